Background: an optimization exercise with open tools, aiming at small area, a short achievable clock period and few clock cycles per item. Do not read the settings as production practice. RTL that was checked went through simulation tests only; none was proved equivalent to the original. Order is by start time. A run may have started before the one above it ended, and the first run may already hold edits. The series may have gaps, and a smaller design here may also do less where the tests do not look. No functional check of the RTL was part of run 2. Power figures rest on the tool's default switching activity, not on a simulated workload.

`design/flow/config.mk`:
```
export PLATFORM = sky130hd
export DESIGN_NAME = booth_multiplier
export DESIGN_NICKNAME = booth_multiplier
export VERILOG_FILES = /design/flow/design.v
export SDC_FILE = /design/flow/constraint.sdc
export NUM_CORES = 4
export LEC_CHECK = 0
export CAP_MARGIN = 20
export CORE_MARGIN = 2
export CORE_UTILIZATION = 40
export SLEW_MARGIN = 20
```
`design/flow/constraint.sdc`:
```
create_clock -name core_clock -period 4.5 [get_ports {clk}]
set_input_delay 0.9000 -clock core_clock [delete_from_list [all_inputs] [get_ports {clk}]]
set_output_delay 0.9000 -clock core_clock [all_outputs]
set_load 0.01 [all_outputs]
```
`design/flow/design.v`:
```
module booth_multiplier #(
    parameter N = 32
) (
    input clk,
    input start,
    input signed [N-1:0] multiplicand,
    input signed [N-1:0] multiplier,
    output reg signed [2*N-1:0] product,
    output reg done
);
    always @(posedge clk) begin
        if (start) begin
            product <= multiplicand * multiplier;
            done <= 1'b1;
        end
    end
endmodule
```
`design/flow/run.sh`:
```
#!/bin/bash
# synth_recipe.tcl (not shown) runs the flow's synth.tcl, then flattens the netlist and writes it again
# the make line also repeats each setting of config.mk as NAME=value (left out here)
make -C /OpenROAD-flow-scripts/flow DESIGN_CONFIG=/design/flow/config.mk WORK_HOME=/design/flow/orfs CLKGATE_MAP_FILE= SYNTH_SCRIPT=/design/flow/synth_recipe.tcl finish
```
==> impl_metrics.ini, run 1 <==
[run_status]
status = failed layout checks
so_faults = negative setup slack

[synthesis]
synth_cell_types = 65
synthArstFlopShare = 0
syn-num-nets = 5218
synth_cells = 3886
synth.yosys.seq_area_share = 0.0507
ys_seq_elements = 64
synth_area_leader_cell = fa_1
synthDominantCellAreaShare = 0.572
synth_ff_type = edfxtp_1
synth_most_common_cell = fa_1
syn-cell-area_mm2 = 0.0379
ys.warnings.count = 1
synth-edff-count = 64
syn_avg_cell_area_um2 = 9.75
synthTopCellsByArea = fa_1 (57%), inv_1 (9.4%), and2_1 (8.5%)
yosys-top-cells-count = fa_1 (1,082), inv_1 (952), and2_1 (516)

[finish]
drive_gt1_frac = 0.293
largest_reg_flops = 64
reg_top3 = product (64)
area_delta_synth_final_pct = 36.8
utilization = 0.554
layout.nets = 5897
regMostFlops = product
final_area_mm2 = 0.0518

[floorplan]
rows = 112
io_pins = 131
die_area_mm2 = 0.0972
chipHeight_um = 312
die_w_um = 312
fp.coreArea_mm2 = 0.0936
start_util = 0.405

[worst_setup_path]
path_class = input pin to flop
arrival_ns = 7.93
critPathLaunchType = input pin
crit_slowest_cell = fa_2
critPathMaxStageDelay_ns = 0.64
cp-startpoint = multiplicand[31]
crit_fanout = 6
cp-end-kind = flop
cp.required_ns = 4.59
cpMostUsedCell = fa_1

[run]
drv_cap = 0

[clock_network]
path_clk_slew_ns = 0.06
cts_htree_levels = 3
cts_made_buffers = 9
cts_tree = built
clockRootBuffer = clkbuf_16
clock-sinks = 64
cts_buffer_depth = 2
holdBufCountCts = 0

[detailed_routing]
first_pass_iters = 5
wl_per_cell_um = 21.7
drt_iter0_drc = 1778
vias = 29400
drc_errors = 0
antenna_left = 0
post_drt_via_cell_ratio = 5.05
routed_wl_mm = 127

[grt]
grt_max_degree = 65
grt_pass1_vias = 33800
antenna_found_initial = 7
grt_usage = 0.270
grt_overflow = 0
grt_first_pass_wirelength_mm = 197

[min_path]
min_from = multiplier[0]
whs_endpoint = product[0]
whs_path_depth = 3
worstHoldPathType = input pin to flop

[timing]
tightestPinTransition_ns = 0.920
slew_headroom = 0.387
setup_ws_ns = -3.34
hold_violations = 0
slew_violations = 0
fin_crit_ns = 7.84
setup_viol = 58
rsz0062_at_grt = true
min_period_over_period = 1.74
clock.fmax_mhz = 128

[place]
place_hpwl_mm = 90.5
place.gp.congestion = 0.871
placed_cell_area_mm2 = 0.0454
io_buffers = 129
-- area by class of cell --
cell class	count	area, um^2
clock buffers	10	229
flip-flops and latches	64	1920
multi-input cells	2669	34200
repair buffers	869	10300
well taps	1254	1570
fillers	8057	41800
inverters	952	3580
clock inverters	6	60.1
diodes	1	2.50
-- routing by layer --
layer  share of wire  up-vias  track usage  routed length, um
met2            0.51     1062        0.475              64700
li1                -    12500            -                  -
met1            0.35    15500        0.308              44700
met5        0.000055        -            0                  7
met4           0.065        2        0.144               8250
met3           0.070      357       0.0536               8860
-- through the flow --
step	setup TNS, ns	cells	hold WS (ns)	setup WS, ns
5_1_grt	-159.30	5825	1.16	-3.52
4_1_cts	-151.49	5803	1.13	-3.29
3_5_place_dp	-195.00	5539	1.69	-4.29
3_3_place_gp	-193.80	5539	1.70	-4.21
2_1_floorplan	-128.66	3886	1.01	-3.52
6_report	-149.93	5825	1.15	-3.34
-- logic make-up after synthesis --
logic type / synth area share
compound gates: 0.0340
fa+ha+maj: 0.632
buf+inv: 0.114
simple gates: 0.151
flops: 0.0507
xor+xnor: 0.0173
other cells: 0.0000990
-- critical path, delay by kind of cell --
kind / cells / cell delay, ns
simple gates: 4 / 0.76
xor+xnor: 1 / 0.10
compound gates: 4 / 0.64
fa+ha+maj: 9 / 4.52
buf+inv: 10 / 1.00
-- how the worst max path moves through the flow --
stage	endpoint	cells past startpoint
after floorplan	product[62]	25
after global placement	product[58]	24
after detailed placement	product[62]	24
after CTS	product[62]	24
after global routing	product[62]	28
final	product[62]	28
-- layout by cell type, fill, tap and decap left out, drive strengths merged, types with 4 or more instances in the layout --
cell | synthesis | final
nand2 | 511 | 511
and2 | 516 | 516
o31ai | 7 | 7
a31oi | 13 | 13
a21o | 25 | 25
or3 | 5 | 5
nand2b | 9 | 9
o21bai | 15 | 15
nor2 | 42 | 42
nand3 | 15 | 15
clkinvlp | 0 | 4
clkdlybuf4s50 | 0 | 64
clkbuf | 195 | 13
nand4 | 7 | 7
a21oi | 68 | 68
buf | 6 | 759
edfxtp | 64 | 64
bufbuf | 0 | 37
o21ai | 31 | 31
nor3 | 7 | 7
o21a | 4 | 4
inv | 952 | 950
xnor2 | 53 | 53
and3 | 9 | 9
ha | 184 | 184
and4 | 4 | 4
fa | 1082 | 1082
xor2 | 22 | 22
a211oi | 8 | 8
-- timing repair --
item                       in CTS  in global routing
setup endpoints to repair      59                 58
cloned                         67                  2
setup buffers                 190                 52
pin swaps                     340                181
resized for setup             831                193
Testbench counts, summed over its fixed seeds: cycles 2,400, items 2,400.
Power of run 1 is not shown: default switching activity piles up to over one toggle a cycle in this logic, so the estimate is an artifact.
## Run 2: large edit since run 1, in outline
design/flow/design.v: 17 -> 1665 lines; modules unchanged: 0
  booth_multiplier: edited, 17 -> 1665 lines, shown in part
==> module booth_multiplier, changes in run 2, first 25 of 1662 lines <==
@@ -7,8 +7,1655 @@
     input signed [N-1:0] multiplier,
-    output reg signed [2*N-1:0] product,
+    output signed [2*N-1:0] product,
     output reg done
 );
+    wire one1 = multiplier[0] ^ 1'b0;
+    wire two2 = (multiplier[1] ^ multiplier[0]) & ~(multiplier[0] ^ 1'b0);
+    wire pp3 = ((one1 & multiplicand[0])) ^ multiplier[1];
+    wire pp4 = ((one1 & multiplicand[1]) | (two2 & multiplicand[0])) ^ multiplier[1];
+    wire pp5 = ((one1 & multiplicand[2]) | (two2 & multiplicand[1])) ^ multiplier[1];
+    wire pp6 = ((one1 & multiplicand[3]) | (two2 & multiplicand[2])) ^ multiplier[1];
+    wire pp7 = ((one1 & multiplicand[4]) | (two2 & multiplicand[3])) ^ multiplier[1];
+    wire pp8 = ((one1 & multiplicand[5]) | (two2 & multiplicand[4])) ^ multiplier[1];
+    wire pp9 = ((one1 & multiplicand[6]) | (two2 & multiplicand[5])) ^ multiplier[1];
+    wire pp10 = ((one1 & multiplicand[7]) | (two2 & multiplicand[6])) ^ multiplier[1];
+    wire pp11 = ((one1 & multiplicand[8]) | (two2 & multiplicand[7])) ^ multiplier[1];
+    wire pp12 = ((one1 & multiplicand[9]) | (two2 & multiplicand[8])) ^ multiplier[1];
+    wire pp13 = ((one1 & multiplicand[10]) | (two2 & multiplicand[9])) ^ multiplier[1];
+    wire pp14 = ((one1 & multiplicand[11]) | (two2 & multiplicand[10])) ^ multiplier[1];
+    wire pp15 = ((one1 & multiplicand[12]) | (two2 & multiplicand[11])) ^ multiplier[1];
+    wire pp16 = ((one1 & multiplicand[13]) | (two2 & multiplicand[12])) ^ multiplier[1];
+    wire pp17 = ((one1 & multiplicand[14]) | (two2 & multiplicand[13])) ^ multiplier[1];
+    wire pp18 = ((one1 & multiplicand[15]) | (two2 & multiplicand[14])) ^ multiplier[1];
+    wire pp19 = ((one1 & multiplicand[16]) | (two2 & multiplicand[15])) ^ multiplier[1];
==> run 2 against run 1 <==
  * The layout still fails its checks (negative setup slack)
  * Count of clock-buffer cells in the layout up 8
  * Global-route usage rose by 9.0 points
  * Sequential share of layout area increased by 3.6 points
  * Hold slack got worse by 0.23 ns
  * Die area is 5.0% lower
  * Routed wire length increased by 37%
  * Cell count increased by 15%
  * Critical path depth down 8
  * Via count is 43% higher
  * Area after synthesis decreased by 5.1%
  * Largest cell class unchanged
==> impl_metrics.ini, run 2 <==
[run_status]
status = failed layout checks
so_faults = negative setup slack

[synthesis]
synthDominantCellAreaShare = 0.233
synth_compound_area_frac = 0.314
synthTopCellsByArea = fa_1 (23%), edfxtp_1 (10%), a21oi_1 (7.4%)
synthAdderAreaFrac = 0.308
syn-num-nets = 5506
synthArstFlopShare = 0
synth_top_family_by_area = compound AO/OA/AOI/OAI gates
synth_cell_types = 68
synth_most_common_cell = nand2_1
ys_seq_elements = 125
synth_ff_type = edfxtp_1
synth.area.mux_share = 0.000869
synth-simple-area-share = 0.132
synth.yosys.seq_area_share = 0.104
ys.warnings.count = 1
synth_cells = 4899
synth-edff-count = 125
syn_avg_cell_area_um2 = 7.34
syn-cell-area_mm2 = 0.0360
yosys-top-cells-count = nand2_1 (575), a21oi_1 (530), clkbuf_1 (526)
synth_area_leader_cell = fa_1
synth_xor_area_frac = 0.0297

[clock_network]
cts_tree = built
path_clk_slew_ns = 0.06
clockRootBuffer = clkbuf_16
holdBufCountCts = 0
cts_made_buffers = 17
cts_htree_levels = 4
cts_buffer_depth = 2
clock-sinks = 125

[detailed_routing]
first_pass_iters = 9
vias = 42100
post_drt_via_cell_ratio = 6.26
drt_iter0_drc = 5885
drc_errors = 0
wl_per_cell_um = 25.8
antenna_left = 0
routed_wl_mm = 173

[finish]
layout_commonest_cell = buf_4
largest_reg_flops = 63
area_delta_synth_final_pct = 42.4
fillCellCount = 7924
drive_gt1_frac = 0.373
reg_top3 = acc_s (63), acc_c (62)
regMostFlops = acc_s
layout.nets = 6154
final_cell_mix = buf_4 (885), nand2_1 (549), a21oi_1 (453)

[worst_setup_path]
path_class = input pin to flop
cp-end-kind = flop
crit_fanout = 6
critPathBufInv = 9
critPathLaunchType = input pin
cp.required_ns = 4.66
cpMostUsedCell = fa_2
crit_cells = 20
crit_slowest_cell = fa_2
arrival_ns = 4.99
cp_top_family = adder cells
critPathMaxStageDelay_ns = 0.55
crit_chain = buf_12 -> buf_12 -> buf_8 -> nor2_4 -> buf_12 -> buf_16 -> a21oi_2 -> nor2_1 -> a221oi_2 -> fa_2 -> fa_2 -> inv_2 -> fa_2 -> fa_2 -> inv_2 -> fa_1 -> inv_2 -> fa_2 -> inv_2 -> fa_1

[timing]
tightestPinTransition_ns = 0.704
setup_ws_ns = -0.324
fin_crit_ns = 4.82
slew_violations = 0
setup_viol = 43
hold-worst-slack_ns = 0.924
min_period_over_period = 1.07
hold_violations = 0
clock.fmax_mhz = 207
slew_headroom = 0.531
rsz0062_at_grt = true

[power]
power_uw = 34100
p_sw_frac = 0.501
p_int_uw = 17000
peakVddDrop_mv = 0.635
leakage_uw = 0.0208
power_switching_uw = 17100
comb_power_share = 0.863
pwr_density_cell_mw_per_mm2 = 665
clkPwrFrac = 0.040
p_seq_frac = 0.097

[floorplan]
fp.coreArea_mm2 = 0.0888
chipHeight_um = 304
io_pins = 131
die_w_um = 304
start_util = 0.405
die_area_mm2 = 0.0924
rows = 109

[grt]
grt_first_pass_wirelength_mm = 254
antenna_found_initial = 3
grt_pass1_vias = 39100
grt_usage = 0.360
grt_overflow = 0
grt_max_degree = 71

[place]
place.gp.congestion = 0.995
io_buffers = 129
place_hpwl_mm = 134

[min_path]
worstHoldPathType = input pin to flop
whs_path_depth = 1

[run]
drv_cap = 0
[run 2: cell count changes after synthesis, sizes merged, moves of 64 or more]
cell,before,now
o22ai,0,170
a211oi,8,126
nand2,511,575
a221oi,1,142
nor2,42,379
o21ai,31,378
fa,1082,419
inv,952,417
buf,6,109
clkbuf,195,526
a22oi,0,255
maj3,0,117
a21oi,68,530
and2,516,31
[run 2: timing repair]
item	in CTS	in global routing
buffers inserted	117	66
endpoints found under the setup margin	109	101
gates cloned	17	2
gates resized for setup	811	396
pin swaps	271	236
[run 2: routing by layer]
| metal | vias up | share of wire | track usage |
|---|---|---|---|
| met5 | - | 0.00020 | 0 |
| met4 | 4 | 0.046 | 0.128 |
| met3 | 475 | 0.13 | 0.0866 |
| met2 | 2828 | 0.42 | 0.535 |
| met1 | 20400 | 0.41 | 0.506 |
| li1 | 18400 | - | - |
[run 2: power groups by stage]
stage	clock network, uW	logic, uW	registers [uW]
final	1360	29400	3300
after global routing	1410	31800	3360
after CTS	1380	27700	3280
after detailed placement	0	25300	3270
after global placement	0	25100	3270
after floorplan	0	13600	3190
[run 2: path summary, 6_finish.rpt]
| check | start | to | slack [ns] |
|---|---|---|---|
| setup / recovery | multiplier[11] | acc_c[32] | -0.32 |
| hold / removal | start | acc_c[14] | 0.92 |
[run 2: cell type report]
class                           instances  area (um^2)  share of cell area
Antenna cell                            1         2.50           0.0000488
Clock buffer                           18          429             0.00838
Clock inverter                         12          146             0.00286
Inverter                              425         1660              0.0324
Multi-Input combinational cell       3717        31700               0.618
Sequential cell                       125         3750              0.0733
Tap cell                             1165         1460              0.0285
Timing Repair Buffer                 1261        12100               0.236
[run 2: logic make-up after synthesis]
family                     after synthesis
other                                    1
adders and majority gates              658
AOI/OAI and AO/OA                     1784
xor gates and xnor gates               122
and+or+nand+nor                       1146
DFF                                    125
muxes                                    3
buffers and inverters                 1060
[run 2: per-stage QoR]
step	util	area (um^2)	worst slack [ns]	std cells	TNS [ns]
after CTS	0.557	49500	-0.293	6668	-5.72
after detailed placement	0.508	45100	-1.53	6518	-93.14
after global placement	0.508	45100	-1.50	6518	-90.80
after floorplan	-	37400	-0.438	4899	-10.43
final	0.577	51200	-0.324	6724	-6.72
after global routing	0.577	51200	-0.382	6723	-10.22
--- run 3: outline of the changes from run 2 ---
design/flow/design.v: 1665 -> 2308 lines; modules unchanged: 0
  booth_multiplier: edited, 1665 -> 2308 lines, shown in part
==> module booth_multiplier as of run 3, first 33 of 2308 lines <==
module booth_multiplier #(
    parameter N = 32
) (
    input clk,
    input start,
    input signed [N-1:0] multiplicand,
    input signed [N-1:0] multiplier,
    output signed [2*N-1:0] product,
    output reg done
);
    wire one1 = multiplier[0] ^ 1'b0;
    wire two2 = (multiplier[1] ^ multiplier[0]) & ~(multiplier[0] ^ 1'b0);
    wire sel3 = (one1 & multiplicand[0]);
    wire sel4 = (one1 & multiplicand[1]) | (two2 & multiplicand[0]);
    wire sel5 = (one1 & multiplicand[2]) | (two2 & multiplicand[1]);
    wire sel6 = (one1 & multiplicand[3]) | (two2 & multiplicand[2]);
    wire sel7 = (one1 & multiplicand[4]) | (two2 & multiplicand[3]);
    wire sel8 = (one1 & multiplicand[5]) | (two2 & multiplicand[4]);
    wire sel9 = (one1 & multiplicand[6]) | (two2 & multiplicand[5]);
    wire sel10 = (one1 & multiplicand[7]) | (two2 & multiplicand[6]);
    wire sel11 = (one1 & multiplicand[8]) | (two2 & multiplicand[7]);
    wire sel12 = (one1 & multiplicand[9]) | (two2 & multiplicand[8]);
    wire sel13 = (one1 & multiplicand[10]) | (two2 & multiplicand[9]);
    wire sel14 = (one1 & multiplicand[11]) | (two2 & multiplicand[10]);
    wire sel15 = (one1 & multiplicand[12]) | (two2 & multiplicand[11]);
    wire sel16 = (one1 & multiplicand[13]) | (two2 & multiplicand[12]);
    wire sel17 = (one1 & multiplicand[14]) | (two2 & multiplicand[13]);
    wire sel18 = (one1 & multiplicand[15]) | (two2 & multiplicand[14]);
    wire sel19 = (one1 & multiplicand[16]) | (two2 & multiplicand[15]);
    wire sel20 = (one1 & multiplicand[17]) | (two2 & multiplicand[16]);
    wire sel21 = (one1 & multiplicand[18]) | (two2 & multiplicand[17]);
    wire sel22 = (one1 & multiplicand[19]) | (two2 & multiplicand[18]);
    wire sel23 = (one1 & multiplicand[20]) | (two2 & multiplicand[19]);
--- a/design/flow/config.mk
+++ b/design/flow/config.mk
@@ -9,3 +9,3 @@
 export CORE_MARGIN = 2
-export CORE_UTILIZATION = 40
+export CORE_UTILIZATION = 60
 export SLEW_MARGIN = 20
==> run 3 against run 2 <==
  * Still fails the layout checks on negative setup slack
  * Count of clock-buffer cells in the layout down 1
  * Non-clock buffer count decreased by 108
  * Area after synthesis is 4.3% higher
  * Setup slack better by 0.14 ns
  * Sequential cell count unchanged
  * Via count increased by 3.2%
  * Global-route usage grew 11 points
  * Combinational power fell by 1%
  * Largest power group unchanged
  * Hold slack better by 0.096 ns
  * Maximum frequency rose by 3.0%
==> impl_metrics.ini, run 3 <==
[run_status]
status = failed layout checks
so_faults = negative setup slack

[floorplan]
rows = 91
start_util = 0.607
chipHeight_um = 254
io_pins = 131
die_w_um = 254
fp.coreArea_mm2 = 0.0618
die_area_mm2 = 0.0646

[clock_network]
holdBufCountCts = 0
cts_tree = built
path_clk_slew_ns = 0.06
clockRootBuffer = clkbuf_16
clock-sinks = 125
cts_buffer_depth = 2
cts_htree_levels = 4
cts_made_buffers = 17

[timing]
slew_violations = 0
hold_violations = 0
finalSetupTns_ns = -0.497
fin_crit_ns = 4.68
hold-worst-slack_ns = 1.02
rsz0062_at_grt = true
setup_ws_ns = -0.184
slew_headroom = 0.399
tightestPinTransition_ns = 0.892
min_period_over_period = 1.04
clock.fmax_mhz = 213
setup_viol = 5

[synthesis]
syn_avg_cell_area_um2 = 7.13
synth_most_common_cell = nand2_1
synth.yosys.seq_area_share = 0.100
ys_seq_elements = 125
synthTopCellsByArea = fa_1 (17%), edfxtp_1 (10%), nand2_1 (7.1%)
syn-cell-area_mm2 = 0.0375
synthDominantCellAreaShare = 0.168
synthArstFlopShare = 0
synth_area_leader_cell = fa_1
synth-edff-count = 125
yosys-top-cells-count = nand2_1 (708), a21oi_1 (520), clkbuf_1 (516)
synth_ff_type = edfxtp_1
synth_cells = 5264
synth_cell_types = 73
ys.warnings.count = 1
syn-num-nets = 5762

[finish]
fillCellCount = 4709
reg_top3 = acc_s (63), acc_c (62)
layout_commonest_cell = buf_4
final_area_mm2 = 0.0476
drive_gt1_frac = 0.238
layout.nets = 6284
largest_reg_flops = 63
final_cell_mix = buf_4 (933), nand2_1 (704), a21oi_1 (509)
area_delta_synth_final_pct = 26.7
regMostFlops = acc_s

[worst_setup_path]
critPathBufInv = 3
crit_chain = ha_4 -> o211ai_1 -> o211ai_1 -> a211oi_2 -> buf_4 -> nor4_4 -> o211ai_1 -> buf_4 -> a21oi_2 -> a41oi_2 -> o31ai_4 -> xnor2_1 -> buf_2
crit_cells = 13
critPathMaxStageDelay_ns = 0.44
path_class = flop to output port
cp_top_family = compound AO/OA/AOI/OAI gates
cp.required_ns = 3.60
cpMostUsedCell = o211ai_1
cp-end-kind = output port
critPathLaunchType = flop
arrival_ns = 3.78
crit_fanout = 3
crit_slowest_cell = edfxtp_1

[power]
pwr_density_cell_mw_per_mm2 = 707
leakage_uw = 0.0198
peakVddDrop_mv = 0.682
power_uw = 33600

[detailed_routing]
drc_errors = 0
first_pass_iters = 9
routed_wl_mm = 155
vias = 43500
antenna_left = 0
post_drt_via_cell_ratio = 6.55
drt_iter0_drc = 6821
wl_per_cell_um = 23.3

[min_path]
min_from = multiplier[1]
whs_path_depth = 2
worstHoldPathType = input pin to flop
whs_endpoint = acc_c[2]

[grt]
grt_first_pass_wirelength_mm = 230
grt_max_degree = 126
antenna_found_initial = 2
grt_pass1_vias = 38800
grt_overflow = 0
grt_usage = 0.466

[place]
place.gp.congestion = 1.09
place_hpwl_mm = 122
pre_cts_ws_ns = -0.978
placed_cell_area_mm2 = 0.0459
io_buffers = 129

[run]
drv_cap = 0
-- run 3: logic make-up after synthesis --
kind of cell	synth area share
other	0.0000999
and+or+nand+nor	0.152
xor gates and xnor gates	0.0698
DFF	0.100
muxes	0.00670
AOI/OAI and AO/OA	0.307
buffers and inverters	0.0979
adders and majority gates	0.267
-- run 3: report_power, final --
group / switching, uW / internal, uW / total [uW]
logic: 15200 / 13800 / 29000
clock network: 591 / 880 / 1470
registers: 289 / 2890 / 3180
total: 16000 / 17600 / 33600
-- run 3: worst max path at each step --
| stage | start | to | slack, ns |
|---|---|---|---|
| after floorplan | multiplier[28] | acc_s[30] | -0.06 |
| after global placement | multiplier[20] | acc_s[37] | -0.87 |
| after detailed placement | multiplier[20] | acc_s[37] | -0.98 |
| after CTS | acc_s[3] | product[60] | -0.04 |
| after global routing | acc_c[4] | product[60] | -0.27 |
| final | acc_c[4] | product[62] | -0.18 |
-- run 3: through the flow --
| stage | instances | util |
|---|---|---|
| 2_1_floorplan | 5264 | - |
| 3_3_place_gp | 6584 | 0.743 |
| 3_5_place_dp | 6584 | 0.743 |
| 4_1_cts | 6628 | 0.761 |
| 5_1_grt | 6636 | 0.769 |
| 6_report | 6637 | 0.769 |
-- run 3: final cells by class --
type	instances	area, um^2	share of cell area
Clock inverter	15	186	0.00392
Antenna cell	1	2.50	0.0000526
Inverter	326	1220	0.0257
Timing Repair Buffer	1153	9760	0.205
Multi-Input combinational cell	4163	31100	0.655
Tap cell	837	1050	0.0220
Clock buffer	17	425	0.00895
Sequential cell	125	3750	0.0789
-- run 3: timing repair --
| action | in CTS | in global routing |
|---|---|---|
| endpoints found under the hold margin | 0 | 0 |
| pin swaps | 51 | 58 |
| setup buffers | 12 | 9 |
| setup endpoints to repair | 96 | 90 |
| gates cloned | 2 | 1 |
| gates resized for setup | 167 | 184 |
-- run 3: layer usage --
layer	vias to the layer above	routed length [um]	track usage
li1	19500	-	-
met1	20400	60100	0.638
met2	3110	63100	0.670
met3	474	25200	0.181
met4	6	6430	0.152
met5	-	83	0.00463
Testbench counts for the RTL of run 3, summed over its fixed seeds: cycles 2,400, items 2,400.
==> inputs of run 4 (changes only) <==
==> design/flow/flow/run.sh (new file) <==
#!/bin/bash
# Standard layout, except that the delay cells (clkdlybuf*, dlygate*, dlymetal*)
# may not be used after synthesis: the port buffers and repairs then use
# ordinary buffers.  Synthesis is the standard one.
set -e
cp standard.sh standard_sh.txt
bash standard.sh synth > run_synth.log 2>&1
cat >> config.mk <<'CFG'
export DONT_USE_CELLS += sky130_fd_sc_hd__clkdlybuf4s15_1 sky130_fd_sc_hd__clkdlybuf4s15_2 sky130_fd_sc_hd__clkdlybuf4s18_1 sky130_fd_sc_hd__clkdlybuf4s18_2 sky130_fd_sc_hd__clkdlybuf4s25_1 sky130_fd_sc_hd__clkdlybuf4s25_2 sky130_fd_sc_hd__clkdlybuf4s50_1 sky130_fd_sc_hd__clkdlybuf4s50_2 sky130_fd_sc_hd__dlygate4sd1_1 sky130_fd_sc_hd__dlygate4sd2_1 sky130_fd_sc_hd__dlygate4sd3_1 sky130_fd_sc_hd__dlymetal6s2s_1 sky130_fd_sc_hd__dlymetal6s4s_1 sky130_fd_sc_hd__dlymetal6s6s_1
CFG
bash standard.sh finish > run_finish.log 2>&1
==> design/flow/standard.sh (new file) <==
#!/bin/bash
# synth_recipe.tcl (not shown) runs the flow's synth.tcl, then flattens the netlist and writes it again
# the make line also repeats each setting of config.mk as NAME=value (left out here)
make -C /OpenROAD-flow-scripts/flow DESIGN_CONFIG=/design/flow/config.mk WORK_HOME=/design/flow/orfs CLKGATE_MAP_FILE= SYNTH_SCRIPT=/design/flow/synth_recipe.tcl "${@:-finish}"
--- a/design/flow/config.mk
+++ b/design/flow/config.mk
@@ -11 +11,2 @@
 export SLEW_MARGIN = 20
+export DONT_USE_CELLS += sky130_fd_sc_hd__clkdlybuf4s15_1 sky130_fd_sc_hd__clkdlybuf4s15_2 sky130_fd_sc_hd__clkdlybuf4s18_1 sky130_fd_sc_hd__clkdlybuf4s18_2 sky130_fd_sc_hd__clkdlybuf4s25_1 sky130_fd_sc_hd__clkdlybuf4s25_2 sky130_fd_sc_hd__clkdlybuf4s50_1 sky130_fd_sc_hd__clkdlybuf4s50_2 sky130_fd_sc_hd__dlygate4sd1_1 sky130_fd_sc_hd__dlygate4sd2_1 sky130_fd_sc_hd__dlygate4sd3_1 sky130_fd_sc_hd__dlymetal6s2s_1 sky130_fd_sc_hd__dlymetal6s4s_1 sky130_fd_sc_hd__dlymetal6s6s_1
removed: design/flow/run.sh
==> run 4 against run 3 <==
  * The layout still fails its checks (negative setup slack)
  * Critical path depth is 1 higher
  * Total power fell by 6.8%
  * Cell count increased by 4.2%
  * Global-route usage increased by 0.059 points
  * First-iteration DRC count rose by 6.1%
  * Combinational power shrank 8.3%
  * Sequential power increased by 2%
  * Clock power about the same
  * Routed wire length grew 0.45%
==> impl_metrics.ini, run 4 <==
[timing]
setup_ws_ns = -0.0844
tightestPinTransition_ns = 0.925
slew_headroom = 0.383
min_period_over_period = 1.02
rsz0062_at_grt = true
hold_violations = 0
fin_crit_ns = 4.58
clock.fmax_mhz = 218
setup_viol = 6
finalSetupTns_ns = -0.210
slew_violations = 0

[grt]
grt_max_degree = 70
grt_pass1_vias = 39100
grt_usage = 0.466
antenna_found_initial = 6
grt_overflow = 0
grt_first_pass_wirelength_mm = 230

[power]
peakVddDrop_mv = 0.542
leakage_uw = 0.0187
pwr_density_cell_mw_per_mm2 = 680

[finish]
utilization = 0.745
drive_gt1_frac = 0.191
fin_cells = 6915
layout.nets = 6558
area_delta_synth_final_pct = 22.8
largest_reg_flops = 63
fillCellCount = 4965
regMostFlops = acc_s
final_cell_mix = nand2_1 (707), buf_1 (514), a21oi_1 (511)
reg_top3 = acc_s (63), acc_c (62)
layout_commonest_cell = nand2_1

[floorplan]
rows = 91
chipHeight_um = 254
start_util = 0.607
die_w_um = 254
die_area_mm2 = 0.0646
io_pins = 131
fp.coreArea_mm2 = 0.0618

[detailed_routing]
first_pass_iters = 9
drt_iter0_drc = 7235
antenna_left = 0
routed_wl_mm = 156
drc_errors = 0
wl_per_cell_um = 22.5
post_drt_via_cell_ratio = 6.41
vias = 44300

[place]
pre_cts_ws_ns = -0.619
dp.cells = 6840
place.gp.congestion = 1.06
place_hpwl_mm = 124
io_buffers = 129

[worst_setup_path]
cp-end-kind = output port
critPathLaunchType = flop
crit_fanout = 3
cp.required_ns = 3.60
path_class = flop to output port
arrival_ns = 3.68

[clock_network]
cts_htree_levels = 4
clock-sinks = 125
path_clk_slew_ns = 0.06
holdBufCountCts = 0
cts_tree = built
cts_buffer_depth = 2
cts_made_buffers = 17
clockRootBuffer = clkbuf_16

[synthesis]
yosys-top-cells-count = nand2_1 (708), a21oi_1 (520), clkbuf_1 (516)
synthDominantCellAreaShare = 0.168
synthAdderAreaFrac = 0.267
syn-cell-area_mm2 = 0.0375
synth_top_family_by_area = compound AO/OA/AOI/OAI gates
syn-num-nets = 5762
ys_seq_elements = 125
synth.area.mux_share = 0.00670
syn_avg_cell_area_um2 = 7.13
synth_compound_area_frac = 0.307
synth_area_leader_cell = fa_1
synth_cells = 5264
synth_ff_type = edfxtp_1
synth-edff-count = 125
synth_most_common_cell = nand2_1
synthTopCellsByArea = fa_1 (17%), edfxtp_1 (10%), nand2_1 (7.1%)
synthArstFlopShare = 0
synth.yosys.seq_area_share = 0.100
synth_xor_area_frac = 0.0698
synth-simple-area-share = 0.152
synth_cell_types = 73
ys.warnings.count = 1

[run]
drv_cap = 0

[run_status]
status = failed layout checks
so_faults = negative setup slack

[min_path]
worstHoldPathType = input pin to flop
## run 4: cell counts after synthesis
Identical to the previous run, type by type.
## run 4: timing repair
item	CTS	global route
pin swaps	22	43
setup endpoints to repair	46	81
resized for setup	45	199
buffers inserted	30	17
## run 4: worst max-delay path, cell delays in order, from the launching register on
cell and delay (ns):
edfxtp_1 0.42, ha_4 0.27, buf_6 0.12, a31oi_4 0.21, buf_6 0.14, a221oi_4 0.07
o41ai_4 0.39, o211ai_2 0.18, a21oi_4 0.30, o41ai_4 0.10, a21o_2 0.24, a2111o_1 0.42
o311ai_1 0.10, buf_2 0.17, buf_6 0.10
## run 4: report_power, final
group | switching [uW] | internal (uW)
Combinational | 14900 | 11800
Clock | 668 | 780
Sequential | 362 | 2890
## run 4: metrics by stage
| step | area [um^2] | hold slack [ns] | power, uW |
|---|---|---|---|
| after floorplan | 38500 | 0.999 | 19500 |
| after global placement | 44600 | 1.45 | 26700 |
| after detailed placement | 44600 | 1.48 | 27600 |
| after CTS | 45400 | 1.18 | 29600 |
| after global routing | 46100 | 1.23 | 33300 |
| final | 46100 | 1.22 | 31300 |
## run 4: layer usage
metal,up-vias,part of all wire,track usage
li1,20100,-,-
met1,20800,0.39,0.631
met2,2987,0.41,0.670
met3,461,0.16,0.185
met4,8,0.042,0.169
met5,-,0.00040,0
## run 4: final timing paths
kind                          start     endpoint  depth (start not counted)
worst min-delay path  multiplier[1]     acc_s[0]                          2
worst max-delay path       acc_c[2]  product[53]                         14
## run 4: logic make-up (layout without fill, tap and decap cells)
group / count (synthesis) / after routing
multiplexers: 25 / 25
XOR/XNOR: 296 / 296
buffers and inverters: 976 / 1785
AND/OR/NAND/NOR: 1362 / 1362
AO/OA/AOI/OAI: 1821 / 1821
other: 1 / 6
adder cells (fa/ha/maj): 658 / 658
flip-flops: 125 / 125
## run 4: final cells by class
class / instances / area, um^2 / area share
Tap cell: 837 / 1050 / 0.0227
Multi-Input combinational cell: 4163 / 31000 / 0.673
Sequential cell: 125 / 3750 / 0.0815
Clock inverter: 15 / 153 / 0.00331
Inverter: 326 / 1230 / 0.0266
Antenna cell: 5 / 12.5 / 0.000272
Timing Repair Buffer: 1427 / 8450 / 0.183
Clock buffer: 17 / 425 / 0.00923
==> inputs of run 5 (changes only) <==
--- a/design/flow/config.mk
+++ b/design/flow/config.mk
@@ -7,5 +7,6 @@
 export LEC_CHECK = 0
+export ABC_AREA = 1
 export CAP_MARGIN = 20
 export CORE_MARGIN = 2
-export CORE_UTILIZATION = 60
+export CORE_UTILIZATION = 50
 export SLEW_MARGIN = 20
==> run 5 against run 4 <==
  * The run now finishes clean
  * Cell count shrank 22%
  * Sequential share of layout area grew 2.3 points
  * Synthesized cell count shrank 23%
  * Area after synthesis shrank 19%
  * Sequential cell count is the same
  * Highest routed layer unchanged
==> impl_metrics.ini, run 5 <==
[grt]
grt_overflow = 0
antenna_found_initial = 2
grt_usage = 0.364
grt_pass1_vias = 28400
grt_first_pass_wirelength_mm = 172
grt_max_degree = 70

[worst_setup_path]
crit_chain = clkbuf_2 -> buf_8 -> nor2_4 -> buf_1 -> inv_1 -> nand2_4 -> buf_6 -> o22ai_1 -> xor2_1 -> fa_1 -> fa_2 -> fa_1 -> inv_1 -> ha_2 -> xnor2_1 -> inv_1 -> or2_4 -> nand2_4 -> xor2_2 -> xor2_1
critPathMaxStageDelay_ns = 0.55
cp_top_family = adder cells
critPathLaunchType = input pin
path_class = input pin to flop
critPathBufInv = 7
cp.required_ns = 4.69
cp-end-kind = flop
crit_fanout = 9
cpMostUsedCell = inv_1
crit_slowest_cell = fa_1
arrival_ns = 4.60

[place]
place_hpwl_mm = 95.2
place.gp.congestion = 1.01
io_buffers = 129
pre_cts_ws_ns = -0.488

[clock_network]
holdBufCountCts = 0
cts_tree = built
clock-sinks = 125
clockRootBuffer = clkbuf_16
cts_htree_levels = 4
cts_buffer_depth = 2
cts_made_buffers = 17
path_clk_slew_ns = 0.06

[finish]
layout_commonest_cell = nand2_1
regMostFlops = acc_s
drive_gt1_frac = 0.144
reg_top3 = acc_s (63), acc_c (62)
area_delta_synth_final_pct = 18.5
diodes = 0
utilization = 0.599
layout.nets = 5109
final_cell_mix = nand2_1 (769), inv_1 (644), xor2_1 (619)
largest_reg_flops = 63

[synthesis]
synth-edff-count = 125
syn-num-nets = 4528
synthTopCellsByArea = fa_1 (21%), xor2_1 (18%), edfxtp_1 (12%)
synth_ff_type = edfxtp_1
syn_avg_cell_area_um2 = 7.55
ys.warnings.count = 1
synthDominantCellAreaShare = 0.207
syn-cell-area_mm2 = 0.0304
ys_seq_elements = 125
synth_cells = 4030
synth_area_leader_cell = fa_1
yosys-top-cells-count = nand2_1 (780), inv_1 (648), xor2_1 (626)
synth_most_common_cell = nand2_1
synth.yosys.seq_area_share = 0.123
synth_cell_types = 44
synthArstFlopShare = 0

[timing]
rsz0062_at_grt = true
clock.fmax_mhz = 227
min_period_over_period = 0.981
tightestPinTransition_ns = 0.979
slew_headroom = 0.348
setup_ws_ns = 0.0874
hold_violations = 0
setup_viol = 0
fin_crit_ns = 4.41
slew_violations = 0

[floorplan]
die_area_mm2 = 0.0629
rows = 90
chipHeight_um = 251
io_pins = 131
start_util = 0.505
die_w_um = 251
fp.coreArea_mm2 = 0.0602

[detailed_routing]
post_drt_via_cell_ratio = 5.49
drt_iter0_drc = 3222
drc_errors = 0
wl_per_cell_um = 21.0
routed_wl_mm = 114
vias = 29700
antenna_left = 0
first_pass_iters = 6

[run_status]
status = no timing/DRC/antenna violations

[min_path]
worstHoldPathType = input pin to flop

[run]
drv_cap = 0
==> run 5: changes by cell type after synthesis, moves of 262 or more <==
cell / before / now
a21oi_1: 520 / 86
o22ai_1: 216 / 478
inv_1: 322 / 648
clkbuf_1: 516 / 85
o21ai_0: 411 / 46
xor2_1: 74 / 626
==> run 5: final cells by class <==
cell class                      instances  area (um^2)
Clock inverter                         15          150
Sequential cell                       125         3750
Timing Repair Buffer                  818         4870
Multi-Input combinational cell       2981        23400
Inverter                              668         2530
Tap cell                              782          978
Fill cell                            5707        24200
Clock buffer                           17          425
==> run 5: routing by layer <==
layer | track usage | vias to the layer above | wire, um | part of all wire
met2 | 0.526 | 1608 | 46400 | 0.41
met5 | 0 | - | 13 | 0.00011
met3 | 0.0926 | 215 | 13400 | 0.12
met4 | 0.128 | 2 | 4300 | 0.038
li1 | - | 14000 | - | -
met1 | 0.523 | 13800 | 49600 | 0.44
==> run 5: through the flow <==
stage	cell area [um^2]	cells	hold WS, ns	TNS, ns
2_1_floorplan	30700	4030	0.999	-0.0115
3_3_place_gp	35200	5369	1.49	-19.47
3_5_place_dp	35200	5369	1.49	-21.96
4_1_cts	35800	5403	1.02	0
5_1_grt	36100	5406	1.04	-0.161
6_report	36100	5406	1.04	0
==> run 5: logic make-up after synthesis <==
| logic type | Yosys count | synth area share |
|---|---|---|
| buf+inv | 924 | 0.123 |
| fa+ha+maj | 459 | 0.264 |
| flops | 125 | 0.123 |
| xor+xnor | 708 | 0.204 |
| simple gates | 1157 | 0.154 |
| other cells | 1 | 0.000123 |
| mux | 2 | 0.000740 |
| compound gates | 654 | 0.131 |
==> run 5: worst paths after layout <==
kind,endpoint,depth (start not counted),slack (ns),from
worst max-delay path,acc_s[30],20,0.09,multiplier[15]
worst min-delay path,acc_c[0],4,1.04,multiplicand[0]
==> run 5: timing repair <==
| action | CTS | global route |
|---|---|---|
| endpoints found under the hold margin | 0 | 0 |
| pin swaps | 2 | 26 |
| setup endpoints to repair | 2 | 50 |
| setup buffers | 2 | 3 |
| resized for setup | 1 | 73 |
Power of run 5 is not shown: the default activity estimate is doubtful for this run.
==> run 6: too many edits to list; what changed since run 5 <==
design/flow/design.v: 2308 -> 2136 lines; modules unchanged: 0
  booth_multiplier: edited, 2308 -> 2136 lines, shown in part
==> module booth_multiplier as of run 6, first 33 of 2136 lines <==
module booth_multiplier #(
    parameter N = 32
) (
    input clk,
    input start,
    input signed [N-1:0] multiplicand,
    input signed [N-1:0] multiplier,
    output signed [2*N-1:0] product,
    output reg done
);
    wire one1 = multiplier[0] ^ 1'b0;
    wire two2 = (multiplier[1] ^ multiplier[0]) & ~(multiplier[0] ^ 1'b0);
    wire sel3 = (one1 & multiplicand[0]);
    wire sel4 = (one1 & multiplicand[1]) | (two2 & multiplicand[0]);
    wire sel5 = (one1 & multiplicand[2]) | (two2 & multiplicand[1]);
    wire sel6 = (one1 & multiplicand[3]) | (two2 & multiplicand[2]);
    wire sel7 = (one1 & multiplicand[4]) | (two2 & multiplicand[3]);
    wire sel8 = (one1 & multiplicand[5]) | (two2 & multiplicand[4]);
    wire sel9 = (one1 & multiplicand[6]) | (two2 & multiplicand[5]);
    wire sel10 = (one1 & multiplicand[7]) | (two2 & multiplicand[6]);
    wire sel11 = (one1 & multiplicand[8]) | (two2 & multiplicand[7]);
    wire sel12 = (one1 & multiplicand[9]) | (two2 & multiplicand[8]);
    wire sel13 = (one1 & multiplicand[10]) | (two2 & multiplicand[9]);
    wire sel14 = (one1 & multiplicand[11]) | (two2 & multiplicand[10]);
    wire sel15 = (one1 & multiplicand[12]) | (two2 & multiplicand[11]);
    wire sel16 = (one1 & multiplicand[13]) | (two2 & multiplicand[12]);
    wire sel17 = (one1 & multiplicand[14]) | (two2 & multiplicand[13]);
    wire sel18 = (one1 & multiplicand[15]) | (two2 & multiplicand[14]);
    wire sel19 = (one1 & multiplicand[16]) | (two2 & multiplicand[15]);
    wire sel20 = (one1 & multiplicand[17]) | (two2 & multiplicand[16]);
    wire sel21 = (one1 & multiplicand[18]) | (two2 & multiplicand[17]);
    wire sel22 = (one1 & multiplicand[19]) | (two2 & multiplicand[18]);
    wire sel23 = (one1 & multiplicand[20]) | (two2 & multiplicand[19]);
removed: design/flow/flow/run.sh
removed: design/flow/standard.sh
==> design/flow/run.sh (new file) <==
#!/bin/bash
# synth_recipe.tcl (not shown) runs the flow's synth.tcl, then flattens the netlist and writes it again
# the make line also repeats each setting of config.mk as NAME=value (left out here)
make -C /OpenROAD-flow-scripts/flow DESIGN_CONFIG=/design/flow/config.mk WORK_HOME=/design/flow/orfs CLKGATE_MAP_FILE= SYNTH_SCRIPT=/design/flow/synth_recipe.tcl finish
==> design/flow/config.mk (replaced) <==
export PLATFORM = sky130hd
export DESIGN_NAME = booth_multiplier
export DESIGN_NICKNAME = booth_multiplier
export VERILOG_FILES = /design/flow/design.v
export SDC_FILE = /design/flow/constraint.sdc
export NUM_CORES = 4
export LEC_CHECK = 0
export ABC_AREA = 1
export CAP_MARGIN = 20
export CORE_MARGIN = 2
export CORE_UTILIZATION = 50
export SETUP_SLACK_MARGIN = 0.4
export SLEW_MARGIN = 20
==> run 6 against run 5 <==
  * Critical path depth decreased by 7
  * Maximum frequency up 2.7%
  * Synthesized cell count down 7.7%
  * Core utilization rose by 8.0 points
  * Routed wire length grew 15%
  * Hold slack worse by 0.28 ns
  * Area after synthesis is 2.9% higher
  * Count of clock-buffer cells in the layout rose by 1
  * Global-route usage rose by 3.4 points
  * Cell count shrank 7.0%
  * Via count down 1.1%
  * First-iteration DRC count grew 0.12%
==> impl_metrics.ini, run 6 <==
[run_status]
status = no timing/DRC/antenna violations

[timing]
tightestPinTransition_ns = 0.601
min_period_over_period = 0.955
hold_violations = 0
fin_crit_ns = 4.30
finalSetupTns_ns = 0
slew_headroom = 0.598
rsz0062_at_grt = true
clock.fmax_mhz = 233
slew_violations = 0
setup_viol = 0

[synthesis]
synth_cells = 3719
synth_most_common_cell = inv_1
synthTopCellsByArea = fa_1 (27%), edfxtp_1 (17%), xor2_1 (15%)
ys.warnings.count = 1
yosys-top-cells-count = inv_1 (708), nand2_1 (635), xor2_1 (537)
syn-cell-area_mm2 = 0.0313
synth-edff-count = 181
ys_seq_elements = 181
synth_cell_types = 42
synthDominantCellAreaShare = 0.270
synth_area_leader_cell = fa_1
synthArstFlopShare = 0
synth.yosys.seq_area_share = 0.174
synth_ff_type = edfxtp_1
syn_avg_cell_area_um2 = 8.42
syn-num-nets = 4321

[worst_setup_path]
cp-end-kind = output port
crit_fanout = 4
crit_chain = fa_2 -> ha_4 -> nand2_1 -> nor2_2 -> nand2_2 -> nor2_1 -> nand2_1 -> nand3_4 -> nand2_2 -> nand3_1 -> nand2_1 -> nand2_1 -> clkdlybuf4s50_1
critPathLaunchType = flop
path_class = flop to output port
critPathMaxStageDelay_ns = 0.57
crit_slowest_cell = fa_2
cp.required_ns = 3.60
cpMostUsedCell = nand2_1
arrival_ns = 3.40

[floorplan]
die_area_mm2 = 0.0647
fp.coreArea_mm2 = 0.0618
chipHeight_um = 254
start_util = 0.507
die_w_um = 254
rows = 91
io_pins = 131

[finish]
diodes = 0
drive_gt1_frac = 0.331
layout.nets = 4780
layout_commonest_cell = inv_1
regMostFlops = acc_s
area_delta_synth_final_pct = 34.0
largest_reg_flops = 62
utilization = 0.679
final_cell_mix = inv_1 (623), nand2_1 (515), xor2_1 (469)
reg_top3 = acc_s (62), acc_c (61), acc_t (58)

[clock_network]
cts_made_buffers = 17
cts_buffer_depth = 2
clock-sinks = 181
path_clk_slew_ns = 0.07
cts_tree = built
cts_htree_levels = 4
clockRootBuffer = clkbuf_16

[grt]
grt_pass1_vias = 29400
grt_max_degree = 68
antenna_found_initial = 3
grt_overflow = 0
grt_usage = 0.398
grt_first_pass_wirelength_mm = 186

[detailed_routing]
post_drt_via_cell_ratio = 5.84
vias = 29300
wl_per_cell_um = 26.1
first_pass_iters = 7
antenna_left = 0
routed_wl_mm = 131
drt_iter0_drc = 3226
drc_errors = 0

[place]
io_buffers = 129
place_hpwl_mm = 101
place.gp.congestion = 1.03

[run]
drv_cap = 0

[min_path]
worstHoldPathType = input pin to flop
## run 6: cell count changes after synthesis, sizes merged, moves of 15 or more
| cell | before | now |
|---|---|---|
| a21oi | 87 | 59 |
| edfxtp | 125 | 181 |
| fa | 314 | 423 |
| nand2 | 803 | 647 |
| nand3 | 113 | 66 |
| or2 | 18 | 3 |
| o21ai | 58 | 23 |
| maj3 | 27 | 0 |
| xnor2 | 82 | 1 |
| xor2 | 626 | 538 |
| inv | 668 | 726 |
| nor2 | 190 | 136 |
## run 6: path summary, 6_finish.rpt
kind	startpoint	end	slack, ns	cells after the start
max	acc_t[17]	product[54]	0.20	13
min	multiplier[3]	acc_s[2]	0.76	1
## run 6: cell families after synthesis
| kind of cell | count (synthesis) | synth area share |
|---|---|---|
| AND/OR/NAND/NOR | 887 | 0.115 |
| flip-flops | 181 | 0.174 |
| XOR/XNOR | 539 | 0.151 |
| buffers and inverters | 980 | 0.126 |
| AO/OA/AOI/OAI | 595 | 0.118 |
| other | 1 | 0.000120 |
| adder cells (fa/ha/maj) | 536 | 0.316 |
## run 6: final cells by class
cell class / instances / area, um^2
fillers: 4908 / 19900
multi-input cells: 2558 / 25700
clock inverters: 14 / 140
flip-flops and latches: 181 / 5440
inverters: 727 / 2790
repair buffers: 693 / 6470
well taps: 837 / 1050
clock buffers: 18 / 429
## run 6: critical path, delay by kind of cell, from the launching register on
| family | cells | cell delay (ns) |
|---|---|---|
| simple gates | 10 | 1.05 |
| fa+ha+maj | 2 | 0.92 |
| buf+inv | 1 | 0.52 |
| flops | 1 | 0.41 |
## run 6: timing repair
item	4_1_cts	5_1_grt
cloned	6	6
resized for setup	654	463
buffers inserted	59	74
hold buffers	0	0
setup endpoints to repair	144	89
pin swaps	152	208
## run 6: through the flow
stage	cell area (um^2)	worst slack, ns	std cells	hold slack, ns
after floorplan	32100	0.107	3719	0.999
after global placement	36400	-0.591	4851	1.29
after CTS	39800	0.149	4948	0.767
final	42000	0.203	5028	0.763
after global routing	42000	0.0550	5028	0.746
after detailed placement	36400	-0.656	4851	1.29
## run 6: routing by layer
layer | track usage | wire length, um | up-vias
met2 | 0.594 | 55900 | 1903
li1 | - | - | 12700
met5 | 0 | 13 | -
met4 | 0.161 | 7860 | 2
met1 | 0.539 | 51300 | 14300
met3 | 0.124 | 16200 | 431
Testbench counts for the RTL of run 6, summed over its fixed seeds: cycles 2,400, items 2,400.
Power of run 6 is not shown: the default activity estimate is doubtful for this run.
==> inputs of run 7 (changes only) <==
==> design/flow/flow/run.sh (new file) <==
#!/bin/bash
# Standard layout, except that the delay cells (clkdlybuf*, dlygate*, dlymetal*)
# may not be used after synthesis: the port buffers and repairs then use
# ordinary buffers.  Synthesis is the standard one.
set -e
cp standard.sh standard_sh.txt
bash standard.sh synth > run_synth.log 2>&1
cat >> config.mk <<'CFG'
export DONT_USE_CELLS += sky130_fd_sc_hd__clkdlybuf4s15_1 sky130_fd_sc_hd__clkdlybuf4s15_2 sky130_fd_sc_hd__clkdlybuf4s18_1 sky130_fd_sc_hd__clkdlybuf4s18_2 sky130_fd_sc_hd__clkdlybuf4s25_1 sky130_fd_sc_hd__clkdlybuf4s25_2 sky130_fd_sc_hd__clkdlybuf4s50_1 sky130_fd_sc_hd__clkdlybuf4s50_2 sky130_fd_sc_hd__dlygate4sd1_1 sky130_fd_sc_hd__dlygate4sd2_1 sky130_fd_sc_hd__dlygate4sd3_1 sky130_fd_sc_hd__dlymetal6s2s_1 sky130_fd_sc_hd__dlymetal6s4s_1 sky130_fd_sc_hd__dlymetal6s6s_1
CFG
bash standard.sh finish > run_finish.log 2>&1
==> design/flow/standard.sh (new file) <==
#!/bin/bash
# synth_recipe.tcl (not shown) runs the flow's synth.tcl, then flattens the netlist and writes it again
# the make line also repeats each setting of config.mk as NAME=value (left out here)
make -C /OpenROAD-flow-scripts/flow DESIGN_CONFIG=/design/flow/config.mk WORK_HOME=/design/flow/orfs CLKGATE_MAP_FILE= SYNTH_SCRIPT=/design/flow/synth_recipe.tcl "${@:-finish}"
--- a/design/flow/config.mk
+++ b/design/flow/config.mk
@@ -13 +13,2 @@
 export SLEW_MARGIN = 20
+export DONT_USE_CELLS += sky130_fd_sc_hd__clkdlybuf4s15_1 sky130_fd_sc_hd__clkdlybuf4s15_2 sky130_fd_sc_hd__clkdlybuf4s18_1 sky130_fd_sc_hd__clkdlybuf4s18_2 sky130_fd_sc_hd__clkdlybuf4s25_1 sky130_fd_sc_hd__clkdlybuf4s25_2 sky130_fd_sc_hd__clkdlybuf4s50_1 sky130_fd_sc_hd__clkdlybuf4s50_2 sky130_fd_sc_hd__dlygate4sd1_1 sky130_fd_sc_hd__dlygate4sd2_1 sky130_fd_sc_hd__dlygate4sd3_1 sky130_fd_sc_hd__dlymetal6s2s_1 sky130_fd_sc_hd__dlymetal6s4s_1 sky130_fd_sc_hd__dlymetal6s6s_1
removed: design/flow/run.sh
==> run 7 against run 6 <==
  * Critical path depth increased by 2
  * First-iteration DRC count fell by 4.6%
  * Core utilization shrank 8.1 points
  * Count of clock-buffer cells in the layout fell by 1
  * Maximum frequency is 2.7% higher
  * Setup slack better by 0.11 ns
  * Via count down 5.1%
  * Hold slack improved by 0.10 ns
  * Highest routed layer unchanged
==> impl_metrics.ini, run 7 <==
[worst_setup_path]
path_class = input pin to flop
cp-end-kind = flop
crit_fanout = 5
arrival_ns = 4.38
cp.required_ns = 4.70
critPathLaunchType = input pin

[synthesis]
ys_seq_elements = 181
synth_cell_types = 42
synthDominantCellAreaShare = 0.270
synthArstFlopShare = 0
synth_ff_type = edfxtp_1
synth_most_common_cell = inv_1
synth.yosys.seq_area_share = 0.174
ys.warnings.count = 1
synthTopCellsByArea = fa_1 (27%), edfxtp_1 (17%), xor2_1 (15%)
syn-cell-area_mm2 = 0.0313
syn_avg_cell_area_um2 = 8.42
synth_area_leader_cell = fa_1
yosys-top-cells-count = inv_1 (708), nand2_1 (635), xor2_1 (537)
synth_cells = 3719
syn-num-nets = 4321
synth-edff-count = 181

[place]
place_hpwl_mm = 94.7
placed_cell_area_mm2 = 0.0346
dp.cells = 4819
place.gp.congestion = 0.996
io_buffers = 129

[grt]
grt_overflow = 0
gr-max-usage-layer = met2
antenna_found_initial = 4
grt_pass1_vias = 26900
grt_first_pass_wirelength_mm = 171
grt_usage = 0.361
grt_util_met2 = 0.538
grt_max_degree = 103
use_met3 = 0.102
grtUsageMet1 = 0.504

[finish]
fin_cells = 4890
largest_reg_flops = 62
layout.nets = 4639
layout_commonest_cell = inv_1
drive_gt1_frac = 0.187
area_delta_synth_final_pct = 18.0
multi_input_area_mm2 = 0.0236
final_cell_mix = inv_1 (686), nand2_1 (586), xor2_1 (515)
final_area_mm2 = 0.0370
reg_top3 = acc_s (62), acc_c (61), acc_t (58)
fillCellCount = 5625
utilization = 0.598
regMostFlops = acc_s
seqCellArea_mm2 = 0.00544

[detailed_routing]
drc_errors = 0
vias = 27800
wl_per_cell_um = 24.0
drt_iter0_drc = 3076
post_drt_via_cell_ratio = 5.69
routed_wl_mm = 117
antenna_left = 0
first_pass_iters = 6

[timing]
setup_viol = 0
min_period_over_period = 0.930
fin_crit_ns = 4.18
tightestPinTransition_ns = 0.795
hold-worst-slack_ns = 0.865
hold_violations = 0
slew_violations = 0
clock.fmax_mhz = 239
slew_headroom = 0.470
rsz0062_at_grt = true

[run_status]
status = no timing/DRC/antenna violations

[floorplan]
fp.coreArea_mm2 = 0.0618
chipHeight_um = 254
die_area_mm2 = 0.0647
rows = 91
start_util = 0.507
die_w_um = 254
io_pins = 131

[clock_network]
cts_buffer_depth = 2
cts_htree_levels = 4
cts_tree = built
path_clk_slew_ns = 0.10
clock-sinks = 181
clockRootBuffer = clkbuf_16
cts_made_buffers = 17

[run]
drv_cap = 0

[min_path]
whs_path_depth = 1
worstHoldPathType = input pin to flop
==> run 7: cell counts after synthesis <==
Identical to the previous run, type by type.
==> run 7: final timing paths <==
| path | from | endpoint | slack, ns |
|---|---|---|---|
| hold / removal | start | acc_t[44] | 0.87 |
| setup / recovery | multiplier[15] | acc_t[29] | 0.32 |
==> run 7: stage by stage <==
step / TNS [ns] / worst slack (ns)
2_1_floorplan: 0 / 0.107
3_3_place_gp: -4.27 / -0.245
3_5_place_dp: -4.63 / -0.287
4_1_cts: 0 / 0.370
5_1_grt: 0 / 0.303
6_report: 0 / 0.316
==> run 7: critical path, cell delays in order <==
cell and delay [ns]:
buf_1 0.12, buf_8 0.16, nor2_4 0.06, inv_1 0.09
nand2_4 0.08, buf_6 0.13, o22ai_2 0.15, xor2_1 0.30
fa_2 0.54, fa_2 0.39, fa_2 0.36, fa_1 0.55
inv_1 0.05, ha_1 0.19, ha_1 0.29
==> run 7: layout make-up <==
type                       instances  area share
tap                              837      0.0283
inverter                         727      0.0744
multi-input combinational       2559       0.640
timing repair buffer             551      0.0944
antenna                            3    0.000203
clock inverter                    15     0.00444
clock buffer                      17      0.0115
sequential                       181       0.147
==> run 7: metal layers <==
layer,up-vias,wire length [um]
li1,12400,-
met1,13400,48000
met2,1663,49900
met3,296,14100
met4,4,5140
met5,-,44
==> run 7: logic make-up (layout without fill, tap and decap cells) <==
family,count (synthesis),after routing,synth area share
other,1,4,0.000120
buffers and inverters,980,1310,0.126
xor gates and xnor gates,539,539,0.151
AOI/OAI and AO/OA,595,595,0.118
adders and majority gates,536,536,0.316
and+or+nand+nor,887,888,0.115
DFF,181,181,0.174
==> run 7: what timing repair did <==
item / CTS / global route
gates cloned: 0 / 3
gates resized for setup: 49 / 359
setup endpoints to repair: 43 / 98
hold buffers: 0 / 0
pin swaps: 7 / 72
buffers inserted: 3 / 30
Power of run 7 is not shown: the default activity estimate is doubtful for this run.
--- run 8: outline of the changes from run 7 ---
design/flow/design.v: 2136 -> 2575 lines; modules unchanged: 0
  booth_multiplier: edited, 2136 -> 2575 lines, shown in part
==> module booth_multiplier as of run 8, first 33 of 2575 lines <==
module booth_multiplier #(
    parameter N = 32
) (
    input clk,
    input start,
    input signed [N-1:0] multiplicand,
    input signed [N-1:0] multiplier,
    output signed [2*N-1:0] product,
    output reg done
);
    wire one1 = multiplier[0] ^ 1'b0;
    wire two2 = (multiplier[1] ^ multiplier[0]) & ~(multiplier[0] ^ 1'b0);
    wire sel3 = (one1 & multiplicand[0]);
    wire sel4 = (one1 & multiplicand[1]) | (two2 & multiplicand[0]);
    wire sel5 = (one1 & multiplicand[2]) | (two2 & multiplicand[1]);
    wire sel6 = (one1 & multiplicand[3]) | (two2 & multiplicand[2]);
    wire sel7 = (one1 & multiplicand[4]) | (two2 & multiplicand[3]);
    wire sel8 = (one1 & multiplicand[5]) | (two2 & multiplicand[4]);
    wire sel9 = (one1 & multiplicand[6]) | (two2 & multiplicand[5]);
    wire sel10 = (one1 & multiplicand[7]) | (two2 & multiplicand[6]);
    wire sel11 = (one1 & multiplicand[8]) | (two2 & multiplicand[7]);
    wire sel12 = (one1 & multiplicand[9]) | (two2 & multiplicand[8]);
    wire sel13 = (one1 & multiplicand[10]) | (two2 & multiplicand[9]);
    wire sel14 = (one1 & multiplicand[11]) | (two2 & multiplicand[10]);
    wire sel15 = (one1 & multiplicand[12]) | (two2 & multiplicand[11]);
    wire sel16 = (one1 & multiplicand[13]) | (two2 & multiplicand[12]);
    wire sel17 = (one1 & multiplicand[14]) | (two2 & multiplicand[13]);
    wire sel18 = (one1 & multiplicand[15]) | (two2 & multiplicand[14]);
    wire sel19 = (one1 & multiplicand[16]) | (two2 & multiplicand[15]);
    wire sel20 = (one1 & multiplicand[17]) | (two2 & multiplicand[16]);
    wire sel21 = (one1 & multiplicand[18]) | (two2 & multiplicand[17]);
    wire sel22 = (one1 & multiplicand[19]) | (two2 & multiplicand[18]);
    wire sel23 = (one1 & multiplicand[20]) | (two2 & multiplicand[19]);
--- a/design/flow/config.mk
+++ b/design/flow/config.mk
@@ -10,4 +10,4 @@
 export CORE_MARGIN = 2
-export CORE_UTILIZATION = 50
-export SETUP_SLACK_MARGIN = 0.4
+export CORE_UTILIZATION = 60
+export SETUP_SLACK_MARGIN = 0.55
 export SLEW_MARGIN = 20
==> run 8 against run 7 <==
  * Setup slack gained 0.022 ns
  * Maximum frequency grew 0.53%
  * Synthesized cell count shrank 3.0%
  * Core utilization grew 18 points
  * Sequential share of layout area shrank 2.8 points
  * Sequential cell count shrank 26
  * Hold slack gained 0.20 ns
  * Cell count shrank 3.9%
  * Routed wire length grew 3.6%
  * Area after synthesis shrank 2.8%
==> impl_metrics.ini, run 8 <==
[finish]
regMostFlops = acc_s
multi_input_area_mm2 = 0.0262
layout.nets = 4645
seqCellArea_mm2 = 0.00465
final_cell_mix = nand2_1 (569), inv_1 (550), xor2_1 (454)
drive_gt1_frac = 0.306
area_delta_synth_final_pct = 28.3
layout_commonest_cell = nand2_1
diodes = 0
reg_top3 = acc_s (63), acc_c (62), acc_t (30)
fillCellCount = 3321
largest_reg_flops = 63

[detailed_routing]
vias = 29500
antenna_left = 0
routed_wl_mm = 121
wl_per_cell_um = 25.8
drt_iter0_drc = 4178
post_drt_via_cell_ratio = 6.28
first_pass_iters = 6
drc_errors = 0

[worst_setup_path]
cp-startpoint = multiplier[21]
critPathLaunchType = input pin
cp-end-kind = flop
crit_fanout = 5
arrival_ns = 4.37
cp.required_ns = 4.70
path_class = input pin to flop

[clock_network]
cts_htree_levels = 4
clockRootBuffer = clkbuf_16
cts_tree = built
path_clk_slew_ns = 0.07
cts_buffer_depth = 2
clock-sinks = 155
cts_made_buffers = 17

[timing]
min_period_over_period = 0.925
rsz0062_at_grt = true
slew_headroom = 0.522
tightestPinTransition_ns = 0.710
setup_viol = 0
clock.fmax_mhz = 240
slew_violations = 0
finalSetupTns_ns = 0
fin_crit_ns = 4.16
hold_violations = 0

[floorplan]
die_area_mm2 = 0.0526
io_pins = 131
start_util = 0.607
rows = 82
chipHeight_um = 229
fp.coreArea_mm2 = 0.0502
die_w_um = 229

[grt]
grt_pass1_vias = 28600
grt_usage = 0.437
antenna_found_initial = 5
grt_first_pass_wirelength_mm = 172
grt_overflow = 0
grt_max_degree = 70

[min_path]
worstHoldPathType = input pin to flop
whs_path_depth = 2
min_from = multiplier[1]

[synthesis]
synthDominantCellAreaShare = 0.276
synthTopCellsByArea = fa_1 (28%), xor2_1 (15%), edfxtp_1 (15%)
synth.yosys.seq_area_share = 0.153
yosys-top-cells-count = nand2_1 (651), inv_1 (586), xor2_1 (536)
ys.warnings.count = 1
synth_most_common_cell = nand2_1
synth_cell_types = 35
syn-num-nets = 4242
synth_cells = 3609
synth_ff_type = edfxtp_1
synth-edff-count = 155
syn-cell-area_mm2 = 0.0304
syn_avg_cell_area_um2 = 8.44
synthArstFlopShare = 0
synth_area_leader_cell = fa_1
ys_seq_elements = 155

[place]
io_buffers = 129
place_hpwl_mm = 89.9
place.gp.congestion = 1.05

[run]
drv_cap = 0

[run_status]
status = no timing/DRC/antenna violations
-- run 8: cell count changes in the layout (fill, tap and decap cells not counted), moves of 24 or more --
cell,delta
inv_1,-136
fa_1,-134
fa_2,+131
o22ai_1,-101
o22ai_2,+75
xor2_1,-61
xor2_2,+59
edfxtp_1,-26
o22ai_4,+26
nor2_4,+25
ha_1,+24
-- run 8: per-stage QoR --
stage	setup slack, ns	instances	util	cell area (um^2)	hold slack, ns
finish	0.338	4697	0.779	39100	1.06
detailed placement	-0.301	4569	0.676	33900	1.46
floorplan	0.192	3609	-	31400	0.999
global route	0.234	4697	0.779	39100	1.05
global placement	-0.256	4569	0.676	33900	1.47
CTS	0.478	4625	0.712	35700	1.01
-- run 8: logic make-up after synthesis --
kind of cell    after synthesis  share of synthesized area
fa+ha+maj                   567                      0.337
other cells                   1                   0.000123
flops                       155                      0.153
buf+inv                     852                      0.113
xor+xnor                    539                      0.155
compound gates              583                      0.120
simple gates                912                      0.123
-- run 8: layout make-up --
class | count | area share
Tap cell | 672 | 0.0215
Timing Repair Buffer | 631 | 0.113
Clock buffer | 17 | 0.0109
Inverter | 604 | 0.0588
Multi-Input combinational cell | 2603 | 0.671
Sequential cell | 155 | 0.119
Clock inverter | 15 | 0.00483
-- run 8: per-layer routing --
layer / track usage / vias up / wire length, um
li1: - / 12300 / -
met1: 0.568 / 14100 / 43400
met2: 0.657 / 2431 / 51700
met3: 0.151 / 658 / 17900
met4: 0.203 / 4 / 8370
met5: 0 / - / 27
-- run 8: critical path, stage by stage --
cell     delay, ns
buf_1         0.09
buf_6         0.17
inv_2         0.08
nand2_2       0.09
o21ai_4       0.06
buf_6         0.13
buf_1         0.11
o22ai_2       0.14
xor2_1        0.22
fa_1          0.49
fa_2          0.45
fa_1          0.53
fa_1          0.41
inv_1         0.09
fa_2          0.42
-- run 8: path summary, 6_finish.rpt --
kind	end
max	acc_t[30]
min	acc_s[0]
-- run 8: what timing repair did --
item	4_1_cts	5_1_grt
resized for setup	251	703
hold buffers	0	0
gates cloned	1	5
setup endpoints to repair	117	136
pin swaps	77	203
buffers inserted	23	67
Testbench counts for the RTL of run 8, summed over its fixed seeds: cycles 2,400, items 2,400.
Power of run 8 is not shown: the default activity estimate is doubtful for this run.
==> inputs of run 9 (changes only) <==
--- a/design/flow/config.mk
+++ b/design/flow/config.mk
@@ -11,3 +11,3 @@
 export CORE_UTILIZATION = 60
-export SETUP_SLACK_MARGIN = 0.55
+export SETUP_SLACK_MARGIN = 0.4
 export SLEW_MARGIN = 20
==> run 9 against run 8 <==
  * Still clean
  * Cell area shrank 6.4%
  * Setup slack worse by 0.022 ns
  * Synthesized cell count did not move
  * Hold slack got worse by 0.016 ns
  * Sequential share of layout area increased by 0.82 points
  * Highest routed layer is now met4
==> impl_metrics.ini, run 9 <==
[run_status]
status = no timing/DRC/antenna violations

[detailed_routing]
vias = 29000
met2WireLength_mm = 51.2
dr.max_layer_used = met4
first_pass_iters = 8
drt-met1-wl_mm = 43.1
routed_wl_mm = 118
wl_per_cell_um = 25.2
post_drt_via_cell_ratio = 6.19
drt_iter0_drc = 3761
antenna_left = 0
drc_errors = 0
met3_length_mm = 15.9

[synthesis]
synthTopCellsByArea = fa_1 (28%), xor2_1 (15%), edfxtp_1 (15%)
synth_cell_types = 35
syn_avg_cell_area_um2 = 8.44
yosys-top-cells-count = nand2_1 (651), inv_1 (586), xor2_1 (536)
synth-edff-count = 155
synthDominantCellAreaShare = 0.276
synth_ff_type = edfxtp_1
synth_most_common_cell = nand2_1
ys_seq_elements = 155
synth_cells = 3609
synth_area_leader_cell = fa_1
ys.warnings.count = 1
syn-cell-area_mm2 = 0.0304
synthArstFlopShare = 0
syn-num-nets = 4242
synth.yosys.seq_area_share = 0.153

[min_path]
worstHoldPathType = input pin to flop

[floorplan]
rows = 82
die_area_mm2 = 0.0526
fp.coreArea_mm2 = 0.0502
die_w_um = 229
io_pins = 131
start_util = 0.607
chipHeight_um = 229

[finish]
regMostFlops = acc_s
layout.nets = 4625
utilization = 0.729
drive_gt1_frac = 0.211
largest_reg_flops = 63
reg_top3 = acc_s (63), acc_c (62), acc_t (30)
final_cell_mix = nand2_1 (611), inv_1 (575), xor2_1 (508)
layout_commonest_cell = nand2_1
area_delta_synth_final_pct = 20.1

[worst_setup_path]
critPathMaxStageDelay_ns = 0.46
path_class = input pin to flop
cpMostUsedCell = fa_1
crit_fanout = 9
cp.required_ns = 4.69
arrival_ns = 4.37
crit_chain = clkbuf_2 -> buf_1 -> nand2_2 -> nand2_2 -> o21ai_4 -> buf_4 -> buf_6 -> o22ai_1 -> xor2_1 -> fa_2 -> fa_1 -> fa_2 -> fa_1 -> inv_1 -> fa_1
cp-end-kind = flop
cp_top_family = adder cells
critPathBufInv = 5
critPathLaunchType = input pin
crit_slowest_cell = fa_1

[timing]
tightestPinTransition_ns = 0.927
rsz0062_at_grt = true
hold_violations = 0
slew_headroom = 0.382
fin_crit_ns = 4.18
min_period_over_period = 0.930
hold-worst-slack_ns = 1.05
clock.fmax_mhz = 239
setup_viol = 0
slew_violations = 0

[grt]
grt_usage = 0.434
grt_first_pass_wirelength_mm = 171
grt_max_degree = 53
antenna_found_initial = 0
grt_overflow = 0
grt_pass1_vias = 28600

[place]
place.gp.congestion = 1.07
place_hpwl_mm = 90.5
io_buffers = 129

[clock_network]
path_clk_slew_ns = 0.07
cts_buffer_depth = 2
cts_htree_levels = 4
clockRootBuffer = clkbuf_16
cts_tree = built
cts_made_buffers = 17
clock-sinks = 155

[run]
drv_cap = 0
[run 9: cell counts after synthesis]
No cell type changed its count.
[run 9: kinds of logic after synthesis]
| group | Yosys count | share of synthesized area |
|---|---|---|
| and+or+nand+nor | 912 | 0.123 |
| buffers and inverters | 852 | 0.113 |
| AOI/OAI and AO/OA | 583 | 0.120 |
| DFF | 155 | 0.153 |
| other | 1 | 0.000123 |
| adders and majority gates | 567 | 0.337 |
| xor gates and xnor gates | 539 | 0.155 |
[run 9: path summary, 6_finish.rpt]
check	from	endpoint	slack (ns)	cells after the start
worst min-delay path	multiplier[0]	acc_c[0]	1.05	4
worst max-delay path	multiplier[15]	acc_t[30]	0.32	15
[run 9: cell type report]
type / instances / area (um^2)
clock buffer: 17 / 425
tap: 672 / 841
antenna: 1 / 2.50
fill: 3768 / 13600
sequential: 155 / 4650
clock inverter: 15 / 175
inverter: 604 / 2280
multi-input combinational: 2602 / 24200
timing repair buffer: 612 / 4000
[run 9: stage by stage]
stage	worst slack [ns]	setup TNS (ns)	instance area, um^2	instances
floorplan	0.189	0	31000	3609
global placement	-0.180	-3.77	33700	4593
detailed placement	-0.278	-6.85	33700	4593
CTS	0.313	0	34600	4632
global route	0.264	0	36600	4677
finish	0.316	0	36600	4678
[run 9: worst min-delay path, stage by stage]
cell	delay, ns
clkbuf_2	0.11
buf_1	0.12
nand2_1	0.09
xor2_1	0.10
[run 9: what timing repair did]
item | 4_1_cts | 5_1_grt
hold buffers | 0 | 0
buffers inserted | 7 | 40
cloned | 0 | 5
endpoints found under the setup margin | 57 | 103
resized for setup | 65 | 400
pin swaps | 16 | 105
[run 9: per-layer routing]
layer  GRT usage  vias to the layer above
met5           0                        -
met4       0.202                        0
met3       0.134                      590
met2       0.667                     2162
met1       0.562                    13900
li1            -                    12300
Power of run 9 is not shown: the default activity estimate is doubtful for this run.
==> inputs of run 10 (changes only) <==
--- a/design/flow/design.v
+++ b/design/flow/design.v
@@ -2573,3 +2573,603 @@
     end
-    assign product = {1'b1, acc_s[62], acc_s[61], acc_s[60], acc_s[59], acc_s[58], acc_s[57], acc_s[56], acc_s[55], acc_s[54], acc_s[53], acc_s[52], acc_s[51], acc_s[50], acc_s[49], acc_s[48], acc_s[47], acc_s[46], acc_s[45], acc_s[44], acc_s[43], acc_s[42], acc_s[41], acc_s[40], acc_s[39], acc_s[38], acc_s[37], acc_s[36], acc_s[35], acc_s[34], acc_s[33], acc_s[32], acc_s[31], acc_s[30], acc_s[29], acc_s[28], acc_s[27], acc_s[26], acc_s[25], acc_s[24], acc_s[23], acc_s[22], acc_s[21], acc_s[20], acc_s[19], acc_s[18], acc_s[17], acc_s[16], acc_s[15], acc_s[14], acc_s[13], acc_s[12], acc_s[11], acc_s[10], acc_s[9], acc_s[8], acc_s[7], acc_s[6], acc_s[5], acc_s[4], acc_s[3], acc_s[2], acc_s[1], acc_s[0]} + {1'b0, acc_c[62], acc_c[61], acc_c[60], acc_c[59], acc_c[58], acc_c[57], acc_c[56], acc_c[55], acc_c[54], acc_c[53], acc_c[52], acc_c[51], acc_c[50], acc_c[49], acc_c[48], acc_c[47], acc_c[46], acc_c[45], acc_c[44], acc_c[43], acc_c[42], acc_c[41], acc_c[40], acc_c[39], acc_c[38], acc_c[37], acc_c[36], acc_c[35], acc_c[34], acc_c[33], acc_c[32], acc_c[31], acc_c[30], acc_c[29], acc_c[28], acc_c[27], acc_c[26], acc_c[25], acc_c[24], acc_c[23], acc_c[22], acc_c[21], acc_c[20], acc_c[19], acc_c[18], acc_c[17], acc_c[16], acc_c[15], acc_c[14], acc_c[13], acc_c[12], acc_c[11], acc_c[10], acc_c[9], acc_c[8], acc_c[7], acc_c[6], acc_c[5], acc_c[4], acc_c[3], acc_c[2], 1'b0, acc_c[0]} + {1'b0, 1'b0, 1'b0, 1'b0, 1'b0, 1'b0, 1'b0, 1'b0, 1'b0, 1'b0, 1'b0, 1'b0, 1'b0, 1'b0, 1'b0, 1'b0, acc_t[47], acc_t[46], acc_t[45], acc_t[44], acc_t[43], acc_t[42], acc_t[41], acc_t[40], acc_t[39], acc_t[38], acc_t[37], acc_t[36], acc_t[35], acc_t[34], acc_t[33], acc_t[32], acc_t[31], acc_t[30], acc_t[29], acc_t[28], acc_t[27], acc_t[26], acc_t[25], acc_t[24], acc_t[23], acc_t[22], acc_t[21], acc_t[20], acc_t[19], acc_t[18], 1'b0, 1'b0, 1'b0, 1'b0, 1'b0, 1'b0, 1'b0, 1'b0, 1'b0, 1'b0, 1'b0, 1'b0, 1'b0, 1'b0, 1'b0, 1'b0, 1'b0, 1'b0};
+    wire os2402 = acc_s[18] ^ acc_c[18];
+    wire oc2403 = acc_s[18] & acc_c[18];
+    wire os2404 = acc_s[19] ^ acc_c[19] ^ acc_t[19];
+    wire oc2405 = (acc_s[19] & acc_c[19]) | (acc_s[19] & acc_t[19]) | (acc_c[19] & acc_t[19]);
+    wire os2406 = acc_s[20] ^ acc_c[20] ^ acc_t[20];
+    wire oc2407 = (acc_s[20] & acc_c[20]) | (acc_s[20] & acc_t[20]) | (acc_c[20] & acc_t[20]);
+    wire os2408 = acc_s[21] ^ acc_c[21] ^ acc_t[21];
+    wire oc2409 = (acc_s[21] & acc_c[21]) | (acc_s[21] & acc_t[21]) | (acc_c[21] & acc_t[21]);
+    wire os2410 = acc_s[22] ^ acc_c[22] ^ acc_t[22];
+    wire oc2411 = (acc_s[22] & acc_c[22]) | (acc_s[22] & acc_t[22]) | (acc_c[22] & acc_t[22]);
+    wire os2412 = acc_s[23] ^ acc_c[23] ^ acc_t[23];
+    wire oc2413 = (acc_s[23] & acc_c[23]) | (acc_s[23] & acc_t[23]) | (acc_c[23] & acc_t[23]);
+    wire os2414 = acc_s[24] ^ acc_c[24] ^ acc_t[24];
+    wire oc2415 = (acc_s[24] & acc_c[24]) | (acc_s[24] & acc_t[24]) | (acc_c[24] & acc_t[24]);
+    wire os2416 = acc_s[25] ^ acc_c[25] ^ acc_t[25];
+    wire oc2417 = (acc_s[25] & acc_c[25]) | (acc_s[25] & acc_t[25]) | (acc_c[25] & acc_t[25]);
+    wire os2418 = acc_s[26] ^ acc_c[26] ^ acc_t[26];
+    wire oc2419 = (acc_s[26] & acc_c[26]) | (acc_s[26] & acc_t[26]) | (acc_c[26] & acc_t[26]);
+    wire os2420 = acc_s[27] ^ acc_c[27] ^ acc_t[27];
+    wire oc2421 = (acc_s[27] & acc_c[27]) | (acc_s[27] & acc_t[27]) | (acc_c[27] & acc_t[27]);
+    wire os2422 = acc_s[28] ^ acc_c[28] ^ acc_t[28];
+    wire oc2423 = (acc_s[28] & acc_c[28]) | (acc_s[28] & acc_t[28]) | (acc_c[28] & acc_t[28]);
+    wire os2424 = acc_s[29] ^ acc_c[29] ^ acc_t[29];
+    wire oc2425 = (acc_s[29] & acc_c[29]) | (acc_s[29] & acc_t[29]) | (acc_c[29] & acc_t[29]);
+    wire os2426 = acc_s[30] ^ acc_c[30] ^ acc_t[30];
+    wire oc2427 = (acc_s[30] & acc_c[30]) | (acc_s[30] & acc_t[30]) | (acc_c[30] & acc_t[30]);
+    wire os2428 = acc_s[31] ^ acc_c[31] ^ acc_t[31];
+    wire oc2429 = (acc_s[31] & acc_c[31]) | (acc_s[31] & acc_t[31]) | (acc_c[31] & acc_t[31]);
+    wire os2430 = acc_s[32] ^ acc_c[32] ^ acc_t[32];
+    wire oc2431 = (acc_s[32] & acc_c[32]) | (acc_s[32] & acc_t[32]) | (acc_c[32] & acc_t[32]);
+    wire os2432 = acc_s[33] ^ acc_c[33] ^ acc_t[33];
+    wire oc2433 = (acc_s[33] & acc_c[33]) | (acc_s[33] & acc_t[33]) | (acc_c[33] & acc_t[33]);
+    wire os2434 = acc_s[34] ^ acc_c[34] ^ acc_t[34];
+    wire oc2435 = (acc_s[34] & acc_c[34]) | (acc_s[34] & acc_t[34]) | (acc_c[34] & acc_t[34]);
+    wire os2436 = acc_s[35] ^ acc_c[35] ^ acc_t[35];
+    wire oc2437 = (acc_s[35] & acc_c[35]) | (acc_s[35] & acc_t[35]) | (acc_c[35] & acc_t[35]);
+    wire os2438 = acc_s[36] ^ acc_c[36] ^ acc_t[36];
+    wire oc2439 = (acc_s[36] & acc_c[36]) | (acc_s[36] & acc_t[36]) | (acc_c[36] & acc_t[36]);
+    wire os2440 = acc_s[37] ^ acc_c[37] ^ acc_t[37];
+    wire oc2441 = (acc_s[37] & acc_c[37]) | (acc_s[37] & acc_t[37]) | (acc_c[37] & acc_t[37]);
+    wire os2442 = acc_s[38] ^ acc_c[38] ^ acc_t[38];
+    wire oc2443 = (acc_s[38] & acc_c[38]) | (acc_s[38] & acc_t[38]) | (acc_c[38] & acc_t[38]);
+    wire os2444 = acc_s[39] ^ acc_c[39] ^ acc_t[39];
+    wire oc2445 = (acc_s[39] & acc_c[39]) | (acc_s[39] & acc_t[39]) | (acc_c[39] & acc_t[39]);
+    wire os2446 = acc_s[40] ^ acc_c[40] ^ acc_t[40];
+    wire oc2447 = (acc_s[40] & acc_c[40]) | (acc_s[40] & acc_t[40]) | (acc_c[40] & acc_t[40]);
+    wire os2448 = acc_s[41] ^ acc_c[41] ^ acc_t[41];
+    wire oc2449 = (acc_s[41] & acc_c[41]) | (acc_s[41] & acc_t[41]) | (acc_c[41] & acc_t[41]);
+    wire os2450 = acc_s[42] ^ acc_c[42] ^ acc_t[42];
+    wire oc2451 = (acc_s[42] & acc_c[42]) | (acc_s[42] & acc_t[42]) | (acc_c[42] & acc_t[42]);
+    wire os2452 = acc_s[43] ^ acc_c[43] ^ acc_t[43];
+    wire oc2453 = (acc_s[43] & acc_c[43]) | (acc_s[43] & acc_t[43]) | (acc_c[43] & acc_t[43]);
+    wire os2454 = acc_s[44] ^ acc_c[44] ^ acc_t[44];
+    wire oc2455 = (acc_s[44] & acc_c[44]) | (acc_s[44] & acc_t[44]) | (acc_c[44] & acc_t[44]);
+    wire os2456 = acc_s[45] ^ acc_c[45] ^ acc_t[45];
+    wire oc2457 = (acc_s[45] & acc_c[45]) | (acc_s[45] & acc_t[45]) | (acc_c[45] & acc_t[45]);
+    wire os2458 = acc_s[46] ^ acc_c[46] ^ acc_t[46];
+    wire oc2459 = (acc_s[46] & acc_c[46]) | (acc_s[46] & acc_t[46]) | (acc_c[46] & acc_t[46]);
+    wire os2460 = acc_s[47] ^ acc_c[47] ^ acc_t[47];
+    wire oc2461 = (acc_s[47] & acc_c[47]) | (acc_s[47] & acc_t[47]) | (acc_c[47] & acc_t[47]);
+    wire os2462 = acc_s[48] ^ acc_c[48];
+    wire oc2463 = acc_s[48] & acc_c[48];
+    wire os2464 = acc_s[49] ^ acc_c[49];
+    wire oc2465 = acc_s[49] & acc_c[49];
+    wire os2466 = acc_s[50] ^ acc_c[50];
+    wire oc2467 = acc_s[50] & acc_c[50];
+    wire os2468 = acc_s[51] ^ acc_c[51];
+    wire oc2469 = acc_s[51] & acc_c[51];
+    wire os2470 = acc_s[52] ^ acc_c[52];
+    wire oc2471 = acc_s[52] & acc_c[52];
+    wire os2472 = acc_s[53] ^ acc_c[53];
+    wire oc2473 = acc_s[53] & acc_c[53];
+    wire os2474 = acc_s[54] ^ acc_c[54];
+    wire oc2475 = acc_s[54] & acc_c[54];
+    wire os2476 = acc_s[55] ^ acc_c[55];
+    wire oc2477 = acc_s[55] & acc_c[55];
+    wire os2478 = acc_s[56] ^ acc_c[56];
+    wire oc2479 = acc_s[56] & acc_c[56];
+    wire os2480 = acc_s[57] ^ acc_c[57];
+    wire oc2481 = acc_s[57] & acc_c[57];
+    wire os2482 = acc_s[58] ^ acc_c[58];
+    wire oc2483 = acc_s[58] & acc_c[58];
+    wire os2484 = acc_s[59] ^ acc_c[59];
+    wire oc2485 = acc_s[59] & acc_c[59];
+    wire os2486 = acc_s[60] ^ acc_c[60];
+    wire oc2487 = acc_s[60] & acc_c[60];
+    wire os2488 = acc_s[61] ^ acc_c[61];
+    wire oc2489 = acc_s[61] & acc_c[61];
+    wire os2490 = acc_s[62] ^ acc_c[62];
+    wire oc2491 = acc_s[62] & acc_c[62];
+    wire op2492 = acc_s[0] ^ acc_c[0];
+    wire og2493 = acc_s[0] & acc_c[0];
+    wire op2494 = acc_s[2] ^ acc_c[2];
+    wire og2495 = acc_s[2] & acc_c[2];
+    wire op2496 = acc_s[3] ^ acc_c[3];
+    wire og2497 = acc_s[3] & acc_c[3];
+    wire op2498 = acc_s[4] ^ acc_c[4];
+    wire og2499 = acc_s[4] & acc_c[4];
+    wire op2500 = acc_s[5] ^ acc_c[5];
+    wire og2501 = acc_s[5] & acc_c[5];
+    wire op2502 = acc_s[6] ^ acc_c[6];
+    wire og2503 = acc_s[6] & acc_c[6];
+    wire op2504 = acc_s[7] ^ acc_c[7];
+    wire og2505 = acc_s[7] & acc_c[7];
+    wire op2506 = acc_s[8] ^ acc_c[8];
+    wire og2507 = acc_s[8] & acc_c[8];
+    wire op2508 = acc_s[9] ^ acc_c[9];
+    wire og2509 = acc_s[9] & acc_c[9];
+    wire op2510 = acc_s[10] ^ acc_c[10];
+    wire og2511 = acc_s[10] & acc_c[10];
+    wire op2512 = acc_s[11] ^ acc_c[11];
+    wire og2513 = acc_s[11] & acc_c[11];
+    wire op2514 = acc_s[12] ^ acc_c[12];
+    wire og2515 = acc_s[12] & acc_c[12];
+    wire op2516 = acc_s[13] ^ acc_c[13];
+    wire og2517 = acc_s[13] & acc_c[13];
+    wire op2518 = acc_s[14] ^ acc_c[14];
+    wire og2519 = acc_s[14] & acc_c[14];
+    wire op2520 = acc_s[15] ^ acc_c[15];
+    wire og2521 = acc_s[15] & acc_c[15];
+    wire op2522 = acc_s[16] ^ acc_c[16];
+    wire og2523 = acc_s[16] & acc_c[16];
+    wire op2524 = acc_s[17] ^ acc_c[17];
+    wire og2525 = acc_s[17] & acc_c[17];
+    wire op2526 = acc_t[18] ^ os2402;
+    wire og2527 = acc_t[18] & os2402;
+    wire op2528 = oc2403 ^ os2404;
+    wire og2529 = oc2403 & os2404;
+    wire op2530 = oc2405 ^ os2406;
+    wire og2531 = oc2405 & os2406;
+    wire op2532 = oc2407 ^ os2408;
+    wire og2533 = oc2407 & os2408;
+    wire op2534 = oc2409 ^ os2410;
+    wire og2535 = oc2409 & os2410;
+    wire op2536 = oc2411 ^ os2412;
+    wire og2537 = oc2411 & os2412;
+    wire op2538 = oc2413 ^ os2414;
+    wire og2539 = oc2413 & os2414;
+    wire op2540 = oc2415 ^ os2416;
+    wire og2541 = oc2415 & os2416;
+    wire op2542 = oc2417 ^ os2418;
+    wire og2543 = oc2417 & os2418;
+    wire op2544 = oc2419 ^ os2420;
+    wire og2545 = oc2419 & os2420;
+    wire op2546 = oc2421 ^ os2422;
+    wire og2547 = oc2421 & os2422;
+    wire op2548 = oc2423 ^ os2424;
+    wire og2549 = oc2423 & os2424;
+    wire op2550 = oc2425 ^ os2426;
+    wire og2551 = oc2425 & os2426;
+    wire op2552 = oc2427 ^ os2428;
+    wire og2553 = oc2427 & os2428;
+    wire op2554 = oc2429 ^ os2430;
+    wire og2555 = oc2429 & os2430;
+    wire op2556 = oc2431 ^ os2432;
+    wire og2557 = oc2431 & os2432;
+    wire op2558 = oc2433 ^ os2434;
+    wire og2559 = oc2433 & os2434;
+    wire op2560 = oc2435 ^ os2436;
+    wire og2561 = oc2435 & os2436;
+    wire op2562 = oc2437 ^ os2438;
+    wire og2563 = oc2437 & os2438;
+    wire op2564 = oc2439 ^ os2440;
+    wire og2565 = oc2439 & os2440;
+    wire op2566 = oc2441 ^ os2442;
+    wire og2567 = oc2441 & os2442;
+    wire op2568 = oc2443 ^ os2444;
+    wire og2569 = oc2443 & os2444;
+    wire op2570 = oc2445 ^ os2446;
+    wire og2571 = oc2445 & os2446;
+    wire op2572 = oc2447 ^ os2448;
+    wire og2573 = oc2447 & os2448;
+    wire op2574 = oc2449 ^ os2450;
+    wire og2575 = oc2449 & os2450;
+    wire op2576 = oc2451 ^ os2452;
+    wire og2577 = oc2451 & os2452;
+    wire op2578 = oc2453 ^ os2454;
+    wire og2579 = oc2453 & os2454;
+    wire op2580 = oc2455 ^ os2456;
+    wire og2581 = oc2455 & os2456;
+    wire op2582 = oc2457 ^ os2458;
+    wire og2583 = oc2457 & os2458;
+    wire op2584 = oc2459 ^ os2460;
+    wire og2585 = oc2459 & os2460;
+    wire op2586 = oc2461 ^ os2462;
+    wire og2587 = oc2461 & os2462;
+    wire op2588 = oc2463 ^ os2464;
+    wire og2589 = oc2463 & os2464;
+    wire op2590 = oc2465 ^ os2466;
+    wire og2591 = oc2465 & os2466;
+    wire op2592 = oc2467 ^ os2468;
+    wire og2593 = oc2467 & os2468;
+    wire op2594 = oc2469 ^ os2470;
+    wire og2595 = oc2469 & os2470;
+    wire op2596 = oc2471 ^ os2472;
+    wire og2597 = oc2471 & os2472;
+    wire op2598 = oc2473 ^ os2474;
+    wire og2599 = oc2473 & os2474;
+    wire op2600 = oc2475 ^ os2476;
+    wire og2601 = oc2475 & os2476;
+    wire op2602 = oc2477 ^ os2478;
+    wire og2603 = oc2477 & os2478;
+    wire op2604 = oc2479 ^ os2480;
+    wire og2605 = oc2479 & os2480;
+    wire op2606 = oc2481 ^ os2482;
+    wire og2607 = oc2481 & os2482;
+    wire op2608 = oc2483 ^ os2484;
+    wire og2609 = oc2483 & os2484;
+    wire op2610 = oc2485 ^ os2486;
+    wire og2611 = oc2485 & os2486;
+    wire op2612 = oc2487 ^ os2488;
+    wire og2613 = oc2487 & os2488;
+    wire op2614 = oc2489 ^ os2490;
+    wire og2615 = oc2489 & os2490;
+    wire op2616 = 1'b1 ^ oc2491;
+    wire og2617 = 1'b1 & oc2491;
+    wire pg2618 = 1'b0 | (acc_s[1] & og2493);
+    wire pp2619 = acc_s[1] & op2492;
+    wire pg2620 = og2497 | (op2496 & og2495);
+    wire pp2621 = op2496 & op2494;
+    wire pg2622 = og2501 | (op2500 & og2499);
+    wire pp2623 = op2500 & op2498;
+    wire pg2624 = og2505 | (op2504 & og2503);
+    wire pp2625 = op2504 & op2502;
+    wire pg2626 = og2509 | (op2508 & og2507);
+    wire pp2627 = op2508 & op2506;
+    wire pg2628 = og2513 | (op2512 & og2511);
+    wire pp2629 = op2512 & op2510;
+    wire pg2630 = og2517 | (op2516 & og2515);
+    wire pp2631 = op2516 & op2514;
+    wire pg2632 = og2521 | (op2520 & og2519);
+    wire pp2633 = op2520 & op2518;
+    wire pg2634 = og2525 | (op2524 & og2523);
+    wire pp2635 = op2524 & op2522;
+    wire pg2636 = og2529 | (op2528 & og2527);
+    wire pp2637 = op2528 & op2526;
+    wire pg2638 = og2533 | (op2532 & og2531);
+    wire pp2639 = op2532 & op2530;
+    wire pg2640 = og2537 | (op2536 & og2535);
+    wire pp2641 = op2536 & op2534;
+    wire pg2642 = og2541 | (op2540 & og2539);
+    wire pp2643 = op2540 & op2538;
+    wire pg2644 = og2545 | (op2544 & og2543);
+    wire pp2645 = op2544 & op2542;
+    wire pg2646 = og2549 | (op2548 & og2547);
+    wire pp2647 = op2548 & op2546;
+    wire pg2648 = og2553 | (op2552 & og2551);
+    wire pp2649 = op2552 & op2550;
+    wire pg2650 = og2557 | (op2556 & og2555);
+    wire pp2651 = op2556 & op2554;
+    wire pg2652 = og2561 | (op2560 & og2559);
+    wire pp2653 = op2560 & op2558;
+    wire pg2654 = og2565 | (op2564 & og2563);
+    wire pp2655 = op2564 & op2562;
+    wire pg2656 = og2569 | (op2568 & og2567);
+    wire pp2657 = op2568 & op2566;
+    wire pg2658 = og2573 | (op2572 & og2571);
+    wire pp2659 = op2572 & op2570;
+    wire pg2660 = og2577 | (op2576 & og2575);
+    wire pp2661 = op2576 & op2574;
+    wire pg2662 = og2581 | (op2580 & og2579);
+    wire pp2663 = op2580 & op2578;
+    wire pg2664 = og2585 | (op2584 & og2583);
+    wire pp2665 = op2584 & op2582;
+    wire pg2666 = og2589 | (op2588 & og2587);
+    wire pp2667 = op2588 & op2586;
+    wire pg2668 = og2593 | (op2592 & og2591);
+    wire pp2669 = op2592 & op2590;
+    wire pg2670 = og2597 | (op2596 & og2595);
+    wire pp2671 = op2596 & op2594;
+    wire pg2672 = og2601 | (op2600 & og2599);
+    wire pp2673 = op2600 & op2598;
+    wire pg2674 = og2605 | (op2604 & og2603);
+    wire pp2675 = op2604 & op2602;
+    wire pg2676 = og2609 | (op2608 & og2607);
+    wire pp2677 = op2608 & op2606;
+    wire pg2678 = og2613 | (op2612 & og2611);
+    wire pp2679 = op2612 & op2610;
+    wire pg2680 = og2617 | (op2616 & og2615);
+    wire pp2681 = op2616 & op2614;
+    wire pg2682 = og2495 | (op2494 & pg2618);
+    wire pp2683 = op2494 & pp2619;
+    wire pg2684 = pg2620 | (pp2621 & pg2618);
+    wire pp2685 = pp2621 & pp2619;
+    wire pg2686 = og2503 | (op2502 & pg2622);
+    wire pp2687 = op2502 & pp2623;
+    wire pg2688 = pg2624 | (pp2625 & pg2622);
+    wire pp2689 = pp2625 & pp2623;
+    wire pg2690 = og2511 | (op2510 & pg2626);
+    wire pp2691 = op2510 & pp2627;
+    wire pg2692 = pg2628 | (pp2629 & pg2626);
+    wire pp2693 = pp2629 & pp2627;
+    wire pg2694 = og2519 | (op2518 & pg2630);
+    wire pp2695 = op2518 & pp2631;
+    wire pg2696 = pg2632 | (pp2633 & pg2630);
+    wire pp2697 = pp2633 & pp2631;
+    wire pg2698 = og2527 | (op2526 & pg2634);
+    wire pp2699 = op2526 & pp2635;
+    wire pg2700 = pg2636 | (pp2637 & pg2634);
+    wire pp2701 = pp2637 & pp2635;
+    wire pg2702 = og2535 | (op2534 & pg2638);
+    wire pp2703 = op2534 & pp2639;
+    wire pg2704 = pg2640 | (pp2641 & pg2638);
+    wire pp2705 = pp2641 & pp2639;
+    wire pg2706 = og2543 | (op2542 & pg2642);
+    wire pp2707 = op2542 & pp2643;
+    wire pg2708 = pg2644 | (pp2645 & pg2642);
+    wire pp2709 = pp2645 & pp2643;
+    wire pg2710 = og2551 | (op2550 & pg2646);
+    wire pp2711 = op2550 & pp2647;
+    wire pg2712 = pg2648 | (pp2649 & pg2646);
+    wire pp2713 = pp2649 & pp2647;
+    wire pg2714 = og2559 | (op2558 & pg2650);
+    wire pp2715 = op2558 & pp2651;
+    wire pg2716 = pg2652 | (pp2653 & pg2650);
+    wire pp2717 = pp2653 & pp2651;
+    wire pg2718 = og2567 | (op2566 & pg2654);
+    wire pp2719 = op2566 & pp2655;
+    wire pg2720 = pg2656 | (pp2657 & pg2654);
+    wire pp2721 = pp2657 & pp2655;
+    wire pg2722 = og2575 | (op2574 & pg2658);
+    wire pp2723 = op2574 & pp2659;
+    wire pg2724 = pg2660 | (pp2661 & pg2658);
+    wire pp2725 = pp2661 & pp2659;
+    wire pg2726 = og2583 | (op2582 & pg2662);
+    wire pp2727 = op2582 & pp2663;
+    wire pg2728 = pg2664 | (pp2665 & pg2662);
+    wire pp2729 = pp2665 & pp2663;
+    wire pg2730 = og2591 | (op2590 & pg2666);
+    wire pp2731 = op2590 & pp2667;
+    wire pg2732 = pg2668 | (pp2669 & pg2666);
+    wire pp2733 = pp2669 & pp2667;
+    wire pg2734 = og2599 | (op2598 & pg2670);
+    wire pp2735 = op2598 & pp2671;
+    wire pg2736 = pg2672 | (pp2673 & pg2670);
+    wire pp2737 = pp2673 & pp2671;
+    wire pg2738 = og2607 | (op2606 & pg2674);
+    wire pp2739 = op2606 & pp2675;
+    wire pg2740 = pg2676 | (pp2677 & pg2674);
+    wire pp2741 = pp2677 & pp2675;
+    wire pg2742 = og2615 | (op2614 & pg2678);
+    wire pp2743 = op2614 & pp2679;
+    wire pg2744 = pg2680 | (pp2681 & pg2678);
+    wire pp2745 = pp2681 & pp2679;
+    wire pg2746 = og2499 | (op2498 & pg2684);
+    wire pp2747 = op2498 & pp2685;
+    wire pg2748 = pg2622 | (pp2623 & pg2684);
+    wire pp2749 = pp2623 & pp2685;
+    wire pg2750 = pg2686 | (pp2687 & pg2684);
+    wire pp2751 = pp2687 & pp2685;
+    wire pg2752 = pg2688 | (pp2689 & pg2684);
+    wire pp2753 = pp2689 & pp2685;
+    wire pg2754 = og2515 | (op2514 & pg2692);
+    wire pp2755 = op2514 & pp2693;
+    wire pg2756 = pg2630 | (pp2631 & pg2692);
+    wire pp2757 = pp2631 & pp2693;
+    wire pg2758 = pg2694 | (pp2695 & pg2692);
+    wire pp2759 = pp2695 & pp2693;
+    wire pg2760 = pg2696 | (pp2697 & pg2692);
+    wire pp2761 = pp2697 & pp2693;
+    wire pg2762 = og2531 | (op2530 & pg2700);
+    wire pp2763 = op2530 & pp2701;
+    wire pg2764 = pg2638 | (pp2639 & pg2700);
+    wire pp2765 = pp2639 & pp2701;
+    wire pg2766 = pg2702 | (pp2703 & pg2700);
+    wire pp2767 = pp2703 & pp2701;
+    wire pg2768 = pg2704 | (pp2705 & pg2700);
+    wire pp2769 = pp2705 & pp2701;
+    wire pg2770 = og2547 | (op2546 & pg2708);
+    wire pp2771 = op2546 & pp2709;
+    wire pg2772 = pg2646 | (pp2647 & pg2708);
+    wire pp2773 = pp2647 & pp2709;
+    wire pg2774 = pg2710 | (pp2711 & pg2708);
+    wire pp2775 = pp2711 & pp2709;
+    wire pg2776 = pg2712 | (pp2713 & pg2708);
+    wire pp2777 = pp2713 & pp2709;
+    wire pg2778 = og2563 | (op2562 & pg2716);
+    wire pp2779 = op2562 & pp2717;
+    wire pg2780 = pg2654 | (pp2655 & pg2716);
+    wire pp2781 = pp2655 & pp2717;
+    wire pg2782 = pg2718 | (pp2719 & pg2716);
+    wire pp2783 = pp2719 & pp2717;
+    wire pg2784 = pg2720 | (pp2721 & pg2716);
+    wire pp2785 = pp2721 & pp2717;
+    wire pg2786 = og2579 | (op2578 & pg2724);
+    wire pp2787 = op2578 & pp2725;
+    wire pg2788 = pg2662 | (pp2663 & pg2724);
+    wire pp2789 = pp2663 & pp2725;
+    wire pg2790 = pg2726 | (pp2727 & pg2724);
+    wire pp2791 = pp2727 & pp2725;
+    wire pg2792 = pg2728 | (pp2729 & pg2724);
+    wire pp2793 = pp2729 & pp2725;
+    wire pg2794 = og2595 | (op2594 & pg2732);
+    wire pp2795 = op2594 & pp2733;
+    wire pg2796 = pg2670 | (pp2671 & pg2732);
+    wire pp2797 = pp2671 & pp2733;
+    wire pg2798 = pg2734 | (pp2735 & pg2732);
+    wire pp2799 = pp2735 & pp2733;
+    wire pg2800 = pg2736 | (pp2737 & pg2732);
+    wire pp2801 = pp2737 & pp2733;
+    wire pg2802 = og2611 | (op2610 & pg2740);
+    wire pp2803 = op2610 & pp2741;
+    wire pg2804 = pg2678 | (pp2679 & pg2740);
+    wire pp2805 = pp2679 & pp2741;
+    wire pg2806 = pg2742 | (pp2743 & pg2740);
+    wire pp2807 = pp2743 & pp2741;
+    wire pg2808 = pg2744 | (pp2745 & pg2740);
+    wire pp2809 = pp2745 & pp2741;
+    wire pg2810 = og2507 | (op2506 & pg2752);
+    wire pp2811 = op2506 & pp2753;
+    wire pg2812 = pg2626 | (pp2627 & pg2752);
+    wire pp2813 = pp2627 & pp2753;
+    wire pg2814 = pg2690 | (pp2691 & pg2752);
+    wire pp2815 = pp2691 & pp2753;
+    wire pg2816 = pg2692 | (pp2693 & pg2752);
+    wire pp2817 = pp2693 & pp2753;
+    wire pg2818 = pg2754 | (pp2755 & pg2752);
+    wire pp2819 = pp2755 & pp2753;
+    wire pg2820 = pg2756 | (pp2757 & pg2752);
+    wire pp2821 = pp2757 & pp2753;
+    wire pg2822 = pg2758 | (pp2759 & pg2752);
+    wire pp2823 = pp2759 & pp2753;
+    wire pg2824 = pg2760 | (pp2761 & pg2752);
+    wire pp2825 = pp2761 & pp2753;
+    wire pg2826 = og2539 | (op2538 & pg2768);
+    wire pp2827 = op2538 & pp2769;
+    wire pg2828 = pg2642 | (pp2643 & pg2768);
+    wire pp2829 = pp2643 & pp2769;
+    wire pg2830 = pg2706 | (pp2707 & pg2768);
+    wire pp2831 = pp2707 & pp2769;
+    wire pg2832 = pg2708 | (pp2709 & pg2768);
+    wire pp2833 = pp2709 & pp2769;
+    wire pg2834 = pg2770 | (pp2771 & pg2768);
+    wire pp2835 = pp2771 & pp2769;
+    wire pg2836 = pg2772 | (pp2773 & pg2768);
+    wire pp2837 = pp2773 & pp2769;
+    wire pg2838 = pg2774 | (pp2775 & pg2768);
+    wire pp2839 = pp2775 & pp2769;
+    wire pg2840 = pg2776 | (pp2777 & pg2768);
+    wire pp2841 = pp2777 & pp2769;
+    wire pg2842 = og2571 | (op2570 & pg2784);
+    wire pp2843 = op2570 & pp2785;
+    wire pg2844 = pg2658 | (pp2659 & pg2784);
+    wire pp2845 = pp2659 & pp2785;
+    wire pg2846 = pg2722 | (pp2723 & pg2784);
+    wire pp2847 = pp2723 & pp2785;
+    wire pg2848 = pg2724 | (pp2725 & pg2784);
+    wire pp2849 = pp2725 & pp2785;
+    wire pg2850 = pg2786 | (pp2787 & pg2784);
+    wire pp2851 = pp2787 & pp2785;
+    wire pg2852 = pg2788 | (pp2789 & pg2784);
+    wire pp2853 = pp2789 & pp2785;
+    wire pg2854 = pg2790 | (pp2791 & pg2784);
+    wire pp2855 = pp2791 & pp2785;
+    wire pg2856 = pg2792 | (pp2793 & pg2784);
+    wire pp2857 = pp2793 & pp2785;
+    wire pg2858 = og2603 | (op2602 & pg2800);
+    wire pp2859 = op2602 & pp2801;
+    wire pg2860 = pg2674 | (pp2675 & pg2800);
+    wire pp2861 = pp2675 & pp2801;
+    wire pg2862 = pg2738 | (pp2739 & pg2800);
+    wire pp2863 = pp2739 & pp2801;
+    wire pg2864 = pg2740 | (pp2741 & pg2800);
+    wire pp2865 = pp2741 & pp2801;
+    wire pg2866 = pg2802 | (pp2803 & pg2800);
+    wire pp2867 = pp2803 & pp2801;
+    wire pg2868 = pg2804 | (pp2805 & pg2800);
+    wire pp2869 = pp2805 & pp2801;
+    wire pg2870 = pg2806 | (pp2807 & pg2800);
+    wire pp2871 = pp2807 & pp2801;
+    wire pg2872 = pg2808 | (pp2809 & pg2800);
+    wire pp2873 = pp2809 & pp2801;
+    wire pg2874 = og2523 | (op2522 & pg2824);
+    wire pp2875 = op2522 & pp2825;
+    wire pg2876 = pg2634 | (pp2635 & pg2824);
+    wire pp2877 = pp2635 & pp2825;
+    wire pg2878 = pg2698 | (pp2699 & pg2824);
+    wire pp2879 = pp2699 & pp2825;
+    wire pg2880 = pg2700 | (pp2701 & pg2824);
+    wire pp2881 = pp2701 & pp2825;
+    wire pg2882 = pg2762 | (pp2763 & pg2824);
+    wire pp2883 = pp2763 & pp2825;
+    wire pg2884 = pg2764 | (pp2765 & pg2824);
+    wire pp2885 = pp2765 & pp2825;
+    wire pg2886 = pg2766 | (pp2767 & pg2824);
+    wire pp2887 = pp2767 & pp2825;
+    wire pg2888 = pg2768 | (pp2769 & pg2824);
+    wire pp2889 = pp2769 & pp2825;
+    wire pg2890 = pg2826 | (pp2827 & pg2824);
+    wire pp2891 = pp2827 & pp2825;
+    wire pg2892 = pg2828 | (pp2829 & pg2824);
+    wire pp2893 = pp2829 & pp2825;
+    wire pg2894 = pg2830 | (pp2831 & pg2824);
+    wire pp2895 = pp2831 & pp2825;
+    wire pg2896 = pg2832 | (pp2833 & pg2824);
+    wire pp2897 = pp2833 & pp2825;
+    wire pg2898 = pg2834 | (pp2835 & pg2824);
+    wire pp2899 = pp2835 & pp2825;
+    wire pg2900 = pg2836 | (pp2837 & pg2824);
+    wire pp2901 = pp2837 & pp2825;
+    wire pg2902 = pg2838 | (pp2839 & pg2824);
+    wire pp2903 = pp2839 & pp2825;
+    wire pg2904 = pg2840 | (pp2841 & pg2824);
+    wire pp2905 = pp2841 & pp2825;
+    wire pg2906 = og2587 | (op2586 & pg2856);
+    wire pp2907 = op2586 & pp2857;
+    wire pg2908 = pg2666 | (pp2667 & pg2856);
+    wire pp2909 = pp2667 & pp2857;
+    wire pg2910 = pg2730 | (pp2731 & pg2856);
+    wire pp2911 = pp2731 & pp2857;
+    wire pg2912 = pg2732 | (pp2733 & pg2856);
+    wire pp2913 = pp2733 & pp2857;
+    wire pg2914 = pg2794 | (pp2795 & pg2856);
+    wire pp2915 = pp2795 & pp2857;
+    wire pg2916 = pg2796 | (pp2797 & pg2856);
+    wire pp2917 = pp2797 & pp2857;
+    wire pg2918 = pg2798 | (pp2799 & pg2856);
+    wire pp2919 = pp2799 & pp2857;
+    wire pg2920 = pg2800 | (pp2801 & pg2856);
+    wire pp2921 = pp2801 & pp2857;
+    wire pg2922 = pg2858 | (pp2859 & pg2856);
+    wire pp2923 = pp2859 & pp2857;
+    wire pg2924 = pg2860 | (pp2861 & pg2856);
+    wire pp2925 = pp2861 & pp2857;
+    wire pg2926 = pg2862 | (pp2863 & pg2856);
+    wire pp2927 = pp2863 & pp2857;
+    wire pg2928 = pg2864 | (pp2865 & pg2856);
+    wire pp2929 = pp2865 & pp2857;
+    wire pg2930 = pg2866 | (pp2867 & pg2856);
+    wire pp2931 = pp2867 & pp2857;
+    wire pg2932 = pg2868 | (pp2869 & pg2856);
+    wire pp2933 = pp2869 & pp2857;
+    wire pg2934 = pg2870 | (pp2871 & pg2856);
+    wire pp2935 = pp2871 & pp2857;
+    wire pg2936 = pg2872 | (pp2873 & pg2856);
+    wire pp2937 = pp2873 & pp2857;
+    wire pg2938 = og2555 | (op2554 & pg2904);
+    wire pp2939 = op2554 & pp2905;
+    wire pg2940 = pg2650 | (pp2651 & pg2904);
+    wire pp2941 = pp2651 & pp2905;
+    wire pg2942 = pg2714 | (pp2715 & pg2904);
+    wire pp2943 = pp2715 & pp2905;
+    wire pg2944 = pg2716 | (pp2717 & pg2904);
+    wire pp2945 = pp2717 & pp2905;
+    wire pg2946 = pg2778 | (pp2779 & pg2904);
+    wire pp2947 = pp2779 & pp2905;
+    wire pg2948 = pg2780 | (pp2781 & pg2904);
+    wire pp2949 = pp2781 & pp2905;
+    wire pg2950 = pg2782 | (pp2783 & pg2904);
+    wire pp2951 = pp2783 & pp2905;
+    wire pg2952 = pg2784 | (pp2785 & pg2904);
+    wire pp2953 = pp2785 & pp2905;
+    wire pg2954 = pg2842 | (pp2843 & pg2904);
+    wire pp2955 = pp2843 & pp2905;
+    wire pg2956 = pg2844 | (pp2845 & pg2904);
+    wire pp2957 = pp2845 & pp2905;
+    wire pg2958 = pg2846 | (pp2847 & pg2904);
+    wire pp2959 = pp2847 & pp2905;
+    wire pg2960 = pg2848 | (pp2849 & pg2904);
+    wire pp2961 = pp2849 & pp2905;
+    wire pg2962 = pg2850 | (pp2851 & pg2904);
+    wire pp2963 = pp2851 & pp2905;
+    wire pg2964 = pg2852 | (pp2853 & pg2904);
+    wire pp2965 = pp2853 & pp2905;
+    wire pg2966 = pg2854 | (pp2855 & pg2904);
+    wire pp2967 = pp2855 & pp2905;
+    wire pg2968 = pg2856 | (pp2857 & pg2904);
+    wire pp2969 = pp2857 & pp2905;
+    wire pg2970 = pg2906 | (pp2907 & pg2904);
+    wire pp2971 = pp2907 & pp2905;
+    wire pg2972 = pg2908 | (pp2909 & pg2904);
+    wire pp2973 = pp2909 & pp2905;
+    wire pg2974 = pg2910 | (pp2911 & pg2904);
+    wire pp2975 = pp2911 & pp2905;
+    wire pg2976 = pg2912 | (pp2913 & pg2904);
+    wire pp2977 = pp2913 & pp2905;
+    wire pg2978 = pg2914 | (pp2915 & pg2904);
+    wire pp2979 = pp2915 & pp2905;
+    wire pg2980 = pg2916 | (pp2917 & pg2904);
+    wire pp2981 = pp2917 & pp2905;
+    wire pg2982 = pg2918 | (pp2919 & pg2904);
+    wire pp2983 = pp2919 & pp2905;
+    wire pg2984 = pg2920 | (pp2921 & pg2904);
+    wire pp2985 = pp2921 & pp2905;
+    wire pg2986 = pg2922 | (pp2923 & pg2904);
+    wire pp2987 = pp2923 & pp2905;
+    wire pg2988 = pg2924 | (pp2925 & pg2904);
+    wire pp2989 = pp2925 & pp2905;
+    wire pg2990 = pg2926 | (pp2927 & pg2904);
+    wire pp2991 = pp2927 & pp2905;
+    wire pg2992 = pg2928 | (pp2929 & pg2904);
+    wire pp2993 = pp2929 & pp2905;
+    wire pg2994 = pg2930 | (pp2931 & pg2904);
+    wire pp2995 = pp2931 & pp2905;
+    wire pg2996 = pg2932 | (pp2933 & pg2904);
+    wire pp2997 = pp2933 & pp2905;
+    wire pg2998 = pg2934 | (pp2935 & pg2904);
+    wire pp2999 = pp2935 & pp2905;
+    wire pg3000 = pg2936 | (pp2937 & pg2904);
+    wire pp3001 = pp2937 & pp2905;
+    assign product = {op2616 ^ pg2998, op2614 ^ pg2996, op2612 ^ pg2994, op2610 ^ pg2992, op2608 ^ pg2990, op2606 ^ pg2988, op2604 ^ pg2986, op2602 ^ pg2984, op2600 ^ pg2982, op2598 ^ pg2980, op2596 ^ pg2978, op2594 ^ pg2976, op2592 ^ pg2974, op2590 ^ pg2972, op2588 ^ pg2970, op2586 ^ pg2968, op2584 ^ pg2966, op2582 ^ pg2964, op2580 ^ pg2962, op2578 ^ pg2960, op2576 ^ pg2958, op2574 ^ pg2956, op2572 ^ pg2954, op2570 ^ pg2952, op2568 ^ pg2950, op2566 ^ pg2948, op2564 ^ pg2946, op2562 ^ pg2944, op2560 ^ pg2942, op2558 ^ pg2940, op2556 ^ pg2938, op2554 ^ pg2904, op2552 ^ pg2902, op2550 ^ pg2900, op2548 ^ pg2898, op2546 ^ pg2896, op2544 ^ pg2894, op2542 ^ pg2892, op2540 ^ pg2890, op2538 ^ pg2888, op2536 ^ pg2886, op2534 ^ pg2884, op2532 ^ pg2882, op2530 ^ pg2880, op2528 ^ pg2878, op2526 ^ pg2876, op2524 ^ pg2874, op2522 ^ pg2824, op2520 ^ pg2822, op2518 ^ pg2820, op2516 ^ pg2818, op2514 ^ pg2816, op2512 ^ pg2814, op2510 ^ pg2812, op2508 ^ pg2810, op2506 ^ pg2752, op2504 ^ pg2750, op2502 ^ pg2748, op2500 ^ pg2746, op2498 ^ pg2684, op2496 ^ pg2682, op2494 ^ pg2618, acc_s[1] ^ og2493, op2492};
 endmodule
==> run 10 against run 9 <==
  * Still clean
  * Die area fell by 7.8%
  * Maximum frequency about the same
  * First-iteration DRC count shrank 23%
  * Count of clock-buffer cells in the layout grew 2
  * Hold slack got worse by 0.28 ns
  * Routed wire length is 14% lower
  * Critical endpoint is now acc_t[32]
  * Highest routed layer unchanged
==> impl_metrics.ini, run 10 <==
[finish]
area_delta_synth_final_pct = 21.3
largest_reg_flops = 63
utilization = 0.734
layout_commonest_cell = xor2_1
drive_gt1_frac = 0.230
diodes = 0
layout.nets = 3991
regMostFlops = acc_s
final_cell_mix = xor2_1 (497), o22ai_1 (440), inv_1 (380)
reg_top3 = acc_s (63), acc_c (62), acc_t (30)

[synthesis]
syn_avg_cell_area_um2 = 9.24
synth.yosys.seq_area_share = 0.166
synthArstFlopShare = 0
syn-num-nets = 3658
synth_xor_area_frac = 0.165
synth_compound_area_frac = 0.135
synth_most_common_cell = xor2_1
synthAdderAreaFrac = 0.362
synth-edff-count = 155
synth.area.mux_share = 0
synth_ff_type = edfxtp_1
syn-cell-area_mm2 = 0.0280
yosys-top-cells-count = xor2_1 (520), o22ai_1 (495), fa_1 (424)
synth_cell_types = 42
synth_cells = 3036
synthTopCellsByArea = fa_1 (30%), edfxtp_1 (17%), xor2_1 (16%)
synth-simple-area-share = 0.0783
ys_seq_elements = 155
ys.warnings.count = 1
synthDominantCellAreaShare = 0.303
synth_area_leader_cell = fa_1
synth_top_family_by_area = adder cells

[floorplan]
rows = 79
io_pins = 131
chipHeight_um = 220
die_area_mm2 = 0.0485
die_w_um = 220
start_util = 0.605
fp.coreArea_mm2 = 0.0464

[worst_setup_path]
arrival_ns = 4.41
crit_fanout = 9
crit_chain = buf_2 -> nor2_2 -> inv_1 -> nand2_4 -> buf_2 -> o22ai_2 -> xor2_1 -> fa_2 -> fa_2 -> fa_1 -> inv_1 -> fa_1 -> fa_1
critPathBufInv = 4
cp_top_family = adder cells
critPathLaunchType = input pin
crit_slowest_cell = fa_2
critPathMaxStageDelay_ns = 0.55
path_class = input pin to flop
cpMostUsedCell = fa_1
cp.required_ns = 4.73
cp-end-kind = flop

[detailed_routing]
first_pass_iters = 6
vias = 25200
wl_per_cell_um = 25.3
routed_wl_mm = 101
antenna_left = 0
drt_iter0_drc = 2896
post_drt_via_cell_ratio = 6.32
drc_errors = 0

[clock_network]
clockRootBuffer = clkbuf_16
cts_made_buffers = 17
holdBufCountCts = 0
cts_buffer_depth = 2
cts_htree_levels = 4
clock-sinks = 155
path_clk_slew_ns = 0.07
cts_tree = built

[timing]
setup_viol = 0
fin_crit_ns = 4.18
tightestPinTransition_ns = 0.815
rsz0062_at_grt = true
slew_violations = 0
slew_headroom = 0.457
hold_violations = 0
finalSetupTns_ns = 0
clock.fmax_mhz = 239
min_period_over_period = 0.929

[run_status]
status = no timing/DRC/antenna violations

[place]
place.gp.congestion = 0.961
place_hpwl_mm = 72.6
io_buffers = 129

[grt]
grt_pass1_vias = 25000
grt_first_pass_wirelength_mm = 145
antenna_found_initial = 1
grt_usage = 0.409
grt_overflow = 0
grt_max_degree = 54

[min_path]
worstHoldPathType = input pin to flop

[run]
drv_cap = 0
## run 10: metal layers
metal	vias up	global-route usage	part of all wire	wire [um]
met2	1833	0.618	0.44	44900
met5	-	0	0	0
li1	10700	-	-	-
met4	0	0.202	0.054	5500
met3	439	0.122	0.12	12500
met1	12300	0.538	0.38	38200
## run 10: stage by stage
stage | std cells | instance area, um^2 | hold WS [ns] | setup slack (ns)
2_1_floorplan | 3036 | 29000 | 0.999 | 0.256
3_3_place_gp | 3907 | 31600 | 1.33 | -0.174
3_5_place_dp | 3907 | 31600 | 1.30 | -0.244
4_1_cts | 3948 | 32500 | 0.775 | 0.388
5_1_grt | 3989 | 34000 | 0.753 | 0.275
6_report | 3989 | 34000 | 0.764 | 0.318
## run 10: cell families (layout without fill, tap and decap cells)
logic type / count (synthesis) / in the layout
flops: 155 / 155
other cells: 1 / 1
buf+inv: 663 / 1007
compound gates: 607 / 607
fa+ha+maj: 556 / 556
xor+xnor: 529 / 529
simple gates: 525 / 527
## run 10: path summary, 6_finish.rpt
path / from / endpoint / cells after the start
worst min-delay path: multiplier[1] / acc_s[0] / 2
worst max-delay path: multiplier[7] / acc_t[32] / 13
## run 10: layout make-up
cell class / count / area (um^2)
clock buffers: 19 / 433
fillers: 3299 / 12400
clock inverters: 13 / 143
inverters: 409 / 1570
multi-input cells: 2220 / 22500
repair buffers: 566 / 3990
flip-flops and latches: 155 / 4650
well taps: 607 / 759
## run 10: what timing repair did
item                       in CTS  in global routing
setup endpoints to repair      48                 85
pin swaps                      14                 93
resized for setup              52                305
buffers inserted                7                 35
cloned                          2                  6
Testbench counts for the RTL of run 10, summed over its fixed seeds: cycles 2,400, items 2,400.
Power of run 10 is not shown: the default activity estimate is doubtful for this run.
## Run 11: large edit since run 10, in outline
design/flow/design.v: 3175 -> 3183 lines; modules unchanged: 0
  booth_multiplier: edited, 3175 -> 3183 lines, shown in part
==> module booth_multiplier as of run 11, first 33 of 3183 lines <==
module booth_multiplier #(
    parameter N = 32
) (
    input clk,
    input start,
    input signed [N-1:0] multiplicand,
    input signed [N-1:0] multiplier,
    output signed [2*N-1:0] product,
    output reg done
);
    wire one1 = multiplier[0] ^ 1'b0;
    wire two2 = (multiplier[1] ^ multiplier[0]) & ~(multiplier[0] ^ 1'b0);
    wire sel3 = (one1 & multiplicand[0]);
    wire sel4 = (one1 & multiplicand[1]) | (two2 & multiplicand[0]);
    wire sel5 = (one1 & multiplicand[2]) | (two2 & multiplicand[1]);
    wire sel6 = (one1 & multiplicand[3]) | (two2 & multiplicand[2]);
    wire sel7 = (one1 & multiplicand[4]) | (two2 & multiplicand[3]);
    wire sel8 = (one1 & multiplicand[5]) | (two2 & multiplicand[4]);
    wire sel9 = (one1 & multiplicand[6]) | (two2 & multiplicand[5]);
    wire sel10 = (one1 & multiplicand[7]) | (two2 & multiplicand[6]);
    wire sel11 = (one1 & multiplicand[8]) | (two2 & multiplicand[7]);
    wire sel12 = (one1 & multiplicand[9]) | (two2 & multiplicand[8]);
    wire sel13 = (one1 & multiplicand[10]) | (two2 & multiplicand[9]);
    wire sel14 = (one1 & multiplicand[11]) | (two2 & multiplicand[10]);
    wire sel15 = (one1 & multiplicand[12]) | (two2 & multiplicand[11]);
    wire sel16 = (one1 & multiplicand[13]) | (two2 & multiplicand[12]);
    wire sel17 = (one1 & multiplicand[14]) | (two2 & multiplicand[13]);
    wire sel18 = (one1 & multiplicand[15]) | (two2 & multiplicand[14]);
    wire sel19 = (one1 & multiplicand[16]) | (two2 & multiplicand[15]);
    wire sel20 = (one1 & multiplicand[17]) | (two2 & multiplicand[16]);
    wire sel21 = (one1 & multiplicand[18]) | (two2 & multiplicand[17]);
    wire sel22 = (one1 & multiplicand[19]) | (two2 & multiplicand[18]);
    wire sel23 = (one1 & multiplicand[20]) | (two2 & multiplicand[19]);
--- a/design/flow/config.mk
+++ b/design/flow/config.mk
@@ -10,3 +10,3 @@
 export CORE_MARGIN = 2
-export CORE_UTILIZATION = 60
+export CORE_UTILIZATION = 55
 export SETUP_SLACK_MARGIN = 0.4
==> run 11 against run 10 <==
  * Highest routed layer unchanged
  * Routed wire length increased by 1.0%
  * Synthesized cell count is 0.72% lower
  * Critical path type unchanged
  * Via count decreased by 0.61%
  * Largest cell class unchanged
  * First-iteration DRC count decreased by 5.6%
  * Die area up 7.6%
  * Setup slack worse by 0.065 ns
==> impl_metrics.ini, run 11 <==
[run_status]
status = no timing/DRC/antenna violations

[run]
drv_cap = 0

[grt]
grt_usage = 0.384
grt_max_degree = 53
grt_first_pass_wirelength_mm = 150
antenna_found_initial = 0
grt_pass1_vias = 25300
grt_overflow = 0

[timing]
fin_crit_ns = 4.25
slew_headroom = 0.411
min_period_over_period = 0.944
finalSetupTns_ns = 0
setup_viol = 0
tightestPinTransition_ns = 0.884
hold_violations = 0
clock.fmax_mhz = 235
rsz0062_at_grt = true
slew_violations = 0

[finish]
regMostFlops = acc_s
layout_commonest_cell = xor2_1
final_cell_mix = xor2_1 (474), o22ai_1 (401), inv_1 (344)
diodes = 0
largest_reg_flops = 63
area_delta_synth_final_pct = 28.1
layout.nets = 4085
drive_gt1_frac = 0.297
reg_top3 = acc_s (63), acc_c (62), acc_t (20)

[synthesis]
ys_seq_elements = 145
syn_avg_cell_area_um2 = 9.19
ys.warnings.count = 1
synth_most_common_cell = xor2_1
synth_area_leader_cell = fa_1
syn-num-nets = 3640
synthArstFlopShare = 0
synth-edff-count = 145
synth_ff_type = edfxtp_1
synth_cell_types = 41
syn-cell-area_mm2 = 0.0277
yosys-top-cells-count = xor2_1 (520), o22ai_1 (495), fa_1 (424)
synthTopCellsByArea = fa_1 (31%), xor2_1 (16%), edfxtp_1 (16%)
synth_cells = 3014
synthDominantCellAreaShare = 0.306
synth.yosys.seq_area_share = 0.157

[detailed_routing]
wl_per_cell_um = 24.6
drc_errors = 0
drt_iter0_drc = 2734
antenna_left = 0
first_pass_iters = 7
post_drt_via_cell_ratio = 6.05
routed_wl_mm = 102
vias = 25100

[worst_setup_path]
critPathLaunchType = input pin
crit_fanout = 5
crit_chain = buf_4 -> nor2_4 -> o21ai_4 -> buf_6 -> buf_12 -> buf_6 -> o22ai_4 -> xor2_2 -> fa_2 -> fa_2 -> fa_1 -> fa_2 -> inv_1 -> fa_1
critPathMaxStageDelay_ns = 0.54
path_class = input pin to flop
cp-end-kind = flop
cpMostUsedCell = fa_2
crit_slowest_cell = fa_2
arrival_ns = 4.48
cp.required_ns = 4.73

[place]
io_buffers = 129
place_hpwl_mm = 77.0
place.gp.congestion = 0.982

[clock_network]
clockRootBuffer = clkbuf_16
clock-sinks = 145
holdBufCountCts = 0
cts_made_buffers = 17
cts_buffer_depth = 2
cts_htree_levels = 4
path_clk_slew_ns = 0.06
cts_tree = built

[floorplan]
die_w_um = 228
start_util = 0.554
chipHeight_um = 228
io_pins = 131
fp.coreArea_mm2 = 0.0500
die_area_mm2 = 0.0522
rows = 82

[min_path]
worstHoldPathType = input pin to flop
## run 11: layout make-up
cell class	count	area (um^2)
repair buffers	676	4830
flip-flops and latches	145	4350
well taps	672	841
multi-input cells	2231	23500
inverters	388	1490
clock buffers	20	437
clock inverters	12	83.8
fillers	3842	14500
## run 11: cell families after synthesis
logic type      Yosys count  share of synthesized area
xor+xnor                530                      0.168
other cells               1                   0.000135
simple gates            533                     0.0821
fa+ha+maj               560                      0.368
flops                   145                      0.157
buf+inv                 640                     0.0904
compound gates          605                      0.135
## run 11: per-stage QoR
stage,setup WS [ns],std cells,hold WS (ns),instance area (um^2),util
after CTS,0.311,4085,0.705,33300,0.667
final,0.253,4144,0.605,35500,0.710
after global routing,0.208,4144,0.592,35500,0.710
after global placement,-0.336,4032,1.22,32000,0.641
after floorplan,0.00844,3014,0.999,28900,-
after detailed placement,-0.368,4032,1.21,32000,0.641
## run 11: final timing paths
kind	startpoint	endpoint	slack [ns]	cells past startpoint
max	multiplier[3]	acc_t[30]	0.25	14
min	multiplier[1]	acc_s[0]	0.60	1
## run 11: timing repair
item                       in CTS  in global routing
setup endpoints to repair      84                 99
resized for setup             149                427
gates cloned                    2                  8
setup buffers                  19                 51
pin swaps                      48                125
## run 11: per-layer routing
layer	vias up	GRT usage	wire, um
met5	-	0	0
met4	0	0.136	3850
met3	246	0.0855	11100
met2	1497	0.581	45400
met1	12500	0.544	41700
li1	10800	-	-
## run 11: critical path: cells and delay by family
| family | cells | cell delay, ns |
|---|---|---|
| AOI/OAI and AO/OA | 2 | 0.23 |
| xor gates and xnor gates | 1 | 0.18 |
| adders and majority gates | 5 | 2.34 |
| buffers and inverters | 5 | 0.62 |
| and+or+nand+nor | 1 | 0.20 |
Testbench counts for the RTL of run 11, summed over its fixed seeds: cycles 2,400, items 2,400.
Power of run 11 is not shown: the default activity estimate is doubtful for this run.
==> inputs of run 12 (changes only) <==
==> design/flow/design.v: back to that of run 10 <==
--- a/design/flow/config.mk
+++ b/design/flow/config.mk
@@ -10,4 +10,4 @@
 export CORE_MARGIN = 2
-export CORE_UTILIZATION = 55
-export SETUP_SLACK_MARGIN = 0.4
+export CORE_UTILIZATION = 60
+export SETUP_SLACK_MARGIN = 0.3
 export SLEW_MARGIN = 20
==> run 12 against run 11 <==
  * Die area down 7.1%
  * Count of clock-buffer cells in the layout unchanged
  * Cell area down 7.1%
  * Setup slack better by 0.037 ns
  * First-iteration DRC count down 0.48%
  * Cell count down 3.9%
  * Via count down 0.87%
  * Hold slack better by 0.30 ns
  * Sequential share of layout area up 1.9 points
  * Routed wire length down 5.2%
  * Maximum frequency up 0.88%
  * Critical endpoint is now product[51]
  * Largest cell class unchanged
==> impl_metrics.ini, run 12 <==
[timing]
slew_headroom = 0.533
hold_violations = 0
setup_viol = 0
tightestPinTransition_ns = 0.700
setup_ws_ns = 0.290
finalSetupTns_ns = 0
min_period_over_period = 0.936
hold-worst-slack_ns = 0.903
fin_crit_ns = 4.21
slew_violations = 0
clock.fmax_mhz = 238
rsz0062_at_grt = true

[synthesis]
synth-edff-count = 155
yosys-top-cells-count = xor2_1 (520), o22ai_1 (495), fa_1 (424)
synth_area_leader_cell = fa_1
synthArstFlopShare = 0
synth_cells = 3036
synth_cell_types = 42
synthDominantCellAreaShare = 0.303
syn-num-nets = 3658
ys.warnings.count = 1
synthTopCellsByArea = fa_1 (30%), edfxtp_1 (17%), xor2_1 (16%)
ys_seq_elements = 155
synth_ff_type = edfxtp_1
syn_avg_cell_area_um2 = 9.24
synth.yosys.seq_area_share = 0.166
syn-cell-area_mm2 = 0.0280
synth_most_common_cell = xor2_1

[finish]
largest_reg_flops = 63
multi_input_area_mm2 = 0.0216
layout.nets = 3985
layout_commonest_cell = xor2_1
drive_gt1_frac = 0.180
fillCellCount = 3510
final_cell_mix = xor2_1 (517), o22ai_1 (477), inv_1 (386)
seqCellArea_mm2 = 0.00465
area_delta_synth_final_pct = 17.5
regMostFlops = acc_s
reg_top3 = acc_s (63), acc_c (62), acc_t (30)
final_area_mm2 = 0.0330

[detailed_routing]
drt_iter0_drc = 2721
drc_errors = 0
first_pass_iters = 9
post_drt_via_cell_ratio = 6.24
antenna_left = 0
routed_wl_mm = 96.8
vias = 24800
wl_per_cell_um = 24.3

[place]
placed_cell_area_mm2 = 0.0315
pre_cts_ws_ns = -0.301
place.gp.congestion = 0.967
io_buffers = 129
place_hpwl_mm = 71.8

[clock_network]
path_clk_slew_ns = 0.07
clockRootBuffer = clkbuf_16
cts_buffer_depth = 2
cts_tree = built
cts_htree_levels = 4
clock-sinks = 155
cts_made_buffers = 17

[run]
drv_cap = 0

[worst_setup_path]
cp-end-kind = output port
path_class = flop to output port
endpoint = product[51]
cp_top_family = adder cells
arrival_ns = 3.31
cp.required_ns = 3.60
crit_slowest_cell = fa_2
crit_chain = fa_2 -> ha_1 -> nand2_1 -> a21oi_1 -> nor2_4 -> nand2_4 -> nand2_8 -> nand2_8 -> buf_1 -> a21oi_4 -> nand2_1 -> nand2_1 -> nand2_1 -> clkbuf_2
crit_fanout = 8
cp-startpoint = acc_s[39]
critPathMaxStageDelay_ns = 0.57
critPathLaunchType = flop
crit_cells = 14
critPathBufInv = 2
cpMostUsedCell = nand2_1

[min_path]
worstHoldPathType = input pin to flop

[grt]
grt_first_pass_wirelength_mm = 142
grt_max_degree = 55
antenna_found_initial = 1
grt_pass1_vias = 24500
grt_usage = 0.397
grt_overflow = 0

[floorplan]
chipHeight_um = 220
die_area_mm2 = 0.0485
start_util = 0.605
rows = 79
die_w_um = 220
io_pins = 131
fp.coreArea_mm2 = 0.0464

[run_status]
status = no timing/DRC/antenna violations
## run 12: cell types whose count changed in the layout (fill, tap and decap cells not counted), sizes merged, moves of 2 or more
cell,previous run,this run
buf,646,514
bufinv,0,6
clkbuf,50,64
clkinvlp,4,1
edfxtp,145,155
ha,136,132
inv,391,408
nand2,363,359
nor2,91,89
nor3,10,12
## run 12: timing repair
action / 4_1_cts / 5_1_grt
setup buffers: 1 / 29
gates cloned: 0 / 6
gates resized for setup: 17 / 140
pin swaps: 1 / 28
hold buffers: 0 / 0
endpoints found under the setup margin: 39 / 79
## run 12: tightest hold or removal path, cell delays in order
cell and delay, ns:
buf_1 0.10, nand2_2 0.11, a21oi_1 0.07, a21oi_1 0.10
## run 12: area by class of cell
cell class,instances,share of cell area
flip-flops and latches,155,0.141
inverters,409,0.0475
well taps,607,0.0230
diodes,1,0.0000759
repair buffers,558,0.113
clock inverters,11,0.00661
clock buffers,20,0.0133
multi-input cells,2222,0.655
## run 12: stage by stage
step	utilization	std cells
after CTS	0.695	3947
final	0.711	3983
after detailed placement	0.679	3915
after global routing	0.711	3983
after floorplan	-	3036
after global placement	0.679	3915
## run 12: metal layers
metal	vias up	share of wire	wire length, um	track usage
li1	10700	-	-	-
met1	12100	0.39	37700	0.537
met2	1685	0.45	43200	0.610
met3	358	0.11	11000	0.0977
met4	0	0.051	4890	0.176
met5	-	0	0	0
## run 12: worst min-delay path by stage
stage	slack (ns)	startpoint	cells past startpoint	to
detailed placement	1.39	multiplier[30]	4	acc_s[62]
floorplan	1.0	multiplier[1]	0	acc_s[0]
CTS	0.86	multiplier[30]	4	acc_s[62]
global placement	1.40	multiplier[30]	4	acc_s[62]
finish	0.90	multiplier[30]	4	acc_s[62]
global route	0.94	multiplier[30]	4	acc_s[62]
## run 12: kinds of logic after synthesis
kind of cell / synth area share
other: 0.000134
buffers and inverters: 0.0934
flip-flops: 0.166
XOR/XNOR: 0.165
AND/OR/NAND/NOR: 0.0783
AO/OA/AOI/OAI: 0.135
adder cells (fa/ha/maj): 0.362
Testbench counts for the RTL of run 12, summed over its fixed seeds: cycles 2,400, items 2,400.
Power of run 12 is not shown: the default activity estimate is doubtful for this run.
==> inputs of run 13 (changes only) <==
--- a/design/flow/config.mk
+++ b/design/flow/config.mk
@@ -10,4 +10,4 @@
 export CORE_MARGIN = 2
-export CORE_UTILIZATION = 60
-export SETUP_SLACK_MARGIN = 0.3
+export CORE_UTILIZATION = 65
+export SETUP_SLACK_MARGIN = 0.4
 export SLEW_MARGIN = 20
==> run 13 against run 12 <==
  * Sequential cell count stayed put
  * Critical path type unchanged
  * Maximum frequency is 0.22% lower
  * Hold slack worse by 0.15 ns
  * Core utilization is 8.1 points higher
  * Routed wire length is 3.4% higher
  * Count of clock-buffer cells in the layout is 2 lower
  * Still clean on timing, DRC and antenna
  * Cell area is 2.8% higher
  * First-iteration DRC count is 14% higher
==> impl_metrics.ini, run 13 <==
[run_status]
status = no timing/DRC/antenna violations

[grt]
grt_overflow = 0
grt_pass1_vias = 25700
grt_first_pass_wirelength_mm = 146
grt_max_degree = 80
grt_usage = 0.440
antenna_found_initial = 2

[timing]
hold_violations = 0
slew_headroom = 0.480
tightestPinTransition_ns = 0.780
rsz0062_at_grt = true
finalSetupTns_ns = 0
setup_viol = 0
slew_violations = 0
clock.fmax_mhz = 237
hold-worst-slack_ns = 0.754
fin_crit_ns = 4.22
min_period_over_period = 0.938

[min_path]
worstHoldPathType = input pin to flop
whs_endpoint = acc_s[0]
whs_path_depth = 2
min_from = multiplier[1]

[synthesis]
yosys-top-cells-count = xor2_1 (520), o22ai_1 (495), fa_1 (424)
ys_seq_elements = 155
synth.yosys.seq_area_share = 0.166
synthTopCellsByArea = fa_1 (30%), edfxtp_1 (17%), xor2_1 (16%)
synthDominantCellAreaShare = 0.303
ys.warnings.count = 1
synth-edff-count = 155
syn-num-nets = 3658
synth_ff_type = edfxtp_1
synth_cell_types = 42
syn_avg_cell_area_um2 = 9.24
synth_area_leader_cell = fa_1
synth_cells = 3036
syn-cell-area_mm2 = 0.0280
synth_most_common_cell = xor2_1
synthArstFlopShare = 0

[floorplan]
io_pins = 131
die_w_um = 212
die_area_mm2 = 0.0448
fp.coreArea_mm2 = 0.0428
chipHeight_um = 212
rows = 76
start_util = 0.655

[worst_setup_path]
path_class = flop to output port
critPathLaunchType = flop
cp-end-kind = output port
critPathMaxStageDelay_ns = 0.55
crit_chain = fa_1 -> ha_4 -> nand2_1 -> nor2_2 -> nand2_2 -> nor2_1 -> nand2_1 -> nand2_4 -> buf_8 -> clkbuf_16 -> a21oi_2 -> nor2_1 -> buf_2
crit_fanout = 7
arrival_ns = 3.32
cp.required_ns = 3.60
crit_slowest_cell = fa_1

[detailed_routing]
drt_iter0_drc = 3093
first_pass_iters = 8
routed_wl_mm = 100
post_drt_via_cell_ratio = 6.47
vias = 25500
wl_per_cell_um = 25.3
antenna_left = 0
drc_errors = 0

[finish]
final_cell_mix = xor2_1 (505), o22ai_1 (445), inv_1 (379)
largest_reg_flops = 63
layout_commonest_cell = xor2_1
reg_top3 = acc_s (63), acc_c (62), acc_t (30)
layout.nets = 4010
drive_gt1_frac = 0.227
regMostFlops = acc_s
area_delta_synth_final_pct = 20.8

[place]
place.gp.congestion = 1.00
place_hpwl_mm = 72.7
io_buffers = 129

[clock_network]
cts_made_buffers = 17
cts_htree_levels = 4
clockRootBuffer = clkbuf_16
cts_buffer_depth = 2
path_clk_slew_ns = 0.07
cts_tree = built
clock-sinks = 155

[run]
drv_cap = 0
==> run 13: per-stage QoR <==
stage	utilization	instances	setup slack, ns	area, um^2
final	0.792	3948	0.280	33900
after global routing	0.792	3948	0.166	33900
after CTS	0.759	3900	0.381	32500
after detailed placement	0.737	3859	-0.229	31500
after global placement	0.737	3859	-0.155	31500
after floorplan	-	3036	0.256	29000
==> run 13: what timing repair did <==
action,CTS,global route
pin swaps,10,91
gates cloned,1,5
endpoints found under the setup margin,61,87
buffers inserted,8,42
resized for setup,55,281
hold buffers,0,0
==> run 13: how the worst max path moves through the flow <==
stage | from | endpoint | slack (ns) | cells past startpoint
floorplan | multiplier[5] | acc_t[30] | 0.26 | 12
detailed placement | multiplier[7] | acc_c[17] | -0.23 | 13
global placement | multiplier[17] | acc_t[35] | -0.16 | 14
finish | acc_t[29] | product[34] | 0.28 | 13
global route | acc_t[29] | product[60] | 0.17 | 15
CTS | acc_t[41] | product[63] | 0.38 | 14
==> run 13: kinds of logic after synthesis <==
family,share of synthesized area
buf+inv,0.0934
compound gates,0.135
fa+ha+maj,0.362
xor+xnor,0.165
simple gates,0.0783
flops,0.166
other cells,0.000134
==> run 13: per-layer routing <==
| metal | vias to the layer above | share of wire | track usage |
|---|---|---|---|
| met3 | 479 | 0.12 | 0.114 |
| li1 | 10700 | - | - |
| met4 | 2 | 0.066 | 0.249 |
| met1 | 12300 | 0.37 | 0.572 |
| met5 | - | 0.00013 | 0 |
| met2 | 1976 | 0.45 | 0.673 |
==> run 13: cell type report <==
type / count / area, um^2
Multi-Input combinational cell: 2219 / 22400
Tap cell: 546 / 683
Inverter: 409 / 1570
Clock inverter: 14 / 159
Fill cell: 2795 / 8920
Antenna cell: 1 / 2.50
Timing Repair Buffer: 586 / 3960
Clock buffer: 18 / 429
Sequential cell: 155 / 4650
==> run 13: worst max-delay path: cells and delay by family (launching register included) <==
kind / cells / cell delay, ns
AOI/OAI and AO/OA: 1 / 0.07
adders and majority gates: 2 / 0.87
buffers and inverters: 3 / 0.52
DFF: 1 / 0.40
and+or+nand+nor: 7 / 0.96
Power of run 13 is not shown: the default activity estimate is doubtful for this run.
==> inputs of run 14 (changes only) <==
--- a/design/flow/config.mk
+++ b/design/flow/config.mk
@@ -10,4 +10,4 @@
 export CORE_MARGIN = 2
-export CORE_UTILIZATION = 65
-export SETUP_SLACK_MARGIN = 0.4
+export CORE_UTILIZATION = 60
+export SETUP_SLACK_MARGIN = 0.2
 export SLEW_MARGIN = 20
==> run 14 against run 13 <==
  * Cell area down 5.1%
  * Routed wire length down 5.4%
  * First-iteration DRC count down 11%
  * Critical endpoint is now acc_c[15]
  * Still clean
  * Hold slack better by 0.20 ns
  * Non-clock buffer count down 58
  * Highest routed layer is now met4
  * Critical path type is now input pin to flop
  * Critical path depth up 2
  * Core utilization down 9.8 points
  * Global-route usage down 4.5 points
==> impl_metrics.ini, run 14 <==
[clock_network]
cts_made_buffers = 17
clock-sinks = 155
clockRootBuffer = clkbuf_16
path_clk_slew_ns = 0.07
cts_htree_levels = 4
cts_buffer_depth = 2
cts_tree = built

[timing]
min_period_over_period = 0.940
setup_viol = 0
hold_violations = 0
fin_crit_ns = 4.23
slew_headroom = 0.375
rsz0062_at_grt = true
clock.fmax_mhz = 236
slew_violations = 0
tightestPinTransition_ns = 0.938

[grt]
grt_overflow = 0
grt_usage = 0.394
grt_pass1_vias = 24700
grt_max_degree = 57
antenna_found_initial = 0
grt_first_pass_wirelength_mm = 141

[detailed_routing]
routed_wl_mm = 94.6
wl_per_cell_um = 23.9
met2WireLength_mm = 41.7
drc_errors = 0
dr.max_layer_used = met4
first_pass_iters = 6
vias = 24500
post_drt_via_cell_ratio = 6.21
drt_iter0_drc = 2762
met3_length_mm = 10.9
drt-met1-wl_mm = 37.1
antenna_left = 0

[synthesis]
synthDominantCellAreaShare = 0.303
synth.yosys.seq_area_share = 0.166
synth_cell_types = 42
synthArstFlopShare = 0
synthTopCellsByArea = fa_1 (30%), edfxtp_1 (17%), xor2_1 (16%)
synth_area_leader_cell = fa_1
ys.warnings.count = 1
synth-edff-count = 155
synth_cells = 3036
ys_seq_elements = 155
synth_most_common_cell = xor2_1
synth_ff_type = edfxtp_1
syn_avg_cell_area_um2 = 9.24
yosys-top-cells-count = xor2_1 (520), o22ai_1 (495), fa_1 (424)
syn-num-nets = 3658
syn-cell-area_mm2 = 0.0280

[floorplan]
io_pins = 131
die_area_mm2 = 0.0485
rows = 79
fp.coreArea_mm2 = 0.0464
start_util = 0.605
die_w_um = 220
chipHeight_um = 220

[min_path]
worstHoldPathType = input pin to flop

[place]
io_buffers = 129
place_hpwl_mm = 70.2
placed_cell_area_mm2 = 0.0311
dp.cells = 3902
place.gp.congestion = 0.951

[worst_setup_path]
arrival_ns = 4.50
critPathLaunchType = input pin
crit_fanout = 3
cp.required_ns = 4.76
cp-end-kind = flop
path_class = input pin to flop

[finish]
regMostFlops = acc_s
area_delta_synth_final_pct = 14.6
diodes = 0
drive_gt1_frac = 0.137
final_area_mm2 = 0.0321
layout.nets = 3954
fillCellCount = 3745
fin_cells = 3952
reg_top3 = acc_s (63), acc_c (62), acc_t (30)
final_cell_mix = xor2_1 (519), o22ai_1 (491), fa_1 (405)
layout_commonest_cell = xor2_1
largest_reg_flops = 63

[run]
drv_cap = 0

[run_status]
status = no timing/DRC/antenna violations
run 14: cell types whose count changed in the layout (fill, tap and decap cells not counted), moves of 20 or more:
cell      delta
clkbuf_2    -23
fa_1        +79
fa_2        -79
ha_1        +22
ha_4        -23
nand2_1     +42
nand2_2     -20
nand2_4     -22
o22ai_1     +46
o22ai_2     -43
run 14: metal layers:
metal / global-route usage / up-vias
met1: 0.529 / 12000
met4: 0.197 / 0
met3: 0.0950 / 328
li1: - / 10600
met5: 0 / -
met2: 0.601 / 1610
run 14: cells by family after synthesis:
kind of cell               after synthesis  share of synthesized area
buffers and inverters                  663                     0.0934
AOI/OAI and AO/OA                      607                      0.135
adders and majority gates              556                      0.362
xor gates and xnor gates               529                      0.165
and+or+nand+nor                        525                     0.0783
DFF                                    155                      0.166
other                                    1                   0.000134
run 14: final cells by class:
type | count | area (um^2) | area share
Sequential cell | 155 | 4650 | 0.145
Clock buffer | 20 | 437 | 0.0136
Tap cell | 607 | 759 | 0.0236
Clock inverter | 12 | 148 | 0.00459
Multi-Input combinational cell | 2221 | 21200 | 0.659
Timing Repair Buffer | 528 | 3430 | 0.107
Inverter | 409 | 1540 | 0.0480
run 14: critical path, cell delays in order:
cell and delay [ns]:
buf_1 0.23, nor2_4 0.05, buf_2 0.17, buf_6 0.14, o21ai_4 0.15, buf_2 0.18, buf_1 0.17, o22ai_1 0.10
xor2_1 0.17, fa_1 0.43, fa_1 0.42, fa_1 0.51, fa_1 0.54, inv_1 0.04, ha_1 0.28
run 14: repair_timing:
action | 4_1_cts | 5_1_grt
setup buffers | 0 | 15
endpoints found under the hold margin | 0 | 0
setup endpoints to repair | 31 | 64
hold buffers | 0 | 0
pin swaps | 2 | 11
cloned | 0 | 3
gates resized for setup | 14 | 58
run 14: final timing paths:
kind,cells after the start,endpoint,startpoint
max,15,acc_c[15],multiplier[4]
min,2,acc_s[0],multiplier[1]
run 14: stage by stage:
stage	hold WS [ns]	setup TNS, ns	util	setup slack, ns
finish	0.952	0	0.693	0.268
floorplan	0.999	0	-	0.185
global route	0.961	0	0.693	0.123
CTS	0.927	0	0.685	0.212
global placement	1.46	-7.19	0.672	-0.293
detailed placement	1.46	-10.23	0.672	-0.328
Power of run 14 is not shown: the default activity estimate is doubtful for this run.
==> inputs of run 15 (changes only) <==
--- a/design/flow/config.mk
+++ b/design/flow/config.mk
@@ -11,3 +11,3 @@
 export CORE_UTILIZATION = 60
-export SETUP_SLACK_MARGIN = 0.2
+export SETUP_SLACK_MARGIN = 0.1
 export SLEW_MARGIN = 20
==> run 15 against run 14 <==
  * Still clean
  * Die area stayed put
  * Routed wire length is 0.42% lower
  * Core utilization decreased by 0.46 points
  * Non-clock buffer count fell by 11
  * Hold slack gained 0.10 ns
  * Global-route usage grew 0.29 points
  * Cell count is 0.33% lower
  * Critical path depth fell by 2
  * Via count grew 0.66%
  * Highest routed layer unchanged
==> impl_metrics.ini, run 15 <==
[run_status]
status = no timing/DRC/antenna violations

[timing]
rsz0062_at_grt = false
hold-worst-slack_ns = 1.05
slew_headroom = 0.450
tightestPinTransition_ns = 0.825
clock.fmax_mhz = 234
setup_viol = 0
fin_crit_ns = 4.27
hold_violations = 0
min_period_over_period = 0.948
slew_violations = 0

[synthesis]
synthAdderAreaFrac = 0.362
synth_top_family_by_area = adder cells
synth_xor_area_frac = 0.165
synth_ff_type = edfxtp_1
synth_cell_types = 42
ys_seq_elements = 155
synth.area.mux_share = 0
synth_cells = 3036
synth_area_leader_cell = fa_1
yosys-top-cells-count = xor2_1 (520), o22ai_1 (495), fa_1 (424)
synthTopCellsByArea = fa_1 (30%), edfxtp_1 (17%), xor2_1 (16%)
syn-num-nets = 3658
ys.warnings.count = 1
synthDominantCellAreaShare = 0.303
syn_avg_cell_area_um2 = 9.24
synth_most_common_cell = xor2_1
syn-cell-area_mm2 = 0.0280
synthArstFlopShare = 0
synth-edff-count = 155
synth.yosys.seq_area_share = 0.166
synth_compound_area_frac = 0.135
synth-simple-area-share = 0.0783

[finish]
fillCellCount = 3753
final_cell_mix = xor2_1 (520), o22ai_1 (494), fa_1 (422)
seqCellArea_mm2 = 0.00465
layout.nets = 3941
drive_gt1_frac = 0.119
regMostFlops = acc_s
largest_reg_flops = 63
multi_input_area_mm2 = 0.0209
diodes = 0
reg_top3 = acc_s (63), acc_c (62), acc_t (30)
layout_commonest_cell = xor2_1
area_delta_synth_final_pct = 13.8

[floorplan]
die_area_mm2 = 0.0485
start_util = 0.605
io_pins = 131
rows = 79
die_w_um = 220
chipHeight_um = 220
fp.coreArea_mm2 = 0.0464

[worst_setup_path]
crit_fanout = 9
crit_chain = fa_1 -> ha_4 -> nand2_1 -> inv_1 -> nand2_1 -> nand2_1 -> nand2_1 -> nand2_4 -> a21oi_2 -> nand2_4 -> fa_1 -> xor2_1 -> clkbuf_2
critPathMaxStageDelay_ns = 0.62
cp-end-kind = output port
cp-startpoint = acc_t[19]
crit_slowest_cell = fa_1
arrival_ns = 3.37
critPathBufInv = 2
cpMostUsedCell = nand2_1
critPathLaunchType = flop
cp_top_family = adder cells
path_class = flop to output port
cp.required_ns = 3.60

[detailed_routing]
antenna_left = 0
first_pass_iters = 9
drc_errors = 0
vias = 24700
routed_wl_mm = 94.2
wl_per_cell_um = 23.9
drt_iter0_drc = 2884
post_drt_via_cell_ratio = 6.27

[place]
place.gp.congestion = 0.955
place_hpwl_mm = 70.3
io_buffers = 129

[clock_network]
clockRootBuffer = clkbuf_16
cts_buffer_depth = 2
clock-sinks = 155
cts_made_buffers = 17
cts_tree = built
cts_htree_levels = 4
path_clk_slew_ns = 0.06

[run]
drv_cap = 0

[grt]
antenna_found_initial = 0
grt_max_degree = 52
grt_overflow = 0
grt_first_pass_wirelength_mm = 142
grt_usage = 0.397
grt_pass1_vias = 24600

[min_path]
min_from = multiplier[0]
worstHoldPathType = input pin to flop
==> run 15: changes by cell type in the layout (fill, tap and decap cells not counted), moves of 4 or more <==
cell,change
buf_8,+6
nand2_1,+14
buf_1,+10
buf_4,+16
clkbuf_2,-11
buf_2,-30
fa_2,-17
nor2_1,+4
buf_12,-4
fa_1,+17
nand2_2,-13
==> run 15: what timing repair did <==
| item | CTS | global route |
|---|---|---|
| cloned | 0 | 1 |
| buffers inserted | 0 | 5 |
| setup endpoints to repair | 6 | 36 |
| gates resized for setup | 3 | 23 |
| hold buffers | 0 | 0 |
| pin swaps | 0 | 3 |
==> run 15: metrics by stage <==
stage / cells / setup WS (ns) / utilization / area [um^2] / setup TNS (ns)
floorplan: 3036 / 0.0546 / - / 28100 / 0
global placement: 3901 / -0.278 / 0.672 / 31200 / -5.47
finish: 3939 / 0.235 / 0.689 / 31900 / 0
global route: 3939 / 0.0920 / 0.689 / 31900 / 0
CTS: 3933 / 0.107 / 0.686 / 31800 / 0
detailed placement: 3901 / -0.335 / 0.672 / 31200 / -8.93
==> run 15: final timing paths <==
check  depth (start not counted)          end  slack (ns)
min                            4     acc_c[0]        1.05
max                           13  product[33]        0.23
==> run 15: cell type report <==
type                       instances  area share
sequential                       155       0.146
clock buffer                      18      0.0134
tap                              607      0.0238
timing repair buffer             517       0.107
inverter                         409      0.0482
clock inverter                    14     0.00604
multi-input combinational       2219       0.656
==> run 15: worst min-delay path, stage by stage <==
cell and delay [ns]:
buf_1 0.12, buf_1 0.14, nand2_1 0.13, xor2_1 0.09
==> run 15: cell families after synthesis <==
group / count (synthesis)
AO/OA/AOI/OAI: 607
AND/OR/NAND/NOR: 525
other: 1
adder cells (fa/ha/maj): 556
XOR/XNOR: 529
flip-flops: 155
buffers and inverters: 663
==> run 15: routing by layer <==
layer  GRT usage  vias up  share of wire
met5           0        -              0
met4       0.187        0          0.051
met1       0.542    12000           0.39
li1            -    10600              -
met2       0.589     1687           0.43
met3       0.111      416           0.12
Power of run 15 is not shown: the default activity estimate is doubtful for this run.
==> inputs of run 16 (changes only) <==
--- a/design/flow/config.mk
+++ b/design/flow/config.mk
@@ -10,4 +10,4 @@
 export CORE_MARGIN = 2
-export CORE_UTILIZATION = 60
-export SETUP_SLACK_MARGIN = 0.1
+export CORE_UTILIZATION = 65
+export SETUP_SLACK_MARGIN = 0.2
 export SLEW_MARGIN = 20
==> run 16 against run 15 <==
  * Maximum frequency down 0.36%
  * Non-clock buffer count decreased by 16
  * Cell count is 1.9% lower
  * Hold slack got worse by 0.32 ns
  * First-iteration DRC count down 3.7%
  * Critical endpoint is now acc_t[38]
  * Highest routed layer unchanged
==> impl_metrics.ini, run 16 <==
[synthesis]
synth.yosys.seq_area_share = 0.166
ys_seq_elements = 155
yosys-top-cells-count = xor2_1 (520), o22ai_1 (495), fa_1 (424)
synthTopCellsByArea = fa_1 (30%), edfxtp_1 (17%), xor2_1 (16%)
ys.warnings.count = 1
synthDominantCellAreaShare = 0.303
syn_avg_cell_area_um2 = 9.24
synth_cells = 3036
syn-cell-area_mm2 = 0.0280
synth_area_leader_cell = fa_1
syn-num-nets = 3658
synth_ff_type = edfxtp_1
synth_cell_types = 42
synthArstFlopShare = 0
synth-edff-count = 155
synth_most_common_cell = xor2_1

[finish]
layout.nets = 3925
regMostFlops = acc_s
reg_top3 = acc_s (63), acc_c (62), acc_t (30)
final_area_mm2 = 0.0318
area_delta_synth_final_pct = 13.5
layout_commonest_cell = xor2_1
drive_gt1_frac = 0.130
largest_reg_flops = 63
final_cell_mix = xor2_1 (518), o22ai_1 (491), fa_1 (403)
fillCellCount = 3205

[min_path]
worstHoldPathType = input pin to flop

[timing]
slew_headroom = 0.391
setup_viol = 0
tightestPinTransition_ns = 0.903
slew_violations = 0
hold_violations = 0
hold-worst-slack_ns = 0.732
fin_crit_ns = 4.28
rsz0062_at_grt = true
clock.fmax_mhz = 234
min_period_over_period = 0.951

[run_status]
status = no timing/DRC/antenna violations

[floorplan]
rows = 76
fp.coreArea_mm2 = 0.0428
start_util = 0.655
die_area_mm2 = 0.0448
die_w_um = 212
io_pins = 131
chipHeight_um = 212

[worst_setup_path]
path_class = input pin to flop
cp.required_ns = 4.76
crit_fanout = 6
critPathMaxStageDelay_ns = 0.53
arrival_ns = 4.54
crit_slowest_cell = fa_1
cp-end-kind = flop
crit_chain = buf_1 -> inv_1 -> o22ai_1 -> xor2_1 -> fa_1 -> fa_1 -> fa_1 -> fa_1 -> fa_1 -> inv_1
cpMostUsedCell = fa_1
critPathLaunchType = input pin

[run]
drv_cap = 0

[grt]
antenna_found_initial = 1
grt_max_degree = 74
grt_overflow = 0
grt_first_pass_wirelength_mm = 140
grt_usage = 0.421
grt_pass1_vias = 25200

[clock_network]
cts_buffer_depth = 2
clockRootBuffer = clkbuf_16
path_clk_slew_ns = 0.07
cts_htree_levels = 4
cts_made_buffers = 17
clock-sinks = 155
holdBufCountCts = 0
cts_tree = built

[place]
place.gp.congestion = 0.977
placed_cell_area_mm2 = 0.0308
place_hpwl_mm = 69.2
io_buffers = 129

[detailed_routing]
post_drt_via_cell_ratio = 6.39
drc_errors = 0
drt_iter0_drc = 2776
routed_wl_mm = 92.8
antenna_left = 0
vias = 24700
first_pass_iters = 6
wl_per_cell_um = 24.0
## run 16: metrics by stage
| step | utilization | std cells | setup WS [ns] | setup TNS [ns] |
|---|---|---|---|---|
| 2_1_floorplan | - | 3036 | 0.185 | 0 |
| 3_3_place_gp | 0.720 | 3821 | -0.289 | -6.81 |
| 3_5_place_dp | 0.720 | 3821 | -0.306 | -9.18 |
| 4_1_cts | 0.736 | 3854 | 0.167 | 0 |
| 5_1_grt | 0.744 | 3863 | 0.123 | 0 |
| 6_report | 0.744 | 3863 | 0.220 | 0 |
## run 16: layer usage
metal / vias up / part of all wire / track usage
li1: 10500 / - / -
met2: 1762 / 0.45 / 0.652
met4: 0 / 0.052 / 0.215
met5: - / 0 / 0
met3: 375 / 0.12 / 0.112
met1: 12000 / 0.37 / 0.548
## run 16: repair_timing
item	CTS	global route
setup endpoints to repair	31	52
resized for setup	8	47
buffers inserted	1	6
gates cloned	0	2
pin swaps	1	8
## run 16: area by class of cell
class	count	area, um^2	area share
inverter	409	1540	0.0485
timing repair buffer	501	3160	0.0993
multi-input combinational	2219	21200	0.665
clock buffer	18	429	0.0135
sequential	155	4650	0.146
tap	546	683	0.0215
antenna	1	2.50	0.0000787
clock inverter	14	194	0.00610
## run 16: critical path, delay by kind of cell
family                   cells  cell delay, ns
buffers and inverters        3            0.64
adder cells (fa/ha/maj)      5            2.41
AO/OA/AOI/OAI                1            0.28
XOR/XNOR                     1            0.30
## run 16: worst paths after layout
kind	from	to	cells after the start	slack, ns
worst max-delay path	multiplicand[31]	acc_t[38]	10	0.22
worst min-delay path	multiplier[1]	acc_s[0]	1	0.73
## run 16: kinds of logic (layout without fill, tap and decap cells)
logic type,count (synthesis),in the layout,synth area share
buffers and inverters,663,942,0.0934
AO/OA/AOI/OAI,607,607,0.135
XOR/XNOR,529,529,0.165
AND/OR/NAND/NOR,525,526,0.0783
other,1,2,0.000134
flip-flops,155,155,0.166
adder cells (fa/ha/maj),556,556,0.362
Power of run 16 is not shown: the default activity estimate is doubtful for this run.
==> inputs of run 17 (changes only) <==
--- a/design/flow/config.mk
+++ b/design/flow/config.mk
@@ -10,5 +10,6 @@
 export CORE_MARGIN = 2
-export CORE_UTILIZATION = 65
+export CORE_UTILIZATION = 60
 export SETUP_SLACK_MARGIN = 0.2
 export SLEW_MARGIN = 20
+export TNS_END_PERCENT = 20
 export DONT_USE_CELLS += sky130_fd_sc_hd__clkdlybuf4s15_1 sky130_fd_sc_hd__clkdlybuf4s15_2 sky130_fd_sc_hd__clkdlybuf4s18_1 sky130_fd_sc_hd__clkdlybuf4s18_2 sky130_fd_sc_hd__clkdlybuf4s25_1 sky130_fd_sc_hd__clkdlybuf4s25_2 sky130_fd_sc_hd__clkdlybuf4s50_1 sky130_fd_sc_hd__clkdlybuf4s50_2 sky130_fd_sc_hd__dlygate4sd1_1 sky130_fd_sc_hd__dlygate4sd2_1 sky130_fd_sc_hd__dlygate4sd3_1 sky130_fd_sc_hd__dlymetal6s2s_1 sky130_fd_sc_hd__dlymetal6s4s_1 sky130_fd_sc_hd__dlymetal6s6s_1
==> run 17 against run 16 <==
  * Critical path type is now flop to output port
  * Global-route usage decreased by 2.5 points
  * Via count decreased by 1.1%
  * Core utilization decreased by 5.9 points
  * Setup slack improved by 0.013 ns
  * Highest routed layer unchanged
  * Critical endpoint is now product[33]
  * Largest cell class unchanged
  * Maximum frequency increased by 0.29%
  * Critical path depth increased by 3
  * Sequential share of layout area about the same
==> impl_metrics.ini, run 17 <==
[min_path]
whs_path_depth = 2
worstHoldPathType = input pin to flop

[synthesis]
synth_xor_area_frac = 0.165
synth.yosys.seq_area_share = 0.166
synth_most_common_cell = xor2_1
synth_compound_area_frac = 0.135
synthDominantCellAreaShare = 0.303
synth_ff_type = edfxtp_1
synthAdderAreaFrac = 0.362
synthTopCellsByArea = fa_1 (30%), edfxtp_1 (17%), xor2_1 (16%)
synth_top_family_by_area = adder cells
ys_seq_elements = 155
yosys-top-cells-count = xor2_1 (520), o22ai_1 (495), fa_1 (424)
synth-edff-count = 155
synth-simple-area-share = 0.0783
synthArstFlopShare = 0
ys.warnings.count = 1
syn_avg_cell_area_um2 = 9.24
synth.area.mux_share = 0
synth_cells = 3036
synth_area_leader_cell = fa_1
syn-cell-area_mm2 = 0.0280
synth_cell_types = 42
syn-num-nets = 3658

[timing]
setup_viol = 0
slew_violations = 0
tightestPinTransition_ns = 0.857
hold_violations = 0
fin_crit_ns = 4.27
slew_headroom = 0.422
setup_ws_ns = 0.232
min_period_over_period = 0.948
rsz0062_at_grt = true
clock.fmax_mhz = 234

[detailed_routing]
post_drt_via_cell_ratio = 6.25
routed_wl_mm = 94.2
drt-met1-wl_mm = 36.0
first_pass_iters = 6
vias = 24400
wl_per_cell_um = 24.1
dr.max_layer_used = met4
drc_errors = 0
antenna_left = 0
met2WireLength_mm = 41.3
met3_length_mm = 11.5
drt_iter0_drc = 2747

[worst_setup_path]
cp.required_ns = 3.60
arrival_ns = 3.37
crit_fanout = 9
critPathLaunchType = flop
cp-end-kind = output port
path_class = flop to output port

[finish]
area_delta_synth_final_pct = 13.1
final_area_mm2 = 0.0317
fillCellCount = 3745
seqCellArea_mm2 = 0.00465
diodes = 0
final_cell_mix = xor2_1 (520), o22ai_1 (492), fa_1 (408)
multi_input_area_mm2 = 0.0210
drive_gt1_frac = 0.125
layout.nets = 3910
regMostFlops = acc_s
largest_reg_flops = 63
layout_commonest_cell = xor2_1
reg_top3 = acc_s (63), acc_c (62), acc_t (30)

[grt]
grt_pass1_vias = 24900
grt_overflow = 0
antenna_found_initial = 0
grt_usage = 0.396
grt_max_degree = 50
grt_first_pass_wirelength_mm = 142

[clock_network]
cts_tree = built
cts_buffer_depth = 2
holdBufCountCts = 0
cts_htree_levels = 4
path_clk_slew_ns = 0.06
clockRootBuffer = clkbuf_16
cts_made_buffers = 17
clock-sinks = 155

[run]
drv_cap = 0

[place]
io_buffers = 129
placed_cell_area_mm2 = 0.0308
pre_cts_ws_ns = -0.316
place_hpwl_mm = 69.2
place.gp.congestion = 0.944

[floorplan]
start_util = 0.605
chipHeight_um = 220
fp.coreArea_mm2 = 0.0464
rows = 79
die_w_um = 220
die_area_mm2 = 0.0485
io_pins = 131

[run_status]
status = no timing/DRC/antenna violations
[run 17: worst paths after layout]
check	from	slack (ns)	endpoint
worst min-delay path	multiplier[1]	0.95	acc_s[0]
worst max-delay path	acc_s[19]	0.23	product[33]
[run 17: stage by stage]
stage               TNS, ns   util  hold WS [ns]  std cells
floorplan                 0      -         0.999       3036
finish                    0  0.684         0.953       3906
global placement      -9.82  0.665          1.46       3860
detailed placement   -12.12  0.665          1.46       3860
global route              0  0.684         0.968       3906
CTS                       0  0.679         0.932       3890
[run 17: worst max-delay path, cell delays in order, from the launching register on]
cell      delay [ns]
edfxtp_1        0.40
fa_1            0.48
ha_1            0.33
nand2_1         0.12
inv_1           0.05
nand2_1         0.06
nand2_1         0.09
nand2_1         0.09
nand2_2         0.14
a21oi_4         0.20
nand2_4         0.13
fa_1            0.40
xor2_1          0.20
clkbuf_2        0.16
[run 17: logic make-up (layout without fill, tap and decap cells)]
family / after synthesis / in the layout
simple gates: 525 / 526
compound gates: 607 / 607
other cells: 1 / 1
fa+ha+maj: 556 / 556
flops: 155 / 155
xor+xnor: 529 / 529
buf+inv: 663 / 925
[run 17: layout make-up]
type                       count  share of cell area
clock buffer                  18              0.0135
clock inverter                12             0.00619
inverter                     409              0.0486
multi-input combinational   2219               0.663
sequential                   155               0.147
tap                          607              0.0239
timing repair buffer         486              0.0975
[run 17: repair_timing]
action                                  CTS  global route
endpoints found under the setup margin   18            77
setup buffers                             0            15
resized for setup                         5            42
pin swaps                                 0             5
gates cloned                              0             1
[run 17: layer usage]
| layer | GRT usage | vias up |
|---|---|---|
| met1 | 0.515 | 11800 |
| met5 | 0 | - |
| met3 | 0.116 | 412 |
| li1 | - | 10500 |
| met4 | 0.204 | 0 |
| met2 | 0.605 | 1658 |
Power of run 17 is not shown: the default activity estimate is doubtful for this run.
==> inputs of run 18 (changes only) <==
--- a/design/flow/config.mk
+++ b/design/flow/config.mk
@@ -11,3 +11,4 @@
 export CORE_UTILIZATION = 60
-export SETUP_SLACK_MARGIN = 0.2
+export GPL_TIMING_DRIVEN = 0
+export SETUP_SLACK_MARGIN = 0.3
 export SLEW_MARGIN = 20
==> run 18 against run 17 <==
  * Area after synthesis unchanged
  * Routed wire length increased by 44%
  * Maximum frequency decreased by 3.7%
  * Core utilization increased by 2.8 points
==> impl_metrics.ini, run 18 <==
[grt]
grt_max_degree = 38
grt_first_pass_wirelength_mm = 183
grt_overflow = 0
antenna_found_initial = 5
grt_pass1_vias = 27300
grt_usage = 0.546

[floorplan]
chipHeight_um = 220
die_w_um = 220
io_pins = 131
rows = 79
fp.coreArea_mm2 = 0.0464
start_util = 0.605
die_area_mm2 = 0.0485

[worst_setup_path]
cp-end-kind = output port
arrival_ns = 3.53
crit_fanout = 10
critPathLaunchType = flop
path_class = flop to output port
cp.required_ns = 3.60

[synthesis]
yosys-top-cells-count = xor2_1 (520), o22ai_1 (495), fa_1 (424)
synth_ff_type = edfxtp_1
synth_area_leader_cell = fa_1
synth_cell_types = 42
synth-edff-count = 155
synthTopCellsByArea = fa_1 (30%), edfxtp_1 (17%), xor2_1 (16%)
ys_seq_elements = 155
syn-num-nets = 3658
syn-cell-area_mm2 = 0.0280
ys.warnings.count = 1
synth.yosys.seq_area_share = 0.166
synthArstFlopShare = 0
synth_cells = 3036
syn_avg_cell_area_um2 = 9.24
synth_most_common_cell = xor2_1
synthDominantCellAreaShare = 0.303

[finish]
layout.nets = 3845
final_cell_mix = xor2_1 (494), o22ai_1 (460), inv_1 (376)
fin_cells = 3849
largest_reg_flops = 63
regMostFlops = acc_s
fillCellCount = 3275
multi_input_area_mm2 = 0.0222
layout_commonest_cell = xor2_1
drive_gt1_frac = 0.206
reg_top3 = acc_s (63), acc_c (62), acc_t (30)
seqCellArea_mm2 = 0.00465
area_delta_synth_final_pct = 17.7

[timing]
hold_violations = 0
setup_viol = 0
fin_crit_ns = 4.43
finalSetupTns_ns = 0
min_period_over_period = 0.984
clock.fmax_mhz = 226
slew_violations = 0
tightestPinTransition_ns = 0.963
rsz0062_at_grt = true
hold-worst-slack_ns = 0.624
slew_headroom = 0.351
setup_ws_ns = 0.0703

[clock_network]
clockRootBuffer = clkbuf_16
cts_buffer_depth = 2
cts_tree = built
path_clk_slew_ns = 0.07
holdBufCountCts = 0
cts_htree_levels = 4
cts_made_buffers = 17
clock-sinks = 155

[detailed_routing]
wl_per_cell_um = 35.3
first_pass_iters = 13
vias = 27900
post_drt_via_cell_ratio = 7.26
routed_wl_mm = 136
drt_iter0_drc = 4978
antenna_left = 0
drc_errors = 0

[place]
dp.cells = 3772
place.gp.congestion = 1.19
pre_cts_ws_ns = -1.18
io_buffers = 125
place_hpwl_mm = 99.3

[min_path]
whs_path_depth = 1
worstHoldPathType = input pin to flop

[run_status]
status = no timing/DRC/antenna violations

[run]
drv_cap = 0
[run 18: path summary, 6_finish.rpt]
kind | start | endpoint | slack (ns)
max | acc_s[25] | product[55] | 0.07
min | multiplier[1] | acc_s[0] | 0.62
[run 18: cell type report]
type / count / share of cell area
clock inverters: 15 / 0.00705
diodes: 6 / 0.000455
well taps: 607 / 0.0230
multi-input cells: 2218 / 0.673
plain buffers: 254 / 0.0672
clock buffers: 17 / 0.0129
repair buffers: 168 / 0.0266
inverters: 409 / 0.0483
flip-flops and latches: 155 / 0.141
[run 18: logic make-up (layout without fill, tap and decap cells)]
| kind of cell | count (synthesis) | after routing | synth area share |
|---|---|---|---|
| AOI/OAI and AO/OA | 607 | 607 | 0.135 |
| xor gates and xnor gates | 529 | 529 | 0.165 |
| adders and majority gates | 556 | 556 | 0.362 |
| buffers and inverters | 663 | 863 | 0.0934 |
| DFF | 155 | 155 | 0.166 |
| other | 1 | 7 | 0.000134 |
| and+or+nand+nor | 525 | 525 | 0.0783 |
[run 18: per-stage QoR]
step                      utilization  instance area, um^2
after detailed placement        0.648                30000
after floorplan                     -                28700
final                           0.712                33000
after global routing            0.712                33000
after CTS                       0.687                31900
after global placement          0.646                29900
[run 18: repair_timing]
| item | in CTS | in global routing |
|---|---|---|
| setup buffers | 15 | 23 |
| resized for setup | 365 | 276 |
| pin swaps | 22 | 65 |
| cloned | 0 | 1 |
| endpoints found under the setup margin | 146 | 69 |
[run 18: metal layers]
metal	global-route usage	vias to the layer above	share of wire
li1	-	10400	-
met1	0.648	13400	0.33
met2	0.741	3087	0.39
met3	0.314	1067	0.18
met4	0.371	14	0.098
met5	0.0505	-	0.0030
[run 18: worst max-delay path: stages (launching register included)]
cell and delay (ns):
edfxtp_1 0.44, fa_1 0.57, ha_4 0.33, nand2_2 0.07, inv_2 0.09, nand2_4 0.08
inv_2 0.09, nand2_2 0.08, nor2_1 0.13, nand2_2 0.10, nand2_4 0.20, buf_6 0.16
buf_6 0.15, nand2_1 0.09, nand2_1 0.12, nand2_1 0.11, nand2_1 0.08, clkbuf_2 0.13
Power of run 18 is not shown: the default activity estimate is doubtful for this run.

-- afterwards: timing with drivers on the ports --
How much do the figures lean on ideal ports? The routed layouts below were timed once more, with nothing changed but the port constraints.
Step 1: set_driving_cell puts a clkbuf_16 on clk and a buf_2 on each other input, an assumption about the parent block.
Step 2 moves the port delays by t, midway between the first and last clock arrival at a register: inputs arrive t later, outputs are due t later. That takes back most of the time a late clock gives input paths.
a / b / c = ideal ports / drivers / drivers and shift; a / b = the first two.
run | t, ns | setup WS [ns] | hold slack, ns | latest minus earliest clock arrival (ns) | pins driven straight from the clock port
run 1 | 0.394 | -3.337 / -3.334 / -3.728 | 1.152 / 1.152 / 1.545 | 0.016 / 0.015 | 1
run 2 | 0.478 | -0.324 / -0.426 / -0.905 | 0.924 / 0.890 / 1.368 | 0.013 / 0.013 | 1
run 3 | 0.489 | -0.184 / -0.234 / -0.493 | 1.020 / 0.992 / 1.481 | 0.011 / 0.011 | 1
run 4 | 0.509 | -0.084 / -0.136 / -0.512 | 1.219 / 1.196 / 1.523 | 0.024 / 0.024 | 1
run 5 | 0.506 | 0.087 / 0.094 / -0.411 | 1.044 / 1.009 / 1.515 | 0.021 / 0.021 | 1
run 6 | 0.556 | 0.203 / 0.138 / -0.184 | 0.763 / 0.730 / 1.286 | 0.013 / 0.014 | 1
run 7 | 0.528 | 0.316 / 0.352 / -0.175 | 0.865 / 0.818 / 1.346 | 0.035 / 0.035 | 1
run 8 | 0.526 | 0.338 / 0.345 / -0.180 | 1.063 / 1.029 / 1.479 | 0.023 / 0.023 | 1
run 9 | 0.521 | 0.316 / 0.325 / -0.196 | 1.047 / 1.007 / 1.485 | 0.024 / 0.024 | 1
run 10 | 0.553 | 0.318 / 0.360 / -0.193 | 0.764 / 0.744 / 1.297 | 0.020 / 0.020 | 1
run 11 | 0.557 | 0.253 / 0.290 / -0.268 | 0.605 / 0.596 / 1.154 | 0.016 / 0.015 | 1
run 12 | 0.559 | 0.290 / 0.227 / -0.218 | 0.903 / 0.861 / 1.420 | 0.019 / 0.019 | 1
run 13 | 0.565 | 0.280 / 0.219 / -0.161 | 0.754 / 0.736 / 1.301 | 0.016 / 0.017 | 1
run 14 | 0.563 | 0.268 / 0.219 / -0.269 | 0.952 / 0.912 / 1.475 | 0.022 / 0.022 | 1
run 15 | 0.564 | 0.235 / 0.171 / -0.294 | 1.054 / 1.015 / 1.493 | 0.017 / 0.016 | 1
run 16 | 0.564 | 0.220 / 0.234 / -0.307 | 0.732 / 0.691 / 1.255 | 0.022 / 0.022 | 1
run 17 | 0.557 | 0.232 / 0.171 / -0.293 | 0.953 / 0.913 / 1.470 | 0.015 / 0.015 | 1
run 18 | 0.573 | 0.070 / -0.001 / -0.376 | 0.624 / 0.578 / 1.151 | 0.018 / 0.017 | 1
Met with ideal ports but missed after step 2: setup timing in 14 of these runs. For run 2, which loses most, drivers alone change the setup slack by -0.102 ns; drivers and shift together by -0.581 ns.
